What follows belongs to an exercise in optimizing a design on an open flow for small area; a production flow would make more cautious choices. At most, simulation tests tie the RTL to the original design; equivalence was not proved. The runs stand in the order in which they began. Some may have run side by side, so a run need not build on the results above it, and the first need not be the original design. Some runs may be left out. An edit can pass the tests and still lose a function that they never use. Function not checked in runs 3 to 5, 16 and 17: the RTL went through the layout flow alone. The clock cells of runs 12 to 20 come from the design's own scripts or RTL, not from TritonCTS. No driver is modelled on the clock port, so clock power and skew are understated where the tree is cut down; a real chip needs a root buffer or a tree. No activity file was given, so power comes from the tool's default toggle rates.

### flow/design.v
module simple_spi_wb_bridge (
    input wire clk,
    input wire rst,
    input wire spi_sclk,
    input wire spi_mosi,
    output wire spi_miso,
    input wire spi_cs_n,
    output reg [15:0] wb_adr_o,
    output reg [7:0] wb_dat_o,
    input wire [7:0] wb_dat_i,
    output reg wb_we_o,
    output reg wb_cyc_o,
    output reg wb_stb_o,
    input wire wb_ack_i
);
    reg spi_cs_n_d1, spi_cs_n_d2, spi_cs_n_d3;
    reg spi_sclk_d1, spi_sclk_d2, spi_sclk_d3;
    reg spi_mosi_d1, spi_mosi_d2;
    always @(posedge clk) begin
        spi_cs_n_d1 <= spi_cs_n;
        spi_cs_n_d2 <= spi_cs_n_d1;
        spi_cs_n_d3 <= spi_cs_n_d2;
        spi_sclk_d1 <= spi_sclk;
        spi_sclk_d2 <= spi_sclk_d1;
        spi_sclk_d3 <= spi_sclk_d2;
        spi_mosi_d1 <= spi_mosi;
        spi_mosi_d2 <= spi_mosi_d1;
    end
    wire spi_cs_active = !spi_cs_n_d2;
    wire spi_sclk_posedge = spi_sclk_d2 && !spi_sclk_d3;
    wire spi_sclk_negedge = !spi_sclk_d2 && spi_sclk_d3;
    reg [2:0] bit_count;
    reg [7:0] byte_shift;
    reg [2:0] byte_count;
    reg [7:0] cmd;
    reg [7:0] addr_high;
    reg [7:0] addr_low;
    reg [15:0] addr;
    reg [7:0] data_in;
    reg transaction_complete;
    reg is_read;
    reg start_read;
    reg [7:0] tx_shift;
    reg [7:0] read_data;
    reg read_data_valid;
    reg tx_active;
    assign spi_miso = tx_shift[7];
    localparam WB_IDLE = 2'd0;
    localparam WB_WAIT_ACK = 2'd1;
    localparam WB_DONE = 2'd2;
    reg [1:0] wb_state;
    always @(posedge clk or posedge rst) begin
        if (rst) begin
            bit_count <= 0;
            byte_shift <= 0;
            byte_count <= 0;
            cmd <= 0;
            addr_high <= 0;
            addr_low <= 0;
            addr <= 0;
            data_in <= 0;
            transaction_complete <= 0;
            is_read <= 0;
            start_read <= 0;
        end else begin
            transaction_complete <= 0;
            start_read <= 0;
            if (!spi_cs_active) begin
                bit_count <= 0;
                byte_count <= 0;
                is_read <= 0;
            end else if (spi_sclk_posedge) begin
                byte_shift <= {byte_shift[6:0], spi_mosi_d2};
                bit_count <= bit_count + 1;
                if (bit_count == 3'd7) begin
                    bit_count <= 0;
                    case (byte_count)
                        3'd0: begin
                            cmd <= {byte_shift[6:0], spi_mosi_d2};
                            is_read <= ({byte_shift[6:0], spi_mosi_d2} == 8'h00);
                        end
                        3'd1: addr_high <= {byte_shift[6:0], spi_mosi_d2};
                        3'd2: begin
                            addr_low <= {byte_shift[6:0], spi_mosi_d2};
                            addr <= {addr_high, {byte_shift[6:0], spi_mosi_d2}};
                            if (is_read) begin
                                start_read <= 1;
                            end
                        end
                        3'd3: begin
                            data_in <= {byte_shift[6:0], spi_mosi_d2};
                            if (!is_read) begin
                                transaction_complete <= 1;
                            end
                        end
                    endcase
                    if (byte_count < 3'd7)
                        byte_count <= byte_count + 1;
                end
            end
        end
    end
    reg [2:0] tx_bit_count;
    reg tx_data_loaded;
    reg first_bit_sent;   
    always @(posedge clk or posedge rst) begin
        if (rst) begin
            tx_shift <= 8'hFF;
            tx_active <= 0;
            tx_bit_count <= 0;
            tx_data_loaded <= 0;
            first_bit_sent <= 0;
        end else begin
            if (!spi_cs_active) begin
                tx_shift <= 8'hFF;
                tx_active <= 0;
                tx_bit_count <= 0;
                tx_data_loaded <= 0;
                first_bit_sent <= 0;
            end else begin
                if (read_data_valid && !tx_data_loaded) begin
                    tx_shift <= read_data;
                    tx_active <= 1;
                    tx_bit_count <= 0;
                    tx_data_loaded <= 1;
                    first_bit_sent <= 0;   
                end else if (spi_sclk_posedge && tx_active && !first_bit_sent) begin
                    first_bit_sent <= 1;
                end else if (spi_sclk_negedge && tx_active && first_bit_sent && tx_bit_count < 3'd7) begin
                    tx_shift <= {tx_shift[6:0], 1'b1};
                    tx_bit_count <= tx_bit_count + 1;
                end
            end
        end
    end
    always @(posedge clk or posedge rst) begin
        if (rst) begin
            wb_state <= WB_IDLE;
            wb_adr_o <= 0;
            wb_dat_o <= 0;
            wb_we_o <= 0;
            wb_cyc_o <= 0;
            wb_stb_o <= 0;
            read_data <= 8'hFF;
            read_data_valid <= 0;
        end else begin
            case (wb_state)
                WB_IDLE: begin
                    wb_cyc_o <= 0;
                    wb_stb_o <= 0;
                    if (!spi_cs_active) begin
                        read_data_valid <= 0;
                    end
                    if (start_read) begin
                        wb_adr_o <= addr;
                        wb_we_o <= 0;
                        wb_cyc_o <= 1;
                        wb_stb_o <= 1;
                        wb_state <= WB_WAIT_ACK;
                        read_data_valid <= 0;
                    end
                    else if (transaction_complete && cmd == 8'h01) begin
                        wb_adr_o <= addr;
                        wb_dat_o <= data_in;
                        wb_we_o <= 1;
                        wb_cyc_o <= 1;
                        wb_stb_o <= 1;
                        wb_state <= WB_WAIT_ACK;
                    end
                end
                WB_WAIT_ACK: begin
                    if (wb_ack_i) begin
                        if (!wb_we_o) begin
                            read_data <= wb_dat_i;
                            read_data_valid <= 1;
                        end
                        wb_cyc_o <= 0;
                        wb_stb_o <= 0;
                        wb_state <= WB_DONE;
                    end
                end
                WB_DONE: begin
                    wb_state <= WB_IDLE;
                end
                default: wb_state <= WB_IDLE;
            endcase
        end
    end
endmodule
### flow/run.sh
#!/bin/bash
# synth_recipe.tcl (not shown) runs the flow's synth.tcl, then flattens the netlist and writes it again
# the make line also repeats each setting of config.mk as NAME=value (left out here)
make -C /OpenROAD-flow-scripts/flow DESIGN_CONFIG=/design/flow/config.mk WORK_HOME=/design/flow/orfs CLKGATE_MAP_FILE= SYNTH_SCRIPT=/design/flow/synth_recipe.tcl finish
### flow/config.mk
export PLATFORM = sky130hd
export DESIGN_NAME = simple_spi_wb_bridge
export DESIGN_NICKNAME = simple_spi_wb_bridge
export VERILOG_FILES = /design/flow/design.v
export SDC_FILE = /design/flow/constraint.sdc
export NUM_CORES = 4
export LEC_CHECK = 0
export CAP_MARGIN = 20
export CORE_MARGIN = 2
export CORE_UTILIZATION = 40
export SLEW_MARGIN = 20
### flow/constraint.sdc
create_clock -name core_clock -period 5.0 [get_ports {clk}]
set_input_delay 1.0000 -clock core_clock [delete_from_list [all_inputs] [get_ports {clk}]]
set_output_delay 1.0000 -clock core_clock [all_outputs]
set_load 0.01 [all_outputs]
==> results.json, run 1 <==
{
  "cts_buffers": 17,
  "final_hold_viol_count": 0,
  "drc": 0,
  "ys_seq_area_frac": 0.603,
  "clock-sinks": 113,
  "slew_headroom": 0.388,
  "drt_first_iter_violations": 123,
  "grt_pass1_wl_mm": 14.0,
  "utilization": 0.509,
  "status": "no timing/DRC/antenna violations",
  "fillers": 996,
  "diodes": 0,
  "cp-end-kind": "output pin",
  "cp-startpoint": "tx_shift[7]",
  "clock-root-buffer": "clkbuf_16",
  "period_needed_ns": 2.46,
  "clock_latency_ns": 0.41,
  "max_freq_mhz": 406,
  "async_flop_share": 0.938,
  "die_area_um2": 12500,
  "chipHeight_um": 112,
  "synth-edff-count": 0,
  "synth_area_leader_cell": "dfrtp_1",
  "post-cts-setup-buffer-count": 0,
  "ant_nets": 0,
  "drv_cap": 0,
  "avgSynthCellArea_um2": 14.1,
  "hold_buffers": 0,
  "critPathMaxFanout": 2,
  "layout.nets": 401,
  "syn_nets": 352,
  "wl_per_cell_um": 15.4,
  "vias": 2739,
  "cp_num_buf_inv": 1,
  "hp-class": "flip-flop to flip-flop",
  "overflow": 0,
  "pin_count": 42,
  "critical_path_class": "flip-flop to output pin",
  "ys_types": 47,
  "finClkSkew_ns": 0.00973,
  "peakVddDrop_v": 0.000217,
  "cp_num_cells": 1,
  "seq_area_um2": 2810,
  "cts_buffer_depth": 2,
  "rsz0062_at_grt": "no",
  "synth_ff_type": "dfrtp_1",
  "ys_warn_count": 1,
  "reg2reg_from": "spi_cs_n_d2",
  "crit_arrival_ns": 1.46,
  "fin_crit_sh": 0.493,
  "cts_tree": "yes",
  "grt_pass1_vias": 2793,
  "io_buffers": 41,
  "grt_use_total": 0.142,
  "setup_viol": 0,
  "vias_per_cell": 5.12,
  "grt_max_degree": 80,
  "finalWirelength_mm": 8.22,
  "report.final.slew_viol_count": 0,
  "leakage_nw": 2.73,
  "fp.coreArea_um2": 11400,
  "clk_pin_slew_ns": 0.05,
  "cp-endpoint": "spi_miso",
  "netlist.area_leader.share": 0.483,
  "cts_resized": 0,
  "critPathSlowestCell": "dfstp_2",
  "crit_required_ns": 4.00,
  "finalSetupTns_ns": 0,
  "path_cells": "clkdlybuf4s50_1",
  "areaGrowthSynthToFinish_pct": 24.6,
  "hpwl_mm": 5.22,
  "synth_area_um2": 4660,
  "tightest_slew_ns": 0.917,
  "start_kind": "flip-flop",
  "multi_input_area_um2": 1740,
  "ys_ff_latch": 113,
  "dr.pass1.iters": 4,
  "fp.dieW_um": 112,
  "cpPeakStageDelay_ns": 0.53,
  "drive_gt1_frac": 0.352,
  "yosys-top-cells-area": "dfrtp_1 48%, mux2_2 17%, dfstp_2 9.0%",
  "worstReg2RegEnd": "data_in[3]",
  "synthCells": 330,
  "reg2reg_depth": 3,
  "place.gp.congestion": 0.738,
  "antenna_found_initial": 0,
  "reg2reg_slack_ns": 2.94,
  "row_count": 39,
  "crit_family": "flip-flops",
  "cts_htree_levels": 4,
  "power.density_nw_per_um2": 393,
  "floorplan.initialDensity": 0.408
}
cell usage after synthesis (2+ instances only):
master / instances
a41oi_1: 7
dfstp_2: 16
nor3b_1: 2
mux2_4: 9
buf_4: 2
nand3_1: 5
o21ai_0: 6
nor4_1: 3
a211oi_1: 2
mux2_2: 70
inv_1: 7
nor2_1: 10
buf_2: 4
dfxtp_1: 7
a21o_1: 2
nor2b_1: 3
ha_1: 8
clkbuf_1: 3
and3b_1: 2
and2_1: 5
and4b_1: 2
nand3_2: 2
nand2b_1: 3
a21oi_1: 9
nand3b_1: 2
a2111oi_0: 7
nand2_1: 22
and3_1: 2
dfrtp_1: 90
stage by stage:
step / power [mW] / instance area (µm²) / setup WS, ns / hold WS [ns] / std cells
finish: 2.28 / 5810 / 2.54 / 0.326 / 535
detailed placement: 1.10 / 5180 / 2.39 / 0.312 / 502
floorplan: 1.05 / 4660 / 1.24 / 0.310 / 330
global placement: 1.10 / 5180 / 2.43 / 0.311 / 502
CTS: 2.31 / 5780 / 2.52 / 0.327 / 534
global route: 2.37 / 5810 / 2.49 / 0.335 / 535
cell usage in the layout, fill, tap and decap left out, types with 2 or more instances in the layout:
| master | synthesis | final |
|---|---|---|
| a2111oi_0 | 7 | 7 |
| and3_1 | 2 | 2 |
| clkinvlp_4 | 0 | 2 |
| dfrtp_1 | 90 | 90 |
| mux2_2 | 70 | 70 |
| and2_1 | 5 | 5 |
| nand2b_1 | 3 | 3 |
| nor2b_1 | 3 | 3 |
| inv_1 | 7 | 6 |
| clkinv_2 | 0 | 4 |
| dfxtp_1 | 7 | 7 |
| clkbuf_16 | 0 | 17 |
| nand3_2 | 2 | 2 |
| nand2_1 | 22 | 22 |
| dfstp_2 | 16 | 16 |
| nand3_1 | 5 | 5 |
| clkbuf_8 | 0 | 5 |
| and4b_1 | 2 | 2 |
| nor3b_1 | 2 | 2 |
| a211oi_1 | 2 | 2 |
| o21ai_0 | 6 | 6 |
| a21oi_1 | 9 | 9 |
| a21o_1 | 2 | 2 |
| nand3b_1 | 2 | 2 |
| and3b_1 | 2 | 2 |
| a41oi_1 | 7 | 7 |
| bufinv_16 | 0 | 2 |
| ha_1 | 8 | 8 |
| nor2_1 | 10 | 10 |
| mux2_4 | 9 | 9 |
| nor4_1 | 3 | 3 |
| clkdlybuf4s50_1 | 0 | 41 |
flip-flops by register name (all words and copies together), names as in the netlist, 3 cells and up:
| register | cells |
|---|---|
| tx_shift | 8 |
| addr | 16 |
| cmd | 8 |
| addr_high | 8 |
| read_data | 8 |
| data_in | 8 |
| wb_dat_o | 8 |
| wb_adr_o | 16 |
| tx_bit_count | 3 |
| bit_count | 3 |
| byte_shift | 7 |
| byte_count | 3 |
per-layer routing:
metal  GRT usage  routed length [µm]  vias up
li1            -                   -     1296
met1       0.192                4010     1372
met2       0.209                3790       58
met3      0.0528                 303       13
met4      0.0545                 116        0
met5           0                   0        -
power breakdown:
| part | switching, mW | internal [mW] |
|---|---|---|
| sequential | 0.0630 | 0.953 |
| combinational | 0.0320 | 0.0413 |
| clock | 0.400 | 0.795 |
| total | 0.495 | 1.79 |
worst min-delay path by stage:
stage	start	to	depth (start not counted)
after floorplan	spi_cs_n_d1	spi_cs_n_d2	0
after global placement	spi_cs_n_d1	spi_cs_n_d2	0
after detailed placement	spi_mosi_d1	spi_mosi_d2	0
after CTS	spi_sclk_d1	spi_sclk_d2	0
after global routing	spi_sclk_d1	spi_sclk_d2	0
final	spi_sclk_d1	spi_sclk_d2	0
cell families after synthesis:
family                   share of synthesized area
AO/OA/AOI/OAI                               0.0569
XOR/XNOR                                   0.00188
adder cells (fa/ha/maj)                     0.0215
buffers and inverters                       0.0231
flip-flops                                   0.603
multiplexers                                 0.200
AND/OR/NAND/NOR                             0.0934
layout make-up:
type / instances / share of cell area
Clock inverter: 9 / 0.0179
Tap cell: 143 / 0.0308
Timing Repair Buffer: 43 / 0.0767
Clock buffer: 23 / 0.0857
Inverter: 7 / 0.00495
Multi-Input combinational cell: 197 / 0.300
Sequential cell: 113 / 0.484
==> run 2: changes to the inputs <==
==> flow/design.v (replaced) <==
module simple_spi_wb_bridge (
    input wire clk,
    input wire rst,
    input wire spi_sclk,
    input wire spi_mosi,
    output wire spi_miso,
    input wire spi_cs_n,
    output reg [15:0] wb_adr_o,
    output wire [7:0] wb_dat_o,
    input wire [7:0] wb_dat_i,
    output wire wb_we_o,
    output wire wb_cyc_o,
    output wire wb_stb_o,
    input wire wb_ack_i
);
    reg spi_cs_n_d1, spi_cs_n_d2;
    reg spi_sclk_d1, spi_sclk_d2, spi_sclk_d3;
    always @(posedge clk) begin
        spi_cs_n_d1 <= spi_cs_n;
        spi_cs_n_d2 <= spi_cs_n_d1;
        spi_sclk_d1 <= spi_sclk;
        spi_sclk_d2 <= spi_sclk_d1;
        spi_sclk_d3 <= spi_sclk_d2;
    end
    wire spi_cs_active = !spi_cs_n_d2;
    wire sclk_rise = spi_cs_active && spi_sclk_d2 && !spi_sclk_d3;
    localparam ST_CMD = 3'b000;   
    localparam ST_R1  = 3'b001;   
    localparam ST_R2  = 3'b010;   
    localparam ST_R3  = 3'b011;   
    localparam ST_NOP = 3'b100;   
    localparam ST_W1  = 3'b101;   
    localparam ST_W2  = 3'b110;   
    localparam ST_W3  = 3'b111;   
    reg [2:0] state;
    reg [2:0] bit_count;
    reg [7:0] shift;        
    reg       start;        
    reg       cyc;
    wire byte_done = sclk_rise && (bit_count == 3'd7);
    wire cmd_hi_zero = (shift[6:0] == 7'd0);
    assign spi_miso = (state != ST_R3) | shift[7];
    assign wb_dat_o = shift;
    assign wb_we_o  = state[2];
    assign wb_cyc_o = cyc;
    assign wb_stb_o = cyc;
    always @(posedge clk) begin
        if (!spi_cs_active)
            bit_count <= 3'd0;
        else if (sclk_rise)
            bit_count <= bit_count + 3'd1;
    end
    always @(posedge clk or posedge rst) begin
        if (rst) begin
            state <= ST_CMD;
        end else if (!spi_cs_active) begin
            state <= ST_CMD;
        end else if (byte_done) begin
            case (state)
                ST_CMD: state <= !cmd_hi_zero ? ST_NOP : (spi_mosi ? ST_W1 : ST_R1);
                ST_R1:  state <= ST_R2;
                ST_R2:  state <= ST_R3;
                ST_R3:  state <= ST_R3;
                ST_W1:  state <= ST_W2;
                ST_W2:  state <= ST_W3;
                default: state <= ST_NOP;
            endcase
        end
    end
    always @(posedge clk or posedge rst) begin
        if (rst) begin
            start <= 1'b0;
            cyc <= 1'b0;
        end else begin
            start <= byte_done && (state == ST_R2 || state == ST_W3);
            if (start)
                cyc <= 1'b1;
            else if (wb_ack_i)
                cyc <= 1'b0;
        end
    end
    always @(posedge clk) begin
        if (wb_ack_i)
            shift <= wb_dat_i;
        else if (sclk_rise)
            shift <= {shift[6:0], spi_mosi};
    end
    always @(posedge clk) begin
        if (sclk_rise && state != ST_W3)
            wb_adr_o <= {wb_adr_o[14:0], spi_mosi};
    end
endmodule
==> results.json, run 2 <==
{
  "cts_resized": 0,
  "layout_setup_ws_ns": 2.41,
  "netlist.area_leader.share": 0.524,
  "drt_first_iter_violations": 17,
  "hpwl_mm": 1.72,
  "status": "no timing/DRC/antenna violations",
  "finalWirelength_mm": 2.39,
  "drv_cap": 0,
  "yosys-top-cells-area": "edfxtp_1 52%, dfxtp_1 12%, dfrtp_1 9.1%",
  "yosysMostFrequentCell": "edfxtp_1",
  "areaGrowthSynthToFinish_pct": 36.5,
  "antenna_found_initial": 0,
  "post-place-ws_ns": 2.31,
  "finClkSkew_ns": 0.00773,
  "clk_pin_slew_ns": 0.10,
  "path_cells": "nor2_1 > nand3_1 > clkdlybuf4s50_1",
  "seqPwrFrac": 0.626,
  "synth_area_leader_cell": "edfxtp_1",
  "overflow": 0,
  "post-cts-setup-buffer-count": 0,
  "diodes": 0,
  "ys_warn_count": 1,
  "ant_nets": 0,
  "final_cell_area_um2": 1880,
  "row_count": 21,
  "leakage_nw": 0.690,
  "rsz0062_at_grt": "no",
  "power.density_nw_per_um2": 296,
  "stdcell_count": 178,
  "dr.pass1.iters": 4,
  "fin_crit_sh": 0.517,
  "crit_arrival_ns": 1.59,
  "floorplan.initialDensity": 0.416,
  "layout_commonest_cell": "clkdlybuf4s50_1",
  "placed_cell_area_um2": 1820,
  "switching_share": 0.210,
  "drc": 0,
  "comb_power_share": 0.089,
  "critical_path_class": "flip-flop to output pin",
  "clock-root-buffer": "clkbuf_4",
  "p_clk_frac": 0.286,
  "die_area_um2": 3930,
  "synthCells": 88,
  "layout.nets": 147,
  "report.final.slew_viol_count": 0,
  "chipHeight_um": 62.7,
  "cts_buffers": 5,
  "hold_buffers": 0,
  "reg_top3": "wb_adr_o: 16 flops, shift: 8 flops",
  "start_kind": "flip-flop",
  "ys_ff_latch": 37,
  "cts_tree": "yes",
  "p_sw_mw": 0.117,
  "internal_power_mw": 0.440,
  "async_flop_share": 0.135,
  "clock_latency_ns": 0.33,
  "ys_seq_area_frac": 0.731,
  "holdPathStages": 0,
  "grt_max_degree": 17,
  "fp.coreArea_um2": 3310,
  "final_hold_viol_count": 0,
  "vias": 862,
  "fp.dieW_um": 62.7,
  "max_freq_mhz": 387,
  "period_needed_ns": 2.59,
  "cts_buffer_depth": 2,
  "slew_headroom": 0.520,
  "utilization": 0.568,
  "syn_nets": 104,
  "fillers": 290,
  "ys_top_cells_by_count": "24 x edfxtp_1, 8 x dfxtp_1, 8 x mux2_2, 5 x dfrtp_1, 5 x nand2_1",
  "tightest_slew_ns": 0.715,
  "drive_gt1_frac": 0.144,
  "finalSetupTns_ns": 0,
  "synth_ff_type": "edfxtp_1",
  "avgSynthCellArea_um2": 15.6,
  "io_buffers": 41,
  "pin_count": 42,
  "grt_use_total": 0.136,
  "cp-end-kind": "output pin",
  "ys_types": 28,
  "reg2reg_depth": 2,
  "largest_reg_flops": 16,
  "hp-class": "flip-flop to flip-flop",
  "place.gp.congestion": 0.772,
  "critPathMaxFanout": 8,
  "synth_area_um2": 1380,
  "critPathSlowestCell": "clkdlybuf4s50_1",
  "largest-register": "wb_adr_o",
  "vias_per_cell": 4.84,
  "clock-sinks": 37,
  "grt_pass1_wl_mm": 4.04,
  "crit_required_ns": 4.00,
  "placed_cells": 170,
  "wl_per_cell_um": 13.4,
  "cts_htree_levels": 2,
  "cpPeakStageDelay_ns": 0.54,
  "synth-edff-count": 24,
  "final_cell_mix": "41 x clkdlybuf4s50_1, 24 x edfxtp_1, 8 x mux2_2, 8 x dfxtp_1",
  "grt_pass1_vias": 822,
  "peakVddDrop_v": 0.000160,
  "setup_viol": 0
}
## run 2: changes by cell type in the layout (fill, tap and decap cells not counted), sizes merged, moves of 6 or more
cell / before / now
a41oi: 7 / 0
dfrtp: 90 / 5
dfstp: 16 / 0
ha: 8 / 2
a2111oi: 7 / 0
nand2: 22 / 5
clkbuf: 23 / 8
mux2: 79 / 8
nand3: 8 / 1
nor2: 11 / 4
edfxtp: 0 / 24
## run 2: cell families after synthesis
family,synth area share
multiplexers,0.0655
AO/OA/AOI/OAI,0.0536
adder cells (fa/ha/maj),0.0182
flip-flops,0.731
AND/OR/NAND/NOR,0.0836
buffers and inverters,0.0354
XOR/XNOR,0.0127
## run 2: final timing paths
kind / from / to / slack [ns]
worst min-delay path: spi_sclk_d1 / spi_sclk_d2 / 0.34
worst min register to register: spi_sclk_d1 / spi_sclk_d2 / 0.34
worst max-delay path: state[2] / spi_miso / 2.41
max in group asynchronous: rst / state[1] / 3.96
min in group asynchronous: rst / state[2] / 0.87
worst max register to register: spi_sclk_d3 / shift[6] / 3.51
## run 2: layout make-up
cell class	instances	area, µm²	area share
clock buffers	8	58.8	0.0313
inverters	3	11.3	0.00599
multi-input cells	42	328	0.174
flip-flops and latches	37	1010	0.535
well taps	46	57.6	0.0306
repair buffers	42	418	0.222
## run 2: power by group through the flow
stage	combinational [mW]	sequential [mW]	clock (mW)
floorplan	0.0170	0.357	0
global placement	0.0492	0.355	0
detailed placement	0.0498	0.355	0
CTS	0.0501	0.348	0.166
global route	0.0535	0.350	0.181
finish	0.0494	0.348	0.159
## run 2: metal layers
layer | vias up | global-route usage | wire length [µm]
li1 | 410 | - | -
met1 | 406 | 0.184 | 1150
met2 | 41 | 0.192 | 1010
met3 | 5 | 0.0595 | 184
met4 | 0 | 0.0500 | 40
met5 | - | 0 | 0
## run 2: worst max-delay path: cells and delay by family (launching register included)
kind / cells / cell delay [ns]
flops: 1 / 0.53
buf+inv: 1 / 0.54
simple gates: 2 / 0.18
## run 2: through the flow
step / hold slack, ns / total power, mW
finish: 0.335 / 0.556
detailed placement: 0.314 / 0.405
floorplan: 0.310 / 0.374
CTS: 0.338 / 0.564
global placement: 0.311 / 0.404
global route: 0.342 / 0.584
==> run 3: changes to the inputs <==
--- a/flow/design.v
+++ b/flow/design.v
@@ -13,16 +13,13 @@
     output wire wb_stb_o,
     input wire wb_ack_i
 );
-    reg spi_cs_n_d1, spi_cs_n_d2;
     reg spi_sclk_d1, spi_sclk_d2, spi_sclk_d3;
     always @(posedge clk) begin
-        spi_cs_n_d1 <= spi_cs_n;
-        spi_cs_n_d2 <= spi_cs_n_d1;
         spi_sclk_d1 <= spi_sclk;
         spi_sclk_d2 <= spi_sclk_d1;
         spi_sclk_d3 <= spi_sclk_d2;
     end
-    wire spi_cs_active = !spi_cs_n_d2;
+    wire spi_cs_active = !spi_cs_n;
     wire sclk_rise = spi_cs_active && spi_sclk_d2 && !spi_sclk_d3;
     localparam ST_CMD = 3'b000;   
     localparam ST_R1  = 3'b001;   
==> flow/flow/run.sh (new file) <==
#!/bin/bash
# Standard layout, with the port buffers made from the smallest buffer cell.
set -o pipefail
bash standard.sh finish "BUFFER_PORTS_ARGS=-buffer_cell sky130_fd_sc_hd__buf_1" > standard.log 2>&1
==> flow/standard.sh (new file) <==
#!/bin/bash
# synth_recipe.tcl (not shown) runs the flow's synth.tcl, then flattens the netlist and writes it again
# the make line also repeats each setting of config.mk as NAME=value (left out here)
make -C /OpenROAD-flow-scripts/flow DESIGN_CONFIG=/design/flow/config.mk WORK_HOME=/design/flow/orfs CLKGATE_MAP_FILE= SYNTH_SCRIPT=/design/flow/synth_recipe.tcl "${@:-finish}"
removed: flow/run.sh
==> results.json, run 3 <==
{
  "status": "no timing/DRC/antenna violations",
  "ant_nets": 0,
  "drv_cap": 0,
  "fin_crit_sh": 0.444,
  "critPathMaxFanout": 8,
  "ys_top_cells_by_count": "24 x edfxtp_1, 8 x mux2_2, 6 x dfxtp_1, 6 x nand2_1, 5 x dfrtp_1",
  "synth-simple-area-share": 0.0829,
  "placed_cell_area_um2": 1520,
  "reg2reg_slack_ns": 3.30,
  "fp.dieW_um": 61.6,
  "grt_pass1_wl_mm": 3.54,
  "crit_arrival_ns": 1.22,
  "synth_compound_area_frac": 0.0490,
  "leakage_nw": 0.548,
  "cp_num_buf_inv": 1,
  "pin_count": 42,
  "worstReg2RegEnd": "wb_adr_o[2]",
  "overflow": 0,
  "avgSynthCellArea_um2": 16.0,
  "synth_ff_type": "edfxtp_1",
  "yosysMostFrequentCell": "edfxtp_1",
  "die_area_um2": 3800,
  "layout_setup_ws_ns": 2.78,
  "diodes": 0,
  "reg_top3": "wb_adr_o: 16 flops, shift: 8 flops",
  "chipHeight_um": 61.6,
  "netlist.area_leader.share": 0.542,
  "holdPathStages": 0,
  "yosys-top-cells-area": "edfxtp_1 54%, dfrtp_1 9.4%, dfxtp_1 9.0%",
  "peakVddDrop_v": 0.000181,
  "syn_nets": 99,
  "cp-end-kind": "output pin",
  "setup_viol": 0,
  "post-place-ws_ns": 2.42,
  "drive_gt1_frac": 0.134,
  "vias": 798,
  "synthCells": 83,
  "antenna_found_initial": 0,
  "report.final.slew_viol_count": 0,
  "cts_htree_levels": 2,
  "hold_buffers": 0,
  "finalWirelength_mm": 2.17,
  "worstHoldStart": "spi_sclk_d1",
  "synth-edff-count": 24,
  "ys_types": 28,
  "cts_buffer_depth": 2,
  "reg2reg_depth": 1,
  "clock-sinks": 35,
  "rsz0062_at_grt": "no",
  "post-cts-setup-buffer-count": 0,
  "synth_top_family_by_area": "simple AND/OR/NAND/NOR gates",
  "cts_resized": 0,
  "layout.nets": 142,
  "grt_use_total": 0.135,
  "grt_pass1_vias": 773,
  "areaGrowthSynthToFinish_pct": 18.2,
  "largest_reg_flops": 16,
  "clock-root-buffer": "clkbuf_4",
  "clk_pin_slew_ns": 0.10,
  "final_cell_area_um2": 1570,
  "finalSetupTns_ns": 0,
  "io_buffers": 41,
  "hpwl_mm": 1.60,
  "cpPeakStageDelay_ns": 0.55,
  "tightest_slew_ns": 0.834,
  "synth_area_leader_cell": "edfxtp_1",
  "vias_per_cell": 4.67,
  "fp.coreArea_um2": 3100,
  "cts_tree": "yes",
  "cp-startpoint": "state[2]",
  "finClkSkew_ns": 0.00495,
  "crit_family": "flip-flops",
  "drc": 0,
  "cts_buffers": 5,
  "critPathSlowestCell": "dfrtp_1",
  "floorplan.initialDensity": 0.428,
  "critical_path_class": "flip-flop to output pin",
  "hp-class": "flip-flop to flip-flop",
  "ys_seq_area_frac": 0.727,
  "largest-register": "wb_adr_o",
  "place.gp.congestion": 0.640,
  "layout_commonest_cell": "buf_1",
  "clock_latency_ns": 0.33,
  "synth_area_um2": 1330,
  "dr.pass1.iters": 3,
  "stdcell_count": 171,
  "wl_per_cell_um": 12.7,
  "synth_fa_ha_area_frac": 0.0188,
  "synthXorXnorAreaFrac": 0.0132,
  "power.density_nw_per_um2": 319,
  "ys_warn_count": 1,
  "max_freq_mhz": 450,
  "path_cells": "nand4bb_1 > buf_1",
  "slew_headroom": 0.444,
  "row_count": 20,
  "grt_max_degree": 17,
  "design_power_total_mw": 0.501,
  "period_needed_ns": 2.22,
  "ys_ff_latch": 35,
  "async_flop_share": 0.143,
  "final_cell_mix": "41 x buf_1, 24 x edfxtp_1, 8 x mux2_2, 6 x nand2_1, 6 x dfxtp_1",
  "reg2reg_from": "state[0]",
  "hold-path-endpoint": "spi_sclk_d2",
  "final_hold_viol_count": 0,
  "crit_required_ns": 4.00,
  "placed_cells": 163,
  "synth_mux_area_frac": 0.0753,
  "start_kind": "flip-flop",
  "drt_first_iter_violations": 13
}
-- run 3: logic make-up after synthesis --
family                   count (synthesis)
flip-flops                              35
AND/OR/NAND/NOR                         18
AO/OA/AOI/OAI                            9
multiplexers                             9
buffers and inverters                    8
XOR/XNOR                                 2
adder cells (fa/ha/maj)                  2
-- run 3: stage by stage --
stage | util | hold WS (ns)
floorplan | - | 0.310
global placement | 0.487 | 0.312
detailed placement | 0.490 | 0.316
CTS | 0.506 | 0.338
global route | 0.506 | 0.351
finish | 0.506 | 0.335
-- run 3: report_power, final --
group	switching [mW]	leakage (nW)	internal, mW
Combinational	0.0187	0.175	0.0145
Clock	0.0855	0.0273	0.0520
Sequential	0.00749	0.346	0.322
-- run 3: worst max-delay path by stage --
| stage | end | slack (ns) | cells past startpoint |
|---|---|---|---|
| global placement | wb_adr_o[0] | 2.43 | 2 |
| floorplan | wb_adr_o[0] | 2.16 | 2 |
| CTS | spi_miso | 2.76 | 2 |
| detailed placement | shift[2] | 2.42 | 2 |
| finish | spi_miso | 2.78 | 2 |
| global route | spi_miso | 2.69 | 2 |
-- run 3: layer usage --
| metal | track usage | up-vias | part of all wire |
|---|---|---|---|
| met5 | 0 | - | 0 |
| met1 | 0.170 | 365 | 0.47 |
| li1 | - | 391 | - |
| met3 | 0.0588 | 5 | 0.085 |
| met2 | 0.198 | 37 | 0.43 |
| met4 | 0.0638 | 0 | 0.020 |
-- run 3: cell type report --
cell class,instances,area [µm²]
flip-flops and latches,35,966
clock buffers,6,41.3
clock inverters,2,7.51
inverters,3,11.3
repair buffers,41,154
fillers,301,1530
well taps,44,55.1
multi-input cells,40,335
==> run 4: changes to the inputs <==
==> flow/run.sh (new file) <==
#!/bin/bash
# synth_recipe.tcl (not shown) runs the flow's synth.tcl, then flattens the netlist and writes it again
# the make line also repeats each setting of config.mk as NAME=value (left out here)
make -C /OpenROAD-flow-scripts/flow DESIGN_CONFIG=/design/flow/config.mk WORK_HOME=/design/flow/orfs CLKGATE_MAP_FILE= SYNTH_SCRIPT=/design/flow/synth_recipe.tcl finish
removed: flow/flow/run.sh
removed: flow/standard.sh
==> results.json, run 4 <==
{
  "post-cts-setup-buffer-count": 0,
  "chipHeight_um": 61.6,
  "largest-register": "wb_adr_o",
  "stdcell_count": 171,
  "vias": 814,
  "antenna_found_initial": 0,
  "place.gp.congestion": 0.659,
  "fillers": 278,
  "rsz0062_at_grt": "no",
  "layout_commonest_cell": "clkdlybuf4s50_1",
  "cp-startpoint": "state[2]",
  "utilization": 0.589,
  "ys_types": 28,
  "ant_nets": 0,
  "grt_max_degree": 17,
  "die_area_um2": 3800,
  "netlist.area_leader.share": 0.542,
  "finClkSkew_ns": 0.00925,
  "max_freq_mhz": 384,
  "grt_use_total": 0.138,
  "yosysMostFrequentCell": "edfxtp_1",
  "clock_latency_ns": 0.32,
  "period_needed_ns": 2.61,
  "drive_gt1_frac": 0.142,
  "drc": 0,
  "power.density_nw_per_um2": 284,
  "status": "no timing/DRC/antenna violations",
  "row_count": 20,
  "reg2reg_slack_ns": 3.31,
  "cts_resized": 0,
  "synth_ff_type": "edfxtp_1",
  "synth_area_leader_cell": "edfxtp_1",
  "cp-end-kind": "output pin",
  "hp-class": "flip-flop to flip-flop",
  "placed_cells": 163,
  "finalSetupTns_ns": 0,
  "ys_ff_latch": 35,
  "pin_count": 42,
  "diodes": 0,
  "drv_cap": 0,
  "clk_pin_slew_ns": 0.10,
  "hpwl_mm": 1.71,
  "cts_tree": "yes",
  "critPathMaxFanout": 8,
  "fin_crit_sh": 0.522,
  "setup_viol": 0,
  "dr.pass1.iters": 4,
  "wl_per_cell_um": 13.2,
  "finalWirelength_mm": 2.26,
  "hold_buffers": 0,
  "cts_buffers": 5,
  "crit_arrival_ns": 1.61,
  "cts_htree_levels": 2,
  "ys_seq_area_frac": 0.727,
  "ys_top_cells_by_count": "24 x edfxtp_1, 8 x mux2_2, 6 x dfxtp_1, 6 x nand2_1, 5 x dfrtp_1",
  "clock-sinks": 35,
  "synth_area_um2": 1330,
  "slew_headroom": 0.456,
  "reg_top3": "wb_adr_o: 16 flops, shift: 8 flops",
  "leakage_nw": 0.661,
  "avgSynthCellArea_um2": 16.0,
  "syn_nets": 99,
  "floorplan.initialDensity": 0.428,
  "worstHoldStart": "spi_sclk_d1",
  "yosys-top-cells-area": "edfxtp_1 54%, dfrtp_1 9.4%, dfxtp_1 9.0%",
  "peakVddDrop_v": 0.000160,
  "async_flop_share": 0.143,
  "tightest_slew_ns": 0.816,
  "largest_reg_flops": 16,
  "fp.coreArea_um2": 3100,
  "reg2reg_from": "state[0]",
  "grt_pass1_wl_mm": 3.63,
  "layout.nets": 142,
  "report.final.slew_viol_count": 0,
  "cts_buffer_depth": 2,
  "overflow": 0,
  "final_hold_viol_count": 0,
  "fp.dieW_um": 61.6,
  "start_kind": "flip-flop",
  "synth-edff-count": 24,
  "crit_required_ns": 4.00,
  "synthCells": 83,
  "clock-root-buffer": "clkbuf_4",
  "areaGrowthSynthToFinish_pct": 37.6,
  "final_cell_mix": "41 x clkdlybuf4s50_1, 24 x edfxtp_1, 8 x mux2_2, 6 x nand2_1, 6 x dfxtp_1",
  "grt_pass1_vias": 837,
  "io_buffers": 41,
  "vias_per_cell": 4.76,
  "drt_first_iter_violations": 13,
  "critical_path_class": "flip-flop to output pin",
  "ys_warn_count": 1
}
-- run 4: layer usage --
layer  vias to the layer above  GRT usage  share of wire  wire [µm]
met5                         -          0              0          0
met4                         0     0.0638         0.0062         14
met3                         2     0.0609          0.065        146
met2                        38      0.220           0.47       1060
met1                       384      0.160           0.46       1040
li1                        390          -              -          -
-- run 4: path summary, 6_finish.rpt --
| path | cells after the start | to |
|---|---|---|
| max | 2 | spi_miso |
| max in group asynchronous | 2 | cyc |
| min reg2reg | 0 | spi_sclk_d2 |
| min in group asynchronous | 2 | state[0] |
| max reg2reg | 1 | wb_adr_o[9] |
| min | 0 | spi_sclk_d2 |
-- run 4: per-stage QoR --
step / instance area, µm² / worst slack (ns) / power, mW / hold WS (ns)
after floorplan: 1330 / 2.16 / 0.357 / 0.310
after global placement: 1770 / 2.05 / 0.387 / 0.317
after detailed placement: 1780 / 2.07 / 0.388 / 0.314
after CTS: 1830 / 2.36 / 0.525 / 0.338
after global routing: 1830 / 2.28 / 0.543 / 0.340
final: 1830 / 2.39 / 0.518 / 0.336
-- run 4: report_power, final --
part           switching (mW)  leakage, nW  internal, mW
registers             0.00766        0.346         0.323
clock network          0.0849       0.0297        0.0528
logic                  0.0191        0.286        0.0314
total                   0.112        0.661         0.407
-- run 4: cell type report --
type                            count  area, µm²  area share
Tap cell                           44       55.1      0.0301
Clock buffer                        6       41.3      0.0226
Multi-Input combinational cell     40        335       0.183
Timing Repair Buffer               41        410       0.225
Clock inverter                      2       8.76     0.00479
Inverter                            3       11.3     0.00616
Sequential cell                    35        966       0.528
-- run 4: kinds of logic after synthesis --
family	Yosys count	share of synthesized area
AO/OA/AOI/OAI	9	0.0490
XOR/XNOR	2	0.0132
adder cells (fa/ha/maj)	2	0.0188
buffers and inverters	8	0.0339
flip-flops	35	0.727
multiplexers	9	0.0753
AND/OR/NAND/NOR	18	0.0829
-- run 4: critical path, stage by stage (launching register included) --
cell             delay (ns)
dfrtp_1                0.54
nand4bb_1              0.19
clkdlybuf4s50_1        0.56
==> run 5: changes to the inputs <==
==> flow/design.v (replaced) <==
module simple_spi_wb_bridge (
    input wire clk,
    input wire rst,
    input wire spi_sclk,
    input wire spi_mosi,
    output wire spi_miso,
    input wire spi_cs_n,
    output reg [15:0] wb_adr_o,
    output wire [7:0] wb_dat_o,
    input wire [7:0] wb_dat_i,
    output wire wb_we_o,
    output wire wb_cyc_o,
    output wire wb_stb_o,
    input wire wb_ack_i
);
    reg spi_sclk_d1, spi_sclk_d2, spi_sclk_d3;
    always @(posedge clk) begin
        spi_sclk_d1 <= spi_sclk;
        spi_sclk_d2 <= spi_sclk_d1;
        spi_sclk_d3 <= spi_sclk_d2;
    end
    wire spi_cs_active = !spi_cs_n;
    wire sclk_rise = spi_sclk_d2 && !spi_sclk_d3;
    reg       kind;
    reg [1:0] byte_idx;
    reg [2:0] bit_count;
    reg [7:0] shift;        
    reg       start;        
    reg       cyc;
    wire last_bit = (bit_count == 3'd7);
    wire tx_phase = !kind && (byte_idx == 2'd3);
    assign spi_miso = !tx_phase | shift[7];
    assign wb_dat_o = shift;
    assign wb_we_o  = kind;
    assign wb_cyc_o = cyc;
    assign wb_stb_o = cyc;
    always @(posedge clk) begin
        if (!spi_cs_active) begin
            bit_count <= 3'd0;
            kind <= 1'b0;
            byte_idx <= 2'd0;
        end else if (sclk_rise) begin
            bit_count <= bit_count + 3'd1;
            if (byte_idx == 2'd0) begin
                if (!kind) begin
                    kind <= spi_mosi;
                    if (last_bit)
                        byte_idx <= 2'd1;
                end
            end else if (last_bit && !tx_phase) begin
                byte_idx <= byte_idx + 2'd1;
            end
        end
    end
    always @(posedge clk) begin
        start <= spi_cs_active && sclk_rise && last_bit &&
                 (kind ? (byte_idx == 2'd3) : (byte_idx == 2'd2));
    end
    always @(posedge clk or posedge rst) begin
        if (rst)
            cyc <= 1'b0;
        else if (start)
            cyc <= 1'b1;
        else if (wb_ack_i)
            cyc <= 1'b0;
    end
    always @(posedge clk) begin
        if (wb_ack_i)
            shift <= wb_dat_i;
        else if (sclk_rise)
            shift <= {shift[6:0], spi_mosi};
    end
    always @(posedge clk) begin
        if (sclk_rise && !(kind && byte_idx == 2'd3))
            wb_adr_o <= {wb_adr_o[14:0], spi_mosi};
    end
endmodule
==> flow/flow/run.sh (new file) <==
#!/bin/bash
# Standard layout, with the port buffers made from the smallest buffer cell.
set -o pipefail
bash standard.sh finish "BUFFER_PORTS_ARGS=-buffer_cell sky130_fd_sc_hd__buf_1" > standard.log 2>&1
==> flow/standard.sh (new file) <==
#!/bin/bash
# synth_recipe.tcl (not shown) runs the flow's synth.tcl, then flattens the netlist and writes it again
# the make line also repeats each setting of config.mk as NAME=value (left out here)
make -C /OpenROAD-flow-scripts/flow DESIGN_CONFIG=/design/flow/config.mk WORK_HOME=/design/flow/orfs CLKGATE_MAP_FILE= SYNTH_SCRIPT=/design/flow/synth_recipe.tcl "${@:-finish}"
removed: flow/run.sh
==> results.json, run 5 <==
{
  "grt_max_degree": 17,
  "areaGrowthSynthToFinish_pct": 22.7,
  "start_kind": "flip-flop",
  "period_needed_ns": 2.46,
  "cts_buffers": 5,
  "synthCells": 83,
  "yosys-top-cells-area": "edfxtp_1 54%, dfxtp_1 15%, mux2_2 6.8%",
  "finalWirelength_mm": 2.23,
  "final_cell_mix": "41 x buf_1, 24 x edfxtp_1, 10 x dfxtp_1, 8 x mux2_2, 6 x inv_1",
  "chipHeight_um": 61.6,
  "fp.dieW_um": 61.6,
  "largest-register": "wb_adr_o",
  "tightest_slew_ns": 0.465,
  "async_flop_share": 0.0286,
  "clock-root-buffer": "clkbuf_4",
  "floorplan.initialDensity": 0.427,
  "drive_gt1_frac": 0.131,
  "post-cts-setup-buffer-count": 0,
  "syn_nets": 102,
  "max_freq_mhz": 406,
  "die_area_um2": 3790,
  "cp-end-kind": "output pin",
  "ys_warn_count": 1,
  "synth_area_um2": 1330,
  "rsz0062_at_grt": "no",
  "ys_seq_area_frac": 0.714,
  "setup_viol": 0,
  "ys_ff_latch": 35,
  "final_hold_viol_count": 0,
  "drv_cap": 0,
  "wl_per_cell_um": 12.8,
  "reg_top3": "wb_adr_o: 16 flops, shift: 8 flops, bit_count: 3 flops",
  "finalSetupTns_ns": 0,
  "cts_htree_levels": 2,
  "cts_tree": "yes",
  "hpwl_mm": 1.63,
  "layout.nets": 148,
  "report.final.slew_viol_count": 0,
  "reg2reg_slack_ns": 3.51,
  "slew_headroom": 0.690,
  "finClkSkew_ns": 0.00392,
  "synth_ff_type": "edfxtp_1",
  "yosysMostFrequentCell": "edfxtp_1",
  "clock_latency_ns": 0.33,
  "clock-sinks": 35,
  "ys_types": 26,
  "cts_resized": 0,
  "io_buffers": 41,
  "antenna_found_initial": 0,
  "vias_per_cell": 4.68,
  "crit_required_ns": 4.00,
  "leakage_nw": 0.601,
  "diodes": 0,
  "synth-edff-count": 24,
  "drt_first_iter_violations": 33,
  "cts_buffer_depth": 2,
  "netlist.area_leader.share": 0.544,
  "fp.coreArea_um2": 3100,
  "drc": 0,
  "clk_pin_slew_ns": 0.10,
  "hp-class": "flip-flop to flip-flop",
  "ys_top_cells_by_count": "24 x edfxtp_1, 10 x dfxtp_1, 8 x mux2_2, 6 x inv_1",
  "dr.pass1.iters": 3,
  "ant_nets": 0,
  "status": "no timing/DRC/antenna violations",
  "grt_use_total": 0.128,
  "peakVddDrop_v": 0.000213,
  "critPathMaxFanout": 4,
  "hold_buffers": 0,
  "crit_arrival_ns": 1.46,
  "power.density_nw_per_um2": 379,
  "pin_count": 42,
  "critical_path_class": "flip-flop to output pin",
  "place.gp.congestion": 0.760,
  "avgSynthCellArea_um2": 16.0,
  "row_count": 20,
  "layout_setup_ws_ns": 2.54,
  "layout_commonest_cell": "buf_1",
  "grt_pass1_vias": 715,
  "grt_pass1_wl_mm": 3.33,
  "largest_reg_flops": 16,
  "synth_area_leader_cell": "edfxtp_1",
  "overflow": 0,
  "post-place-ws_ns": 2.85,
  "vias": 814,
  "fin_crit_sh": 0.493
}
==> run 5: path summary, 6_finish.rpt <==
| kind | end | start | depth (start not counted) |
|---|---|---|---|
| setup / recovery | spi_miso | byte_idx[0] | 4 |
| hold / removal | spi_sclk_d2 | spi_sclk_d1 | 0 |
| setup reg to reg | byte_idx[0] | byte_idx[0] | 5 |
| hold reg to reg | spi_sclk_d2 | spi_sclk_d1 | 0 |
| max in group asynchronous | cyc | rst | 2 |
| min in group asynchronous | cyc | rst | 2 |
==> run 5: per-stage QoR <==
stage | utilization | hold slack, ns | cell area, µm² | std cells | power, mW
floorplan | - | 0.310 | 1330 | 83 | 0.360
global placement | 0.491 | 0.317 | 1520 | 166 | 0.376
detailed placement | 0.491 | 0.313 | 1520 | 166 | 0.377
CTS | 0.524 | 0.345 | 1630 | 174 | 0.627
global route | 0.524 | 0.343 | 1630 | 174 | 0.647
finish | 0.524 | 0.338 | 1630 | 174 | 0.616
==> run 5: layout make-up <==
| cell class | count | area [µm²] |
|---|---|---|
| clock buffer | 6 | 41.3 |
| timing repair buffer | 42 | 161 |
| multi-input combinational | 39 | 339 |
| fill | 278 | 1480 |
| clock inverter | 2 | 60.1 |
| sequential | 35 | 946 |
| tap | 44 | 55.1 |
| inverter | 6 | 22.5 |
==> run 5: cell families (layout without fill, tap and decap cells) <==
| group | after synthesis | count (layout) | share of synthesized area |
|---|---|---|---|
| buffers and inverters | 9 | 56 | 0.0302 |
| and+or+nand+nor | 13 | 13 | 0.0614 |
| AOI/OAI and AO/OA | 7 | 7 | 0.0349 |
| adders and majority gates | 5 | 5 | 0.0472 |
| xor gates and xnor gates | 1 | 1 | 0.00661 |
| DFF | 35 | 35 | 0.714 |
| muxes | 13 | 13 | 0.106 |
==> run 5: worst max-delay path, cell delays in order (launching register included) <==
cell	delay (ns)
dfxtp_1	0.41
ha_1	0.23
inv_1	0.07
or3_1	0.30
buf_1	0.13
==> run 5: where the power goes <==
| part | switching, mW | internal, mW |
|---|---|---|
| logic | 0.0210 | 0.0154 |
| registers | 0.00758 | 0.325 |
| clock network | 0.0908 | 0.156 |
| total | 0.119 | 0.497 |
==> run 5: metal layers <==
| layer | GRT usage | vias up | wire length [µm] |
|---|---|---|---|
| li1 | - | 393 | - |
| met1 | 0.148 | 390 | 981 |
| met2 | 0.195 | 29 | 1080 |
| met3 | 0.0693 | 2 | 155 |
| met4 | 0.0608 | 0 | 8 |
| met5 | 0 | - | 0 |
==> run 6: changes to the inputs <==
==> flow/design.v (replaced) <==
module simple_spi_wb_bridge (
    input wire clk,
    input wire rst,
    input wire spi_sclk,
    input wire spi_mosi,
    output wire spi_miso,
    input wire spi_cs_n,
    output reg [15:0] wb_adr_o,
    output wire [7:0] wb_dat_o,
    input wire [7:0] wb_dat_i,
    output wire wb_we_o,
    output wire wb_cyc_o,
    output wire wb_stb_o,
    input wire wb_ack_i
);
    reg spi_sclk_d1, spi_sclk_d2, spi_sclk_d3;
    always @(posedge clk) begin
        spi_sclk_d1 <= spi_sclk;
        spi_sclk_d2 <= spi_sclk_d1;
        spi_sclk_d3 <= spi_sclk_d2;
    end
    wire spi_cs_active = !spi_cs_n;
    wire sclk_rise = spi_sclk_d2 && !spi_sclk_d3;
    reg       kind;
    reg [4:0] pos;
    reg [7:0] shift;        
    reg       start;        
    reg       cyc;
    wire in_byte1 = (pos[4:3] == 2'd0);
    wire in_byte4 = (pos[4:3] == 2'd3);
    wire tx_phase = !kind && in_byte4;
    assign spi_miso = !tx_phase | shift[7];
    assign wb_dat_o = shift;
    assign wb_we_o  = kind;
    assign wb_cyc_o = cyc;
    assign wb_stb_o = cyc;
    always @(posedge clk) begin
        if (!spi_cs_active) begin
            pos <= 5'd0;
            kind <= 1'b0;
        end else if (sclk_rise && !(kind && in_byte1)) begin
            pos <= pos + 5'd1;
            if (in_byte1 || pos == 5'd31)
                kind <= in_byte1 ? spi_mosi : 1'b1;
        end
    end
    always @(posedge clk) begin
        start <= spi_cs_active && sclk_rise &&
                 (kind ? (pos == 5'd31) : (pos == 5'd23));
    end
    always @(posedge clk or posedge rst) begin
        if (rst)
            cyc <= 1'b0;
        else if (start)
            cyc <= 1'b1;
        else if (wb_ack_i)
            cyc <= 1'b0;
    end
    always @(posedge clk) begin
        if (wb_ack_i)
            shift <= wb_dat_i;
        else if (sclk_rise)
            shift <= {shift[6:0], spi_mosi};
    end
    always @(posedge clk) begin
        if (sclk_rise && !(kind && in_byte4))
            wb_adr_o <= {wb_adr_o[14:0], spi_mosi};
    end
endmodule
==> results.json, run 6 <==
{
  "status": "no timing/DRC/antenna violations",
  "synth_ff_type": "edfxtp_1",
  "setup_viol": 0,
  "netlist.area_leader.share": 0.538,
  "pin_count": 42,
  "ys_ff_latch": 35,
  "cpPeakStageDelay_ns": 0.52,
  "drt_first_iter_violations": 12,
  "start_kind": "flip-flop",
  "floorplan.initialDensity": 0.408,
  "row_count": 21,
  "critPathSlowestCell": "dfxtp_1",
  "layout.nets": 148,
  "cts_buffer_depth": 2,
  "ys_top_cells_by_count": "24 x edfxtp_1, 10 x dfxtp_1, 8 x mux2_2, 6 x a21oi_1",
  "clock-sinks": 35,
  "internal_power_mw": 0.394,
  "post-place-ws_ns": 2.90,
  "comb_power_share": 0.075,
  "ys_seq_area_frac": 0.706,
  "grt_max_degree": 17,
  "leakage_nw": 0.565,
  "chipHeight_um": 61.9,
  "synth_area_leader_cell": "edfxtp_1",
  "crit_family": "flip-flops",
  "dr.pass1.iters": 4,
  "io_buffers": 41,
  "final_cell_area_um2": 1570,
  "largest_reg_flops": 16,
  "peakVddDrop_v": 0.000147,
  "cts_htree_levels": 2,
  "p_clk_frac": 0.274,
  "power.density_nw_per_um2": 325,
  "ant_nets": 0,
  "areaGrowthSynthToFinish_pct": 17.2,
  "synth_area_um2": 1340,
  "async_flop_share": 0.0286,
  "layout_setup_ws_ns": 2.89,
  "design_power_total_mw": 0.511,
  "rsz0062_at_grt": "no",
  "post-cts-setup-buffer-count": 0,
  "yosys-top-cells-area": "edfxtp_1 54%, dfxtp_1 15%, mux2_2 6.7%",
  "placed_cells": 171,
  "clk_pin_slew_ns": 0.10,
  "report.final.slew_viol_count": 0,
  "critPathMaxFanout": 10,
  "cts_tree": "yes",
  "fin_crit_sh": 0.422,
  "cp-end-kind": "output pin",
  "clock-root-buffer": "clkbuf_4",
  "hold_buffers": 0,
  "yosysMostFrequentCell": "edfxtp_1",
  "placed_cell_area_um2": 1520,
  "grt_pass1_wl_mm": 3.28,
  "die_area_um2": 3830,
  "path_cells": "nand3_1 > buf_1",
  "ys_types": 31,
  "hp-class": "flip-flop to flip-flop",
  "stdcell_count": 179,
  "switching_share": 0.229,
  "grt_pass1_vias": 740,
  "syn_nets": 104,
  "p_sw_mw": 0.117,
  "period_needed_ns": 2.11,
  "finalSetupTns_ns": 0,
  "cts_buffers": 5,
  "grt_use_total": 0.123,
  "wl_per_cell_um": 12.4,
  "tightest_slew_ns": 0.452,
  "final_hold_viol_count": 0,
  "cts_resized": 0,
  "drc": 0,
  "fp.dieW_um": 61.9,
  "finClkSkew_ns": 0.00766,
  "avgSynthCellArea_um2": 15.2,
  "final_cell_mix": "41 x buf_1, 24 x edfxtp_1, 10 x dfxtp_1, 8 x mux2_2, 6 x a21oi_1",
  "crit_required_ns": 4.00,
  "place.gp.congestion": 0.676,
  "clock_latency_ns": 0.33,
  "vias": 845,
  "seqPwrFrac": 0.651,
  "overflow": 0,
  "vias_per_cell": 4.72,
  "critical_path_class": "flip-flop to output pin",
  "antenna_found_initial": 0,
  "drv_cap": 0,
  "layout_commonest_cell": "buf_1",
  "drive_gt1_frac": 0.158,
  "hpwl_mm": 1.67,
  "slew_headroom": 0.699,
  "reg_top3": "wb_adr_o: 16 flops, shift: 8 flops, pos: 5 flops",
  "fp.coreArea_um2": 3280,
  "diodes": 0,
  "synthCells": 88,
  "cp_num_buf_inv": 1,
  "ys_warn_count": 1,
  "max_freq_mhz": 474,
  "finalWirelength_mm": 2.21,
  "crit_arrival_ns": 1.11,
  "synth-edff-count": 24,
  "largest-register": "wb_adr_o"
}
[run 6: changes by cell type in the layout (fill, tap and decap cells not counted), sizes merged, moves of 2 or more]
cell	change
a21oi	+4
mux2i	-4
nand3	+4
clkinv	+3
ha	-3
inv	-3
o21ai	+3
bufinv	-2
nand2b	-2
nor2	-2
or4	+2
[run 6: area by class of cell]
class,instances,area [µm²]
Timing Repair Buffer,42,161
Clock buffer,5,37.5
Multi-Input combinational cell,44,337
Inverter,4,16.3
Fill cell,317,1710
Tap cell,46,57.6
Clock inverter,3,15.0
Sequential cell,35,946
[run 6: cell families (layout without fill, tap and decap cells)]
| logic type | after synthesis | after routing | synth area share |
|---|---|---|---|
| buf+inv | 9 | 54 | 0.0429 |
| mux | 9 | 9 | 0.0747 |
| flops | 35 | 35 | 0.706 |
| simple gates | 20 | 20 | 0.105 |
| fa+ha+maj | 2 | 2 | 0.0187 |
| compound gates | 13 | 13 | 0.0532 |
[run 6: final timing paths]
check                            start  slack (ns)  depth (start not counted)     endpoint
max                             pos[4]        2.89                          2     spi_miso
min                        spi_sclk_d1        0.34                          0  spi_sclk_d2
max reg2reg                     pos[0]        3.55                          4       pos[2]
min reg2reg                spi_sclk_d1        0.34                          0  spi_sclk_d2
max in group asynchronous          rst        4.46                          2          cyc
min in group asynchronous          rst        0.46                          2          cyc
[run 6: metal layers]
layer,routed length [µm],global-route usage,up-vias
met5,0,0,-
met4,24,0.0547,0
met3,169,0.0642,4
met2,1050,0.192,31
met1,965,0.142,395
li1,-,-,415
[run 6: power groups by stage]
| stage | Clock (mW) | Sequential, mW | Combinational [mW] |
|---|---|---|---|
| after floorplan | 0 | 0.344 | 0.0179 |
| after detailed placement | 0 | 0.340 | 0.0391 |
| after global placement | 0 | 0.339 | 0.0380 |
| after global routing | 0.159 | 0.335 | 0.0436 |
| after CTS | 0.148 | 0.333 | 0.0392 |
| final | 0.140 | 0.332 | 0.0383 |
[run 6: per-stage QoR]
stage,hold slack (ns),utilization
2_1_floorplan,0.310,-
3_3_place_gp,0.320,0.462
3_5_place_dp,0.314,0.462
4_1_cts,0.345,0.478
5_1_grt,0.354,0.478
6_report,0.339,0.478
==> run 7: changes to the inputs <==
==> flow/flow/run.sh (replaced) <==
#!/bin/bash
# Standard layout, with the port buffers made from the smallest buffer cell
# and no dummy loads on the clock tree.
set -o pipefail
bash standard.sh finish \
  "BUFFER_PORTS_ARGS=-buffer_cell sky130_fd_sc_hd__buf_1" \
  "CTS_ARGS=-sink_clustering_enable -repair_clock_nets -dont_use_dummy_load" \
  > standard.log 2>&1
==> results.json, run 7 <==
{
  "final_hold_viol_count": 0,
  "wl_per_cell_um": 12.5,
  "clock_latency_ns": 0.32,
  "worstHoldStart": "spi_sclk_d1",
  "hpwl_mm": 1.67,
  "fin_crit_sh": 0.418,
  "cp-end-kind": "output pin",
  "floorplan.initialDensity": 0.408,
  "design_power_total_mw": 0.494,
  "post-cts-setup-buffer-count": 0,
  "layout_commonest_cell": "buf_1",
  "clock-sinks": 35,
  "vias_per_cell": 4.75,
  "tightest_slew_ns": 0.449,
  "cts_resized": 0,
  "internal_power_mw": 0.388,
  "overflow": 0,
  "dr.pass1.iters": 4,
  "synthCells": 88,
  "place.gp.congestion": 0.676,
  "synth-edff-count": 24,
  "vias": 836,
  "ys_ff_latch": 35,
  "fillers": 315,
  "pin_count": 42,
  "critPathMaxFanout": 10,
  "reg2reg_from": "pos[0]",
  "finalSetupTns_ns": 0,
  "antenna_found_initial": 0,
  "seqPwrFrac": 0.672,
  "cts_tree": "yes",
  "critical_path_class": "flip-flop to output pin",
  "grt_max_degree": 17,
  "rsz0062_at_grt": "no",
  "peakVddDrop_v": 0.000135,
  "p_sw_mw": 0.106,
  "period_needed_ns": 2.09,
  "layout_setup_ws_ns": 2.91,
  "ys_warn_count": 1,
  "ys_top_cells_by_count": "24 x edfxtp_1, 10 x dfxtp_1, 8 x mux2_2, 6 x a21oi_1",
  "hold_buffers": 0,
  "grt_pass1_wl_mm": 3.26,
  "stdcell_count": 176,
  "die_area_um2": 3830,
  "drive_gt1_frac": 0.138,
  "final_cell_mix": "41 x buf_1, 24 x edfxtp_1, 10 x dfxtp_1, 8 x mux2_2, 6 x a21oi_1",
  "crit_arrival_ns": 1.09,
  "start_kind": "flip-flop",
  "areaGrowthSynthToFinish_pct": 16.1,
  "clk_pin_slew_ns": 0.08,
  "drv_cap": 0,
  "finalWirelength_mm": 2.20,
  "hp-class": "flip-flop to flip-flop",
  "placed_cell_area_um2": 1520,
  "fp.coreArea_um2": 3280,
  "drt_first_iter_violations": 14,
  "slew_headroom": 0.701,
  "layout.nets": 148,
  "synth_ff_type": "edfxtp_1",
  "p_clk_frac": 0.250,
  "clock-root-buffer": "clkbuf_4",
  "yosysMostFrequentCell": "edfxtp_1",
  "netlist.area_leader.share": 0.538,
  "synth_area_um2": 1340,
  "cts_htree_levels": 2,
  "switching_share": 0.215,
  "yosys-top-cells-area": "edfxtp_1 54%, dfxtp_1 15%, mux2_2 6.7%",
  "report.final.slew_viol_count": 0,
  "cp-startpoint": "pos[4]",
  "status": "no timing/DRC/antenna violations",
  "fp.dieW_um": 61.9,
  "io_buffers": 41,
  "crit_required_ns": 4.00,
  "avgSynthCellArea_um2": 15.2,
  "async_flop_share": 0.0286,
  "largest-register": "wb_adr_o",
  "leakage_nw": 0.554,
  "drc": 0,
  "final_cell_area_um2": 1560,
  "cts_buffers": 5,
  "reg_top3": "wb_adr_o: 16 flops, shift: 8 flops, pos: 5 flops",
  "comb_power_share": 0.077,
  "grt_pass1_vias": 745,
  "setup_viol": 0,
  "diodes": 0,
  "max_freq_mhz": 478,
  "row_count": 21,
  "cts_buffer_depth": 2,
  "grt_use_total": 0.122,
  "ys_seq_area_frac": 0.706,
  "post-place-ws_ns": 2.90,
  "largest_reg_flops": 16,
  "placed_cells": 171,
  "syn_nets": 104,
  "synth_area_leader_cell": "edfxtp_1",
  "power.density_nw_per_um2": 318,
  "finClkSkew_ns": 0.0125,
  "chipHeight_um": 61.9,
  "ant_nets": 0,
  "ys_types": 31
}
==> run 7: cell counts after synthesis <==
No cell type changed its count.
==> run 7: final cells by class <==
| type | instances | area, µm² | area share |
|---|---|---|---|
| tap | 46 | 57.6 | 0.0370 |
| sequential | 35 | 946 | 0.608 |
| inverter | 4 | 16.3 | 0.0105 |
| timing repair buffer | 42 | 161 | 0.104 |
| clock buffer | 5 | 37.5 | 0.0241 |
| multi-input combinational | 44 | 337 | 0.216 |
==> run 7: metal layers <==
| layer | routed length (µm) | share of wire | vias to the layer above | global-route usage |
|---|---|---|---|---|
| li1 | - | - | 413 | - |
| met1 | 957 | 0.44 | 386 | 0.142 |
| met2 | 1050 | 0.48 | 32 | 0.191 |
| met3 | 155 | 0.071 | 5 | 0.0455 |
| met4 | 38 | 0.017 | 0 | 0.0729 |
| met5 | 0 | 0 | - | 0 |
==> run 7: worst paths after layout <==
check / end / slack, ns / cells after the start
setup / recovery: spi_miso / 2.91 / 2
hold / removal: spi_sclk_d2 / 0.34 / 0
setup reg to reg: pos[2] / 3.55 / 4
hold reg to reg: spi_sclk_d2 / 0.34 / 0
max in group asynchronous: cyc / 4.44 / 2
min in group asynchronous: cyc / 0.48 / 2
==> run 7: cells by family after synthesis <==
family                   count (synthesis)  synth area share
AND/OR/NAND/NOR                         20             0.105
buffers and inverters                    9            0.0429
adder cells (fa/ha/maj)                  2            0.0187
multiplexers                             9            0.0747
AO/OA/AOI/OAI                           13            0.0532
flip-flops                              35             0.706
==> run 7: power groups by stage <==
| stage | combinational [mW] | sequential [mW] | clock (mW) |
|---|---|---|---|
| floorplan | 0.0179 | 0.344 | 0 |
| global placement | 0.0380 | 0.339 | 0 |
| detailed placement | 0.0391 | 0.340 | 0 |
| CTS | 0.0392 | 0.333 | 0.130 |
| global route | 0.0436 | 0.335 | 0.140 |
| finish | 0.0383 | 0.332 | 0.124 |
==> run 7: through the flow <==
stage | hold slack, ns | utilization
6_report | 0.336 | 0.474
5_1_grt | 0.351 | 0.474
4_1_cts | 0.341 | 0.474
3_5_place_dp | 0.314 | 0.462
3_3_place_gp | 0.320 | 0.462
2_1_floorplan | 0.310 | -
==> run 7: critical path, cell delays in order (launching register included) <==
cell     delay (ns)
dfxtp_1        0.51
nand3_1        0.11
buf_1          0.16
==> run 8: changes to the inputs <==
==> flow/flow/run.sh (replaced) <==
#!/bin/bash
# Standard layout, with the port buffers made from the smallest buffer cell
# and a one-level clock tree without dummy loads.
set -o pipefail
bash standard.sh finish \
  "BUFFER_PORTS_ARGS=-buffer_cell sky130_fd_sc_hd__buf_1" \
  "CTS_ARGS=-sink_clustering_enable -repair_clock_nets -dont_use_dummy_load -root_buf sky130_fd_sc_hd__clkbuf_8 -buf_list sky130_fd_sc_hd__clkbuf_8 -sink_clustering_size 50 -sink_clustering_max_diameter 300" \
  > standard.log 2>&1
==> results.json, run 8 <==
{
  "status": "no timing/DRC/antenna violations",
  "ys_types": 31,
  "drt_first_iter_violations": 14,
  "final_hold_viol_count": 0,
  "post-cts-setup-buffer-count": 0,
  "overflow": 0,
  "fin_crit_sh": 0.407,
  "cts_resized": 0,
  "max_freq_mhz": 491,
  "path_cells": "nand3_1 > buf_1",
  "largest_reg_flops": 16,
  "cts_tree": "yes",
  "yosysMostFrequentCell": "edfxtp_1",
  "drc": 0,
  "report.final.slew_viol_count": 0,
  "synth-edff-count": 24,
  "cts_buffers": 5,
  "critical_path_class": "flip-flop to output pin",
  "cts_buffer_depth": 2,
  "clock_latency_ns": 0.27,
  "dr.pass1.iters": 4,
  "place.gp.congestion": 0.676,
  "ant_nets": 0,
  "netlist.area_leader.share": 0.538,
  "ys_ff_latch": 35,
  "drive_gt1_frac": 0.138,
  "synth_area_um2": 1340,
  "reg_top3": "wb_adr_o: 16 flops, shift: 8 flops, pos: 5 flops",
  "crit_arrival_ns": 1.04,
  "ys_top_cells_by_count": "24 x edfxtp_1, 10 x dfxtp_1, 8 x mux2_2, 6 x a21oi_1",
  "cp-end-kind": "output pin",
  "synth_area_leader_cell": "edfxtp_1",
  "finalWirelength_mm": 2.19,
  "grt_max_degree": 17,
  "peakVddDrop_v": 0.000171,
  "leakage_nw": 0.567,
  "final_cell_area_um2": 1590,
  "crit_required_ns": 4.00,
  "synthCells": 88,
  "io_buffers": 41,
  "slew_headroom": 0.700,
  "async_flop_share": 0.0286,
  "finClkSkew_ns": 0.00706,
  "fp.coreArea_um2": 3280,
  "die_area_um2": 3830,
  "layout_commonest_cell": "buf_1",
  "clock-sinks": 35,
  "critPathMaxFanout": 10,
  "finalSetupTns_ns": 0,
  "ys_warn_count": 1,
  "vias_per_cell": 4.74,
  "period_needed_ns": 2.04,
  "cts_htree_levels": 2,
  "placed_cell_area_um2": 1520,
  "fp.dieW_um": 61.9,
  "floorplan.initialDensity": 0.408,
  "start_kind": "flip-flop",
  "tightest_slew_ns": 0.450,
  "areaGrowthSynthToFinish_pct": 18.4,
  "row_count": 21,
  "layout.nets": 148,
  "pin_count": 42,
  "rsz0062_at_grt": "no",
  "clock-root-buffer": "clkbuf_8",
  "largest-register": "wb_adr_o",
  "power.density_nw_per_um2": 342,
  "cp_num_buf_inv": 1,
  "clk_pin_slew_ns": 0.06,
  "crit_family": "flip-flops",
  "yosys-top-cells-area": "edfxtp_1 54%, dfxtp_1 15%, mux2_2 6.7%",
  "ys_seq_area_frac": 0.706,
  "grt_use_total": 0.120,
  "hp-class": "flip-flop to flip-flop",
  "vias": 835,
  "synth_ff_type": "edfxtp_1",
  "antenna_found_initial": 0,
  "avgSynthCellArea_um2": 15.2,
  "grt_pass1_vias": 747,
  "critPathSlowestCell": "dfxtp_1",
  "hpwl_mm": 1.67,
  "cpPeakStageDelay_ns": 0.50,
  "final_cell_mix": "41 x buf_1, 24 x edfxtp_1, 10 x dfxtp_1, 8 x mux2_2, 6 x a21oi_1",
  "hold_buffers": 0,
  "diodes": 0,
  "drv_cap": 0,
  "wl_per_cell_um": 12.4,
  "grt_pass1_wl_mm": 3.24,
  "syn_nets": 104,
  "chipHeight_um": 61.9,
  "setup_viol": 0
}
run 8: kinds of logic after synthesis:
family / Yosys count / share of synthesized area
compound gates: 13 / 0.0532
fa+ha+maj: 2 / 0.0187
buf+inv: 9 / 0.0429
flops: 35 / 0.706
mux: 9 / 0.0747
simple gates: 20 / 0.105
run 8: stage by stage:
step	hold slack [ns]	power (mW)	worst slack (ns)	std cells	util
detailed placement	0.314	0.379	2.90	171	0.462
global route	0.344	0.566	2.88	176	0.483
floorplan	0.310	0.362	3.08	88	-
CTS	0.334	0.549	2.95	176	0.483
global placement	0.320	0.377	2.96	171	0.462
finish	0.329	0.542	2.96	176	0.483
run 8: worst reg2reg max path, cell delays in order, from the launching register on:
cell and delay [ns]:
dfxtp_1 0.36, ha_1 0.23, clkinvlp_2 0.13, or4_1 0.51, a21oi_1 0.15
run 8: report_power, final:
part | internal (mW) | total (mW) | switching [mW]
Combinational | 0.0162 | 0.0383 | 0.0221
Clock | 0.0894 | 0.171 | 0.0813
Sequential | 0.326 | 0.333 | 0.00728
run 8: metal layers:
layer	global-route usage	vias to the layer above	part of all wire
met5	0	-	0
li1	-	411	-
met3	0.0455	5	0.068
met2	0.191	28	0.48
met1	0.142	391	0.44
met4	0.0638	0	0.016
run 8: path summary, 6_finish.rpt:
check                             from          end  slack [ns]  cells after the start
max in group asynchronous          rst          cyc        4.39                      2
hold reg to reg            spi_sclk_d1  spi_sclk_d2        0.33                      0
setup reg to reg                pos[0]       pos[2]        3.55                      4
min in group asynchronous          rst          cyc        0.53                      2
hold / removal             spi_sclk_d1  spi_sclk_d2        0.33                      0
setup / recovery                pos[4]     spi_miso        2.96                      2
run 8: cell type report:
| type | count | area (µm²) |
|---|---|---|
| fillers | 309 | 1700 |
| flip-flops and latches | 35 | 946 |
| multi-input cells | 44 | 337 |
| repair buffers | 42 | 161 |
| clock buffers | 5 | 68.8 |
| well taps | 46 | 57.6 |
| inverters | 4 | 16.3 |
==> run 9: changes to the inputs <==
==> flow/flow/run.sh (replaced) <==
#!/bin/bash
# The standard layout (standard.sh), with three changes:
# - synthesis maps the combinational logic with an area-oriented abc script
#   (flow/synth.tcl, flow/area.abc); registers are mapped as in the standard
#   synthesis;
# - the port buffers are the smallest buffer cell;
# - the clock tree gets no dummy loads.
# Each tool's log is in orfs/logs/; make's own output is in standard.log.
set -o pipefail
here=$(pwd)
export AREA_ABC_SCRIPT=$here/flow/area.abc
bash standard.sh finish \
  "SYNTH_SCRIPT=$here/flow/synth.tcl" \
  "AREA_ABC_SCRIPT=$here/flow/area.abc" \
  "BUFFER_PORTS_ARGS=-buffer_cell sky130_fd_sc_hd__buf_1" \
  "CTS_ARGS=-sink_clustering_enable -repair_clock_nets -dont_use_dummy_load" \
  > standard.log 2>&1
==> flow/flow/area.abc (new file) <==
strash
balance
rewrite
refactor
balance
rewrite
rewrite -z
balance
refactor -z
rewrite -z
balance
balance
rewrite
refactor
balance
rewrite
rewrite -z
balance
refactor -z
rewrite -z
balance
dch -f
amap
topo
==> flow/flow/synth.tcl (new file) <==
# The standard synthesis (synth_recipe.tcl), with the combinational logic
# mapped by an area-oriented abc script. Registers are mapped by dfflibmap
# before abc runs, exactly as in the standard synthesis.
proc synth {args} { yosys synth -nofsm -noshare {*}$args }
proc abc {args} {
  set i [lsearch -exact $args -script]
  if {$i >= 0} { set args [lreplace $args $i [expr {$i + 1}] -script $::env(AREA_ABC_SCRIPT)] }
  yosys abc {*}$args
}
source $::env(SCRIPTS_DIR)/synth.tcl
# left out here: clear keep_hierarchy, flatten, clean up, hide names made inside functions, write 1_2_yosys.v
==> results.json, run 9 <==
{
  "status": "no timing/DRC/antenna violations",
  "ant_nets": 0,
  "clock_latency_ns": 0.32,
  "chipHeight_um": 59.4,
  "dr.max_layer_used": "met4",
  "critPathMaxFanout": 6,
  "seqPwrFrac": 0.673,
  "layout.nets": 143,
  "layout_setup_ws_ns": 2.44,
  "p_clk_frac": 0.255,
  "clk_pin_slew_ns": 0.09,
  "diodes": 0,
  "pin_count": 42,
  "tightest_slew_ns": 0.945,
  "met3_length_um": 93,
  "final_hold_viol_count": 0,
  "crit_required_ns": 4.00,
  "period_needed_ns": 2.56,
  "fp.dieW_um": 59.4,
  "max_freq_mhz": 390,
  "drive_gt1_frac": 0.0480,
  "start_kind": "flip-flop",
  "holdPathStages": 0,
  "ys_types": 22,
  "ys_top_cells_by_count": "24 x edfxtp_1, 10 x dfxtp_1, 8 x nor2_1, 8 x o22a_1, 5 x clkinv_1",
  "crit_arrival_ns": 1.56,
  "antenna_found_initial": 0,
  "overflow": 0,
  "finalWirelength_mm": 2.26,
  "hold_buffers": 0,
  "grt_use_total": 0.136,
  "reg2reg_slack_ns": 3.12,
  "layout_commonest_cell": "buf_1",
  "fin_crit_sh": 0.512,
  "final_cell_mix": "41 x buf_1, 24 x edfxtp_1, 10 x dfxtp_1, 8 x o22a_1, 8 x nor2_1",
  "p_sw_mw": 0.109,
  "floorplan.initialDensity": 0.412,
  "worstHoldStart": "spi_sclk_d1",
  "finClkSkew_ns": 0.00986,
  "fp.coreArea_um2": 2980,
  "clock-root-buffer": "clkbuf_4",
  "ys_warn_count": 1,
  "finalSetupTns_ns": 0,
  "hp-class": "flip-flop to flip-flop",
  "dr.pass1.iters": 4,
  "setup_viol": 0,
  "drv_cap": 0,
  "hpwl_mm": 1.67,
  "io_buffers": 41,
  "drt_first_iter_violations": 14,
  "synth_area_leader_cell": "edfxtp_1",
  "peakVddDrop_v": 0.000164,
  "largest_reg_flops": 16,
  "route.met2.wl_mm": 1.11,
  "wl_per_cell_um": 14.3,
  "reg_top3": "wb_adr_o: 16 flops, shift: 8 flops, pos: 5 flops",
  "drc": 0,
  "grt_max_degree": 17,
  "rsz0062_at_grt": "no",
  "cpPeakStageDelay_ns": 0.54,
  "clock-sinks": 35,
  "worstReg2RegEnd": "pos[3]",
  "slew_headroom": 0.368,
  "syn_nets": 96,
  "synth-edff-count": 24,
  "critPathSlowestCell": "or4_1",
  "avgSynthCellArea_um2": 15.3,
  "synthCells": 80,
  "async_flop_share": 0.0286,
  "synth_ff_type": "edfxtp_1",
  "met1Wirelength_um": 981,
  "reg2reg_from": "pos[4]",
  "reg2reg_depth": 6,
  "post-cts-setup-buffer-count": 0,
  "hold-path-endpoint": "spi_sclk_d2",
  "grt_pass1_vias": 727,
  "crit_family": "simple AND/OR/NAND/NOR gates",
  "yosysMostFrequentCell": "edfxtp_1",
  "row_count": 20,
  "netlist.area_leader.share": 0.587,
  "cts_tree": "yes",
  "cp-end-kind": "output pin",
  "leakage_nw": 0.491,
  "post-place-ws_ns": 2.62,
  "cts_buffers": 5,
  "cts_buffer_depth": 2,
  "largest-register": "wb_adr_o",
  "cts_htree_levels": 2,
  "grt_pass1_wl_mm": 3.31,
  "cp_num_buf_inv": 2,
  "switching_share": 0.221,
  "report.final.slew_viol_count": 0,
  "place.gp.congestion": 0.806,
  "critical_path_class": "flip-flop to output pin",
  "comb_power_share": 0.071,
  "areaGrowthSynthToFinish_pct": 18.9,
  "ys_ff_latch": 35,
  "internal_power_mw": 0.385,
  "cts_resized": 0,
  "power.density_nw_per_um2": 339,
  "ys_seq_area_frac": 0.771,
  "vias": 818,
  "die_area_um2": 3530,
  "synth_area_um2": 1230,
  "vias_per_cell": 5.18,
  "yosys-top-cells-area": "edfxtp_1 59%, dfxtp_1 16%, o22a_1 5.7%",
  "path_cells": "clkinv_1 > or4_1 > buf_1"
}
run 9: changes by cell type in the layout (fill, tap and decap cells not counted), sizes merged, moves of 2 or more:
cell	before	now
a21oi	6	1
a22oi	0	3
nand3	4	1
a31oi	1	3
mux2	8	0
inv	3	0
nor2	1	8
o22a	0	8
o21ai	4	0
clkinv	0	5
run 9: worst max path at each step:
stage,cells after the start,end,start
finish,3,spi_miso,pos[3]
global route,3,spi_miso,pos[3]
CTS,3,spi_miso,pos[3]
detailed placement,3,shift[4],wb_ack_i
global placement,3,shift[4],wb_ack_i
floorplan,2,spi_miso,pos[3]
run 9: stage by stage:
step           area [µm²]  hold WS, ns  std cells  power [mW]  utilization
6_report             1460        0.334        158       0.494        0.490
5_1_grt              1460        0.344        158       0.515        0.490
4_1_cts              1460        0.338        158       0.501        0.490
3_5_place_dp         1420        0.319        153       0.375        0.477
3_3_place_gp         1420        0.310        153       0.374        0.477
2_1_floorplan        1230        0.310         80       0.356            -
run 9: kinds of logic (layout without fill, tap and decap cells):
| kind of cell | count (synthesis) | after routing | synth area share |
|---|---|---|---|
| DFF | 35 | 35 | 0.771 |
| and+or+nand+nor | 19 | 19 | 0.0734 |
| AOI/OAI and AO/OA | 18 | 18 | 0.114 |
| buffers and inverters | 6 | 51 | 0.0214 |
| adders and majority gates | 2 | 2 | 0.0204 |
run 9: power by group through the flow:
stage / registers, mW / clock network [mW] / logic, mW
2_1_floorplan: 0.343 / 0 / 0.0135
3_3_place_gp: 0.339 / 0 / 0.0349
3_5_place_dp: 0.339 / 0 / 0.0360
4_1_cts: 0.333 / 0.133 / 0.0361
5_1_grt: 0.334 / 0.141 / 0.0393
6_report: 0.332 / 0.126 / 0.0353
run 9: per-layer routing:
layer	vias to the layer above	global-route usage
li1	395	-
met1	390	0.162
met2	26	0.199
met3	7	0.0415
met4	0	0.110
met5	-	0
run 9: layout make-up:
cell class                      count  area, µm²
Fill cell                         274       1520
Multi-Input combinational cell     39        262
Inverter                            5       18.8
Timing Repair Buffer               41        154
Tap cell                           33       41.3
Clock buffer                        5       37.5
Sequential cell                    35        946
==> run 10: changes to the inputs <==
--- a/flow/design.v
+++ b/flow/design.v
@@ -34,19 +34,22 @@
     assign wb_we_o  = kind;
     assign wb_cyc_o = cyc;
     assign wb_stb_o = cyc;
+    wire pos_clear = !spi_cs_active || (kind && in_byte1);
     always @(posedge clk) begin
-        if (!spi_cs_active) begin
+        if (pos_clear)
             pos <= 5'd0;
-            kind <= 1'b0;
-        end else if (sclk_rise && !(kind && in_byte1)) begin
+        else if (sclk_rise)
             pos <= pos + 5'd1;
-            if (in_byte1 || pos == 5'd31)
-                kind <= in_byte1 ? spi_mosi : 1'b1;
-        end
     end
     always @(posedge clk) begin
-        start <= spi_cs_active && sclk_rise &&
-                 (kind ? (pos == 5'd31) : (pos == 5'd23));
+        if (!spi_cs_active)
+            kind <= 1'b0;
+        else if (sclk_rise && ((in_byte1 && spi_mosi) || pos == 5'd31))
+            kind <= 1'b1;
+    end
+    always @(posedge clk) begin
+        start <= spi_cs_active && sclk_rise && (pos[4] && pos[2] && pos[1] && pos[0]) &&
+                 (kind == pos[3]);
     end
     always @(posedge clk or posedge rst) begin
         if (rst)
==> results.json, run 10 <==
{
  "layout.nets": 144,
  "crit_arrival_ns": 1.23,
  "antenna_found_initial": 0,
  "fillers": 273,
  "io_buffers": 41,
  "vias": 783,
  "diodes": 0,
  "holdPathStages": 0,
  "max_freq_mhz": 448,
  "design_power_total_mw": 0.494,
  "yosys-top-cells-area": "edfxtp_1 59%, dfxtp_1 16%, o22a_1 5.0%",
  "hold_buffers": 0,
  "pin_count": 42,
  "drc": 0,
  "period_needed_ns": 2.23,
  "reg_top3": "wb_adr_o: 16 flops, shift: 8 flops, pos: 5 flops",
  "syn_nets": 97,
  "ant_nets": 0,
  "synth-edff-count": 24,
  "fp.dieW_um": 59.1,
  "overflow": 0,
  "finalSetupTns_ns": 0,
  "synth_area_leader_cell": "edfxtp_1",
  "reg2reg_depth": 3,
  "rsz0062_at_grt": "no",
  "ys_seq_area_frac": 0.778,
  "floorplan.initialDensity": 0.408,
  "hpwl_mm": 1.47,
  "place.gp.congestion": 0.796,
  "hp-class": "flip-flop to flip-flop",
  "hold-path-endpoint": "spi_sclk_d2",
  "drv_cap": 0,
  "drt_first_iter_violations": 26,
  "fp.coreArea_um2": 2980,
  "ys_warn_count": 1,
  "post-place-ws_ns": 2.70,
  "tightest_slew_ns": 0.932,
  "worstHoldStart": "spi_sclk_d1",
  "post-cts-setup-buffer-count": 0,
  "cp-end-kind": "output pin",
  "report.final.slew_viol_count": 0,
  "async_flop_share": 0.0286,
  "finClkSkew_ns": 0.0247,
  "avgSynthCellArea_um2": 15.0,
  "leakage_nw": 0.500,
  "grt_pass1_wl_mm": 3.15,
  "final_cell_area_um2": 1450,
  "peakVddDrop_v": 0.000147,
  "chipHeight_um": 59.1,
  "ys_ff_latch": 35,
  "synth_ff_type": "edfxtp_1",
  "grt_max_degree": 17,
  "placed_cell_area_um2": 1410,
  "dr.pass1.iters": 4,
  "clock-sinks": 35,
  "slew_headroom": 0.376,
  "grt_use_total": 0.128,
  "synthCells": 81,
  "yosysMostFrequentCell": "edfxtp_1",
  "power.density_nw_per_um2": 341,
  "synth_area_um2": 1220,
  "critical_path_class": "flip-flop to output pin",
  "status": "no timing/DRC/antenna violations",
  "row_count": 20,
  "largest-register": "wb_adr_o",
  "crit_required_ns": 4.00,
  "grt_pass1_vias": 729,
  "cts_tree": "yes",
  "wl_per_cell_um": 12.6,
  "start_kind": "flip-flop",
  "final_cell_mix": "41 x buf_1, 24 x edfxtp_1, 10 x nor2_1, 10 x dfxtp_1, 7 x o22a_1",
  "cts_resized": 0,
  "reg2reg_from": "spi_sclk_d2",
  "vias_per_cell": 4.92,
  "setup_viol": 0,
  "clk_pin_slew_ns": 0.08,
  "reg2reg_slack_ns": 2.91,
  "clock_latency_ns": 0.33,
  "cts_buffer_depth": 2,
  "finalWirelength_mm": 2.00,
  "largest_reg_flops": 16,
  "layout_commonest_cell": "buf_1",
  "cp-startpoint": "pos[3]",
  "clock-root-buffer": "clkbuf_4",
  "worstReg2RegEnd": "wb_adr_o[2]",
  "layout_setup_ws_ns": 2.77,
  "critPathMaxFanout": 5,
  "die_area_um2": 3500,
  "ys_top_cells_by_count": "24 x edfxtp_1, 10 x dfxtp_1, 10 x nor2_1, 7 x o22a_1, 6 x clkinv_1",
  "cts_buffers": 5,
  "fin_crit_sh": 0.446,
  "drive_gt1_frac": 0.0476,
  "netlist.area_leader.share": 0.593,
  "areaGrowthSynthToFinish_pct": 19.0,
  "ys_types": 21,
  "cts_htree_levels": 2,
  "final_hold_viol_count": 0
}
[run 10: cell count changes in the layout (fill, tap and decap cells not counted), moves of 2 or more]
cell     previous run  this run
a22oi_1             3         0
o22ai_1             0         2
a31oi_1             2         0
nor2_1              8        10
a21oi_1             1         3
[run 10: logic make-up (layout without fill, tap and decap cells)]
group	after synthesis	in the layout	share of synthesized area
AO/OA/AOI/OAI	17	17	0.102
AND/OR/NAND/NOR	20	20	0.0751
buffers and inverters	7	52	0.0247
flip-flops	35	35	0.778
adder cells (fa/ha/maj)	2	2	0.0206
[run 10: through the flow]
step | instances | hold WS [ns] | util
CTS | 159 | 0.332 | 0.486
global route | 159 | 0.348 | 0.486
finish | 159 | 0.330 | 0.486
floorplan | 81 | 0.310 | -
global placement | 154 | 0.310 | 0.474
detailed placement | 154 | 0.314 | 0.474
[run 10: how the worst max path moves through the flow]
stage                       end
finish                 spi_miso
global route        wb_adr_o[1]
CTS                    spi_miso
detailed placement     shift[6]
global placement       shift[5]
floorplan           wb_adr_o[0]
[run 10: routing by layer]
layer | track usage | up-vias | share of wire
met1 | 0.155 | 359 | 0.47
met3 | 0.0655 | 2 | 0.051
met2 | 0.190 | 26 | 0.48
met5 | 0 | - | 0
met4 | 0.0584 | 0 | 0.0065
li1 | - | 396 | -
[run 10: worst max-delay path, cell delays in order (launching register included)]
cell and delay, ns:
dfxtp_1 0.37, clkinv_1 0.15, nor2_1 0.15, nand3b_1 0.10, buf_1 0.14
[run 10: power breakdown]
group / total [mW] / internal (mW) / switching (mW)
registers: 0.334 / 0.325 / 0.00816
logic: 0.0368 / 0.0141 / 0.0227
clock network: 0.124 / 0.0469 / 0.0770
total: 0.494 / 0.386 / 0.108
[run 10: cell type report]
class	instances	area (µm²)	share of cell area
well taps	33	41.3	0.0285
multi-input cells	39	246	0.170
clock buffers	5	37.5	0.0259
inverters	6	22.5	0.0156
repair buffers	41	154	0.106
flip-flops and latches	35	946	0.653
==> run 11: changes to the inputs <==
--- a/flow/config.mk
+++ b/flow/config.mk
@@ -7,5 +7,6 @@
 export LEC_CHECK = 0
 export CAP_MARGIN = 20
 export CORE_MARGIN = 2
-export CORE_UTILIZATION = 40
+export CORE_UTILIZATION = 70
+export PLACE_DENSITY = 0.85
 export SLEW_MARGIN = 20
==> results.json, run 11 <==
{
  "utilization": 0.855,
  "grt_pass1_wl_mm": 3.42,
  "crit_arrival_ns": 1.24,
  "ys_seq_area_frac": 0.778,
  "hpwl_mm": 1.66,
  "ys_warn_count": 1,
  "period_needed_ns": 2.24,
  "largest_reg_flops": 16,
  "power.density_nw_per_um2": 347,
  "start_kind": "flip-flop",
  "vias": 803,
  "layout.nets": 145,
  "chipHeight_um": 45.7,
  "avgSynthCellArea_um2": 15.0,
  "ys_types": 21,
  "pin_count": 42,
  "wl_per_cell_um": 15.4,
  "dr.max_layer_used": "met4",
  "drive_gt1_frac": 0.0472,
  "grt_max_degree": 17,
  "hp-class": "flip-flop to flip-flop",
  "synth_area_leader_cell": "edfxtp_1",
  "max_freq_mhz": 447,
  "slew_headroom": 0.607,
  "antenna_found_initial": 0,
  "cts_tree": "yes",
  "status": "no timing/DRC/antenna violations",
  "setup_viol": 0,
  "floorplan.initialDensity": 0.728,
  "ant_nets": 0,
  "cts_resized": 0,
  "clock_latency_ns": 0.33,
  "vias_per_cell": 5.58,
  "route.met2.wl_mm": 1.17,
  "fin_crit_sh": 0.447,
  "grt_use_total": 0.259,
  "clock-sinks": 35,
  "io_buffers": 41,
  "die_area_um2": 2090,
  "crit_required_ns": 4.00,
  "met1Wirelength_um": 920,
  "finClkSkew_ns": 0.0190,
  "clock-root-buffer": "clkbuf_4",
  "async_flop_share": 0.0286,
  "yosys-top-cells-area": "edfxtp_1 59%, dfxtp_1 16%, o22a_1 5.0%",
  "dr.pass1.iters": 4,
  "grt_pass1_vias": 720,
  "post-cts-setup-buffer-count": 0,
  "ys_ff_latch": 35,
  "overflow": 0,
  "finalSetupTns_ns": 0,
  "synth_area_um2": 1220,
  "ys_top_cells_by_count": "24 x edfxtp_1, 10 x dfxtp_1, 10 x nor2_1, 7 x o22a_1, 6 x clkinv_1",
  "clk_pin_slew_ns": 0.09,
  "fillers": 93,
  "cts_htree_levels": 2,
  "cts_buffer_depth": 2,
  "fp.coreArea_um2": 1670,
  "critical_path_class": "flip-flop to output pin",
  "cts_buffers": 5,
  "areaGrowthSynthToFinish_pct": 17.5,
  "yosysMostFrequentCell": "edfxtp_1",
  "tightest_slew_ns": 0.583,
  "synth_ff_type": "edfxtp_1",
  "report.final.slew_viol_count": 0,
  "synth-edff-count": 24,
  "drv_cap": 0,
  "met3_length_um": 124,
  "drc": 0,
  "cp-end-kind": "output pin",
  "final_cell_mix": "41 x buf_1, 24 x edfxtp_1, 10 x nor2_1, 10 x dfxtp_1, 7 x o22a_1",
  "place.gp.congestion": 0.772,
  "rsz0062_at_grt": "no",
  "layout_commonest_cell": "buf_1",
  "largest-register": "wb_adr_o",
  "finalWirelength_mm": 2.22,
  "syn_nets": 97,
  "hold_buffers": 0,
  "critPathMaxFanout": 5,
  "synthCells": 81,
  "diodes": 0,
  "fp.dieW_um": 45.7,
  "peakVddDrop_v": 0.000259,
  "leakage_nw": 0.504,
  "reg_top3": "wb_adr_o: 16 flops, shift: 8 flops, pos: 5 flops",
  "row_count": 15,
  "final_hold_viol_count": 0,
  "netlist.area_leader.share": 0.593,
  "drt_first_iter_violations": 33
}
==> run 11: per-layer routing <==
metal	vias up	global-route usage
li1	397	-
met1	376	0.310
met2	28	0.397
met3	2	0.0952
met4	0	0.159
met5	-	0
==> run 11: final timing paths <==
check / startpoint / end / slack, ns / cells after the start
max: pos[3] / spi_miso / 2.76 / 4
min reg2reg: spi_sclk_d1 / spi_sclk_d2 / 0.34 / 0
min: spi_sclk_d1 / spi_sclk_d2 / 0.34 / 0
max in group asynchronous: rst / cyc / 4.43 / 2
max reg2reg: spi_sclk_d2 / wb_adr_o[10] / 3.24 / 4
min in group asynchronous: rst / cyc / 0.49 / 2
==> run 11: cell type report <==
| type | count | area [µm²] | area share |
|---|---|---|---|
| clock buffers | 5 | 37.5 | 0.0263 |
| inverters | 6 | 22.5 | 0.0158 |
| multi-input cells | 39 | 240 | 0.168 |
| flip-flops and latches | 35 | 946 | 0.662 |
| well taps | 17 | 21.3 | 0.0149 |
| repair buffers | 42 | 161 | 0.113 |
==> run 11: cell families (layout without fill, tap and decap cells) <==
family	after synthesis	in the layout	share of synthesized area
DFF	35	35	0.778
and+or+nand+nor	20	20	0.0751
AOI/OAI and AO/OA	17	17	0.102
buffers and inverters	7	53	0.0247
adders and majority gates	2	2	0.0206
==> run 11: per-stage QoR <==
step	area, µm²	hold WS [ns]	power [mW]	std cells	setup slack (ns)
floorplan	1220	0.310	0.360	81	2.90
global placement	1390	0.318	0.376	139	2.78
detailed placement	1390	0.315	0.379	139	2.63
CTS	1430	0.345	0.500	144	2.76
global route	1430	0.352	0.517	144	2.66
finish	1430	0.342	0.496	144	2.76
==> run 11: where the power goes <==
part | switching [mW] | internal, mW
clock | 0.0774 | 0.0469
sequential | 0.00831 | 0.325
combinational | 0.0239 | 0.0144
total | 0.110 | 0.387
==> run 11: critical path, stage by stage (launching register included) <==
cell	delay, ns
dfxtp_1	0.37
clkinv_1	0.15
nor2_1	0.15
nand3b_1	0.10
buf_1	0.14
==> run 12: changes to the inputs <==
==> flow/flow/run.sh (replaced) <==
#!/bin/bash
# The standard layout (standard.sh), with these changes:
# - synthesis maps the combinational logic with an area-oriented abc script
#   (flow/synth.tcl, flow/area.abc); registers are mapped as in the standard
#   synthesis;
# - the port buffers are the smallest buffer cell;
# - the clock tree is three buffers driven by the clock port, each driving a
#   third of the registers (flow/clock_tree.tcl).
# Each tool's log is in orfs/logs/; make's own output is in standard.log.
set -o pipefail
here=$(pwd)
export AREA_ABC_SCRIPT=$here/flow/area.abc
export CLK_BUF=sky130_fd_sc_hd__buf_4
export CLK_BUF_COUNT=3
bash standard.sh finish \
  "SYNTH_SCRIPT=$here/flow/synth.tcl" \
  "AREA_ABC_SCRIPT=$here/flow/area.abc" \
  "BUFFER_PORTS_ARGS=-buffer_cell sky130_fd_sc_hd__buf_1" \
  "PRE_CTS_TCL=$here/flow/clock_tree.tcl" \
  > standard.log 2>&1
==> flow/flow/clock_tree.tcl (new file) <==
# Clock tree made by hand, in place of clock_tree_synthesis (run as the
# PRE_CTS_TCL hook of ORFS's cts.tcl). The clock port drives CLK_BUF_COUNT
# buffers of type CLK_BUF; each drives the registers of one horizontal band
# of the placement and is placed at their centroid (legalised afterwards by
# cts.tcl's detailed_placement). All registers are one buffer from the port.
set block [ord::get_db_block]
set clknet [[$block findBTerm clk] getNet]
set master [[ord::get_db] findMaster $::env(CLK_BUF)]
set n $::env(CLK_BUF_COUNT)
set sinks {}
foreach it [$clknet getITerms] {
  set b [[$it getInst] getBBox]
  lappend sinks [list $it [$b xMin] [$b yMin]]
}
set sinks [lsort -integer -index 2 $sinks]
set total [llength $sinks]
for {set k 0} {$k < $n} {incr k} {
  set lo [expr {$k * $total / $n}]
  set hi [expr {($k + 1) * $total / $n - 1}]
  set group [lrange $sinks $lo $hi]
  set buf [odb::dbInst_create $block $master clkbuf_$k]
  set net [odb::dbNet_create $block clk_buf_$k]
  $net setSigType CLOCK
  set sx 0; set sy 0
  foreach s $group {
    set it [lindex $s 0]
    $it disconnect
    $it connect $net
    incr sx [lindex $s 1]; incr sy [lindex $s 2]
  }
  [$buf findITerm A] connect $clknet
  [$buf findITerm X] connect $net
  set cnt [llength $group]
  $buf setLocation [expr {$sx / $cnt}] [expr {$sy / $cnt}]
  $buf setPlacementStatus PLACED
  puts "clock_tree.tcl: [$buf getName] ($::env(CLK_BUF)) drives $cnt registers"
}
# cts.tcl calls clock_tree_synthesis next: the tree is already built.
rename clock_tree_synthesis {}
proc clock_tree_synthesis {args} {
  puts "clock_tree.tcl: clock tree built by hand, clock_tree_synthesis skipped"
  set_propagated_clock [all_clocks]
}
--- a/flow/config.mk
+++ b/flow/config.mk
@@ -5,8 +5,8 @@
 export SDC_FILE = /design/flow/constraint.sdc
 export NUM_CORES = 4
 export LEC_CHECK = 0
-export CAP_MARGIN = 20
+export CAP_MARGIN = 0
 export CORE_MARGIN = 2
 export CORE_UTILIZATION = 70
 export PLACE_DENSITY = 0.85
-export SLEW_MARGIN = 20
+export SLEW_MARGIN = 0
==> results.json, run 12 <==
{
  "status": "no timing/DRC/antenna violations",
  "drive_gt1_frac": 0.0320,
  "finClkSkew_ns": 0.00298,
  "grt_max_degree": 17,
  "areaGrowthSynthToFinish_pct": 16.3,
  "cts_resized": 0,
  "leakage_nw": 0.496,
  "ys_warn_count": 1,
  "cpPeakStageDelay_ns": 0.38,
  "reg2reg_depth": 4,
  "fin_hold_ws_ns": 0.339,
  "async_flop_share": 0.0286,
  "crit_family": "buffers and inverters",
  "worstReg2RegEnd": "wb_adr_o[0]",
  "fin_crit_sh": 0.446,
  "multi_input_area_um2": 240,
  "slew_headroom": 0.623,
  "synth_fa_ha_area_frac": 0.0206,
  "clk_pin_slew_ns": 0.10,
  "critPathMaxFanout": 11,
  "vias": 793,
  "rsz0062_at_grt": "no",
  "synth_top_family_by_area": "compound AO/OA/AOI/OAI gates",
  "layout_commonest_cell": "buf_1",
  "reg2reg_slack_ns": 3.25,
  "design_power_total_mw": 0.468,
  "fp.dieW_um": 45.7,
  "start_kind": "input port",
  "wl_per_cell_um": 15.0,
  "worstHoldStart": "spi_sclk_d1",
  "netlist.area_leader.share": 0.593,
  "max_freq_mhz": 449,
  "grt_pass1_vias": 711,
  "fp.coreArea_um2": 1670,
  "yosysMostFrequentCell": "edfxtp_1",
  "post-cts-setup-buffer-count": 0,
  "reg2reg_from": "spi_sclk_d2",
  "period_needed_ns": 2.23,
  "setup_viol": 0,
  "grt_use_total": 0.224,
  "ant_nets": 0,
  "synth_area_leader_cell": "edfxtp_1",
  "crit_required_ns": 4.82,
  "dr.pass1.iters": 4,
  "hpwl_mm": 1.66,
  "syn_nets": 97,
  "synth-simple-area-share": 0.0751,
  "chipHeight_um": 45.7,
  "synth-edff-count": 24,
  "grt_pass1_wl_mm": 3.36,
  "floorplan.initialDensity": 0.728,
  "power.density_nw_per_um2": 331,
  "seq_area_um2": 946,
  "tightest_slew_ns": 0.560,
  "synth_ff_type": "edfxtp_1",
  "finalSetupTns_ns": 0,
  "diodes": 0,
  "largest_reg_flops": 16,
  "clock_latency_ns": 0.14,
  "hold-path-endpoint": "spi_sclk_d2",
  "hold_buffers": 0,
  "fillers": 93,
  "cp-startpoint": "wb_ack_i",
  "post-place-ws_ns": 2.63,
  "largest-register": "wb_adr_o",
  "critical_path_class": "input port to flip-flop",
  "finalWirelength_mm": 2.12,
  "avgSynthCellArea_um2": 15.0,
  "ys_top_cells_by_count": "24 x edfxtp_1, 10 x dfxtp_1, 10 x nor2_1, 7 x o22a_1, 6 x clkinv_1",
  "drt_first_iter_violations": 27,
  "vias_per_cell": 5.58,
  "ys_ff_latch": 35,
  "synth_mux_area_frac": 0,
  "synth_compound_area_frac": 0.102,
  "pin_count": 42,
  "layout.nets": 143,
  "antenna_found_initial": 0,
  "ys_types": 21,
  "die_area_um2": 2090,
  "drv_cap": 0,
  "place.gp.congestion": 0.772,
  "peakVddDrop_v": 0.000253,
  "final_hold_viol_count": 0,
  "final_cell_mix": "41 x buf_1, 24 x edfxtp_1, 10 x nor2_1, 10 x dfxtp_1, 7 x o22a_1",
  "cp_num_buf_inv": 2,
  "io_buffers": 41,
  "overflow": 0,
  "yosys-top-cells-area": "edfxtp_1 59%, dfxtp_1 16%, o22a_1 5.0%",
  "layout_setup_ws_ns": 2.77,
  "synthXorXnorAreaFrac": 0,
  "report.final.slew_viol_count": 0,
  "reg_top3": "wb_adr_o: 16 flops, shift: 8 flops, pos: 5 flops",
  "synth_area_um2": 1220,
  "cp-end-kind": "flip-flop",
  "placed_cells": 139,
  "holdPathStages": 0,
  "stdcell_count": 142,
  "critPathSlowestCell": "clkinv_1",
  "drc": 0,
  "row_count": 15,
  "crit_arrival_ns": 2.05,
  "hp-class": "flip-flop to flip-flop",
  "path_cells": "buf_1 > clkinv_1 > nand2_1",
  "synthCells": 81,
  "ys_seq_area_frac": 0.778
}
run 12: cell counts after synthesis:
No cell type changed its count.
run 12: worst max-delay path by stage:
| stage | endpoint | slack (ns) | cells past startpoint |
|---|---|---|---|
| floorplan | wb_adr_o[0] | 2.90 | 3 |
| global placement | shift[5] | 2.78 | 3 |
| detailed placement | shift[6] | 2.63 | 3 |
| CTS | shift[6] | 2.79 | 3 |
| global route | shift[1] | 2.59 | 3 |
| finish | shift[1] | 2.77 | 3 |
run 12: final cells by class:
type                       instances  share of cell area
sequential                        35               0.669
multi-input combinational         39               0.170
timing repair buffer              42               0.114
buffer                             3              0.0159
inverter                           6              0.0159
tap                               17              0.0150
run 12: metal layers:
| layer | global-route usage | wire (µm) | share of wire |
|---|---|---|---|
| met5 | 0 | 0 | 0 |
| met1 | 0.316 | 896 | 0.42 |
| met3 | 0.0159 | 78 | 0.037 |
| met2 | 0.397 | 1140 | 0.53 |
| met4 | 0.0235 | 12 | 0.0056 |
run 12: kinds of logic after synthesis:
kind of cell	Yosys count
AO/OA/AOI/OAI	17
AND/OR/NAND/NOR	20
adder cells (fa/ha/maj)	2
buffers and inverters	7
flip-flops	35
run 12: power breakdown:
group | total, mW | internal (mW) | leakage (nW) | switching, mW
clock network | 0.0969 | 0.0316 | 0.0144 | 0.0652
logic | 0.0382 | 0.0144 | 0.157 | 0.0238
registers | 0.333 | 0.325 | 0.324 | 0.00809
run 12: through the flow:
stage                     instance area (µm²)  utilization
final                                    1410        0.846
after global routing                     1410        0.846
after CTS                                1410        0.846
after detailed placement                 1390        0.833
after global placement                   1390        0.833
after floorplan                          1220            -
==> run 13: changes to the inputs <==
--- a/flow/config.mk
+++ b/flow/config.mk
@@ -8,5 +8,6 @@
 export CAP_MARGIN = 0
 export CORE_MARGIN = 2
 export CORE_UTILIZATION = 70
+export GPL_TIMING_DRIVEN = 0
 export PLACE_DENSITY = 0.85
 export SLEW_MARGIN = 0
==> results.json, run 13 <==
{
  "syn_nets": 97,
  "grt_use_met3": 0.0119,
  "vias": 821,
  "antenna_found_initial": 0,
  "hpwl_mm": 1.70,
  "async_flop_share": 0.0286,
  "fillers": 102,
  "netlist.area_leader.share": 0.593,
  "report.final.slew_viol_count": 0,
  "use_met1": 0.321,
  "switching_share": 0.214,
  "internal_power_mw": 0.371,
  "path_cells": "buf_1 > clkinv_1 > nand2_1",
  "areaGrowthSynthToFinish_pct": 16.8,
  "largest-register": "wb_adr_o",
  "tightest_slew_ns": 0.938,
  "cp-end-kind": "flip-flop",
  "grt_pass1_vias": 734,
  "p_clk_frac": 0.211,
  "ys_types": 21,
  "yosysMostFrequentCell": "edfxtp_1",
  "wl_per_cell_um": 16.2,
  "final_hold_viol_count": 0,
  "row_count": 15,
  "final_cell_area_um2": 1420,
  "fp.coreArea_um2": 1670,
  "drv_cap": 0,
  "critPathSlowestCell": "nand2_1",
  "grtUsageMet2": 0.392,
  "largest_reg_flops": 16,
  "utilization": 0.850,
  "worstReg2RegEnd": "wb_adr_o[4]",
  "post-place-ws_ns": 2.54,
  "layout.nets": 143,
  "io_buffers": 41,
  "layout_commonest_cell": "buf_1",
  "synth-edff-count": 24,
  "p_sw_mw": 0.101,
  "hp-class": "flip-flop to flip-flop",
  "peakVddDrop_v": 0.000269,
  "hold_buffers": 0,
  "drt_first_iter_violations": 19,
  "crit_arrival_ns": 2.15,
  "slew_headroom": 0.373,
  "ys_warn_count": 1,
  "finClkSkew_ns": 0.0116,
  "drc": 0,
  "grt_max_degree": 17,
  "ys_seq_area_frac": 0.778,
  "placed_cell_area_um2": 1400,
  "leakage_nw": 0.496,
  "avgSynthCellArea_um2": 15.0,
  "synth_ff_type": "edfxtp_1",
  "seqPwrFrac": 0.706,
  "crit_required_ns": 4.81,
  "synthCells": 81,
  "reg2reg_slack_ns": 2.80,
  "ant_nets": 0,
  "ys_ff_latch": 35,
  "ys_top_cells_by_count": "24 x edfxtp_1, 10 x dfxtp_1, 10 x nor2_1, 7 x o22a_1, 6 x clkinv_1",
  "floorplan.initialDensity": 0.728,
  "diodes": 0,
  "hold-path-endpoint": "spi_sclk_d3",
  "start_kind": "input port",
  "reg_top3": "wb_adr_o: 16 flops, shift: 8 flops, pos: 5 flops",
  "holdPathStages": 0,
  "dr.pass1.iters": 4,
  "worstHoldStart": "spi_sclk_d2",
  "synth_area_leader_cell": "edfxtp_1",
  "critical_path_class": "input port to flip-flop",
  "max_freq_mhz": 428,
  "yosys-top-cells-area": "edfxtp_1 59%, dfxtp_1 16%, o22a_1 5.0%",
  "cts_resized": 0,
  "grt_use_total": 0.229,
  "drive_gt1_frac": 0.0400,
  "power.density_nw_per_um2": 333,
  "critPathMaxFanout": 11,
  "rsz0062_at_grt": "no",
  "status": "no timing/DRC/antenna violations",
  "fp.dieW_um": 45.7,
  "finalSetupTns_ns": 0,
  "comb_power_share": 0.083,
  "reg2reg_from": "spi_sclk_d2",
  "grt-busiest-layer": "met2",
  "multi_input_area_um2": 246,
  "pin_count": 42,
  "place.gp.congestion": 0.731,
  "clock_latency_ns": 0.15,
  "chipHeight_um": 45.7,
  "reg2reg_depth": 3,
  "setup_viol": 0,
  "synth_area_um2": 1220,
  "final_cell_mix": "41 x buf_1, 24 x edfxtp_1, 10 x nor2_1, 10 x dfxtp_1, 7 x o22a_1",
  "vias_per_cell": 5.78,
  "die_area_um2": 2090,
  "seq_area_um2": 946,
  "overflow": 0,
  "finalWirelength_mm": 2.30,
  "fin_hold_ws_ns": 0.340,
  "clk_pin_slew_ns": 0.11,
  "fin_crit_sh": 0.468,
  "grt_pass1_wl_mm": 3.45,
  "cpPeakStageDelay_ns": 0.43,
  "period_needed_ns": 2.34,
  "layout_setup_ws_ns": 2.66,
  "post-cts-setup-buffer-count": 0
}
run 13: cell counts after synthesis:
No cell type changed its count.
run 13: cell type report:
cell class	count	share of cell area
buffer	4	0.0211
inverter	6	0.0159
multi-input combinational	39	0.174
sequential	35	0.666
tap	17	0.0150
timing repair buffer	41	0.108
run 13: metal layers:
layer | vias up | part of all wire
li1 | 392 | -
met1 | 381 | 0.44
met2 | 40 | 0.49
met3 | 8 | 0.045
met4 | 0 | 0.029
met5 | - | 0
run 13: worst max-delay path by stage:
stage | start | endpoint | depth (start not counted)
4_1_cts | wb_ack_i | shift[1] | 3
6_report | wb_ack_i | shift[4] | 3
3_3_place_gp | spi_sclk_d2 | wb_adr_o[0] | 3
3_5_place_dp | wb_ack_i | shift[7] | 3
5_1_grt | wb_ack_i | shift[2] | 3
2_1_floorplan | spi_sclk_d2 | wb_adr_o[0] | 3
run 13: cells by family (layout without fill, tap and decap cells):
kind of cell    count (synthesis)  count (layout)  share of synthesized area
simple gates                   20              20                     0.0751
compound gates                 17              17                      0.102
buf+inv                         7              51                     0.0247
fa+ha+maj                       2               2                     0.0206
flops                          35              35                      0.778
run 13: stage by stage:
| stage | instances | power, mW |
|---|---|---|
| after floorplan | 81 | 0.360 |
| after global placement | 139 | 0.375 |
| after detailed placement | 139 | 0.379 |
| after CTS | 142 | 0.472 |
| after global routing | 142 | 0.488 |
| final | 142 | 0.472 |
run 13: power by group through the flow:
stage	clock (mW)	sequential [mW]	combinational, mW
2_1_floorplan	0	0.344	0.0161
3_3_place_gp	0	0.339	0.0358
3_5_place_dp	0	0.340	0.0389
4_1_cts	0.0991	0.334	0.0391
5_1_grt	0.109	0.336	0.0433
6_report	0.0996	0.334	0.0392
run 13: worst max-delay path: cells and delay by family:
family	cells	cell delay [ns]
buffers and inverters	2	0.72
and+or+nand+nor	1	0.43
==> run 14: changes to the inputs <==
==> flow/config.mk (replaced) <==
export PLATFORM = sky130hd
export DESIGN_NAME = simple_spi_wb_bridge
export DESIGN_NICKNAME = simple_spi_wb_bridge
export VERILOG_FILES = /design/flow/design.v
export SDC_FILE = /design/flow/constraint.sdc
export NUM_CORES = 4
export LEC_CHECK = 0
export CAP_MARGIN = 20
export CORE_MARGIN = 2
export CORE_UTILIZATION = 40
export SLEW_MARGIN = 20
==> results.json, run 14 <==
{
  "status": "no timing/DRC/antenna violations",
  "ys_seq_area_frac": 0.778,
  "vias_per_cell": 4.90,
  "post-place-ws_ns": 2.70,
  "ys_top_cells_by_count": "24 x edfxtp_1, 10 x dfxtp_1, 10 x nor2_1, 7 x o22a_1, 6 x clkinv_1",
  "multi_input_area_um2": 246,
  "synth_area_leader_cell": "edfxtp_1",
  "comb_power_share": 0.078,
  "drive_gt1_frac": 0.0323,
  "max_freq_mhz": 468,
  "internal_power_mw": 0.371,
  "critical_path_class": "input port to flip-flop",
  "grt_max_degree": 17,
  "layout_setup_ws_ns": 2.86,
  "finClkSkew_ns": 0.00922,
  "yosys-top-cells-area": "edfxtp_1 59%, dfxtp_1 16%, o22a_1 5.0%",
  "diodes": 0,
  "floorplan.initialDensity": 0.408,
  "drc": 0,
  "async_flop_share": 0.0286,
  "post-cts-setup-buffer-count": 0,
  "grt_pass1_wl_mm": 3.04,
  "slew_headroom": 0.389,
  "crit_required_ns": 4.83,
  "utilization": 0.481,
  "hold_buffers": 0,
  "cts_resized": 0,
  "finalWirelength_mm": 1.95,
  "clk_pin_slew_ns": 0.11,
  "clock_latency_ns": 0.14,
  "drt_first_iter_violations": 24,
  "design_power_total_mw": 0.468,
  "final_cell_mix": "41 x buf_1, 24 x edfxtp_1, 10 x nor2_1, 10 x dfxtp_1, 7 x o22a_1",
  "layout.nets": 142,
  "p_sw_mw": 0.0966,
  "areaGrowthSynthToFinish_pct": 17.8,
  "vias": 770,
  "antenna_found_initial": 0,
  "io_buffers": 41,
  "p_clk_frac": 0.208,
  "ys_types": 21,
  "rsz0062_at_grt": "no",
  "final_cell_area_um2": 1430,
  "seqPwrFrac": 0.713,
  "report.final.slew_viol_count": 0,
  "cp-end-kind": "flip-flop",
  "dr.pass1.iters": 4,
  "switching_share": 0.206,
  "synth-edff-count": 24,
  "tightest_slew_ns": 0.913,
  "peakVddDrop_v": 0.000143,
  "ys_ff_latch": 35,
  "start_kind": "input port",
  "reg_top3": "wb_adr_o: 16 flops, shift: 8 flops, pos: 5 flops",
  "seq_area_um2": 946,
  "row_count": 20,
  "yosysMostFrequentCell": "edfxtp_1",
  "synthCells": 81,
  "grt_use_total": 0.110,
  "period_needed_ns": 2.14,
  "pin_count": 42,
  "fp.coreArea_um2": 2980,
  "hpwl_mm": 1.47,
  "fin_hold_ws_ns": 0.329,
  "fp.dieW_um": 59.1,
  "final_hold_viol_count": 0,
  "chipHeight_um": 59.1,
  "setup_viol": 0,
  "layout_commonest_cell": "buf_1",
  "placed_cells": 154,
  "crit_arrival_ns": 1.96,
  "netlist.area_leader.share": 0.593,
  "synth_ff_type": "edfxtp_1",
  "drv_cap": 0,
  "finalSetupTns_ns": 0,
  "place.gp.congestion": 0.796,
  "stdcell_count": 157,
  "placed_cell_area_um2": 1410,
  "fillers": 271,
  "ys_warn_count": 1,
  "ant_nets": 0,
  "fin_crit_sh": 0.427,
  "overflow": 0,
  "largest-register": "wb_adr_o",
  "wl_per_cell_um": 12.4,
  "avgSynthCellArea_um2": 15.0,
  "leakage_nw": 0.491,
  "hp-class": "flip-flop to flip-flop",
  "die_area_um2": 3500,
  "grt_pass1_vias": 704,
  "largest_reg_flops": 16,
  "critPathMaxFanout": 11,
  "syn_nets": 97,
  "power.density_nw_per_um2": 326,
  "synth_area_um2": 1220
}
run 14: cell counts after synthesis:
No cell type changed its count.
run 14: power by group through the flow:
stage	clock, mW	combinational [mW]	sequential, mW
floorplan	0	0.0161	0.344
global placement	0	0.0367	0.340
CTS	0.103	0.0376	0.334
finish	0.0974	0.0367	0.334
global route	0.112	0.0422	0.336
detailed placement	0	0.0376	0.340
run 14: layout make-up:
type	count	share of cell area
Multi-Input combinational cell	39	0.172
Inverter	6	0.0157
Timing Repair Buffer	41	0.107
Tap cell	33	0.0288
Sequential cell	35	0.660
Buffer	3	0.0157
run 14: cell families after synthesis:
| kind of cell | Yosys count | share of synthesized area |
|---|---|---|
| fa+ha+maj | 2 | 0.0206 |
| buf+inv | 7 | 0.0247 |
| simple gates | 20 | 0.0751 |
| flops | 35 | 0.778 |
| compound gates | 17 | 0.102 |
run 14: worst paths after layout:
check / from / endpoint / slack [ns] / cells past startpoint
worst max-delay path: wb_ack_i / shift[6] / 2.86 / 3
worst min-delay path: spi_sclk_d1 / spi_sclk_d2 / 0.33 / 0
worst max register to register: spi_sclk_d2 / wb_adr_o[6] / 2.91 / 3
worst min register to register: spi_sclk_d1 / spi_sclk_d2 / 0.33 / 0
max in group asynchronous: rst / cyc / 4.28 / 2
min in group asynchronous: rst / cyc / 0.64 / 2
run 14: critical path, cell delays in order:
cell      delay, ns
buf_1          0.26
clkinv_1       0.33
nand2_1        0.37
run 14: metal layers:
metal / part of all wire / vias up / track usage / routed length, µm
met5: 0 / - / 0 / 0
met4: 0.016 / 0 / 0.0195 / 31
met3: 0.033 / 3 / 0.00873 / 64
met2: 0.48 / 23 / 0.181 / 935
met1: 0.47 / 354 / 0.162 / 919
li1: - / 390 / - / -
==> run 15: changes to the inputs <==
--- a/flow/config.mk
+++ b/flow/config.mk
@@ -8,4 +8,5 @@
 export CAP_MARGIN = 20
 export CORE_MARGIN = 2
 export CORE_UTILIZATION = 40
+export PLACE_DENSITY = 0.9
 export SLEW_MARGIN = 20
==> results.json, run 15 <==
{
  "finalSetupTns_ns": 0,
  "layout_setup_ws_ns": 2.80,
  "fp.dieW_um": 59.1,
  "synth-simple-area-share": 0.0751,
  "final_cell_area_um2": 1430,
  "critical_path_class": "input port to flip-flop",
  "finalWirelength_mm": 2.18,
  "post-place-ws_ns": 2.61,
  "wl_per_cell_um": 13.8,
  "grt_use_total": 0.118,
  "synth_mux_area_frac": 0,
  "drc": 0,
  "grt_pass1_wl_mm": 3.25,
  "yosys-top-cells-area": "edfxtp_1 59%, dfxtp_1 16%, o22a_1 5.0%",
  "fin_hold_ws_ns": 0.351,
  "synth_ff_type": "edfxtp_1",
  "peakVddDrop_v": 0.000124,
  "vias_per_cell": 5.06,
  "io_buffers": 41,
  "synthCells": 81,
  "drv_cap": 0,
  "design_power_total_mw": 0.468,
  "synth-edff-count": 24,
  "cts_resized": 0,
  "fp.coreArea_um2": 2980,
  "async_flop_share": 0.0286,
  "ys_warn_count": 1,
  "finClkSkew_ns": 0.0128,
  "synth_compound_area_frac": 0.102,
  "cp-endpoint": "shift[7]",
  "power.density_nw_per_um2": 327,
  "ys_seq_area_frac": 0.778,
  "drive_gt1_frac": 0.0320,
  "drt_first_iter_violations": 19,
  "synth_area_um2": 1220,
  "crit_arrival_ns": 2.02,
  "overflow": 0,
  "hold_buffers": 0,
  "hpwl_mm": 1.68,
  "slew_headroom": 0.620,
  "ys_ff_latch": 35,
  "final_hold_viol_count": 0,
  "die_area_um2": 3500,
  "p_sw_mw": 0.0970,
  "start_kind": "input port",
  "reg_top3": "wb_adr_o: 16 flops, shift: 8 flops, pos: 5 flops",
  "synthXorXnorAreaFrac": 0,
  "grt_max_degree": 17,
  "layout.nets": 143,
  "final_cell_mix": "41 x buf_1, 24 x edfxtp_1, 10 x nor2_1, 10 x dfxtp_1, 7 x o22a_1",
  "synth_area_leader_cell": "edfxtp_1",
  "vias": 800,
  "ant_nets": 0,
  "reg2reg_depth": 4,
  "period_needed_ns": 2.20,
  "yosysMostFrequentCell": "edfxtp_1",
  "p_clk_frac": 0.207,
  "crit_required_ns": 4.82,
  "ys_top_cells_by_count": "24 x edfxtp_1, 10 x dfxtp_1, 10 x nor2_1, 7 x o22a_1, 6 x clkinv_1",
  "largest_reg_flops": 16,
  "largest-register": "wb_adr_o",
  "netlist.area_leader.share": 0.593,
  "leakage_nw": 0.496,
  "setup_viol": 0,
  "place.gp.congestion": 0.768,
  "layout_commonest_cell": "buf_1",
  "syn_nets": 97,
  "avgSynthCellArea_um2": 15.0,
  "cp-startpoint": "wb_ack_i",
  "cp-end-kind": "flip-flop",
  "status": "no timing/DRC/antenna violations",
  "placed_cell_area_um2": 1410,
  "pin_count": 42,
  "dr.pass1.iters": 4,
  "comb_power_share": 0.082,
  "fin_crit_sh": 0.441,
  "synth_fa_ha_area_frac": 0.0206,
  "clk_pin_slew_ns": 0.10,
  "antenna_found_initial": 0,
  "tightest_slew_ns": 0.565,
  "critPathMaxFanout": 11,
  "max_freq_mhz": 454,
  "hp-class": "flip-flop to flip-flop",
  "chipHeight_um": 59.1,
  "rsz0062_at_grt": "no",
  "internal_power_mw": 0.371,
  "ys_types": 21,
  "seqPwrFrac": 0.712,
  "floorplan.initialDensity": 0.408,
  "reg2reg_from": "spi_sclk_d2",
  "row_count": 20,
  "post-cts-setup-buffer-count": 0,
  "reg2reg_slack_ns": 3.27,
  "worstReg2RegEnd": "wb_adr_o[10]",
  "diodes": 0,
  "clock_latency_ns": 0.15,
  "areaGrowthSynthToFinish_pct": 17.9,
  "report.final.slew_viol_count": 0,
  "grt_pass1_vias": 749,
  "switching_share": 0.207,
  "synth_top_family_by_area": "compound AO/OA/AOI/OAI gates"
}
==> run 15: cells by family after synthesis <==
logic type / count (synthesis)
and+or+nand+nor: 20
AOI/OAI and AO/OA: 17
DFF: 35
buffers and inverters: 7
adders and majority gates: 2
==> run 15: layout make-up <==
cell class / instances / area [µm²]
sequential: 35 / 946
inverter: 6 / 22.5
timing repair buffer: 42 / 161
tap: 33 / 41.3
multi-input combinational: 39 / 240
fill: 272 / 1540
buffer: 3 / 22.5
==> run 15: stage by stage <==
step / utilization / std cells
final: 0.482 / 158
after floorplan: - / 81
after CTS: 0.482 / 158
after global routing: 0.482 / 158
after detailed placement: 0.474 / 155
after global placement: 0.474 / 155
==> run 15: worst max-delay path: stages <==
cell      delay [ns]
buf_1           0.26
clkinv_1        0.36
nand2_1         0.39
==> run 15: per-layer routing <==
layer | wire length (µm) | global-route usage | up-vias
met2 | 1030 | 0.216 | 30
met3 | 119 | 0.0197 | 4
met4 | 34 | 0.0162 | 0
met5 | 0 | 0 | -
li1 | - | - | 390
met1 | 992 | 0.151 | 376
==> run 15: power groups by stage <==
stage | Sequential, mW | Clock, mW | Combinational [mW]
floorplan | 0.344 | 0 | 0.0161
global placement | 0.339 | 0 | 0.0366
finish | 0.333 | 0.0969 | 0.0382
CTS | 0.334 | 0.101 | 0.0390
detailed placement | 0.340 | 0 | 0.0388
global route | 0.335 | 0.112 | 0.0425
==> run 15: worst min path at each step <==
stage,depth (start not counted),slack (ns),start,end
6_report,0,0.35,spi_sclk_d1,spi_sclk_d2
5_1_grt,0,0.36,spi_sclk_d1,spi_sclk_d2
4_1_cts,0,0.35,spi_sclk_d1,spi_sclk_d2
3_5_place_dp,0,0.32,spi_sclk_d1,spi_sclk_d2
3_3_place_gp,0,0.31,spi_sclk_d1,spi_sclk_d2
2_1_floorplan,0,0.31,spi_sclk_d1,spi_sclk_d2
==> run 16: changes to the inputs <==
--- a/flow/design.v
+++ b/flow/design.v
@@ -66,7 +66,7 @@
             shift <= {shift[6:0], spi_mosi};
     end
     always @(posedge clk) begin
-        if (sclk_rise && !(kind && in_byte4))
+        if (sclk_rise && !in_byte4)
             wb_adr_o <= {wb_adr_o[14:0], spi_mosi};
     end
 endmodule
--- a/flow/config.mk
+++ b/flow/config.mk
@@ -8,5 +8,4 @@
 export CAP_MARGIN = 20
 export CORE_MARGIN = 2
 export CORE_UTILIZATION = 40
-export PLACE_DENSITY = 0.9
 export SLEW_MARGIN = 20
==> results.json, run 16 <==
{
  "ys_ff_latch": 35,
  "diodes": 0,
  "status": "no timing/DRC/antenna violations",
  "final_cell_area_um2": 1440,
  "ys_seq_area_frac": 0.771,
  "ant_nets": 0,
  "setup_viol": 0,
  "placed_cells": 158,
  "stdcell_count": 161,
  "row_count": 20,
  "vias": 786,
  "synth_ff_type": "edfxtp_1",
  "avgSynthCellArea_um2": 14.6,
  "clk_pin_slew_ns": 0.10,
  "die_area_um2": 3520,
  "utilization": 0.485,
  "yosysMostFrequentCell": "edfxtp_1",
  "leakage_nw": 0.496,
  "multi_input_area_um2": 250,
  "async_flop_share": 0.0286,
  "ys_top_cells_by_count": "24 x edfxtp_1, 13 x nor2_1, 10 x dfxtp_1, 8 x o22a_1, 6 x clkinv_1",
  "max_freq_mhz": 456,
  "chipHeight_um": 59.4,
  "fp.coreArea_um2": 2980,
  "wl_per_cell_um": 12.9,
  "cts_resized": 0,
  "post-cts-setup-buffer-count": 0,
  "design_power_total_mw": 0.469,
  "critical_path_class": "input port to flip-flop",
  "power.density_nw_per_um2": 325,
  "overflow": 0,
  "finalWirelength_mm": 2.08,
  "dr.pass1.iters": 4,
  "drive_gt1_frac": 0.0313,
  "fin_crit_sh": 0.438,
  "finClkSkew_ns": 0.00649,
  "syn_nets": 100,
  "tightest_slew_ns": 0.626,
  "synth_area_um2": 1230,
  "layout.nets": 146,
  "hold_buffers": 0,
  "finalSetupTns_ns": 0,
  "final_cell_mix": "41 x buf_1, 24 x edfxtp_1, 13 x nor2_1, 10 x dfxtp_1, 8 x o22a_1",
  "reg2reg_from": "spi_sclk_d2",
  "synth-edff-count": 24,
  "largest_reg_flops": 16,
  "netlist.area_leader.share": 0.588,
  "place.gp.congestion": 0.759,
  "peakVddDrop_v": 0.000137,
  "rsz0062_at_grt": "no",
  "grt_pass1_vias": 689,
  "grt_max_degree": 17,
  "hp-class": "flip-flop to flip-flop",
  "drv_cap": 0,
  "grt_use_met3": 0.00873,
  "fp.dieW_um": 59.4,
  "crit_arrival_ns": 2.01,
  "cp-startpoint": "wb_ack_i",
  "grt-busiest-layer": "met2",
  "critPathMaxFanout": 10,
  "layout_setup_ws_ns": 2.81,
  "placed_cell_area_um2": 1420,
  "synthCells": 84,
  "ys_types": 20,
  "layout_commonest_cell": "buf_1",
  "antenna_found_initial": 0,
  "use_met1": 0.168,
  "drt_first_iter_violations": 5,
  "clock_latency_ns": 0.14,
  "areaGrowthSynthToFinish_pct": 17.8,
  "largest-register": "wb_adr_o",
  "grt_use_total": 0.116,
  "grt_pass1_wl_mm": 3.19,
  "io_buffers": 41,
  "grtUsageMet2": 0.198,
  "vias_per_cell": 4.88,
  "fillers": 271,
  "synth_area_leader_cell": "edfxtp_1",
  "post-place-ws_ns": 2.64,
  "period_needed_ns": 2.19,
  "pin_count": 42,
  "seq_area_um2": 946,
  "drc": 0,
  "slew_headroom": 0.578,
  "hpwl_mm": 1.58,
  "start_kind": "input port",
  "cp-end-kind": "flip-flop",
  "ys_warn_count": 1,
  "yosys-top-cells-area": "edfxtp_1 59%, dfxtp_1 16%, o22a_1 5.7%",
  "crit_required_ns": 4.82,
  "report.final.slew_viol_count": 0,
  "worstHoldStart": "spi_sclk_d1",
  "fin_hold_ws_ns": 0.349,
  "floorplan.initialDensity": 0.412,
  "reg_top3": "wb_adr_o: 16 flops, shift: 8 flops, pos: 5 flops",
  "final_hold_viol_count": 0
}
[run 16: changes by cell type after synthesis]
cell	change
a21oi_1	-1
a31oi_1	-1
o22a_1	+1
nor2_1	+3
nand2_1	+2
a311oi_1	-1
nand3_1	-1
nor3b_1	+1
[run 16: layout make-up]
class / count / share of cell area
well taps: 33 / 0.0286
plain buffers: 3 / 0.0156
repair buffers: 42 / 0.112
multi-input cells: 42 / 0.173
inverters: 6 / 0.0156
flip-flops and latches: 35 / 0.655
[run 16: path summary, 6_finish.rpt]
| check | to | slack [ns] | depth (start not counted) |
|---|---|---|---|
| max | shift[5] | 2.81 | 3 |
| min | spi_sclk_d2 | 0.35 | 0 |
| max reg2reg | wb_adr_o[15] | 3.41 | 4 |
| min reg2reg | spi_sclk_d2 | 0.35 | 0 |
| max in group asynchronous | cyc | 4.28 | 2 |
| min in group asynchronous | cyc | 0.64 | 2 |
[run 16: metal layers]
metal	vias to the layer above	wire length (µm)	part of all wire
met5	-	0	0
met1	371	964	0.46
met2	18	1040	0.50
li1	397	-	-
met3	0	71	0.034
met4	0	0	0
[run 16: worst max-delay path: stages]
cell,delay (ns)
buf_1,0.29
clkinv_1,0.34
nand2_1,0.37
[run 16: power breakdown]
group	internal, mW	total (mW)	switching [mW]
combinational	0.0145	0.0376	0.0231
sequential	0.325	0.333	0.00779
clock	0.0317	0.0986	0.0669
[run 16: cells by family (layout without fill, tap and decap cells)]
group,Yosys count,after routing,synth area share
buffers and inverters,7,51,0.0245
flip-flops,35,35,0.771
adder cells (fa/ha/maj),2,2,0.0204
AND/OR/NAND/NOR,25,25,0.0918
AO/OA/AOI/OAI,15,15,0.0918
==> run 17: changes to the inputs <==
--- a/flow/design.v
+++ b/flow/design.v
@@ -22,34 +22,39 @@
     wire spi_cs_active = !spi_cs_n;
     wire sclk_rise = spi_sclk_d2 && !spi_sclk_d3;
     reg       kind;
-    reg [4:0] pos;
+    reg [1:0] byte_idx;
+    reg [2:0] bit_count;
     reg [7:0] shift;        
     reg       start;        
     reg       cyc;
-    wire in_byte1 = (pos[4:3] == 2'd0);
-    wire in_byte4 = (pos[4:3] == 2'd3);
-    wire tx_phase = !kind && in_byte4;
+    wire last_bit = (bit_count == 3'd7);
+    wire tx_phase = !kind && (byte_idx == 2'd3);
     assign spi_miso = !tx_phase | shift[7];
     assign wb_dat_o = shift;
     assign wb_we_o  = kind;
     assign wb_cyc_o = cyc;
     assign wb_stb_o = cyc;
-    wire pos_clear = !spi_cs_active || (kind && in_byte1);
     always @(posedge clk) begin
-        if (pos_clear)
-            pos <= 5'd0;
-        else if (sclk_rise)
-            pos <= pos + 5'd1;
+        if (!spi_cs_active) begin
+            bit_count <= 3'd0;
+            kind <= 1'b0;
+            byte_idx <= 2'd0;
+        end else if (sclk_rise) begin
+            bit_count <= bit_count + 3'd1;
+            if (byte_idx == 2'd0) begin
+                if (!kind) begin
+                    kind <= spi_mosi;
+                    if (last_bit)
+                        byte_idx <= 2'd1;
+                end
+            end else if (last_bit && !tx_phase) begin
+                byte_idx <= byte_idx + 2'd1;
+            end
+        end
     end
     always @(posedge clk) begin
-        if (!spi_cs_active)
-            kind <= 1'b0;
-        else if (sclk_rise && ((in_byte1 && spi_mosi) || pos == 5'd31))
-            kind <= 1'b1;
-    end
-    always @(posedge clk) begin
-        start <= spi_cs_active && sclk_rise && (pos[4] && pos[2] && pos[1] && pos[0]) &&
-                 (kind == pos[3]);
+        start <= spi_cs_active && sclk_rise && last_bit &&
+                 (kind ? (byte_idx == 2'd3) : (byte_idx == 2'd2));
     end
     always @(posedge clk or posedge rst) begin
         if (rst)
@@ -66,7 +71,7 @@
             shift <= {shift[6:0], spi_mosi};
     end
     always @(posedge clk) begin
-        if (sclk_rise && !in_byte4)
+        if (sclk_rise && !(kind && byte_idx == 2'd3))
             wb_adr_o <= {wb_adr_o[14:0], spi_mosi};
     end
 endmodule
==> results.json, run 17 <==
{
  "ys_warn_count": 1,
  "reg2reg_from": "spi_sclk_d2",
  "fp.dieW_um": 59.7,
  "die_area_um2": 3570,
  "final_hold_viol_count": 0,
  "synth_area_um2": 1240,
  "grt_max_degree": 17,
  "floorplan.initialDensity": 0.414,
  "hold_buffers": 0,
  "synth_mux_area_frac": 0,
  "synth-simple-area-share": 0.0282,
  "crit_arrival_ns": 2.00,
  "crit_required_ns": 4.82,
  "post-cts-setup-buffer-count": 0,
  "worstHoldStart": "spi_sclk_d1",
  "reg2reg_slack_ns": 3.34,
  "layout_commonest_cell": "buf_1",
  "hp-class": "flip-flop to flip-flop",
  "start_kind": "input port",
  "vias_per_cell": 5.02,
  "ys_top_cells_by_count": "24 x edfxtp_1, 10 x dfxtp_1, 9 x clkinv_1, 8 x o22a_1, 5 x ha_1",
  "yosysMostFrequentCell": "edfxtp_1",
  "synth_fa_ha_area_frac": 0.0504,
  "hpwl_mm": 1.54,
  "period_needed_ns": 2.18,
  "critical_path_class": "input port to flip-flop",
  "critPathMaxFanout": 10,
  "netlist.area_leader.share": 0.580,
  "fp.coreArea_um2": 3000,
  "grt_use_total": 0.111,
  "peakVddDrop_v": 0.000105,
  "avgSynthCellArea_um2": 15.9,
  "design_power_total_mw": 0.464,
  "wl_per_cell_um": 13.1,
  "reg2reg_depth": 4,
  "rsz0062_at_grt": "no",
  "antenna_found_initial": 0,
  "synth_ff_type": "edfxtp_1",
  "p_sw_mw": 0.0936,
  "reg_top3": "wb_adr_o: 16 flops, shift: 8 flops, bit_count: 3 flops",
  "report.final.slew_viol_count": 0,
  "synth_top_family_by_area": "compound AO/OA/AOI/OAI gates",
  "row_count": 20,
  "drive_gt1_frac": 0.0328,
  "synthXorXnorAreaFrac": 0,
  "internal_power_mw": 0.371,
  "finClkSkew_ns": 0.00525,
  "stdcell_count": 155,
  "grt_pass1_vias": 754,
  "dr.pass1.iters": 4,
  "async_flop_share": 0.0286,
  "seqPwrFrac": 0.716,
  "drt_first_iter_violations": 9,
  "clock_latency_ns": 0.14,
  "placed_cells": 152,
  "comb_power_share": 0.076,
  "final_cell_mix": "41 x buf_1, 24 x edfxtp_1, 10 x dfxtp_1, 9 x clkinv_1, 8 x o22a_1",
  "cts_resized": 0,
  "vias": 778,
  "holdPathStages": 0,
  "power.density_nw_per_um2": 318,
  "slew_headroom": 0.702,
  "io_buffers": 41,
  "fin_crit_sh": 0.435,
  "cp-end-kind": "flip-flop",
  "ys_types": 19,
  "synth_compound_area_frac": 0.127,
  "layout.nets": 143,
  "synth_area_leader_cell": "edfxtp_1",
  "drv_cap": 0,
  "overflow": 0,
  "yosys-top-cells-area": "edfxtp_1 58%, dfxtp_1 16%, o22a_1 5.6%",
  "ys_seq_area_frac": 0.761,
  "p_clk_frac": 0.208,
  "finalWirelength_mm": 2.02,
  "largest-register": "wb_adr_o",
  "layout_setup_ws_ns": 2.82,
  "syn_nets": 97,
  "largest_reg_flops": 16,
  "worstReg2RegEnd": "wb_adr_o[14]",
  "leakage_nw": 0.511,
  "utilization": 0.486,
  "finalSetupTns_ns": 0,
  "diodes": 0,
  "ant_nets": 0,
  "hold-path-endpoint": "spi_sclk_d2",
  "drc": 0,
  "ys_ff_latch": 35,
  "post-place-ws_ns": 2.65,
  "areaGrowthSynthToFinish_pct": 17.5,
  "status": "no timing/DRC/antenna violations",
  "clk_pin_slew_ns": 0.10,
  "grt_pass1_wl_mm": 3.17,
  "place.gp.congestion": 0.730,
  "tightest_slew_ns": 0.446,
  "synthCells": 78,
  "fillers": 286,
  "chipHeight_um": 59.7,
  "switching_share": 0.202,
  "pin_count": 42,
  "max_freq_mhz": 460,
  "setup_viol": 0,
  "synth-edff-count": 24
}
==> run 17: layer usage <==
metal / vias up / wire [µm] / GRT usage
li1: 384 / - / -
met1: 370 / 924 / 0.147
met2: 21 / 989 / 0.202
met3: 3 / 72 / 0.00866
met4: 0 / 38 / 0.0190
met5: - / 0 / 0
==> run 17: per-stage QoR <==
step	hold WS [ns]	cell area (µm²)
after floorplan	0.310	1240
after global placement	0.312	1440
after detailed placement	0.315	1440
after CTS	0.340	1460
after global routing	0.344	1460
final	0.338	1460
==> run 17: power by group through the flow <==
stage          Combinational (mW)  Sequential, mW  Clock (mW)
2_1_floorplan              0.0139           0.343           0
3_3_place_gp               0.0349           0.339           0
3_5_place_dp               0.0360           0.339           0
4_1_cts                    0.0360           0.333      0.0999
5_1_grt                    0.0402           0.334       0.108
6_report                   0.0352           0.333      0.0964
==> run 17: worst max-delay path by stage <==
stage	from	end	slack [ns]	cells past startpoint
2_1_floorplan	spi_sclk_d2	wb_adr_o[0]	2.96	3
3_3_place_gp	wb_ack_i	shift[4]	2.72	3
3_5_place_dp	wb_ack_i	shift[4]	2.65	3
4_1_cts	wb_ack_i	shift[3]	2.81	3
5_1_grt	wb_ack_i	shift[4]	2.67	3
6_report	wb_ack_i	shift[5]	2.82	3
==> run 17: cells by family after synthesis <==
family,after synthesis
flip-flops,35
AO/OA/AOI/OAI,21
buffers and inverters,10
AND/OR/NAND/NOR,7
adder cells (fa/ha/maj),5
==> run 17: final cells by class <==
type,instances,area [µm²],area share
buffer,3,22.5,0.0154
timing repair buffer,42,161,0.111
multi-input combinational,33,255,0.175
tap,33,41.3,0.0283
inverter,9,33.8,0.0231
sequential,35,946,0.648
==> run 17: critical path, stage by stage <==
cell,delay (ns)
buf_1,0.30
clkinv_1,0.34
nand2_1,0.35
==> run 18: changes to the inputs <==
==> flow/design.v (replaced) <==
module simple_spi_wb_bridge (
    input wire clk,
    input wire rst,
    input wire spi_sclk,
    input wire spi_mosi,
    output wire spi_miso,
    input wire spi_cs_n,
    output reg [15:0] wb_adr_o,
    output wire [7:0] wb_dat_o,
    input wire [7:0] wb_dat_i,
    output wire wb_we_o,
    output wire wb_cyc_o,
    output wire wb_stb_o,
    input wire wb_ack_i
);
    reg spi_sclk_d1, spi_sclk_d2, spi_sclk_d3;
    always @(posedge clk) begin
        spi_sclk_d1 <= spi_sclk;
        spi_sclk_d2 <= spi_sclk_d1;
        spi_sclk_d3 <= spi_sclk_d2;
    end
    wire spi_cs_active = !spi_cs_n;
    wire sclk_rise = spi_sclk_d2 && !spi_sclk_d3;
    reg       kind;
    reg [4:0] pos;
    reg [7:0] shift;        
    reg       start;        
    reg       cyc;
    wire in_byte1 = (pos[4:3] == 2'd0);
    wire in_byte4 = (pos[4:3] == 2'd3);
    wire tx_phase = !kind && in_byte4;
    assign spi_miso = !tx_phase | shift[7];
    assign wb_dat_o = shift;
    assign wb_we_o  = kind;
    assign wb_cyc_o = cyc;
    assign wb_stb_o = cyc;
    wire pos_clear = !spi_cs_active || (kind && in_byte1);
    always @(posedge clk) begin
        if (pos_clear)
            pos <= 5'd0;
        else if (sclk_rise)
            pos <= pos + 5'd1;
    end
    always @(posedge clk) begin
        if (!spi_cs_active)
            kind <= 1'b0;
        else if (sclk_rise && ((in_byte1 && spi_mosi) || pos == 5'd31))
            kind <= 1'b1;
    end
    always @(posedge clk) begin
        start <= spi_cs_active && sclk_rise && (pos[4] && pos[2] && pos[1] && pos[0]) &&
                 (kind == pos[3]);
    end
    always @(posedge clk or posedge rst) begin
        if (rst)
            cyc <= 1'b0;
        else if (start)
            cyc <= 1'b1;
        else if (wb_ack_i)
            cyc <= 1'b0;
    end
    always @(posedge clk) begin
        if (wb_ack_i)
            shift <= wb_dat_i;
        else if (sclk_rise)
            shift <= {shift[6:0], spi_mosi};
    end
    always @(posedge clk) begin
        if (sclk_rise && !(kind && in_byte4))
            wb_adr_o <= {wb_adr_o[14:0], spi_mosi};
    end
endmodule
--- a/flow/flow/run.sh
+++ b/flow/flow/run.sh
@@ -1,6 +1,7 @@
 #!/bin/bash
 # The standard layout (standard.sh), with these changes:
-# - synthesis maps the combinational logic with an area-oriented abc script
+# - synthesis maps the combinational logic with an area-oriented abc script,
+#   without the adder step
 #   (flow/synth.tcl, flow/area.abc); registers are mapped as in the standard
 #   synthesis;
 # - the port buffers are the smallest buffer cell;
==> flow/flow/area.abc (replaced) <==
strash
balance
rewrite
refactor
balance
rewrite
rewrite -z
balance
refactor -z
rewrite -z
balance
dch -f
amap -F 20 -A 30 -C 5000
topo
==> flow/flow/synth.tcl (replaced) <==
# The standard synthesis (synth_recipe.tcl), with the combinational logic
# mapped by an area-oriented abc script, and without ORFS's adder step (which
# maps adders to half-adder cells before abc, out of abc's reach). Registers
# are mapped by dfflibmap before abc runs, exactly as in the standard
# synthesis.
proc synth {args} { yosys synth -nofsm -noshare {*}$args }
proc abc {args} {
  set i [lsearch -exact $args -script]
  if {$i >= 0} { set args [lreplace $args $i [expr {$i + 1}] -script $::env(AREA_ABC_SCRIPT)] }
  yosys abc {*}$args
}
set ::env(ADDER_MAP_FILE) ""
source $::env(SCRIPTS_DIR)/synth.tcl
# left out here: clear keep_hierarchy, flatten, clean up, hide names made inside functions, write 1_2_yosys.v
--- a/flow/config.mk
+++ b/flow/config.mk
@@ -6,6 +6,6 @@
 export NUM_CORES = 4
 export LEC_CHECK = 0
 export CAP_MARGIN = 20
-export CORE_MARGIN = 2
-export CORE_UTILIZATION = 40
+export CORE_AREA = 2 2 62 62
+export DIE_AREA = 0 0 64 64
 export SLEW_MARGIN = 20
==> results.json, run 18 <==
{
  "synth_compound_area_frac": 0.119,
  "chipHeight_um": 64,
  "clk_pin_slew_ns": 0.11,
  "power.density_nw_per_um2": 331,
  "synth_mux_area_frac": 0,
  "max_freq_mhz": 415,
  "overflow": 0,
  "status": "no timing/DRC/antenna violations",
  "ys_warn_count": 1,
  "synth_area_um2": 1180,
  "reg2reg_from": "spi_sclk_d2",
  "critical_path_class": "flip-flop to output pin",
  "netlist.area_leader.share": 0.610,
  "largest-register": "wb_adr_o",
  "wl_per_cell_um": 12.9,
  "final_cell_mix": "41 x buf_1, 24 x edfxtp_1, 10 x dfxtp_1, 8 x a22o_1, 7 x clkinv_1",
  "finalSetupTns_ns": 0,
  "fin_crit_sh": 0.482,
  "grt_use_met3": 0.0158,
  "hpwl_mm": 1.60,
  "die_area_um2": 4100,
  "drv_cap": 0,
  "yosys-top-cells-area": "edfxtp_1 61%, dfxtp_1 17%, a22o_1 5.9%",
  "synth-edff-count": 24,
  "fp.dieW_um": 64,
  "comb_power_share": 0.073,
  "p_clk_frac": 0.216,
  "floorplan.initialDensity": 0.349,
  "largest_reg_flops": 16,
  "worstReg2RegEnd": "wb_adr_o[6]",
  "report.final.slew_viol_count": 0,
  "cts_resized": 0,
  "grt-busiest-layer": "met2",
  "slew_headroom": 0.402,
  "ys_ff_latch": 35,
  "grt_max_degree": 17,
  "synth_ff_type": "edfxtp_1",
  "fp.coreArea_um2": 3390,
  "ant_nets": 0,
  "place.gp.congestion": 0.787,
  "post-cts-setup-buffer-count": 0,
  "crit_arrival_ns": 1.41,
  "final_cell_area_um2": 1420,
  "layout_commonest_cell": "buf_1",
  "worstHoldStart": "spi_sclk_d1",
  "p_sw_mw": 0.0983,
  "placed_cells": 162,
  "design_power_total_mw": 0.468,
  "placed_cell_area_um2": 1390,
  "use_met1": 0.142,
  "hold_buffers": 0,
  "internal_power_mw": 0.370,
  "final_hold_viol_count": 0,
  "multi_input_area_um2": 209,
  "io_buffers": 41,
  "switching_share": 0.210,
  "synth-simple-area-share": 0.0529,
  "grt_pass1_wl_mm": 3.25,
  "grt_use_total": 0.0964,
  "seq_area_um2": 946,
  "yosysMostFrequentCell": "edfxtp_1",
  "seqPwrFrac": 0.711,
  "synth_area_leader_cell": "edfxtp_1",
  "layout.nets": 135,
  "synth_fa_ha_area_frac": 0,
  "areaGrowthSynthToFinish_pct": 19.7,
  "ys_seq_area_frac": 0.800,
  "avgSynthCellArea_um2": 15.6,
  "peakVddDrop_v": 0.000119,
  "row_count": 21,
  "drt_first_iter_violations": 39,
  "stdcell_count": 165,
  "leakage_nw": 0.481,
  "synth_top_family_by_area": "compound AO/OA/AOI/OAI gates",
  "async_flop_share": 0.0286,
  "cp-end-kind": "output pin",
  "hp-class": "flip-flop to flip-flop",
  "critPathMaxFanout": 5,
  "reg2reg_slack_ns": 3.09,
  "ys_types": 17,
  "grtUsageMet2": 0.151,
  "ys_top_cells_by_count": "24 x edfxtp_1, 10 x dfxtp_1, 8 x a22o_1, 7 x clkinv_1, 5 x nand2_1",
  "syn_nets": 90,
  "finClkSkew_ns": 0.00330,
  "pin_count": 42,
  "dr.pass1.iters": 4,
  "tightest_slew_ns": 0.894,
  "vias_per_cell": 4.75,
  "clock_latency_ns": 0.14,
  "crit_required_ns": 4.00,
  "diodes": 0,
  "setup_viol": 0,
  "start_kind": "flip-flop",
  "vias": 784,
  "hold-path-endpoint": "spi_sclk_d2",
  "drc": 0,
  "synthCells": 76,
  "finalWirelength_mm": 2.13,
  "period_needed_ns": 2.41,
  "rsz0062_at_grt": "no",
  "fillers": 342,
  "holdPathStages": 0,
  "drive_gt1_frac": 0.0336,
  "grt_pass1_vias": 700,
  "reg_top3": "wb_adr_o: 16 flops, shift: 8 flops, pos: 5 flops",
  "reg2reg_depth": 3,
  "synthXorXnorAreaFrac": 0,
  "antenna_found_initial": 0
}
## run 18: cell types whose count changed after synthesis, sizes merged, moves of 3 or more
| cell | before | now |
|---|---|---|
| nand2 | 2 | 5 |
| ha | 5 | 0 |
| a22o | 0 | 8 |
| o22a | 8 | 0 |
## run 18: cell families (layout without fill, tap and decap cells)
logic type / Yosys count / count (layout)
DFF: 35 / 35
and+or+nand+nor: 13 / 13
buffers and inverters: 8 / 51
AOI/OAI and AO/OA: 20 / 20
## run 18: worst max-delay path by stage
stage	depth (start not counted)	slack [ns]	start	to
global route	3	2.52	pos[3]	spi_miso
global placement	3	2.73	wb_ack_i	shift[3]
floorplan	2	2.98	pos[3]	spi_miso
finish	3	2.59	pos[3]	spi_miso
CTS	3	2.62	pos[3]	spi_miso
detailed placement	3	2.66	wb_ack_i	shift[5]
## run 18: power by group through the flow
stage / clock [mW] / sequential [mW] / combinational, mW
global placement: 0 / 0.339 / 0.0340
floorplan: 0 / 0.343 / 0.0126
CTS: 0.104 / 0.333 / 0.0348
finish: 0.101 / 0.333 / 0.0342
detailed placement: 0 / 0.339 / 0.0349
global route: 0.114 / 0.334 / 0.0378
## run 18: per-layer routing
metal	wire length [µm]	vias to the layer above
met5	0	-
met4	36	0
met3	186	4
met2	941	43
met1	967	358
li1	-	379
## run 18: layout make-up
| class | count | area share |
|---|---|---|
| Timing Repair Buffer | 41 | 0.109 |
| Buffer | 3 | 0.0159 |
| Tap cell | 46 | 0.0407 |
| Sequential cell | 35 | 0.668 |
| Inverter | 7 | 0.0186 |
| Multi-Input combinational cell | 33 | 0.148 |
## run 18: critical path, stage by stage (launching register included)
cell and delay, ns:
dfxtp_1 0.41, clkinv_1 0.17, or4_1 0.53, buf_1 0.15
## run 18: metrics by stage
| step | hold WS (ns) | util | worst slack (ns) |
|---|---|---|---|
| after CTS | 0.340 | 0.417 | 2.62 |
| after detailed placement | 0.314 | 0.411 | 2.66 |
| after floorplan | 0.310 | - | 2.98 |
| after global placement | 0.312 | 0.411 | 2.73 |
| final | 0.338 | 0.417 | 2.59 |
| after global routing | 0.353 | 0.417 | 2.52 |
==> run 19: changes to the inputs <==
==> flow/flow/area.abc (replaced) <==
strash
dc2
dc2
dch -f
amap
topo
==> results.json, run 19 <==
{
  "status": "no timing/DRC/antenna violations",
  "utilization": 0.417,
  "report.final.slew_viol_count": 0,
  "synth_area_leader_cell": "edfxtp_1",
  "fp.coreArea_um2": 3390,
  "async_flop_share": 0.0286,
  "avgSynthCellArea_um2": 15.2,
  "diodes": 0,
  "clock_latency_ns": 0.14,
  "yosys-top-cells-area": "edfxtp_1 61%, dfxtp_1 17%, o22a_1 5.9%",
  "grt_pass1_wl_mm": 3.27,
  "layout_commonest_cell": "buf_1",
  "worstHoldStart": "spi_sclk_d1",
  "io_buffers": 41,
  "stdcell_count": 167,
  "drt_first_iter_violations": 40,
  "largest-register": "wb_adr_o",
  "row_count": 21,
  "reg2reg_from": "spi_sclk_d2",
  "path_cells": "buf_1 > clkinv_1 > nand2_1",
  "drv_cap": 0,
  "finalSetupTns_ns": 0,
  "placed_cells": 164,
  "post-cts-setup-buffer-count": 0,
  "p_clk_frac": 0.208,
  "chipHeight_um": 64,
  "vias": 762,
  "ys_seq_area_frac": 0.800,
  "p_sw_mw": 0.0921,
  "drc": 0,
  "pin_count": 42,
  "hold_buffers": 0,
  "design_power_total_mw": 0.461,
  "syn_nets": 92,
  "antenna_found_initial": 0,
  "synth_area_um2": 1180,
  "period_needed_ns": 2.17,
  "finalWirelength_mm": 2.11,
  "internal_power_mw": 0.369,
  "critPathMaxFanout": 10,
  "fp.dieW_um": 64,
  "areaGrowthSynthToFinish_pct": 19.7,
  "layout.nets": 137,
  "cp-startpoint": "wb_ack_i",
  "grt_use_total": 0.0967,
  "synthCells": 78,
  "setup_viol": 0,
  "grt_pass1_vias": 707,
  "slew_headroom": 0.392,
  "place.gp.congestion": 0.882,
  "ys_types": 17,
  "leakage_nw": 0.466,
  "fin_crit_sh": 0.435,
  "finClkSkew_ns": 0.0122,
  "hpwl_mm": 1.64,
  "critPathSlowestCell": "nand2_1",
  "cts_resized": 0,
  "crit_required_ns": 4.82,
  "critical_path_class": "input port to flip-flop",
  "synth-edff-count": 24,
  "switching_share": 0.200,
  "crit_arrival_ns": 1.99,
  "grt_max_degree": 17,
  "synth_ff_type": "edfxtp_1",
  "power.density_nw_per_um2": 326,
  "vias_per_cell": 4.56,
  "final_hold_viol_count": 0,
  "ys_warn_count": 1,
  "max_freq_mhz": 460,
  "hp-class": "flip-flop to flip-flop",
  "drive_gt1_frac": 0.0331,
  "ys_ff_latch": 35,
  "floorplan.initialDensity": 0.349,
  "peakVddDrop_v": 0.000120,
  "start_kind": "input port",
  "reg_top3": "wb_adr_o: 16 flops, shift: 8 flops, pos: 5 flops",
  "tightest_slew_ns": 0.910,
  "rsz0062_at_grt": "no",
  "netlist.area_leader.share": 0.610,
  "overflow": 0,
  "seqPwrFrac": 0.719,
  "dr.pass1.iters": 5,
  "ys_top_cells_by_count": "24 x edfxtp_1, 10 x dfxtp_1, 8 x o22a_1, 7 x clkinv_1, 7 x nor2_1",
  "wl_per_cell_um": 12.6,
  "yosysMostFrequentCell": "edfxtp_1",
  "cp-end-kind": "flip-flop",
  "comb_power_share": 0.073,
  "cpPeakStageDelay_ns": 0.36,
  "die_area_um2": 4100,
  "final_cell_mix": "41 x buf_1, 24 x edfxtp_1, 10 x dfxtp_1, 8 x o22a_1",
  "clk_pin_slew_ns": 0.09,
  "largest_reg_flops": 16,
  "ant_nets": 0
}
-- run 19: kinds of logic after synthesis --
logic type,share of synthesized area
AO/OA/AOI/OAI,0.0952
buffers and inverters,0.0286
flip-flops,0.800
AND/OR/NAND/NOR,0.0762
-- run 19: metal layers --
layer / track usage / up-vias / wire (µm)
met1: 0.145 / 355 / 1020
met4: 0.0136 / 0 / 20
met5: 0 / - / 0
li1: - / 374 / -
met2: 0.152 / 31 / 915
met3: 0.0141 / 2 / 151
-- run 19: stage by stage --
stage               instance area, µm²  worst slack, ns  hold WS (ns)
floorplan                         1180             3.08         0.310
global placement                  1390             2.71         0.311
detailed placement                1390             2.66         0.317
CTS                               1420             2.82         0.341
global route                      1420             2.69         0.344
finish                            1420             2.83         0.337
-- run 19: final timing paths --
check	to	slack, ns	cells past startpoint
min in group asynchronous	cyc	0.66	2
max in group asynchronous	cyc	4.26	2
hold / removal	spi_sclk_d2	0.34	0
hold reg to reg	spi_sclk_d2	0.34	0
setup reg to reg	wb_adr_o[14]	3.11	3
setup / recovery	shift[3]	2.83	3
-- run 19: power by group through the flow --
stage	logic (mW)	registers (mW)	clock network (mW)
after floorplan	0.0129	0.342	0
after global placement	0.0334	0.338	0
after detailed placement	0.0343	0.338	0
after CTS	0.0343	0.332	0.100
after global routing	0.0375	0.333	0.109
final	0.0336	0.331	0.0958
-- run 19: layout make-up --
type                            instances  area (µm²)
Fill cell                             332        1970
Sequential cell                        35         946
Multi-Input combinational cell         35         209
Timing Repair Buffer                   41         154
Tap cell                               46        57.6
Inverter                                7        26.3
Buffer                                  3        22.5
-- run 19: critical path: cells and delay by family --
kind	cells	cell delay, ns
and+or+nand+nor	1	0.36
buffers and inverters	2	0.63
==> run 20: changes to the inputs <==
--- a/flow/design.v
+++ b/flow/design.v
@@ -24,37 +24,35 @@
     reg       kind;
     reg [4:0] pos;
     reg [7:0] shift;        
-    reg       start;        
     reg       cyc;
     wire in_byte1 = (pos[4:3] == 2'd0);
     wire in_byte4 = (pos[4:3] == 2'd3);
+    wire done = kind ? in_byte1 : in_byte4;
     wire tx_phase = !kind && in_byte4;
+    wire bus_start = done && (pos[2:0] == 3'd0);
     assign spi_miso = !tx_phase | shift[7];
     assign wb_dat_o = shift;
     assign wb_we_o  = kind;
     assign wb_cyc_o = cyc;
     assign wb_stb_o = cyc;
-    wire pos_clear = !spi_cs_active || (kind && in_byte1);
     always @(posedge clk) begin
-        if (pos_clear)
+        if (!spi_cs_active)
             pos <= 5'd0;
+        else if (done)
+            pos[0] <= 1'b1;
         else if (sclk_rise)
             pos <= pos + 5'd1;
     end
     always @(posedge clk) begin
         if (!spi_cs_active)
             kind <= 1'b0;
-        else if (sclk_rise && ((in_byte1 && spi_mosi) || pos == 5'd31))
+        else if (sclk_rise && in_byte1 && spi_mosi)
             kind <= 1'b1;
-    end
-    always @(posedge clk) begin
-        start <= spi_cs_active && sclk_rise && (pos[4] && pos[2] && pos[1] && pos[0]) &&
-                 (kind == pos[3]);
     end
     always @(posedge clk or posedge rst) begin
         if (rst)
             cyc <= 1'b0;
-        else if (start)
+        else if (bus_start)
             cyc <= 1'b1;
         else if (wb_ack_i)
             cyc <= 1'b0;
==> results.json, run 20 <==
{
  "status": "no timing/DRC/antenna violations",
  "critPathSlowestCell": "nand2_1",
  "drv_cap": 0,
  "fp.dieW_um": 64,
  "cpPeakStageDelay_ns": 0.38,
  "clock_latency_ns": 0.14,
  "fp.coreArea_um2": 3390,
  "synth-edff-count": 24,
  "hpwl_mm": 1.66,
  "layout.nets": 137,
  "critPathMaxFanout": 11,
  "crit_required_ns": 4.82,
  "vias": 769,
  "floorplan.initialDensity": 0.348,
  "ys_top_cells_by_count": "24 x edfxtp_1, 9 x clkinv_1, 9 x dfxtp_1, 7 x nor2_1, 7 x o22a_1",
  "cp-end-kind": "flip-flop",
  "synthCells": 78,
  "grt_pass1_vias": 701,
  "row_count": 21,
  "yosysMostFrequentCell": "edfxtp_1",
  "start_kind": "input port",
  "pin_count": 42,
  "antenna_found_initial": 0,
  "avgSynthCellArea_um2": 15.1,
  "layout_setup_ws_ns": 2.81,
  "ys_types": 21,
  "max_freq_mhz": 457,
  "finalSetupTns_ns": 0,
  "ys_warn_count": 1,
  "drive_gt1_frac": 0.0331,
  "areaGrowthSynthToFinish_pct": 19.7,
  "final_cell_mix": "41 x buf_1, 24 x edfxtp_1, 9 x clkinv_1, 9 x dfxtp_1",
  "grt_use_total": 0.0939,
  "cp_num_buf_inv": 2,
  "synth_area_um2": 1180,
  "grt_pass1_wl_mm": 3.19,
  "post-place-ws_ns": 2.63,
  "netlist.area_leader.share": 0.611,
  "multi_input_area_um2": 218,
  "wl_per_cell_um": 12.5,
  "largest_reg_flops": 16,
  "chipHeight_um": 64,
  "report.final.slew_viol_count": 0,
  "dr.pass1.iters": 4,
  "place.gp.congestion": 0.766,
  "die_area_um2": 4100,
  "async_flop_share": 0.0294,
  "peakVddDrop_v": 0.000101,
  "drc": 0,
  "stdcell_count": 167,
  "final_cell_area_um2": 1410,
  "seq_area_um2": 926,
  "ant_nets": 0,
  "fin_crit_sh": 0.438,
  "period_needed_ns": 2.19,
  "placed_cells": 164,
  "finalWirelength_mm": 2.08,
  "overflow": 0,
  "cp-startpoint": "wb_ack_i",
  "path_cells": "buf_1 > clkinv_1 > nand2_1",
  "clk_pin_slew_ns": 0.09,
  "finClkSkew_ns": 0.00850,
  "diodes": 0,
  "largest-register": "wb_adr_o",
  "hp-class": "flip-flop to flip-flop",
  "reg2reg_from": "kind",
  "final_hold_viol_count": 0,
  "crit_arrival_ns": 2.01,
  "reg_top3": "wb_adr_o: 16 flops, shift: 8 flops, pos: 5 flops",
  "slew_headroom": 0.375,
  "critical_path_class": "input port to flip-flop",
  "cts_resized": 0,
  "ys_ff_latch": 34,
  "io_buffers": 41,
  "setup_viol": 0,
  "fillers": 356,
  "syn_nets": 92,
  "synth_area_leader_cell": "edfxtp_1",
  "yosys-top-cells-area": "edfxtp_1 61%, dfxtp_1 15%, o22a_1 5.2%",
  "vias_per_cell": 4.60,
  "rsz0062_at_grt": "no",
  "ys_seq_area_frac": 0.786,
  "power.density_nw_per_um2": 326,
  "tightest_slew_ns": 0.935,
  "post-cts-setup-buffer-count": 0,
  "layout_commonest_cell": "buf_1",
  "synth_ff_type": "edfxtp_1",
  "placed_cell_area_um2": 1390,
  "hold_buffers": 0,
  "leakage_nw": 0.447,
  "worstHoldStart": "spi_sclk_d1",
  "grt_max_degree": 17,
  "drt_first_iter_violations": 41,
  "crit_family": "buffers and inverters"
}
run 20: changes by cell type after synthesis, sizes merged, moves of 2 or more:
cell	before	now
nand2	6	2
a21oi	0	2
a22oi	0	2
clkinv	7	9
o21ai	3	1
or2	0	2
run 20: power breakdown:
group / internal (mW) / total [mW] / switching (mW)
Clock: 0.0316 / 0.0950 / 0.0634
Combinational: 0.0150 / 0.0396 / 0.0246
Sequential: 0.318 / 0.326 / 0.00811
run 20: worst paths after layout:
kind / slack (ns) / end / cells past startpoint
min reg2reg: 0.34 / spi_sclk_d2 / 0
max reg2reg: 3.14 / pos[4] / 10
max: 2.81 / shift[6] / 3
min: 0.34 / spi_sclk_d2 / 0
max in group asynchronous: 4.28 / cyc / 2
min in group asynchronous: 0.64 / cyc / 2
run 20: cell families after synthesis:
| logic type | synth area share |
|---|---|
| flip-flops | 0.786 |
| AND/OR/NAND/NOR | 0.0690 |
| AO/OA/AOI/OAI | 0.110 |
| buffers and inverters | 0.0350 |
run 20: layout make-up:
| type | count | share of cell area |
|---|---|---|
| Tap cell | 46 | 0.0408 |
| Inverter | 9 | 0.0239 |
| Sequential cell | 34 | 0.656 |
| Buffer | 3 | 0.0160 |
| Timing Repair Buffer | 41 | 0.109 |
| Multi-Input combinational cell | 34 | 0.154 |
run 20: through the flow:
| step | utilization | total power [mW] | hold slack, ns |
|---|---|---|---|
| after floorplan | - | 0.354 | 0.310 |
| after global placement | 0.410 | 0.371 | 0.314 |
| after detailed placement | 0.410 | 0.373 | 0.318 |
| after CTS | 0.416 | 0.467 | 0.343 |
| after global routing | 0.416 | 0.482 | 0.346 |
| final | 0.416 | 0.461 | 0.339 |
run 20: worst register-to-register path, stage by stage (launching register included):
cell and delay (ns):
dfxtp_1 0.38, clkinv_1 0.10, nand3_1 0.10, o21ai_0 0.16, nor2_1 0.18, clkinv_1 0.09, nor3_1 0.21, nand2_1 0.14
nor2_1 0.17, nor2_1 0.06, a211oi_1 0.19
run 20: metal layers:
layer / global-route usage / vias to the layer above / wire length [µm]
li1: - / 373 / -
met1: 0.128 / 364 / 919
met2: 0.163 / 29 / 969
met3: 0.0141 / 3 / 168
met4: 0.0109 / 0 / 25
met5: 0 / - / 0

-- afterwards: timing with drivers on the ports --
In the flow no input, the clock included, has a driving cell. The finished layouts below were timed again as built, in two steps.
Step 1 (the two cells are an assumption about what drives the block):
set clk [get_ports {clk}]
set_driving_cell -lib_cell sky130_fd_sc_hd__clkbuf_16 $clk
set_driving_cell -lib_cell sky130_fd_sc_hd__buf_2 [delete_from_list [all_inputs] $clk]
Step 2 times the ports against the registers' clock, not the clock port: input delays grow and output delays shrink by t, the midpoint of the rising clock arrivals with the driver on.
Three values: no drivers, after step 1, after step 2; two values: the first two.
| run | t (ns) | slack for setup (ns) | latest minus earliest clock arrival (ns) | worst data-port slew with drivers (ns) |
|---|---|---|---|---|
| run 1 | 0.444 | 2.536 / 2.498 / 2.477 | 0.010 / 0.009 | 0.03 |
| run 2 | 0.345 | 2.415 / 2.393 / 2.401 | 0.007 / 0.008 | 0.03 |
| run 3 | 0.347 | 2.779 / 2.757 / 2.704 | 0.005 / 0.005 | 0.03 |
| run 4 | 0.340 | 2.392 / 2.371 / 2.307 | 0.010 / 0.009 | 0.03 |
| run 5 | 0.347 | 2.536 / 2.516 / 2.863 | 0.004 / 0.004 | 0.03 |
| run 6 | 0.343 | 2.890 / 2.871 / 2.900 | 0.008 / 0.007 | 0.03 |
| run 7 | 0.339 | 2.908 / 2.887 / 2.897 | 0.012 / 0.013 | 0.03 |
| run 8 | 0.292 | 2.963 / 2.941 / 2.889 | 0.008 / 0.008 | 0.03 |
| run 9 | 0.338 | 2.439 / 2.417 / 2.641 | 0.010 / 0.010 | 0.04 |
| run 10 | 0.338 | 2.770 / 2.749 / 2.668 | 0.025 / 0.024 | 0.03 |
| run 11 | 0.337 | 2.764 / 2.743 / 2.592 | 0.019 / 0.019 | 0.03 |
| run 12 | 0.171 | 2.772 / 2.779 / 2.608 | 0.003 / 0.002 | 0.03 |
| run 13 | 0.173 | 2.662 / 2.668 / 2.495 | 0.012 / 0.012 | 0.03 |
| run 14 | 0.172 | 2.864 / 2.876 / 2.704 | 0.009 / 0.009 | 0.03 |
| run 15 | 0.172 | 2.797 / 2.808 / 2.635 | 0.013 / 0.013 | 0.03 |
| run 16 | 0.171 | 2.808 / 2.814 / 2.643 | 0.007 / 0.007 | 0.03 |
| run 17 | 0.173 | 2.824 / 2.834 / 2.661 | 0.005 / 0.005 | 0.03 |
| run 18 | 0.175 | 2.592 / 2.560 / 2.669 | 0.004 / 0.003 | 0.03 |
| run 19 | 0.175 | 2.827 / 2.839 / 2.664 | 0.013 / 0.012 | 0.04 |
| run 20 | 0.171 | 2.810 / 2.820 / 2.649 | 0.009 / 0.008 | 0.04 |
After both steps every run listed still meets setup and hold. For run 11, which loses most, drivers alone change the setup slack by -0.021 ns; drivers and shift together by -0.172 ns.
